This is an optimization exercise on Yosys and OpenROAD, whose aim is small area, a short achievable clock period and few clock cycles per item, not a production implementation. The RTL was checked by simulation tests, not by an equivalence proof against the original design. The runs stand in the order in which they began. Some may have run side by side, so a run need not build on the results above it, and the first need not be the original design. Some runs may be left out. An edit can pass the tests and still lose a function that they never use.

<file path="flow/config.mk">
export PLATFORM = sky130hd
export DESIGN_NAME = TriDiagDet
export DESIGN_NICKNAME = TriDiagDet
export VERILOG_FILES = /design/flow/design.v
export SDC_FILE = /design/flow/constraint.sdc
export NUM_CORES = 4
export LEC_CHECK = 0
export CAP_MARGIN = 20
export CORE_MARGIN = 2
export CORE_UTILIZATION = 40
export SLEW_MARGIN = 20
</file>
<file path="flow/constraint.sdc">
create_clock -name core_clock -period 22.0 [get_ports {clk}]
set_input_delay 4.4000 -clock core_clock [delete_from_list [all_inputs] [get_ports {clk}]]
set_output_delay 4.4000 -clock core_clock [all_outputs]
set_load 0.01 [all_outputs]
</file>
<file path="flow/design.v">
module TriDiagDet #(
    parameter N = 16,  
    parameter WIDTH = 16  
)(
    input clk,
    input rst,
    input start,
    input ack,
    input [WIDTH*(N-1)-1:0] a_flat,   
    input [WIDTH*N-1:0] b_flat,       
    input [WIDTH*(N-1)-1:0] c_flat,   
    output reg done,
    output reg signed [4*WIDTH-1:0] det
);
    localparam IDLE = 1'd0, CALC = 1'd1;
    reg state;
    reg [$clog2(N):0] i;
    reg signed [4*WIDTH-1:0] D0, D1, D2;
    always @(*) begin
        D2 = $signed($signed($signed(b_flat[i*WIDTH +: WIDTH])*D1) - $signed($signed(a_flat[(i-1)*WIDTH +: WIDTH])*$signed(c_flat[(i-1)*WIDTH +: WIDTH])*D0));
    end
    always @(posedge clk or posedge rst) begin
        if (rst) begin
            state <= IDLE;
            i <= 0;
            D0 <= 0;
            D1 <= 0;
            det <= 0;
            done <= 0;
        end else begin
            case (state)
                IDLE: begin
                    done <= 0;
                    if (start) begin
                        D0 <= $signed(b_flat[0 +: WIDTH]);
                        D1 <= $signed(b_flat[WIDTH +: WIDTH])*$signed(b_flat[0 +: WIDTH]) - $signed(a_flat[0 +: WIDTH])*$signed(c_flat[0 +: WIDTH]);
                        i <= 2;
                        state <= CALC;
                    end
                end
                CALC: begin
                    if (i < N) begin
                        D0 <= D1;
                        D1 <= D2;
                        i <= i + 1;
                    end else begin
                        if (i == N) begin
                            det <= D1;
                            done <= 1;
                            i <= N + 1;
                        end else if (ack) begin
                            done <= 0;
                            state <= IDLE;
                        end
                    end
                end
            endcase
        end
    end
endmodule
</file>
<file path="flow/run.sh">
#!/bin/bash
# synth_recipe.tcl (not shown) runs the flow's synth.tcl, then flattens the netlist and writes it again
# the make line also repeats each setting of config.mk as NAME=value (left out here)
make -C /OpenROAD-flow-scripts/flow DESIGN_CONFIG=/design/flow/config.mk WORK_HOME=/design/flow/orfs CLKGATE_MAP_FILE= SYNTH_SCRIPT=/design/flow/synth_recipe.tcl finish
</file>
==> key figures, run 1 <==
Status
  – Status: timing/DRC/antenna clean

Detailed routing
  – DR vias: 87348
  – DRT Pass-1 Iters: 6
  – DRT iter0 DRCs: 8304
  – DR WL/cell: roughly 27 um
  – Number of remaining DRC errors: 0
  – Final WL: 443000 um
  – Vias/cell: 5.38
  – Remaining antenna violation count: 0

CTS
  – Root Driver: clkbuf_16
  – CTS tree: built
  – CTS max path bufs: 3
  – H-tree levels: 4
  – Later-pin clock latency in the skew report: 0.59 ns
  – Post-CTS Setup Inserts: 0
  – Clock transition at path regs: ~0.090 ns
  – Hold Buf Count CTS: 0
  – CTS sink count: 199
  – # resized after CTS: 0
  – Num CTS Buffers: 25

Synth
  – Post-synthesis sequential area ratio: around 4.3%
  – Ranking of synthesized cells by area: fa_1 54%, inv_1 8.5%, and2_1 6.5%, ha_1 5.8%, nand2_1 5.5%
  – Count leader, synth: fa_1
  – Area share of the largest cell type after synthesis: 53.6%
  – Avg Inst Size Synth: 9.58 um^2
  – Cell taking the most area after synthesis: fa_1
  – FFs w/ async S/R, synth: 100%
  – Number of register bits inferred by synthesis: 199
  – Synth warn: 1
  – Synth cell count leaders: 3092 x fa_1, 2623 x inv_1, 1694 x nand2_1
  – Post-Syn Instances: 12049
  – Yosys cell types: 79
  – Syn nets: 16418
  – Primary FF master, synth: dfrtp_1
  – Post-Syn Area: 0.115 mm^2
  – EDFF count, synth: 0

Floorplanning
  – Die area: 0.293 mm^2
  – Floorplan core area: around 0.29 mm^2
  – Initial core utilization: around two fifths
  – Die X: between 500 and 600 um
  – FP Rows: 197
  – Die H: 541 um
  – I/O Pins: 805

Worst setup path
  – Crit path kind: in -> reg
  – Crit path max fanout: 23
  – Most used cell, CP: fa_1
  – Worst setup EP type: flop
  – Slowest cell on crit path: xor2_4
  – CP peak stage delay: 0.74 ns
  – CP Launch Type: input port
  – CP Data Arrival Time: 21.09 ns
  – WP data required: 22.43 ns

Timing
  – RSZ-0062 raised after global routing: false
  – Worst Skew: just over 0.04 ns
  – Final Max Tran Viols: 0
  – Final Cycle Share: 93.9%
  – Minimum clock period: 20.66 ns
  – Max Clk Rate: just under 0.05 GHz
  – Slew @ Worst Pin: ~1.3 ns
  – Final setup viols: 0
  – Setup TNS: 0 ns
  – Rel. slew slack: 13.3%
  – Final hold viol count: 0

Global route
  – All-Layer GR Usage: 30.8%
  – Congestion Overflow GR: 0
  – Met1 GRT Util: 39.2%
  – GR peak layer: met2
  – Largest net degree at the start of global routing: around 110
  – GR Util met2: approximately half
  – Initial antenna violation count: 67
  – Global-route wire length before repair: 654000 um
  – Grt met3 use: about 6.7%
  – Vias in the first global route: 94408

Worst hold path
  – Worst min path class: reg -> reg

Place
  – Input/output buffers: 804
  – Post-DP HPWL: 352000 um
  – GP Congestion: between 0.9 and 1

Final layout
  – Nets: 16772
  – Area growth from synthesis to final layout: 11.7%
  – Filler cells: 27607
  – Share of layout cells above drive strength 1: 5.17%

Job
  – Max Cap Violations: 0
[sequential cells by signal, indices dropped and copies added (netlist names)]
register  flops
det          64
D1           64
i             5
D0           64
done          1
state         1
[path summary, 6_finish.rpt]
kind,startpoint,end,slack [ns],cells past startpoint
worst min register to register,D0[10],D0[10],0.49,2
worst max register to register,i[1],D1[63],3.55,60
worst min-delay path,D0[10],D0[10],0.49,2
min in group asynchronous,rst,det[11],4.31,2
max in group asynchronous,rst,det[37],16.29,3
worst max-delay path,c_flat[2],D1[63],1.34,58
[through the flow]
stage	instance area (um^2)	cells	hold slack, ns	setup WS [ns]	util, %
6_report	129000	16243	0.487	1.34	44.9
5_1_grt	129000	16222	0.498	0.523	44.8
4_1_cts	129000	16190	0.490	1.33	44.8
3_5_place_dp	128000	16157	0.471	0.783	44.5
3_3_place_gp	128000	16156	0.461	0.788	44.5
2_1_floorplan	115000	12049	0.450	3.26	-
[worst max-delay path, delay by kind of cell]
family | cells | cell delay (ns)
muxes | 2 | 1.20
buffers and inverters | 11 | 1.29
adders and majority gates | 17 | 7.81
AOI/OAI and AO/OA | 18 | 3.87
and+or+nand+nor | 8 | 1.37
xor gates and xnor gates | 2 | 1.07
[logic make-up (layout without fill, tap and decap cells)]
kind of cell / after synthesis / in the layout / share of synthesized area [%]
buffers and inverters: 3359 / 3719 / 11.0
flip-flops: 199 / 199 / 4.31
XOR/XNOR: 226 / 226 / 1.81
adder cells (fa/ha/maj): 3629 / 3629 / 59.4
multiplexers: 336 / 336 / 4.81
AND/OR/NAND/NOR: 3688 / 3688 / 15.5
other: 0 / 53 / 0
AO/OA/AOI/OAI: 612 / 612 / 3.16
[final cells by class]
cell class | instances | area [um^2] | area share [%]
clock buffers | 27 | 653 | 0.506
clock inverters | 6 | 161 | 0.125
repair buffers | 1061 | 10200 | 7.88
well taps | 3781 | 4730 | 3.67
flip-flops and latches | 199 | 5020 | 3.89
inverters | 2625 | 9860 | 7.64
diodes | 53 | 133 | 0.103
multi-input cells | 8491 | 98300 | 76.2
[cell usage in the layout, fill, tap and decap left out, drive strengths merged, types with 5 or more instances in the layout]
cell           instances
fa                  3092
inv                 2626
nand2               1695
and2                1204
clkdlybuf4s50        804
ha                   537
nor2                 327
buf                  257
a21oi                221
dfrtp                199
nor2b                198
o21ai                196
xnor2                179
mux4                 167
nand3                116
mux2i                 88
nand2b                81
mux2                  81
diode                 53
a21o                  42
xor2                  41
clkbuf                27
o21bai                21
nor3                  20
a31oi                 17
o21a                  16
a22oi                 13
a211oi                13
o22ai                 12
and3                  10
or3                    8
nand4                  7
o211ai                 6
or2                    6
xnor3                  5
bufinv                 5
a2111oi                5
[layer usage]
layer	part of all wire [%]	routed length [um]	vias up
met5	0.034	149	-
met4	7.2	31800	20
met3	9.6	42500	948
met2	46	202000	4676
met1	38	167000	45868
li1	-	-	35836
Testbench counts, summed over its fixed seeds: cycles 6,528, items 384.
Power of run 1 is not shown: default switching activity piles up to over one toggle a cycle in this logic, so the estimate is an artifact.
==> run 2: too many edits to list; what changed since run 1 <==
flow/design.v: 60 -> 2653 lines; modules unchanged: 0
  TriDiagDet: edited, 60 -> 2653 lines, shown in part
==> module TriDiagDet, changes in run 2, first 59 of 2703 lines <==
@@ -1,60 +1,2653 @@
 module TriDiagDet #(
-    parameter N = 16,  
-    parameter WIDTH = 16  
+    parameter N = 16,
+    parameter WIDTH = 16
 )(
     input clk,
     input rst,
     input start,
     input ack,
-    input [WIDTH*(N-1)-1:0] a_flat,   
-    input [WIDTH*N-1:0] b_flat,       
-    input [WIDTH*(N-1)-1:0] c_flat,   
+    input [WIDTH*(N-1)-1:0] a_flat,
+    input [WIDTH*N-1:0] b_flat,
+    input [WIDTH*(N-1)-1:0] c_flat,
     output reg done,
-    output reg signed [4*WIDTH-1:0] det
+    output [4*WIDTH-1:0] det
 );
-    localparam IDLE = 1'd0, CALC = 1'd1;
-    reg state;
-    reg [$clog2(N):0] i;
-    reg signed [4*WIDTH-1:0] D0, D1, D2;
-    always @(*) begin
-        D2 = $signed($signed($signed(b_flat[i*WIDTH +: WIDTH])*D1) - $signed($signed(a_flat[(i-1)*WIDTH +: WIDTH])*$signed(c_flat[(i-1)*WIDTH +: WIDTH])*D0));
+  reg busy, idle;
+  reg [3:0] j;         
+  reg [63:0] f, g;     
+  reg [15:0] cb, ca, cc;  
+  assign det = f;
+  reg [15:0] nb, na, nc;
+  integer k;
+  always @(*) begin
+    nb = (j == 4'd0) ? 16'd1 : 16'd0;
+    na = 16'd0;
+    nc = 16'd0;
+    for (k = 1; k < 16; k = k + 1) begin
+      if (j == k) begin
+        nb = nb | b_flat[16*k +: 16];
+        na = na | a_flat[16*(k-1) +: 16];
+        if (k < 15) nc = nc | c_flat[16*k +: 16];
+      end
     end
-    always @(posedge clk or posedge rst) begin
-        if (rst) begin
-            state <= IDLE;
-            i <= 0;
-            D0 <= 0;
-            D1 <= 0;
-            det <= 0;
-            done <= 0;
-        end else begin
-            case (state)
-                IDLE: begin
-                    done <= 0;
-                    if (start) begin
-                        D0 <= $signed(b_flat[0 +: WIDTH]);
==> run 2 against run 1 <==
Compared with the run above:
- non-clock buffer count fell by 47
- fmax rose by 120%
- die area fell by 40%
- flip-flop and latch count fell by 16
- hold slack improved by 0.087 ns
- wire length fell by 14%
- critical endpoint is now f[38]
==> key figures, run 2 <==
Timing
  – Slew @ Worst Pin: 1.24 ns (-0.0508 ns)
  – Final setup viols: 0 (unchanged)
  – Minimum clock period: 9.27 ns (-11.39 ns)
  – Final Cycle Share: 42.1% (-52 points)
  – Setup TNS: 0 ns (unchanged)
  – Final Max Tran Viols: 0 (unchanged)
  – RSZ-0062 raised after global routing: false
  – Rel. slew slack: 17.5% (+4.2 points)
  – Final hold viol count: 0 (unchanged)
  – Max Clk Rate: 0.108 GHz (+120%)
  – Worst Skew: 0.0318 ns (-0.00979 ns)

Final layout
  – Final Non-Filler Cells: 10739 (-34%)
  – Nets: 10501 (-37%)
  – Most common cell after layout, fill and taps aside: xnor2_1
  – Filler cells: 16987 (-38%)
  – Most frequent cells in the layout: 1265 x xnor2_1, 1216 x inv_1, 1096 x fa_1
  – Area growth from synthesis to final layout: 15.4%
  – Biggest regs: f x64, g x64
  – Share of layout cells above drive strength 1: 4.50% (-0.67 points)
  – Multi-input gate area: 0.0585 mm^2 (-40%)
  – Flip-flop and latch area: 0.00373 mm^2 (-26%)

Floorplanning
  – FP Rows: 152 (-23%)
  – I/O Pins: 805 (unchanged)
  – Die area: 0.177 mm^2 (-40%)
  – Initial core utilization: 40.4% (+0.21 points)
  – Die X: 421 um (-22%)
  – Die H: 421 um (-22%)
  – Floorplan core area: 0.172 mm^2 (-40%)

Worst setup path
  – Critical path's top delay family: adder cells
  – Worst path cell trace: ha_1, nor2b_4, buf_4, buf_4, xnor2_1, a22oi_1, fa_1, fa_1, fa_1, fa_1, inv_1, fa_1, fa_1, ha_1, a21o_1, a21o_1, a21oi_1, nor2_1, a211oi_1, a21oi_1, nor2b_1, o21ai_0, xnor2_1, o21ai_0
  – Most used cell, CP: fa_1
  – WP data required: 22.40 ns (-0.03 ns)
  – CP peak stage delay: 0.70 ns (-0.04 ns)
  – Crit path kind: reg -> reg
  – CP Launch Type: flop
  – Worst setup EP type: flop
  – Slowest cell on crit path: a211oi_1
  – Buffers plus inverters on the worst setup path: 3 (-8)
  – Crit path max fanout: 34 (+48%)
  – CP Data Arrival Time: 9.67 ns (-11.42 ns)

Synth
  – Ranking of synthesized cells by area: fa_1 32%, xnor2_1 16%, o22ai_1 7.3%, inv_1 6.6%, a22oi_1 5.7%
  – Area share of the largest cell type after synthesis: 31.6% (-22 points)
  – Avg Inst Size Synth: 8.56 um^2 (-11%)
  – Post-Syn Area: 0.0695 mm^2 (-40%)
  – Synth cell count leaders: 1265 x xnor2_1, 1219 x inv_1, 1096 x fa_1
  – Yosys cell types: 89 (+13%)
  – Synth warn: 1 (unchanged)
  – EDFF count, synth: 0 (unchanged)
  – Post-synthesis sequential area ratio: 5.33% (+1.0 points)
  – Syn nets: 10225 (-38%)
  – Count leader, synth: xnor2_1
  – Primary FF master, synth: dfxtp_1
  – Post-Syn Instances: 8114 (-33%)
  – Cell taking the most area after synthesis: fa_1
  – Number of register bits inferred by synthesis: 183 (-8.0%)
  – FFs w/ async S/R, synth: 3.83% (-96 points)

Detailed routing
  – Vias/cell: 6.46 (+20%)
  – DRT iter0 DRCs: 9673 (+16%)
  – DRT Pass-1 Iters: 8 (+2)
  – Final WL: 381000 um (-14%)
  – Number of remaining DRC errors: 0 (unchanged)
  – Remaining antenna violation count: 0 (unchanged)
  – DR WL/cell: 35.5 um (+30%)
  – DR vias: 69344 (-21%)

Global route
  – Vias in the first global route: 68234 (-28%)
  – Initial antenna violation count: 64 (-4.5%)
  – Global-route wire length before repair: 527000 um (-19%)
  – Largest net degree at the start of global routing: 69 (-36%)
  – All-Layer GR Usage: 42.4% (+12 points)
  – Congestion Overflow GR: 0 (unchanged)

Status
  – Status: timing/DRC/antenna clean

CTS
  – CTS tree: built
  – Hold Buf Count CTS: 0 (unchanged)
  – CTS sink count: 183 (-8.0%)
  – Num CTS Buffers: 17 (-32%)
  – Root Driver: clkbuf_16
  – Later-pin clock latency in the skew report: 0.58 ns (about the same)
  – Clock transition at path regs: 0.10 ns (about the same)
  – H-tree levels: 4 (unchanged)
  – CTS max path bufs: 2 (-1)
  – Post-CTS Setup Inserts: 0 (unchanged)
  – # resized after CTS: 0 (unchanged)

Place
  – Input/output buffers: 804 (unchanged)
  – GP Congestion: 1.04 (+8.5%)
  – Cells after DPL: 10678 (-34%)
  – Post-DP HPWL: 310000 um (-12%)

Worst hold path
  – Worst min path class: reg -> reg

Job
  – Max Cap Violations: 0 (unchanged)
## run 2: cell types whose count changed after synthesis, moves of 176 or more
| cell | delta |
|---|---|
| dfrtp_1 | -194 |
| nor2_1 | -193 |
| inv_1 | -1404 |
| xnor2_1 | +1088 |
| fa_1 | -1996 |
| dfxtp_1 | +176 |
| ha_1 | -262 |
| o22ai_1 | +795 |
| a22oi_1 | +512 |
| and2_1 | -1186 |
| nand2_1 | -1508 |
## run 2: final cells by class
type | instances | share of cell area (%)
clock inverters | 15 | 0.270
diodes | 26 | 0.0811
multi-input cells | 5919 | 73.0
inverters | 1255 | 5.87
well taps | 2310 | 3.60
repair buffers | 1014 | 12.0
flip-flops and latches | 183 | 4.66
clock buffers | 17 | 0.531
## run 2: metrics by stage
step           hold WS, ns  worst slack (ns)  cell area (um^2)  utilization, %
5_1_grt              0.611             12.55             80100            46.6
2_1_floorplan        0.496             14.57             69500               -
6_report             0.574             12.73             80200            46.6
3_5_place_dp         0.542             12.73             79400            46.1
3_3_place_gp         0.521             12.83             79400            46.1
4_1_cts              0.566             12.70             80100            46.5
## run 2: path summary, 6_finish.rpt
kind / end / depth (start not counted) / from / slack [ns]
hold / removal: done / 2 / done / 0.57
setup / recovery: f[38] / 24 / cb[13] / 12.73
hold reg to reg: done / 2 / done / 0.57
setup reg to reg: f[38] / 24 / cb[13] / 12.73
max in group asynchronous: idle / 2 / rst / 17.35
min in group asynchronous: j[3] / 2 / rst / 4.35
## run 2: layer usage
metal / share of wire [%] / up-vias / track usage [%]
met5: 0.14 / - / 0
met3: 13 / 1068 / 14.4
met2: 40 / 5074 / 59.7
met4: 7.0 / 56 / 24.5
li1: - / 28160 / -
met1: 39 / 34986 / 56.1
## run 2: cells by family after synthesis
| group | synth area share (%) |
|---|---|
| multiplexers | 1.06 |
| AND/OR/NAND/NOR | 4.57 |
| AO/OA/AOI/OAI | 23.2 |
| XOR/XNOR | 18.3 |
| adder cells (fa/ha/maj) | 36.5 |
| buffers and inverters | 10.9 |
| flip-flops | 5.33 |
## run 2: worst reg2reg max path, delay by kind of cell (launching register included)
family	cells	cell delay (ns)
XOR/XNOR	2	0.69
AND/OR/NAND/NOR	3	0.59
buffers and inverters	3	1.11
flip-flops	1	0.43
AO/OA/AOI/OAI	8	2.40
adder cells (fa/ha/maj)	8	3.85
Testbench counts for the RTL of run 2, summed over its fixed seeds: cycles 6,528, items 384.
Power of run 2 is left out for the same reason.
==> run 3: changes to the inputs <==
==> flow/flow/run.sh (new file) <==
#!/bin/bash
# Standard synthesis and layout; timing repair aims for extra setup slack
# (the period and constraints are the design's own).
set -euo pipefail
export SETUP_SLACK_MARGIN=16
bash standard.sh synth > synth.log 2>&1
bash standard.sh > layout.log 2>&1
==> flow/standard.sh (new file) <==
#!/bin/bash
# synth_recipe.tcl (not shown) runs the flow's synth.tcl, then flattens the netlist and writes it again
# the make line also repeats each setting of config.mk as NAME=value (left out here)
make -C /OpenROAD-flow-scripts/flow DESIGN_CONFIG=/design/flow/config.mk WORK_HOME=/design/flow/orfs CLKGATE_MAP_FILE= SYNTH_SCRIPT=/design/flow/synth_recipe.tcl "${@:-finish}"
removed: flow/run.sh
==> run 3 against run 2 <==
Compared with the run above:
- first-iteration DRC count is 18% higher
- clock skew fell by 0.0057 ns
- cell count grew 5.0%
- largest cell class unchanged
- synthesized cell count did not move
- core utilization rose by 7.6 points
- sequential share of layout area decreased by 0.53 points
==> key figures, run 3 <==
Floorplanning
  – I/O Pins: 805 (unchanged)
  – Floorplan core area: 0.172 mm^2 (unchanged)
  – FP Rows: 152 (unchanged)
  – Die H: 421 um (unchanged)
  – Die X: 421 um (unchanged)
  – Initial core utilization: 40.4% (unchanged)
  – Die area: 0.177 mm^2 (unchanged)

CTS
  – H-tree levels: 4 (unchanged)
  – Num CTS Buffers: 17 (unchanged)
  – CTS sink count: 183 (unchanged)
  – CTS max path bufs: 2 (unchanged)
  – Later-pin clock latency in the skew report: 0.58 ns (about the same)
  – Clock transition at path regs: 0.10 ns (about the same)
  – Root Driver: clkbuf_16
  – CTS tree: built

Timing
  – Min setup slack post-route: 14.82 ns (+2.09 ns)
  – Max Clk Rate: 0.139 GHz (+29%)
  – Final Cycle Share: 32.7% (-9.5 points)
  – Slew @ Worst Pin: 1.12 ns (-0.117 ns)
  – Hold_ws: 0.533 ns (-0.0406 ns)
  – Setup TNS: 0 ns (unchanged)
  – Final setup viols: 0 (unchanged)
  – Rel. slew slack: 24.8% (+7.3 points)
  – Final Max Tran Viols: 0 (unchanged)
  – Final hold viol count: 0 (unchanged)
  – Minimum clock period: 7.18 ns (-2.09 ns)
  – Worst Skew: 0.0261 ns (-0.00572 ns)
  – RSZ-0062 raised after global routing: true

Worst setup path
  – Worst path cell trace: buf_4, nand2b_1, o21ai_2, buf_4, a22oi_1, fa_1, fa_1, fa_2, fa_1, inv_2, fa_2, fa_1, ha_4, and3_4, buf_4, and2_1, a221oi_2, o21ai_1, a31o_2, a41oi_4, o31a_1, nor3_1, nor4_1, o41ai_1
  – Critical path's top delay family: adder cells
  – Worst setup EP type: flop
  – Slowest cell on crit path: fa_1
  – Crit path kind: reg -> reg
  – Most used cell, CP: fa_1
  – Buffers plus inverters on the worst setup path: 4 (+1)
  – CP Launch Type: flop
  – WP data required: 22.41 ns (about the same)
  – CP Data Arrival Time: 7.59 ns (-2.08 ns)
  – CP peak stage delay: 0.62 ns (-0.08 ns)
  – Crit path max fanout: 24 (-29%)
  – Crit path depth: 24 (unchanged)
  – Worst reg-to-reg path cell count: 24 (unchanged)

Global route
  – Global-route wire length before repair: 582000 um (+10%)
  – Largest net degree at the start of global routing: 74 (+7.2%)
  – All-Layer GR Usage: 47.3% (+5.0 points)
  – Congestion Overflow GR: 0 (unchanged)
  – Vias in the first global route: 73459 (+7.7%)
  – Initial antenna violation count: 93 (+45%)

Final layout
  – Most frequent cells in the layout: 1174 x inv_1, 1113 x xnor2_1, 986 x fa_1
  – Flip-flop and latch area: 0.00385 mm^2 (+3.2%)
  – Biggest regs: f x64, g x64
  – Area growth from synthesis to final layout: 34.3%
  – Multi-input gate area: 0.0638 mm^2 (+9.0%)
  – Most common cell after layout, fill and taps aside: inv_1
  – Share of layout cells above drive strength 1: 19.1% (+15 points)
  – Filler cells: 15633 (-8.0%)
  – Nets: 11015 (+4.9%)

Detailed routing
  – DRT iter0 DRCs: 11368 (+18%)
  – DRT Pass-1 Iters: 9 (+1)
  – Vias/cell: 6.61 (+2.4%)
  – DR vias: 74570 (+7.5%)
  – Final WL: 428000 um (+12%)
  – DR WL/cell: 38.0 um (+7.0%)
  – Remaining antenna violation count: 0 (unchanged)
  – Number of remaining DRC errors: 0 (unchanged)

Place
  – DP Worst Slack: 13.34 ns (+0.613 ns)
  – Post-DP HPWL: 312000 um (+0.73%)
  – GP Congestion: 1.03 (-1.1%)
  – Input/output buffers: 804 (unchanged)

Worst hold path
  – Worst min path class: reg -> reg
  – Hold Path Stages: 2 (unchanged)

Synth
  – Post-synthesis compound-gate area fraction: 23.2% (unchanged)
  – Post-Synth Simple-Gate Area: 4.57% (unchanged)
  – Syn nets: 10225 (unchanged)
  – Post-Syn Area: 0.0695 mm^2 (unchanged)
  – Count leader, synth: xnor2_1
  – Yosys cell types: 89 (unchanged)
  – Post-Synth XOR/XNOR Area: 18.3% (unchanged)
  – Largest family of logic cells by synthesized area: adder cells
  – Synth cell count leaders: 1265 x xnor2_1, 1219 x inv_1, 1096 x fa_1
  – Number of register bits inferred by synthesis: 183 (unchanged)
  – FFs w/ async S/R, synth: 3.83% (unchanged)
  – Avg Inst Size Synth: 8.56 um^2 (unchanged)
  – Ranking of synthesized cells by area: fa_1 32%, xnor2_1 16%, o22ai_1 7.3%, inv_1 6.6%, a22oi_1 5.7%
  – Post-Syn Instances: 8114 (unchanged)
  – Mux cell area share after synthesis: 1.06% (unchanged)
  – Post-synthesis sequential area ratio: 5.33% (unchanged)
  – EDFF count, synth: 0 (unchanged)
  – Cell taking the most area after synthesis: fa_1
  – Primary FF master, synth: dfxtp_1
  – Synth warn: 1 (unchanged)
  – Synth Area in Adders: 36.5% (unchanged)
  – Area share of the largest cell type after synthesis: 31.6% (unchanged)

Status
  – Status: timing/DRC/antenna clean

Job
  – Max Cap Violations: 0 (unchanged)
run 3: layout make-up:
type	count	area share (%)
flip-flops and latches	183	4.13
clock inverters	15	0.177
inverters	1255	5.21
repair inverters	1	0.00939
repair buffers	1519	18.4
multi-input cells	5927	68.4
well taps	2310	3.10
clock buffers	17	0.456
diodes	49	0.131
run 3: through the flow:
stage | cell area [um^2] | util (%) | cells
floorplan | 71200 | - | 8114
global placement | 80200 | 46.6 | 10677
detailed placement | 80200 | 46.6 | 10677
CTS | 90500 | 52.6 | 11130
global route | 93200 | 54.1 | 11246
finish | 93300 | 54.2 | 11276
run 3: worst register-to-register path, delay by kind of cell, from the launching register on:
kind	cells	cell delay, ns
and+or+nand+nor	5	0.74
buffers and inverters	4	0.79
DFF	1	0.39
adders and majority gates	7	3.29
AOI/OAI and AO/OA	8	1.79
run 3: final timing paths:
kind,startpoint,end,slack [ns]
worst min register to register,done,done,0.53
worst max-delay path,cb[7],f[51],14.82
min in group asynchronous,rst,j[2],4.31
max in group asynchronous,rst,idle,17.39
worst max register to register,cb[7],f[51],14.82
worst min-delay path,done,done,0.53
run 3: layer usage:
metal	GRT usage (%)	part of all wire, %
met4	33.6	9.0
met3	22.6	16
met2	66.3	40
met1	56.4	35
met5	0.875	0.17
run 3: timing repair:
| action | CTS | global route |
|---|---|---|
| buffers inserted | 362 | 91 |
| endpoints found under the hold margin | 0 | 0 |
| endpoints found under the setup margin | 178 | 106 |
| hold buffers | 0 | 0 |
| pin swaps | 222 | 196 |
| resized for setup | 1165 | 356 |
| gates cloned | 59 | 4 |
run 3: cells by family after synthesis:
| kind of cell | count (synthesis) |
|---|---|
| and+or+nand+nor | 630 |
| adders and majority gates | 1371 |
| muxes | 72 |
| buffers and inverters | 2012 |
| xor gates and xnor gates | 1455 |
| DFF | 183 |
| AOI/OAI and AO/OA | 2391 |
Power of run 3 is left out for the same reason.
==> run 4: changes to the inputs <==
==> flow/flow/run.sh (replaced) <==
#!/bin/bash
# Layout flow: the standard synthesis, then inverters around full adders
# are removed by choosing each full adder's polarity (flow/fixinv.py; a full
# adder is self-dual), then the standard layout. Timing repair aims for
# extra setup slack; the clock period and constraints are the design's.
set -euo pipefail
export SETUP_SLACK_MARGIN=16
export BUFFER_PORTS_ARGS="-buffer_cell sky130_fd_sc_hd__buf_1"
R=orfs/results/sky130hd/TriDiagDet/base
bash standard.sh synth > synth.log 2>&1
cp $R/1_2_yosys.v 1_2_yosys.standard.v
python3 flow/fixinv.py 1_2_yosys.standard.v $R/1_2_yosys.v > fixinv.log 2>&1
rm -f $R/1_synth.odb $R/1_synth.sdc
bash standard.sh > layout.log 2>&1
==> flow/flow/fixinv.py (new file) <==
#!/usr/bin/env python3
"""Remove inverters around full adders in a flat Yosys netlist.

A full adder is self-dual: FA(~a, ~b, ~c) = (~sum, ~cout). Each fa cell may
therefore be used "inverted" (its pins carry the complements of the logical
signals). This script deletes the netlist's inverters (not those on ports),
chooses a polarity for every fa cell by local search so that as few
complemented signals are needed as possible, and adds back one inverter per
signal that still needs its complement. Other cells are left as they are.

usage: fixinv.py IN.v OUT.v
"""
import re
import sys
from collections import defaultdict

src = open(sys.argv[1]).read()
m = re.search(r'module\s+(\w+)\s*\((.*?)\);', src, re.S)
mod_start = m.end()
end_idx = src.rindex('endmodule')
body = src[mod_start:end_idx]

# declarations and instances
decl_re = re.compile(r'^\s*(input|output|wire|inout)\s+(\[\d+:\d+\]\s+)?(\S+)\s*;\s*$', re.M)
inst_re = re.compile(r'^\s*(sky130_fd_sc_hd__\w+)\s+(\S+)\s*\((.*?)\);\s*$', re.M | re.S)
pin_re = re.compile(r'\.(\w+)\(\s*(.*?)\s*\)\s*(?:,|$)', re.S)

decls = []
ports = set()
for d in decl_re.finditer(body):
    kind, rng, name = d.group(1), d.group(2), d.group(3)
    decls.append((kind, rng, name))
    if kind in ('input', 'output', 'inout'):
        if rng:
            hi, lo = map(int, re.findall(r'\d+', rng))
            for i in range(min(hi, lo), max(hi, lo) + 1):
                ports.add('%s[%d]' % (name, i))
        ports.add(name)

insts = []
for im in inst_re.finditer(body):
    ty, name, pins = im.group(1), im.group(2), im.group(3)
    pl = [(p, n) for p, n in pin_re.findall(pins)]
    insts.append([ty, name, pl])
if 'assign' in body:
    sys.exit('assign statements not supported')

OUTP = {'Y', 'X', 'SUM', 'COUT', 'Q', 'Q_N', 'HI', 'LO'}

def norm(n):
    n = n.strip()
    if n.startswith('\\'):
        n = n[1:].strip()
    return n

def is_inv(ty):
    return re.match(r'sky130_fd_sc_hd__(clk)?inv_\d+$', ty) is not None

def is_fa(ty):
    return re.match(r'sky130_fd_sc_hd__fa_\d+$', ty) is not None

# inverters to remove: input and output not ports
inv_of = {}   # output net -> input net
removed = set()
for k, (ty, name, pl) in enumerate(insts):
    if is_inv(ty):
        d = dict((p, norm(n)) for p, n in pl)
        if d['A'] in ports or d['Y'] in ports or d['A'].startswith("1'"):
            continue
        inv_of[d['Y']] = d['A']
        removed.add(k)

def root(n):
    q = 0
    seen = 0
    while n in inv_of:
        n = inv_of[n]
        q ^= 1
        seen += 1
        assert seen < 1000
    return n, q

# drivers
driver = {}   # net -> (inst index, pin)
for k, (ty, name, pl) in enumerate(insts):
    if k in removed:
        continue
    for p, n in pl:
        if p in OUTP:
            driver[norm(n)] = (k, p)

fa_idx = [k for k, (ty, _, _) in enumerate(insts) if is_fa(ty)]
pol = defaultdict(int)  # inst index -> polarity (only fa may be 1)

# sinks: list of (inst index, pin, root, parity); ports handled as fixed sinks
sinks_of_root = defaultdict(list)
sink_list = []
for k, (ty, name, pl) in enumerate(insts):
    if k in removed:
        continue
    for pi, (p, n) in enumerate(pl):
        if p in OUTP:
            continue
        nn = norm(n)
        r, q = root(nn)
        s = (k, pi, r, q)
        sink_list.append(s)
        sinks_of_root[r].append(s)
# output ports driven through removed inverters: ports are never inverter
# outputs here (kept), so nothing to do.

def drv_pol(r):
    d = driver.get(r)
    if d is None:
        return 0
    return pol[d[0]]

def root_cost(r):
    pd = drv_pol(r)
    for (k, pi, _, q) in sinks_of_root[r]:
        if q ^ pol[k] ^ pd:
            return 1
    return 0

roots_of_inst = defaultdict(set)
for k in fa_idx:
    ty, name, pl = insts[k]
    for p, n in pl:
        nn = norm(n)
        if p in OUTP:
            roots_of_inst[k].add(nn)
        else:
            roots_of_inst[k].add(root(nn)[0])

before = sum(root_cost(r) for r in sinks_of_root)
changed = True
it = 0
while changed and it < 50:
    changed = False
    it += 1
    for k in fa_idx:
        rs = roots_of_inst[k]
        c0 = sum(root_cost(r) for r in rs)
        pol[k] ^= 1
        c1 = sum(root_cost(r) for r in rs)
        if c1 < c0:
            changed = True
        else:
            pol[k] ^= 1
after = sum(root_cost(r) for r in sinks_of_root)
sys.stderr.write('inverters removed %d, needed before %d, after %d (%d passes), fa inverted %d\n'
                 % (len(removed), before, after, it, sum(pol[k] for k in fa_idx)))

# rebuild
inv_net = {}
new_insts = []
cnt = 0

def esc(n):
    return n if re.match(r'^[A-Za-z_][A-Za-z0-9_$]*(\[\d+\])?$', n) and not re.search(r'\[\d+\]$', n) or n in ports else '\\' + n + ' '

for k, (ty, name, pl) in enumerate(insts):
    if k in removed:
        continue
    newpl = []
    for p, n in pl:
        if p in OUTP:
            newpl.append((p, n))
            continue
        nn = norm(n)
        r, q = root(nn)
        need = q ^ pol[k] ^ drv_pol(r)
        if need:
            if r not in inv_net:
                cnt += 1
                inv_net[r] = '_polinv_n%d_' % cnt
            newpl.append((p, inv_net[r]))
        else:
            newpl.append((p, r))
    insts[k][2] = newpl

used = set()
for k, (ty, name, pl) in enumerate(insts):
    if k in removed:
        continue
    for p, n in pl:
        used.add(norm(n))
for r in inv_net:
    used.add(r)

def fmt_net(n):
    n = norm(n)
    if n in ports:
        return n
    if re.match(r'^[A-Za-z_][A-Za-z0-9_$]*$', n):
        return n
    return '\\' + n + ' '

out = [src[:mod_start]]
for kind, rng, name in decls:
    nm = norm(name)
    if kind == 'wire' and not rng and nm not in used and nm not in ports:
        continue
    out.append('  %s %s%s ;' % (kind, rng or '', name))
for r, n in inv_net.items():
    out.append('  wire %s;' % n)
for k, (ty, name, pl) in enumerate(insts):
    if k in removed:
        continue
    out.append('  %s %s (' % (ty, name))
    out.append(',\n'.join('    .%s(%s)' % (p, fmt_net(n)) for p, n in pl))
    out.append('  );')
for i, (r, n) in enumerate(inv_net.items()):
    out.append('  sky130_fd_sc_hd__inv_1 _polinv_%d_ (' % i)
    out.append('    .A(%s),\n    .Y(%s)' % (fmt_net(r), n))
    out.append('  );')
out.append('endmodule\n')
open(sys.argv[2], 'w').write('\n'.join(out))
--- a/flow/config.mk
+++ b/flow/config.mk
@@ -7,5 +7,6 @@
 export LEC_CHECK = 0
 export CAP_MARGIN = 20
 export CORE_MARGIN = 2
-export CORE_UTILIZATION = 40
+export CORE_UTILIZATION = 60
 export SLEW_MARGIN = 20
+export TNS_END_PERCENT = 0
==> run 4 against run 3 <==
Compared with the run above:
- the run now fails in global routing (5_1_grt)
- synthesized cell count decreased by 10%
- area after synthesis shrank 4.4%
==> key figures, run 4 <==
Floorplanning
  – Die X: 337 um (-20%)
  – FP Rows: 122 (-20%)
  – I/O Pins: 805 (unchanged)
  – Die H: 337 um (-20%)
  – Initial core utilization: 60.3% (+20 points)

Synth
  – Synth warn: 1 (unchanged)
  – Post-Syn Area: 0.0664 mm^2 (-4.4%)
  – Avg Inst Size Synth: 9.09 um^2 (+6.2%)
  – Syn nets: 9416 (-7.9%)
  – Post-Syn Instances: 7305 (-10%)

Place
  – DP Worst Slack: 13.47 ns (+0.133 ns)
  – Post-DP Area: 0.0703 mm^2 (-12%)
  – Post-DP HPWL: 277000 um (-11%)
  – Cells after DPL: 9029 (-15%)
  – Input/output buffers: 804 (unchanged)
  – GP Congestion: 1.11 (+7.7%)

Status
  – Status: aborted with a tool error
  – Last stage the flow got to: global routing (5_1_grt)
  – Stop err: [ERROR GRT-0116] Global routing finished with congestion. Check the congestion regions in the DRC Viewer.

CTS
  – Root Driver: clkbuf_16
  – CTS max path bufs: 2 (unchanged)
  – Num CTS Buffers: 17 (unchanged)
  – H-tree levels: 4 (unchanged)
  – Hold Buf Count CTS: 0 (unchanged)

Global route
  – Largest net degree at the start of global routing: 74
## run 4: how the worst max path moves through the flow
stage / from / to / slack (ns) / cells after the start
CTS: cb[11] / f[51] / 15.23 / 25
global placement: cb[5] / f[62] / 13.64 / 24
floorplan: cb[11] / f[60] / 15.31 / 27
detailed placement: cb[5] / f[62] / 13.47 / 24
## run 4: through the flow
| stage | hold WS, ns | util, % |
|---|---|---|
| after floorplan | 0.496 | - |
| after CTS | 0.565 | 69.1 |
| after detailed placement | 0.544 | 63.8 |
| after global placement | 0.502 | 63.8 |
## run 4: repair_timing
| action | 4_1_cts |
|---|---|
| buffers inserted | 154 |
| pin swaps | 251 |
| gates cloned | 38 |
| gates resized for setup | 613 |
| endpoints found under the setup margin | 120 |
==> run 5: changes to the inputs <==
--- a/flow/flow/fixinv.py
+++ b/flow/flow/fixinv.py
@@ -147,6 +147,32 @@
             changed = True
         else:
             pol[k] ^= 1
+# simulated annealing on top of the greedy result (deterministic seed)
+import random
+import math
+rng = random.Random(1)
+cur = sum(root_cost(r) for r in sinks_of_root)
+best = cur
+best_pol = {k: pol[k] for k in fa_idx}
+T = 1.0
+steps = 40 * len(fa_idx)
+for step in range(steps):
+    k = fa_idx[rng.randrange(len(fa_idx))]
+    rs = roots_of_inst[k]
+    c0 = sum(root_cost(r) for r in rs)
+    pol[k] ^= 1
+    c1 = sum(root_cost(r) for r in rs)
+    d = c1 - c0
+    if d <= 0 or rng.random() < math.exp(-d / T):
+        cur += d
+        if cur < best:
+            best = cur
+            best_pol = {kk: pol[kk] for kk in fa_idx}
+    else:
+        pol[k] ^= 1
+    T = max(0.05, 1.0 * (1 - step / steps))
+for k in fa_idx:
+    pol[k] = best_pol[k]
 after = sum(root_cost(r) for r in sinks_of_root)
 sys.stderr.write('inverters removed %d, needed before %d, after %d (%d passes), fa inverted %d\n'
                  % (len(removed), before, after, it, sum(pol[k] for k in fa_idx)))
--- a/flow/config.mk
+++ b/flow/config.mk
@@ -7,6 +7,6 @@
 export LEC_CHECK = 0
 export CAP_MARGIN = 20
 export CORE_MARGIN = 2
-export CORE_UTILIZATION = 60
+export CORE_UTILIZATION = 55
 export SLEW_MARGIN = 20
 export TNS_END_PERCENT = 0
==> run 5 against run 4 <==
Compared with the run above:
- the run now finishes clean
- synthesized cell count is essentially flat
- area after synthesis is essentially flat
==> key figures, run 5 <==
CTS
  – CTS tree: built
  – Hold Buf Count CTS: 0 (unchanged)
  – Later-pin clock latency in the skew report: 0.59 ns
  – Root Driver: clkbuf_16
  – Clock transition at path regs: around 0.1 ns
  – CTS sink count: between 150 and 200
  – CTS max path bufs: 2 (unchanged)
  – Num CTS Buffers: 17 (unchanged)
  – H-tree levels: 4 (unchanged)

Final layout
  – Area growth from synthesis to final layout: 14.9%
  – Most frequent cells in the layout: 1220 x xnor2_1, 1026 x fa_1, 804 x buf_1
  – Nets: between 9000 and 10000
  – Biggest regs: f x64, g x64
  – Share of layout cells above drive strength 1: 11.1%
  – Filler cells: 10095
  – Most common cell after layout, fill and taps aside: xnor2_1

Floorplanning
  – I/O Pins: 805 (unchanged)
  – FP Rows: 127 (+4.1%)
  – Die H: 351 um (+4.4%)
  – Die X: 351 um (+4.4%)
  – Floorplan core area: 0.120 mm^2
  – Die area: 0.124 mm^2
  – Initial core utilization: 55.4% (-4.8 points)

Timing
  – Final Max Tran Viols: 0
  – Minimum clock period: 7.15 ns
  – Worst Skew: 0.0288 ns
  – Final Cycle Share: 32.5%
  – Final hold viol count: 0
  – Rel. slew slack: 12.4%
  – Min setup slack post-route: ~15 ns
  – RSZ-0062 raised after global routing: true
  – Setup TNS: 0 ns
  – Max Clk Rate: 0.140 GHz
  – Final setup viols: 0
  – Slew @ Worst Pin: 1.31 ns

Worst hold path
  – Hold Path Stages: 2
  – Worst min path class: reg -> reg

Synth
  – Synth warn: 1 (unchanged)
  – Syn nets: 9412 (-0.042%)
  – Post-Syn Area: 0.0664 mm^2 (about the same)
  – Post-Syn Instances: 7301 (-0.055%)
  – Avg Inst Size Synth: 9.10 um^2 (about the same)

Worst setup path
  – Crit path kind: reg -> reg
  – Slowest cell on crit path: fa_2
  – Buffers plus inverters on the worst setup path: 5
  – Crit path max fanout: 18
  – CP Launch Type: flop
  – Worst path cell trace: buf_12, clkinvlp_4, xnor2_2, a22oi_2, fa_1, fa_1, fa_1, fa_1, inv_1, fa_2, fa_2, ha_4, buf_4, a21o_1, a21o_1, a221oi_2, buf_4, nand2_1, nand2_1, o21ai_0, xnor2_1, o21ai_1
  – Crit path depth: 22
  – Worst setup EP type: flop
  – WP data required: between 20 and 25 ns
  – Worst reg-to-reg path cell count: 22
  – Critical path's top delay family: adder cells
  – CP peak stage delay: 0.64 ns
  – CP Data Arrival Time: 7.56 ns
  – Most used cell, CP: fa_1

Detailed routing
  – Top Metal Used: met5
  – Remaining antenna violation count: 0
  – Vias/cell: roughly 7.5
  – Number of remaining DRC errors: 0
  – Metal1 wirelength: 121000 um
  – Final WL: 372000 um
  – DR WL/cell: 39.5 um
  – DR vias: 71121
  – DRT Pass-1 Iters: 20
  – DRT iter0 DRCs: 13206
  – Met2 wire length: around 140000 um
  – Metal3 WL: 66300 um

Place
  – DP Worst Slack: 13.46 ns (-0.0111 ns)
  – Input/output buffers: 804 (unchanged)
  – Post-DP HPWL: 276000 um (-0.54%)
  – GP Congestion: 1.11 (+0.12%)

Global route
  – Initial antenna violation count: 59
  – Vias in the first global route: ~69000
  – Congestion Overflow GR: 0
  – Global-route wire length before repair: 511000 um
  – All-Layer GR Usage: 58.8%
  – Largest net degree at the start of global routing: 105

Job
  – Max Cap Violations: 0

Status
  – Status: timing/DRC/antenna clean
run 5: tightest hold or removal path: cells and delay by family, from the launching register on:
kind	cells	cell delay, ns
compound gates	1	0.09
flops	1	0.38
simple gates	1	0.06
run 5: cell type report:
type / count / area, um^2 / area share, %
timing repair buffer: 1191 / 7610 / 9.98
inverter: 442 / 1760 / 2.31
multi-input combinational: 5924 / 60400 / 79.2
antenna: 41 / 103 / 0.134
sequential: 183 / 3770 / 4.95
clock buffer: 19 / 453 / 0.594
tap: 1612 / 2020 / 2.64
clock inverter: 13 / 126 / 0.166
run 5: metal layers:
| metal | vias up | GRT usage, % |
|---|---|---|
| met5 | - | 5.02 |
| met4 | 42 | 53.9 |
| met3 | 2344 | 34.5 |
| met2 | 7369 | 75.4 |
| met1 | 34455 | 67.1 |
| li1 | 26911 | - |
run 5: path summary, 6_finish.rpt:
path	startpoint	to	slack, ns
max	f[2]	f[25]	14.85
min	done	done	0.55
max reg2reg	f[2]	f[25]	14.85
min reg2reg	done	done	0.55
max in group asynchronous	rst	j[0]	17.66
min in group asynchronous	rst	busy	4.06
run 5: metrics by stage:
stage / util [%] / std cells / hold WS (ns) / cell area [um^2]
final: 63.7 / 9425 / 0.553 / 76300
after global routing: 63.6 / 9396 / 0.590 / 76200
after CTS: 62.1 / 9312 / 0.546 / 74400
after detailed placement: 58.8 / 9155 / 0.515 / 70500
after global placement: 58.8 / 9155 / 0.516 / 70500
after floorplan: - / 7301 / 0.496 / 66800
run 5: repair_timing:
| action | in CTS | in global routing |
|---|---|---|
| endpoints found under the setup margin | 128 | 119 |
| pin swaps | 83 | 154 |
| cloned | 25 | 8 |
| buffers inserted | 100 | 61 |
| resized for setup | 403 | 231 |
Power of run 5 is left out for the same reason.
==> run 6: changes to the inputs <==
--- a/flow/design.v
+++ b/flow/design.v
@@ -1829,7 +1829,783 @@
   wire F_s1697 = F_c1568 ^ F_s1569 ^ F_s1443;
   wire [63:0] fs = {F_c1696, F_c1694, F_c1692, F_c1690, F_c1688, F_c1686, F_c1684, F_c1682, F_c1680, F_c1678, F_c1676, F_c1674, F_c1672, F_c1670, F_c1668, F_c1666, F_c1664, F_c1662, F_c1660, F_c1658, F_c1656, F_c1654, F_c1652, F_c1650, F_c1648, F_c1646, F_c1644, F_c1642, F_c1640, F_c1638, F_c1636, F_c1634, F_c1632, F_c1630, F_c1628, F_c1626, F_c1624, F_c1622, F_c1620, F_c1618, F_c1616, F_c1614, F_c1612, F_c1610, F_c1608, F_c1606, F_c1604, F_c1602, F_c1600, F_c1598, F_c1596, F_c1594, F_c1592, F_c1590, F_c1588, F_c1586, F_c1584, F_c1582, F_c1580, F_c1578, F_c1576, F_c1574, F_c1572, F_s1571};
   wire [63:0] fc = {F_s1697, F_s1695, F_s1693, F_s1691, F_s1689, F_s1687, F_s1685, F_s1683, F_s1681, F_s1679, F_s1677, F_s1675, F_s1673, F_s1671, F_s1669, F_s1667, F_s1665, F_s1663, F_s1661, F_s1659, F_s1657, F_s1655, F_s1653, F_s1651, F_s1649, F_s1647, F_s1645, F_s1643, F_s1641, F_s1639, F_s1637, F_s1635, F_s1633, F_s1631, F_s1629, F_s1627, F_s1625, F_s1623, F_s1621, F_s1619, F_s1617, F_s1615, F_s1613, F_s1611, F_s1609, F_s1607, F_s1605, F_s1603, F_s1601, F_s1599, F_s1597, F_s1595, F_s1593, F_s1591, F_s1589, F_s1587, F_s1585, F_s1583, F_s1581, F_s1579, F_s1577, F_s1575, F_s1573, ag_neg0};
-  assign fn = fs + fc;
+  wire [63:0] fa_g0 = fs & fc;
+  wire [63:0] fa_p0 = fs ^ fc;
+  wire [63:0] fa_g1, fa_p1;
+  assign fa_g1[0] = fa_g0[0];
+  assign fa_p1[0] = fa_p0[0];
+  assign fa_g1[1] = fa_g0[1] | (fa_p0[1] & fa_g0[0]);
+  assign fa_p1[1] = fa_p0[1] & fa_p0[0];
+  assign fa_g1[2] = fa_g0[2];
+  assign fa_p1[2] = fa_p0[2];
+  assign fa_g1[3] = fa_g0[3] | (fa_p0[3] & fa_g0[2]);
+  assign fa_p1[3] = fa_p0[3] & fa_p0[2];
+  assign fa_g1[4] = fa_g0[4];
+  assign fa_p1[4] = fa_p0[4];
+  assign fa_g1[5] = fa_g0[5] | (fa_p0[5] & fa_g0[4]);
+  assign fa_p1[5] = fa_p0[5] & fa_p0[4];
+  assign fa_g1[6] = fa_g0[6];
+  assign fa_p1[6] = fa_p0[6];
+  assign fa_g1[7] = fa_g0[7] | (fa_p0[7] & fa_g0[6]);
+  assign fa_p1[7] = fa_p0[7] & fa_p0[6];
+  assign fa_g1[8] = fa_g0[8];
+  assign fa_p1[8] = fa_p0[8];
+  assign fa_g1[9] = fa_g0[9] | (fa_p0[9] & fa_g0[8]);
+  assign fa_p1[9] = fa_p0[9] & fa_p0[8];
+  assign fa_g1[10] = fa_g0[10];
+  assign fa_p1[10] = fa_p0[10];
+  assign fa_g1[11] = fa_g0[11] | (fa_p0[11] & fa_g0[10]);
+  assign fa_p1[11] = fa_p0[11] & fa_p0[10];
+  assign fa_g1[12] = fa_g0[12];
+  assign fa_p1[12] = fa_p0[12];
+  assign fa_g1[13] = fa_g0[13] | (fa_p0[13] & fa_g0[12]);
+  assign fa_p1[13] = fa_p0[13] & fa_p0[12];
+  assign fa_g1[14] = fa_g0[14];
+  assign fa_p1[14] = fa_p0[14];
+  assign fa_g1[15] = fa_g0[15] | (fa_p0[15] & fa_g0[14]);
+  assign fa_p1[15] = fa_p0[15] & fa_p0[14];
+  assign fa_g1[16] = fa_g0[16];
+  assign fa_p1[16] = fa_p0[16];
+  assign fa_g1[17] = fa_g0[17] | (fa_p0[17] & fa_g0[16]);
+  assign fa_p1[17] = fa_p0[17] & fa_p0[16];
+  assign fa_g1[18] = fa_g0[18];
+  assign fa_p1[18] = fa_p0[18];
+  assign fa_g1[19] = fa_g0[19] | (fa_p0[19] & fa_g0[18]);
+  assign fa_p1[19] = fa_p0[19] & fa_p0[18];
+  assign fa_g1[20] = fa_g0[20];
+  assign fa_p1[20] = fa_p0[20];
+  assign fa_g1[21] = fa_g0[21] | (fa_p0[21] & fa_g0[20]);
+  assign fa_p1[21] = fa_p0[21] & fa_p0[20];
+  assign fa_g1[22] = fa_g0[22];
+  assign fa_p1[22] = fa_p0[22];
+  assign fa_g1[23] = fa_g0[23] | (fa_p0[23] & fa_g0[22]);
+  assign fa_p1[23] = fa_p0[23] & fa_p0[22];
+  assign fa_g1[24] = fa_g0[24];
+  assign fa_p1[24] = fa_p0[24];
+  assign fa_g1[25] = fa_g0[25] | (fa_p0[25] & fa_g0[24]);
+  assign fa_p1[25] = fa_p0[25] & fa_p0[24];
+  assign fa_g1[26] = fa_g0[26];
+  assign fa_p1[26] = fa_p0[26];
+  assign fa_g1[27] = fa_g0[27] | (fa_p0[27] & fa_g0[26]);
+  assign fa_p1[27] = fa_p0[27] & fa_p0[26];
+  assign fa_g1[28] = fa_g0[28];
+  assign fa_p1[28] = fa_p0[28];
+  assign fa_g1[29] = fa_g0[29] | (fa_p0[29] & fa_g0[28]);
+  assign fa_p1[29] = fa_p0[29] & fa_p0[28];
+  assign fa_g1[30] = fa_g0[30];
+  assign fa_p1[30] = fa_p0[30];
+  assign fa_g1[31] = fa_g0[31] | (fa_p0[31] & fa_g0[30]);
+  assign fa_p1[31] = fa_p0[31] & fa_p0[30];
+  assign fa_g1[32] = fa_g0[32];
+  assign fa_p1[32] = fa_p0[32];
+  assign fa_g1[33] = fa_g0[33] | (fa_p0[33] & fa_g0[32]);
+  assign fa_p1[33] = fa_p0[33] & fa_p0[32];
+  assign fa_g1[34] = fa_g0[34];
+  assign fa_p1[34] = fa_p0[34];
+  assign fa_g1[35] = fa_g0[35] | (fa_p0[35] & fa_g0[34]);
+  assign fa_p1[35] = fa_p0[35] & fa_p0[34];
+  assign fa_g1[36] = fa_g0[36];
+  assign fa_p1[36] = fa_p0[36];
+  assign fa_g1[37] = fa_g0[37] | (fa_p0[37] & fa_g0[36]);
+  assign fa_p1[37] = fa_p0[37] & fa_p0[36];
+  assign fa_g1[38] = fa_g0[38];
+  assign fa_p1[38] = fa_p0[38];
+  assign fa_g1[39] = fa_g0[39] | (fa_p0[39] & fa_g0[38]);
+  assign fa_p1[39] = fa_p0[39] & fa_p0[38];
+  assign fa_g1[40] = fa_g0[40];
+  assign fa_p1[40] = fa_p0[40];
+  assign fa_g1[41] = fa_g0[41] | (fa_p0[41] & fa_g0[40]);
+  assign fa_p1[41] = fa_p0[41] & fa_p0[40];
+  assign fa_g1[42] = fa_g0[42];
+  assign fa_p1[42] = fa_p0[42];
+  assign fa_g1[43] = fa_g0[43] | (fa_p0[43] & fa_g0[42]);
+  assign fa_p1[43] = fa_p0[43] & fa_p0[42];
+  assign fa_g1[44] = fa_g0[44];
+  assign fa_p1[44] = fa_p0[44];
+  assign fa_g1[45] = fa_g0[45] | (fa_p0[45] & fa_g0[44]);
+  assign fa_p1[45] = fa_p0[45] & fa_p0[44];
+  assign fa_g1[46] = fa_g0[46];
+  assign fa_p1[46] = fa_p0[46];
+  assign fa_g1[47] = fa_g0[47] | (fa_p0[47] & fa_g0[46]);
+  assign fa_p1[47] = fa_p0[47] & fa_p0[46];
+  assign fa_g1[48] = fa_g0[48];
+  assign fa_p1[48] = fa_p0[48];
+  assign fa_g1[49] = fa_g0[49] | (fa_p0[49] & fa_g0[48]);
+  assign fa_p1[49] = fa_p0[49] & fa_p0[48];
+  assign fa_g1[50] = fa_g0[50];
+  assign fa_p1[50] = fa_p0[50];
+  assign fa_g1[51] = fa_g0[51] | (fa_p0[51] & fa_g0[50]);
+  assign fa_p1[51] = fa_p0[51] & fa_p0[50];
+  assign fa_g1[52] = fa_g0[52];
+  assign fa_p1[52] = fa_p0[52];
+  assign fa_g1[53] = fa_g0[53] | (fa_p0[53] & fa_g0[52]);
+  assign fa_p1[53] = fa_p0[53] & fa_p0[52];
+  assign fa_g1[54] = fa_g0[54];
+  assign fa_p1[54] = fa_p0[54];
+  assign fa_g1[55] = fa_g0[55] | (fa_p0[55] & fa_g0[54]);
+  assign fa_p1[55] = fa_p0[55] & fa_p0[54];
+  assign fa_g1[56] = fa_g0[56];
+  assign fa_p1[56] = fa_p0[56];
+  assign fa_g1[57] = fa_g0[57] | (fa_p0[57] & fa_g0[56]);
+  assign fa_p1[57] = fa_p0[57] & fa_p0[56];
+  assign fa_g1[58] = fa_g0[58];
+  assign fa_p1[58] = fa_p0[58];
+  assign fa_g1[59] = fa_g0[59] | (fa_p0[59] & fa_g0[58]);
+  assign fa_p1[59] = fa_p0[59] & fa_p0[58];
+  assign fa_g1[60] = fa_g0[60];
+  assign fa_p1[60] = fa_p0[60];
+  assign fa_g1[61] = fa_g0[61] | (fa_p0[61] & fa_g0[60]);
+  assign fa_p1[61] = fa_p0[61] & fa_p0[60];
+  assign fa_g1[62] = fa_g0[62];
+  assign fa_p1[62] = fa_p0[62];
+  assign fa_g1[63] = fa_g0[63] | (fa_p0[63] & fa_g0[62]);
+  assign fa_p1[63] = fa_p0[63] & fa_p0[62];
+  wire [63:0] fa_g2, fa_p2;
+  assign fa_g2[0] = fa_g1[0];
+  assign fa_p2[0] = fa_p1[0];
+  assign fa_g2[1] = fa_g1[1];
+  assign fa_p2[1] = fa_p1[1];
+  assign fa_g2[2] = fa_g1[2] | (fa_p1[2] & fa_g1[1]);
+  assign fa_p2[2] = fa_p1[2] & fa_p1[1];
+  assign fa_g2[3] = fa_g1[3] | (fa_p1[3] & fa_g1[1]);
+  assign fa_p2[3] = fa_p1[3] & fa_p1[1];
+  assign fa_g2[4] = fa_g1[4];
+  assign fa_p2[4] = fa_p1[4];
+  assign fa_g2[5] = fa_g1[5];
+  assign fa_p2[5] = fa_p1[5];
+  assign fa_g2[6] = fa_g1[6] | (fa_p1[6] & fa_g1[5]);
+  assign fa_p2[6] = fa_p1[6] & fa_p1[5];
+  assign fa_g2[7] = fa_g1[7] | (fa_p1[7] & fa_g1[5]);
+  assign fa_p2[7] = fa_p1[7] & fa_p1[5];
+  assign fa_g2[8] = fa_g1[8];
+  assign fa_p2[8] = fa_p1[8];
+  assign fa_g2[9] = fa_g1[9];
+  assign fa_p2[9] = fa_p1[9];
+  assign fa_g2[10] = fa_g1[10] | (fa_p1[10] & fa_g1[9]);
+  assign fa_p2[10] = fa_p1[10] & fa_p1[9];
+  assign fa_g2[11] = fa_g1[11] | (fa_p1[11] & fa_g1[9]);
+  assign fa_p2[11] = fa_p1[11] & fa_p1[9];
+  assign fa_g2[12] = fa_g1[12];
+  assign fa_p2[12] = fa_p1[12];
+  assign fa_g2[13] = fa_g1[13];
+  assign fa_p2[13] = fa_p1[13];
+  assign fa_g2[14] = fa_g1[14] | (fa_p1[14] & fa_g1[13]);
+  assign fa_p2[14] = fa_p1[14] & fa_p1[13];
+  assign fa_g2[15] = fa_g1[15] | (fa_p1[15] & fa_g1[13]);
+  assign fa_p2[15] = fa_p1[15] & fa_p1[13];
+  assign fa_g2[16] = fa_g1[16];
+  assign fa_p2[16] = fa_p1[16];
+  assign fa_g2[17] = fa_g1[17];
+  assign fa_p2[17] = fa_p1[17];
+  assign fa_g2[18] = fa_g1[18] | (fa_p1[18] & fa_g1[17]);
+  assign fa_p2[18] = fa_p1[18] & fa_p1[17];
+  assign fa_g2[19] = fa_g1[19] | (fa_p1[19] & fa_g1[17]);
+  assign fa_p2[19] = fa_p1[19] & fa_p1[17];
+  assign fa_g2[20] = fa_g1[20];
+  assign fa_p2[20] = fa_p1[20];
+  assign fa_g2[21] = fa_g1[21];
+  assign fa_p2[21] = fa_p1[21];
+  assign fa_g2[22] = fa_g1[22] | (fa_p1[22] & fa_g1[21]);
+  assign fa_p2[22] = fa_p1[22] & fa_p1[21];
+  assign fa_g2[23] = fa_g1[23] | (fa_p1[23] & fa_g1[21]);
+  assign fa_p2[23] = fa_p1[23] & fa_p1[21];
+  assign fa_g2[24] = fa_g1[24];
+  assign fa_p2[24] = fa_p1[24];
+  assign fa_g2[25] = fa_g1[25];
+  assign fa_p2[25] = fa_p1[25];
+  assign fa_g2[26] = fa_g1[26] | (fa_p1[26] & fa_g1[25]);
+  assign fa_p2[26] = fa_p1[26] & fa_p1[25];
+  assign fa_g2[27] = fa_g1[27] | (fa_p1[27] & fa_g1[25]);
+  assign fa_p2[27] = fa_p1[27] & fa_p1[25];
+  assign fa_g2[28] = fa_g1[28];
+  assign fa_p2[28] = fa_p1[28];
+  assign fa_g2[29] = fa_g1[29];
+  assign fa_p2[29] = fa_p1[29];
+  assign fa_g2[30] = fa_g1[30] | (fa_p1[30] & fa_g1[29]);
+  assign fa_p2[30] = fa_p1[30] & fa_p1[29];
+  assign fa_g2[31] = fa_g1[31] | (fa_p1[31] & fa_g1[29]);
+  assign fa_p2[31] = fa_p1[31] & fa_p1[29];
+  assign fa_g2[32] = fa_g1[32];
+  assign fa_p2[32] = fa_p1[32];
+  assign fa_g2[33] = fa_g1[33];
+  assign fa_p2[33] = fa_p1[33];
+  assign fa_g2[34] = fa_g1[34] | (fa_p1[34] & fa_g1[33]);
+  assign fa_p2[34] = fa_p1[34] & fa_p1[33];
+  assign fa_g2[35] = fa_g1[35] | (fa_p1[35] & fa_g1[33]);
+  assign fa_p2[35] = fa_p1[35] & fa_p1[33];
+  assign fa_g2[36] = fa_g1[36];
+  assign fa_p2[36] = fa_p1[36];
+  assign fa_g2[37] = fa_g1[37];
+  assign fa_p2[37] = fa_p1[37];
+  assign fa_g2[38] = fa_g1[38] | (fa_p1[38] & fa_g1[37]);
+  assign fa_p2[38] = fa_p1[38] & fa_p1[37];
+  assign fa_g2[39] = fa_g1[39] | (fa_p1[39] & fa_g1[37]);
+  assign fa_p2[39] = fa_p1[39] & fa_p1[37];
+  assign fa_g2[40] = fa_g1[40];
+  assign fa_p2[40] = fa_p1[40];
+  assign fa_g2[41] = fa_g1[41];
+  assign fa_p2[41] = fa_p1[41];
+  assign fa_g2[42] = fa_g1[42] | (fa_p1[42] & fa_g1[41]);
+  assign fa_p2[42] = fa_p1[42] & fa_p1[41];
+  assign fa_g2[43] = fa_g1[43] | (fa_p1[43] & fa_g1[41]);
+  assign fa_p2[43] = fa_p1[43] & fa_p1[41];
+  assign fa_g2[44] = fa_g1[44];
+  assign fa_p2[44] = fa_p1[44];
+  assign fa_g2[45] = fa_g1[45];
+  assign fa_p2[45] = fa_p1[45];
+  assign fa_g2[46] = fa_g1[46] | (fa_p1[46] & fa_g1[45]);
+  assign fa_p2[46] = fa_p1[46] & fa_p1[45];
+  assign fa_g2[47] = fa_g1[47] | (fa_p1[47] & fa_g1[45]);
+  assign fa_p2[47] = fa_p1[47] & fa_p1[45];
+  assign fa_g2[48] = fa_g1[48];
+  assign fa_p2[48] = fa_p1[48];
+  assign fa_g2[49] = fa_g1[49];
+  assign fa_p2[49] = fa_p1[49];
+  assign fa_g2[50] = fa_g1[50] | (fa_p1[50] & fa_g1[49]);
+  assign fa_p2[50] = fa_p1[50] & fa_p1[49];
+  assign fa_g2[51] = fa_g1[51] | (fa_p1[51] & fa_g1[49]);
+  assign fa_p2[51] = fa_p1[51] & fa_p1[49];
+  assign fa_g2[52] = fa_g1[52];
+  assign fa_p2[52] = fa_p1[52];
+  assign fa_g2[53] = fa_g1[53];
+  assign fa_p2[53] = fa_p1[53];
+  assign fa_g2[54] = fa_g1[54] | (fa_p1[54] & fa_g1[53]);
+  assign fa_p2[54] = fa_p1[54] & fa_p1[53];
+  assign fa_g2[55] = fa_g1[55] | (fa_p1[55] & fa_g1[53]);
+  assign fa_p2[55] = fa_p1[55] & fa_p1[53];
+  assign fa_g2[56] = fa_g1[56];
+  assign fa_p2[56] = fa_p1[56];
+  assign fa_g2[57] = fa_g1[57];
+  assign fa_p2[57] = fa_p1[57];
+  assign fa_g2[58] = fa_g1[58] | (fa_p1[58] & fa_g1[57]);
+  assign fa_p2[58] = fa_p1[58] & fa_p1[57];
+  assign fa_g2[59] = fa_g1[59] | (fa_p1[59] & fa_g1[57]);
+  assign fa_p2[59] = fa_p1[59] & fa_p1[57];
+  assign fa_g2[60] = fa_g1[60];
+  assign fa_p2[60] = fa_p1[60];
+  assign fa_g2[61] = fa_g1[61];
+  assign fa_p2[61] = fa_p1[61];
+  assign fa_g2[62] = fa_g1[62] | (fa_p1[62] & fa_g1[61]);
+  assign fa_p2[62] = fa_p1[62] & fa_p1[61];
+  assign fa_g2[63] = fa_g1[63] | (fa_p1[63] & fa_g1[61]);
+  assign fa_p2[63] = fa_p1[63] & fa_p1[61];
+  wire [63:0] fa_g3, fa_p3;
+  assign fa_g3[0] = fa_g2[0];
+  assign fa_p3[0] = fa_p2[0];
+  assign fa_g3[1] = fa_g2[1];
+  assign fa_p3[1] = fa_p2[1];
+  assign fa_g3[2] = fa_g2[2];
+  assign fa_p3[2] = fa_p2[2];
+  assign fa_g3[3] = fa_g2[3];
+  assign fa_p3[3] = fa_p2[3];
+  assign fa_g3[4] = fa_g2[4] | (fa_p2[4] & fa_g2[3]);
+  assign fa_p3[4] = fa_p2[4] & fa_p2[3];
+  assign fa_g3[5] = fa_g2[5] | (fa_p2[5] & fa_g2[3]);
+  assign fa_p3[5] = fa_p2[5] & fa_p2[3];
+  assign fa_g3[6] = fa_g2[6] | (fa_p2[6] & fa_g2[3]);
+  assign fa_p3[6] = fa_p2[6] & fa_p2[3];
+  assign fa_g3[7] = fa_g2[7] | (fa_p2[7] & fa_g2[3]);
+  assign fa_p3[7] = fa_p2[7] & fa_p2[3];
+  assign fa_g3[8] = fa_g2[8];
+  assign fa_p3[8] = fa_p2[8];
+  assign fa_g3[9] = fa_g2[9];
+  assign fa_p3[9] = fa_p2[9];
+  assign fa_g3[10] = fa_g2[10];
+  assign fa_p3[10] = fa_p2[10];
+  assign fa_g3[11] = fa_g2[11];
+  assign fa_p3[11] = fa_p2[11];
+  assign fa_g3[12] = fa_g2[12] | (fa_p2[12] & fa_g2[11]);
+  assign fa_p3[12] = fa_p2[12] & fa_p2[11];
+  assign fa_g3[13] = fa_g2[13] | (fa_p2[13] & fa_g2[11]);
+  assign fa_p3[13] = fa_p2[13] & fa_p2[11];
+  assign fa_g3[14] = fa_g2[14] | (fa_p2[14] & fa_g2[11]);
+  assign fa_p3[14] = fa_p2[14] & fa_p2[11];
+  assign fa_g3[15] = fa_g2[15] | (fa_p2[15] & fa_g2[11]);
+  assign fa_p3[15] = fa_p2[15] & fa_p2[11];
+  assign fa_g3[16] = fa_g2[16];
+  assign fa_p3[16] = fa_p2[16];
+  assign fa_g3[17] = fa_g2[17];
+  assign fa_p3[17] = fa_p2[17];
+  assign fa_g3[18] = fa_g2[18];
+  assign fa_p3[18] = fa_p2[18];
+  assign fa_g3[19] = fa_g2[19];
+  assign fa_p3[19] = fa_p2[19];
+  assign fa_g3[20] = fa_g2[20] | (fa_p2[20] & fa_g2[19]);
+  assign fa_p3[20] = fa_p2[20] & fa_p2[19];
+  assign fa_g3[21] = fa_g2[21] | (fa_p2[21] & fa_g2[19]);
+  assign fa_p3[21] = fa_p2[21] & fa_p2[19];
+  assign fa_g3[22] = fa_g2[22] | (fa_p2[22] & fa_g2[19]);
+  assign fa_p3[22] = fa_p2[22] & fa_p2[19];
+  assign fa_g3[23] = fa_g2[23] | (fa_p2[23] & fa_g2[19]);
+  assign fa_p3[23] = fa_p2[23] & fa_p2[19];
+  assign fa_g3[24] = fa_g2[24];
+  assign fa_p3[24] = fa_p2[24];
+  assign fa_g3[25] = fa_g2[25];
+  assign fa_p3[25] = fa_p2[25];
+  assign fa_g3[26] = fa_g2[26];
+  assign fa_p3[26] = fa_p2[26];
+  assign fa_g3[27] = fa_g2[27];
+  assign fa_p3[27] = fa_p2[27];
+  assign fa_g3[28] = fa_g2[28] | (fa_p2[28] & fa_g2[27]);
+  assign fa_p3[28] = fa_p2[28] & fa_p2[27];
+  assign fa_g3[29] = fa_g2[29] | (fa_p2[29] & fa_g2[27]);
+  assign fa_p3[29] = fa_p2[29] & fa_p2[27];
+  assign fa_g3[30] = fa_g2[30] | (fa_p2[30] & fa_g2[27]);
+  assign fa_p3[30] = fa_p2[30] & fa_p2[27];
+  assign fa_g3[31] = fa_g2[31] | (fa_p2[31] & fa_g2[27]);
+  assign fa_p3[31] = fa_p2[31] & fa_p2[27];
+  assign fa_g3[32] = fa_g2[32];
+  assign fa_p3[32] = fa_p2[32];
+  assign fa_g3[33] = fa_g2[33];
+  assign fa_p3[33] = fa_p2[33];
+  assign fa_g3[34] = fa_g2[34];
+  assign fa_p3[34] = fa_p2[34];
+  assign fa_g3[35] = fa_g2[35];
+  assign fa_p3[35] = fa_p2[35];
+  assign fa_g3[36] = fa_g2[36] | (fa_p2[36] & fa_g2[35]);
+  assign fa_p3[36] = fa_p2[36] & fa_p2[35];
+  assign fa_g3[37] = fa_g2[37] | (fa_p2[37] & fa_g2[35]);
+  assign fa_p3[37] = fa_p2[37] & fa_p2[35];
+  assign fa_g3[38] = fa_g2[38] | (fa_p2[38] & fa_g2[35]);
+  assign fa_p3[38] = fa_p2[38] & fa_p2[35];
+  assign fa_g3[39] = fa_g2[39] | (fa_p2[39] & fa_g2[35]);
+  assign fa_p3[39] = fa_p2[39] & fa_p2[35];
+  assign fa_g3[40] = fa_g2[40];
+  assign fa_p3[40] = fa_p2[40];
+  assign fa_g3[41] = fa_g2[41];
+  assign fa_p3[41] = fa_p2[41];
+  assign fa_g3[42] = fa_g2[42];
+  assign fa_p3[42] = fa_p2[42];
+  assign fa_g3[43] = fa_g2[43];
+  assign fa_p3[43] = fa_p2[43];
+  assign fa_g3[44] = fa_g2[44] | (fa_p2[44] & fa_g2[43]);
+  assign fa_p3[44] = fa_p2[44] & fa_p2[43];
+  assign fa_g3[45] = fa_g2[45] | (fa_p2[45] & fa_g2[43]);
+  assign fa_p3[45] = fa_p2[45] & fa_p2[43];
+  assign fa_g3[46] = fa_g2[46] | (fa_p2[46] & fa_g2[43]);
+  assign fa_p3[46] = fa_p2[46] & fa_p2[43];
+  assign fa_g3[47] = fa_g2[47] | (fa_p2[47] & fa_g2[43]);
+  assign fa_p3[47] = fa_p2[47] & fa_p2[43];
+  assign fa_g3[48] = fa_g2[48];
+  assign fa_p3[48] = fa_p2[48];
+  assign fa_g3[49] = fa_g2[49];
+  assign fa_p3[49] = fa_p2[49];
+  assign fa_g3[50] = fa_g2[50];
+  assign fa_p3[50] = fa_p2[50];
+  assign fa_g3[51] = fa_g2[51];
+  assign fa_p3[51] = fa_p2[51];
+  assign fa_g3[52] = fa_g2[52] | (fa_p2[52] & fa_g2[51]);
+  assign fa_p3[52] = fa_p2[52] & fa_p2[51];
+  assign fa_g3[53] = fa_g2[53] | (fa_p2[53] & fa_g2[51]);
+  assign fa_p3[53] = fa_p2[53] & fa_p2[51];
+  assign fa_g3[54] = fa_g2[54] | (fa_p2[54] & fa_g2[51]);
+  assign fa_p3[54] = fa_p2[54] & fa_p2[51];
+  assign fa_g3[55] = fa_g2[55] | (fa_p2[55] & fa_g2[51]);
+  assign fa_p3[55] = fa_p2[55] & fa_p2[51];
+  assign fa_g3[56] = fa_g2[56];
+  assign fa_p3[56] = fa_p2[56];
+  assign fa_g3[57] = fa_g2[57];
+  assign fa_p3[57] = fa_p2[57];
+  assign fa_g3[58] = fa_g2[58];
+  assign fa_p3[58] = fa_p2[58];
+  assign fa_g3[59] = fa_g2[59];
+  assign fa_p3[59] = fa_p2[59];
+  assign fa_g3[60] = fa_g2[60] | (fa_p2[60] & fa_g2[59]);
+  assign fa_p3[60] = fa_p2[60] & fa_p2[59];
+  assign fa_g3[61] = fa_g2[61] | (fa_p2[61] & fa_g2[59]);
+  assign fa_p3[61] = fa_p2[61] & fa_p2[59];
+  assign fa_g3[62] = fa_g2[62] | (fa_p2[62] & fa_g2[59]);
+  assign fa_p3[62] = fa_p2[62] & fa_p2[59];
+  assign fa_g3[63] = fa_g2[63] | (fa_p2[63] & fa_g2[59]);
+  assign fa_p3[63] = fa_p2[63] & fa_p2[59];
+  wire [63:0] fa_g4, fa_p4;
+  assign fa_g4[0] = fa_g3[0];
+  assign fa_p4[0] = fa_p3[0];
+  assign fa_g4[1] = fa_g3[1];
+  assign fa_p4[1] = fa_p3[1];
+  assign fa_g4[2] = fa_g3[2];
+  assign fa_p4[2] = fa_p3[2];
+  assign fa_g4[3] = fa_g3[3];
+  assign fa_p4[3] = fa_p3[3];
+  assign fa_g4[4] = fa_g3[4];
+  assign fa_p4[4] = fa_p3[4];
+  assign fa_g4[5] = fa_g3[5];
+  assign fa_p4[5] = fa_p3[5];
+  assign fa_g4[6] = fa_g3[6];
+  assign fa_p4[6] = fa_p3[6];
+  assign fa_g4[7] = fa_g3[7];
+  assign fa_p4[7] = fa_p3[7];
+  assign fa_g4[8] = fa_g3[8] | (fa_p3[8] & fa_g3[7]);
+  assign fa_p4[8] = fa_p3[8] & fa_p3[7];
+  assign fa_g4[9] = fa_g3[9] | (fa_p3[9] & fa_g3[7]);
+  assign fa_p4[9] = fa_p3[9] & fa_p3[7];
+  assign fa_g4[10] = fa_g3[10] | (fa_p3[10] & fa_g3[7]);
+  assign fa_p4[10] = fa_p3[10] & fa_p3[7];
+  assign fa_g4[11] = fa_g3[11] | (fa_p3[11] & fa_g3[7]);
+  assign fa_p4[11] = fa_p3[11] & fa_p3[7];
+  assign fa_g4[12] = fa_g3[12] | (fa_p3[12] & fa_g3[7]);
+  assign fa_p4[12] = fa_p3[12] & fa_p3[7];
+  assign fa_g4[13] = fa_g3[13] | (fa_p3[13] & fa_g3[7]);
+  assign fa_p4[13] = fa_p3[13] & fa_p3[7];
+  assign fa_g4[14] = fa_g3[14] | (fa_p3[14] & fa_g3[7]);
+  assign fa_p4[14] = fa_p3[14] & fa_p3[7];
+  assign fa_g4[15] = fa_g3[15] | (fa_p3[15] & fa_g3[7]);
+  assign fa_p4[15] = fa_p3[15] & fa_p3[7];
+  assign fa_g4[16] = fa_g3[16];
+  assign fa_p4[16] = fa_p3[16];
+  assign fa_g4[17] = fa_g3[17];
+  assign fa_p4[17] = fa_p3[17];
+  assign fa_g4[18] = fa_g3[18];
+  assign fa_p4[18] = fa_p3[18];
+  assign fa_g4[19] = fa_g3[19];
+  assign fa_p4[19] = fa_p3[19];
+  assign fa_g4[20] = fa_g3[20];
+  assign fa_p4[20] = fa_p3[20];
+  assign fa_g4[21] = fa_g3[21];
+  assign fa_p4[21] = fa_p3[21];
+  assign fa_g4[22] = fa_g3[22];
+  assign fa_p4[22] = fa_p3[22];
+  assign fa_g4[23] = fa_g3[23];
+  assign fa_p4[23] = fa_p3[23];
+  assign fa_g4[24] = fa_g3[24] | (fa_p3[24] & fa_g3[23]);
+  assign fa_p4[24] = fa_p3[24] & fa_p3[23];
+  assign fa_g4[25] = fa_g3[25] | (fa_p3[25] & fa_g3[23]);
+  assign fa_p4[25] = fa_p3[25] & fa_p3[23];
+  assign fa_g4[26] = fa_g3[26] | (fa_p3[26] & fa_g3[23]);
+  assign fa_p4[26] = fa_p3[26] & fa_p3[23];
+  assign fa_g4[27] = fa_g3[27] | (fa_p3[27] & fa_g3[23]);
+  assign fa_p4[27] = fa_p3[27] & fa_p3[23];
+  assign fa_g4[28] = fa_g3[28] | (fa_p3[28] & fa_g3[23]);
+  assign fa_p4[28] = fa_p3[28] & fa_p3[23];
+  assign fa_g4[29] = fa_g3[29] | (fa_p3[29] & fa_g3[23]);
+  assign fa_p4[29] = fa_p3[29] & fa_p3[23];
+  assign fa_g4[30] = fa_g3[30] | (fa_p3[30] & fa_g3[23]);
+  assign fa_p4[30] = fa_p3[30] & fa_p3[23];
+  assign fa_g4[31] = fa_g3[31] | (fa_p3[31] & fa_g3[23]);
+  assign fa_p4[31] = fa_p3[31] & fa_p3[23];
+  assign fa_g4[32] = fa_g3[32];
+  assign fa_p4[32] = fa_p3[32];
+  assign fa_g4[33] = fa_g3[33];
+  assign fa_p4[33] = fa_p3[33];
+  assign fa_g4[34] = fa_g3[34];
+  assign fa_p4[34] = fa_p3[34];
+  assign fa_g4[35] = fa_g3[35];
+  assign fa_p4[35] = fa_p3[35];
+  assign fa_g4[36] = fa_g3[36];
+  assign fa_p4[36] = fa_p3[36];
+  assign fa_g4[37] = fa_g3[37];
+  assign fa_p4[37] = fa_p3[37];
+  assign fa_g4[38] = fa_g3[38];
+  assign fa_p4[38] = fa_p3[38];
+  assign fa_g4[39] = fa_g3[39];
+  assign fa_p4[39] = fa_p3[39];
+  assign fa_g4[40] = fa_g3[40] | (fa_p3[40] & fa_g3[39]);
+  assign fa_p4[40] = fa_p3[40] & fa_p3[39];
+  assign fa_g4[41] = fa_g3[41] | (fa_p3[41] & fa_g3[39]);
+  assign fa_p4[41] = fa_p3[41] & fa_p3[39];
+  assign fa_g4[42] = fa_g3[42] | (fa_p3[42] & fa_g3[39]);
+  assign fa_p4[42] = fa_p3[42] & fa_p3[39];
+  assign fa_g4[43] = fa_g3[43] | (fa_p3[43] & fa_g3[39]);
+  assign fa_p4[43] = fa_p3[43] & fa_p3[39];
+  assign fa_g4[44] = fa_g3[44] | (fa_p3[44] & fa_g3[39]);
+  assign fa_p4[44] = fa_p3[44] & fa_p3[39];
+  assign fa_g4[45] = fa_g3[45] | (fa_p3[45] & fa_g3[39]);
+  assign fa_p4[45] = fa_p3[45] & fa_p3[39];
+  assign fa_g4[46] = fa_g3[46] | (fa_p3[46] & fa_g3[39]);
+  assign fa_p4[46] = fa_p3[46] & fa_p3[39];
+  assign fa_g4[47] = fa_g3[47] | (fa_p3[47] & fa_g3[39]);
+  assign fa_p4[47] = fa_p3[47] & fa_p3[39];
+  assign fa_g4[48] = fa_g3[48];
+  assign fa_p4[48] = fa_p3[48];
+  assign fa_g4[49] = fa_g3[49];
+  assign fa_p4[49] = fa_p3[49];
+  assign fa_g4[50] = fa_g3[50];
+  assign fa_p4[50] = fa_p3[50];
+  assign fa_g4[51] = fa_g3[51];
+  assign fa_p4[51] = fa_p3[51];
+  assign fa_g4[52] = fa_g3[52];
+  assign fa_p4[52] = fa_p3[52];
+  assign fa_g4[53] = fa_g3[53];
+  assign fa_p4[53] = fa_p3[53];
+  assign fa_g4[54] = fa_g3[54];
+  assign fa_p4[54] = fa_p3[54];
+  assign fa_g4[55] = fa_g3[55];
+  assign fa_p4[55] = fa_p3[55];
+  assign fa_g4[56] = fa_g3[56] | (fa_p3[56] & fa_g3[55]);
+  assign fa_p4[56] = fa_p3[56] & fa_p3[55];
+  assign fa_g4[57] = fa_g3[57] | (fa_p3[57] & fa_g3[55]);
+  assign fa_p4[57] = fa_p3[57] & fa_p3[55];
+  assign fa_g4[58] = fa_g3[58] | (fa_p3[58] & fa_g3[55]);
+  assign fa_p4[58] = fa_p3[58] & fa_p3[55];
+  assign fa_g4[59] = fa_g3[59] | (fa_p3[59] & fa_g3[55]);
+  assign fa_p4[59] = fa_p3[59] & fa_p3[55];
+  assign fa_g4[60] = fa_g3[60] | (fa_p3[60] & fa_g3[55]);
+  assign fa_p4[60] = fa_p3[60] & fa_p3[55];
+  assign fa_g4[61] = fa_g3[61] | (fa_p3[61] & fa_g3[55]);
+  assign fa_p4[61] = fa_p3[61] & fa_p3[55];
+  assign fa_g4[62] = fa_g3[62] | (fa_p3[62] & fa_g3[55]);
+  assign fa_p4[62] = fa_p3[62] & fa_p3[55];
+  assign fa_g4[63] = fa_g3[63] | (fa_p3[63] & fa_g3[55]);
+  assign fa_p4[63] = fa_p3[63] & fa_p3[55];
+  wire [63:0] fa_g5, fa_p5;
+  assign fa_g5[0] = fa_g4[0];
+  assign fa_p5[0] = fa_p4[0];
+  assign fa_g5[1] = fa_g4[1];
+  assign fa_p5[1] = fa_p4[1];
+  assign fa_g5[2] = fa_g4[2];
+  assign fa_p5[2] = fa_p4[2];
+  assign fa_g5[3] = fa_g4[3];
+  assign fa_p5[3] = fa_p4[3];
+  assign fa_g5[4] = fa_g4[4];
+  assign fa_p5[4] = fa_p4[4];
+  assign fa_g5[5] = fa_g4[5];
+  assign fa_p5[5] = fa_p4[5];
+  assign fa_g5[6] = fa_g4[6];
+  assign fa_p5[6] = fa_p4[6];
+  assign fa_g5[7] = fa_g4[7];
+  assign fa_p5[7] = fa_p4[7];
+  assign fa_g5[8] = fa_g4[8];
+  assign fa_p5[8] = fa_p4[8];
+  assign fa_g5[9] = fa_g4[9];
+  assign fa_p5[9] = fa_p4[9];
+  assign fa_g5[10] = fa_g4[10];
+  assign fa_p5[10] = fa_p4[10];
+  assign fa_g5[11] = fa_g4[11];
+  assign fa_p5[11] = fa_p4[11];
+  assign fa_g5[12] = fa_g4[12];
+  assign fa_p5[12] = fa_p4[12];
+  assign fa_g5[13] = fa_g4[13];
+  assign fa_p5[13] = fa_p4[13];
+  assign fa_g5[14] = fa_g4[14];
+  assign fa_p5[14] = fa_p4[14];
+  assign fa_g5[15] = fa_g4[15];
+  assign fa_p5[15] = fa_p4[15];
+  assign fa_g5[16] = fa_g4[16] | (fa_p4[16] & fa_g4[15]);
+  assign fa_p5[16] = fa_p4[16] & fa_p4[15];
+  assign fa_g5[17] = fa_g4[17] | (fa_p4[17] & fa_g4[15]);
+  assign fa_p5[17] = fa_p4[17] & fa_p4[15];
+  assign fa_g5[18] = fa_g4[18] | (fa_p4[18] & fa_g4[15]);
+  assign fa_p5[18] = fa_p4[18] & fa_p4[15];
+  assign fa_g5[19] = fa_g4[19] | (fa_p4[19] & fa_g4[15]);
+  assign fa_p5[19] = fa_p4[19] & fa_p4[15];
+  assign fa_g5[20] = fa_g4[20] | (fa_p4[20] & fa_g4[15]);
+  assign fa_p5[20] = fa_p4[20] & fa_p4[15];
+  assign fa_g5[21] = fa_g4[21] | (fa_p4[21] & fa_g4[15]);
+  assign fa_p5[21] = fa_p4[21] & fa_p4[15];
+  assign fa_g5[22] = fa_g4[22] | (fa_p4[22] & fa_g4[15]);
+  assign fa_p5[22] = fa_p4[22] & fa_p4[15];
+  assign fa_g5[23] = fa_g4[23] | (fa_p4[23] & fa_g4[15]);
+  assign fa_p5[23] = fa_p4[23] & fa_p4[15];
+  assign fa_g5[24] = fa_g4[24] | (fa_p4[24] & fa_g4[15]);
+  assign fa_p5[24] = fa_p4[24] & fa_p4[15];
+  assign fa_g5[25] = fa_g4[25] | (fa_p4[25] & fa_g4[15]);
+  assign fa_p5[25] = fa_p4[25] & fa_p4[15];
+  assign fa_g5[26] = fa_g4[26] | (fa_p4[26] & fa_g4[15]);
+  assign fa_p5[26] = fa_p4[26] & fa_p4[15];
+  assign fa_g5[27] = fa_g4[27] | (fa_p4[27] & fa_g4[15]);
+  assign fa_p5[27] = fa_p4[27] & fa_p4[15];
+  assign fa_g5[28] = fa_g4[28] | (fa_p4[28] & fa_g4[15]);
+  assign fa_p5[28] = fa_p4[28] & fa_p4[15];
+  assign fa_g5[29] = fa_g4[29] | (fa_p4[29] & fa_g4[15]);
+  assign fa_p5[29] = fa_p4[29] & fa_p4[15];
+  assign fa_g5[30] = fa_g4[30] | (fa_p4[30] & fa_g4[15]);
+  assign fa_p5[30] = fa_p4[30] & fa_p4[15];
+  assign fa_g5[31] = fa_g4[31] | (fa_p4[31] & fa_g4[15]);
+  assign fa_p5[31] = fa_p4[31] & fa_p4[15];
+  assign fa_g5[32] = fa_g4[32];
+  assign fa_p5[32] = fa_p4[32];
+  assign fa_g5[33] = fa_g4[33];
+  assign fa_p5[33] = fa_p4[33];
+  assign fa_g5[34] = fa_g4[34];
+  assign fa_p5[34] = fa_p4[34];
+  assign fa_g5[35] = fa_g4[35];
+  assign fa_p5[35] = fa_p4[35];
+  assign fa_g5[36] = fa_g4[36];
+  assign fa_p5[36] = fa_p4[36];
+  assign fa_g5[37] = fa_g4[37];
+  assign fa_p5[37] = fa_p4[37];
+  assign fa_g5[38] = fa_g4[38];
+  assign fa_p5[38] = fa_p4[38];
+  assign fa_g5[39] = fa_g4[39];
+  assign fa_p5[39] = fa_p4[39];
+  assign fa_g5[40] = fa_g4[40];
+  assign fa_p5[40] = fa_p4[40];
+  assign fa_g5[41] = fa_g4[41];
+  assign fa_p5[41] = fa_p4[41];
+  assign fa_g5[42] = fa_g4[42];
+  assign fa_p5[42] = fa_p4[42];
+  assign fa_g5[43] = fa_g4[43];
+  assign fa_p5[43] = fa_p4[43];
+  assign fa_g5[44] = fa_g4[44];
+  assign fa_p5[44] = fa_p4[44];
+  assign fa_g5[45] = fa_g4[45];
+  assign fa_p5[45] = fa_p4[45];
+  assign fa_g5[46] = fa_g4[46];
+  assign fa_p5[46] = fa_p4[46];
+  assign fa_g5[47] = fa_g4[47];
+  assign fa_p5[47] = fa_p4[47];
+  assign fa_g5[48] = fa_g4[48] | (fa_p4[48] & fa_g4[47]);
+  assign fa_p5[48] = fa_p4[48] & fa_p4[47];
+  assign fa_g5[49] = fa_g4[49] | (fa_p4[49] & fa_g4[47]);
+  assign fa_p5[49] = fa_p4[49] & fa_p4[47];
+  assign fa_g5[50] = fa_g4[50] | (fa_p4[50] & fa_g4[47]);
+  assign fa_p5[50] = fa_p4[50] & fa_p4[47];
+  assign fa_g5[51] = fa_g4[51] | (fa_p4[51] & fa_g4[47]);
+  assign fa_p5[51] = fa_p4[51] & fa_p4[47];
+  assign fa_g5[52] = fa_g4[52] | (fa_p4[52] & fa_g4[47]);
+  assign fa_p5[52] = fa_p4[52] & fa_p4[47];
+  assign fa_g5[53] = fa_g4[53] | (fa_p4[53] & fa_g4[47]);
+  assign fa_p5[53] = fa_p4[53] & fa_p4[47];
+  assign fa_g5[54] = fa_g4[54] | (fa_p4[54] & fa_g4[47]);
+  assign fa_p5[54] = fa_p4[54] & fa_p4[47];
+  assign fa_g5[55] = fa_g4[55] | (fa_p4[55] & fa_g4[47]);
+  assign fa_p5[55] = fa_p4[55] & fa_p4[47];
+  assign fa_g5[56] = fa_g4[56] | (fa_p4[56] & fa_g4[47]);
+  assign fa_p5[56] = fa_p4[56] & fa_p4[47];
+  assign fa_g5[57] = fa_g4[57] | (fa_p4[57] & fa_g4[47]);
+  assign fa_p5[57] = fa_p4[57] & fa_p4[47];
+  assign fa_g5[58] = fa_g4[58] | (fa_p4[58] & fa_g4[47]);
+  assign fa_p5[58] = fa_p4[58] & fa_p4[47];
+  assign fa_g5[59] = fa_g4[59] | (fa_p4[59] & fa_g4[47]);
+  assign fa_p5[59] = fa_p4[59] & fa_p4[47];
+  assign fa_g5[60] = fa_g4[60] | (fa_p4[60] & fa_g4[47]);
+  assign fa_p5[60] = fa_p4[60] & fa_p4[47];
+  assign fa_g5[61] = fa_g4[61] | (fa_p4[61] & fa_g4[47]);
+  assign fa_p5[61] = fa_p4[61] & fa_p4[47];
+  assign fa_g5[62] = fa_g4[62] | (fa_p4[62] & fa_g4[47]);
+  assign fa_p5[62] = fa_p4[62] & fa_p4[47];
+  assign fa_g5[63] = fa_g4[63] | (fa_p4[63] & fa_g4[47]);
+  assign fa_p5[63] = fa_p4[63] & fa_p4[47];
+  wire [63:0] fa_g6, fa_p6;
+  assign fa_g6[0] = fa_g5[0];
+  assign fa_p6[0] = fa_p5[0];
+  assign fa_g6[1] = fa_g5[1];
+  assign fa_p6[1] = fa_p5[1];
+  assign fa_g6[2] = fa_g5[2];
+  assign fa_p6[2] = fa_p5[2];
+  assign fa_g6[3] = fa_g5[3];
+  assign fa_p6[3] = fa_p5[3];
+  assign fa_g6[4] = fa_g5[4];
+  assign fa_p6[4] = fa_p5[4];
+  assign fa_g6[5] = fa_g5[5];
+  assign fa_p6[5] = fa_p5[5];
+  assign fa_g6[6] = fa_g5[6];
+  assign fa_p6[6] = fa_p5[6];
+  assign fa_g6[7] = fa_g5[7];
+  assign fa_p6[7] = fa_p5[7];
+  assign fa_g6[8] = fa_g5[8];
+  assign fa_p6[8] = fa_p5[8];
+  assign fa_g6[9] = fa_g5[9];
+  assign fa_p6[9] = fa_p5[9];
+  assign fa_g6[10] = fa_g5[10];
+  assign fa_p6[10] = fa_p5[10];
+  assign fa_g6[11] = fa_g5[11];
+  assign fa_p6[11] = fa_p5[11];
+  assign fa_g6[12] = fa_g5[12];
+  assign fa_p6[12] = fa_p5[12];
+  assign fa_g6[13] = fa_g5[13];
+  assign fa_p6[13] = fa_p5[13];
+  assign fa_g6[14] = fa_g5[14];
+  assign fa_p6[14] = fa_p5[14];
+  assign fa_g6[15] = fa_g5[15];
+  assign fa_p6[15] = fa_p5[15];
+  assign fa_g6[16] = fa_g5[16];
+  assign fa_p6[16] = fa_p5[16];
+  assign fa_g6[17] = fa_g5[17];
+  assign fa_p6[17] = fa_p5[17];
+  assign fa_g6[18] = fa_g5[18];
+  assign fa_p6[18] = fa_p5[18];
+  assign fa_g6[19] = fa_g5[19];
+  assign fa_p6[19] = fa_p5[19];
+  assign fa_g6[20] = fa_g5[20];
+  assign fa_p6[20] = fa_p5[20];
+  assign fa_g6[21] = fa_g5[21];
+  assign fa_p6[21] = fa_p5[21];
+  assign fa_g6[22] = fa_g5[22];
+  assign fa_p6[22] = fa_p5[22];
+  assign fa_g6[23] = fa_g5[23];
+  assign fa_p6[23] = fa_p5[23];
+  assign fa_g6[24] = fa_g5[24];
+  assign fa_p6[24] = fa_p5[24];
+  assign fa_g6[25] = fa_g5[25];
+  assign fa_p6[25] = fa_p5[25];
+  assign fa_g6[26] = fa_g5[26];
+  assign fa_p6[26] = fa_p5[26];
+  assign fa_g6[27] = fa_g5[27];
+  assign fa_p6[27] = fa_p5[27];
+  assign fa_g6[28] = fa_g5[28];
+  assign fa_p6[28] = fa_p5[28];
+  assign fa_g6[29] = fa_g5[29];
+  assign fa_p6[29] = fa_p5[29];
+  assign fa_g6[30] = fa_g5[30];
+  assign fa_p6[30] = fa_p5[30];
+  assign fa_g6[31] = fa_g5[31];
+  assign fa_p6[31] = fa_p5[31];
+  assign fa_g6[32] = fa_g5[32] | (fa_p5[32] & fa_g5[31]);
+  assign fa_p6[32] = fa_p5[32] & fa_p5[31];
+  assign fa_g6[33] = fa_g5[33] | (fa_p5[33] & fa_g5[31]);
+  assign fa_p6[33] = fa_p5[33] & fa_p5[31];
+  assign fa_g6[34] = fa_g5[34] | (fa_p5[34] & fa_g5[31]);
+  assign fa_p6[34] = fa_p5[34] & fa_p5[31];
+  assign fa_g6[35] = fa_g5[35] | (fa_p5[35] & fa_g5[31]);
+  assign fa_p6[35] = fa_p5[35] & fa_p5[31];
+  assign fa_g6[36] = fa_g5[36] | (fa_p5[36] & fa_g5[31]);
+  assign fa_p6[36] = fa_p5[36] & fa_p5[31];
+  assign fa_g6[37] = fa_g5[37] | (fa_p5[37] & fa_g5[31]);
+  assign fa_p6[37] = fa_p5[37] & fa_p5[31];
+  assign fa_g6[38] = fa_g5[38] | (fa_p5[38] & fa_g5[31]);
+  assign fa_p6[38] = fa_p5[38] & fa_p5[31];
+  assign fa_g6[39] = fa_g5[39] | (fa_p5[39] & fa_g5[31]);
+  assign fa_p6[39] = fa_p5[39] & fa_p5[31];
+  assign fa_g6[40] = fa_g5[40] | (fa_p5[40] & fa_g5[31]);
+  assign fa_p6[40] = fa_p5[40] & fa_p5[31];
+  assign fa_g6[41] = fa_g5[41] | (fa_p5[41] & fa_g5[31]);
+  assign fa_p6[41] = fa_p5[41] & fa_p5[31];
+  assign fa_g6[42] = fa_g5[42] | (fa_p5[42] & fa_g5[31]);
+  assign fa_p6[42] = fa_p5[42] & fa_p5[31];
+  assign fa_g6[43] = fa_g5[43] | (fa_p5[43] & fa_g5[31]);
+  assign fa_p6[43] = fa_p5[43] & fa_p5[31];
+  assign fa_g6[44] = fa_g5[44] | (fa_p5[44] & fa_g5[31]);
+  assign fa_p6[44] = fa_p5[44] & fa_p5[31];
+  assign fa_g6[45] = fa_g5[45] | (fa_p5[45] & fa_g5[31]);
+  assign fa_p6[45] = fa_p5[45] & fa_p5[31];
+  assign fa_g6[46] = fa_g5[46] | (fa_p5[46] & fa_g5[31]);
+  assign fa_p6[46] = fa_p5[46] & fa_p5[31];
+  assign fa_g6[47] = fa_g5[47] | (fa_p5[47] & fa_g5[31]);
+  assign fa_p6[47] = fa_p5[47] & fa_p5[31];
+  assign fa_g6[48] = fa_g5[48] | (fa_p5[48] & fa_g5[31]);
+  assign fa_p6[48] = fa_p5[48] & fa_p5[31];
+  assign fa_g6[49] = fa_g5[49] | (fa_p5[49] & fa_g5[31]);
+  assign fa_p6[49] = fa_p5[49] & fa_p5[31];
+  assign fa_g6[50] = fa_g5[50] | (fa_p5[50] & fa_g5[31]);
+  assign fa_p6[50] = fa_p5[50] & fa_p5[31];
+  assign fa_g6[51] = fa_g5[51] | (fa_p5[51] & fa_g5[31]);
+  assign fa_p6[51] = fa_p5[51] & fa_p5[31];
+  assign fa_g6[52] = fa_g5[52] | (fa_p5[52] & fa_g5[31]);
+  assign fa_p6[52] = fa_p5[52] & fa_p5[31];
+  assign fa_g6[53] = fa_g5[53] | (fa_p5[53] & fa_g5[31]);
+  assign fa_p6[53] = fa_p5[53] & fa_p5[31];
+  assign fa_g6[54] = fa_g5[54] | (fa_p5[54] & fa_g5[31]);
+  assign fa_p6[54] = fa_p5[54] & fa_p5[31];
+  assign fa_g6[55] = fa_g5[55] | (fa_p5[55] & fa_g5[31]);
+  assign fa_p6[55] = fa_p5[55] & fa_p5[31];
+  assign fa_g6[56] = fa_g5[56] | (fa_p5[56] & fa_g5[31]);
+  assign fa_p6[56] = fa_p5[56] & fa_p5[31];
+  assign fa_g6[57] = fa_g5[57] | (fa_p5[57] & fa_g5[31]);
+  assign fa_p6[57] = fa_p5[57] & fa_p5[31];
+  assign fa_g6[58] = fa_g5[58] | (fa_p5[58] & fa_g5[31]);
+  assign fa_p6[58] = fa_p5[58] & fa_p5[31];
+  assign fa_g6[59] = fa_g5[59] | (fa_p5[59] & fa_g5[31]);
+  assign fa_p6[59] = fa_p5[59] & fa_p5[31];
+  assign fa_g6[60] = fa_g5[60] | (fa_p5[60] & fa_g5[31]);
+  assign fa_p6[60] = fa_p5[60] & fa_p5[31];
+  assign fa_g6[61] = fa_g5[61] | (fa_p5[61] & fa_g5[31]);
+  assign fa_p6[61] = fa_p5[61] & fa_p5[31];
+  assign fa_g6[62] = fa_g5[62] | (fa_p5[62] & fa_g5[31]);
+  assign fa_p6[62] = fa_p5[62] & fa_p5[31];
+  assign fa_g6[63] = fa_g5[63] | (fa_p5[63] & fa_g5[31]);
+  assign fa_p6[63] = fa_p5[63] & fa_p5[31];
+  assign fn = fa_p0 ^ {fa_g6[62:0], 1'b0};
   wire cf_one0 = cc[0] ^ 1'b0;
   wire cf_two0 = (cc[1] & ~cc[0] & ~1'b0) | (~cc[1] & cc[0] & 1'b0);
   wire cf_neg0 = cc[1] & ~(cc[0] & 1'b0);
@@ -2649,5 +3425,781 @@
   wire G_s2481 = G_c2356 ^ G_s2357 ^ G_s2237;
   wire [63:0] gs = {G_c2480, G_c2478, G_c2476, G_c2474, G_c2472, G_c2470, G_c2468, G_c2466, G_c2464, G_c2462, G_c2460, G_c2458, G_c2456, G_c2454, G_c2452, G_c2450, G_c2448, G_c2446, G_c2444, G_c2442, G_c2440, G_c2438, G_c2436, G_c2434, G_c2432, G_c2430, G_c2428, G_c2426, G_c2424, G_c2422, G_c2420, G_c2418, G_c2416, G_c2414, G_c2412, G_c2410, G_c2408, G_c2406, G_c2404, G_c2402, G_c2400, G_c2398, G_c2396, G_c2394, G_c2392, G_c2390, G_c2388, G_c2386, G_c2384, G_c2382, G_c2380, G_c2378, G_c2376, G_c2374, G_c2372, G_c2370, G_c2368, G_c2366, G_c2364, G_c2362, G_c2360, G_s2359, cf_p0[1], cf_p0[0]};
   wire [63:0] gc = {G_s2481, G_s2479, G_s2477, G_s2475, G_s2473, G_s2471, G_s2469, G_s2467, G_s2465, G_s2463, G_s2461, G_s2459, G_s2457, G_s2455, G_s2453, G_s2451, G_s2449, G_s2447, G_s2445, G_s2443, G_s2441, G_s2439, G_s2437, G_s2435, G_s2433, G_s2431, G_s2429, G_s2427, G_s2425, G_s2423, G_s2421, G_s2419, G_s2417, G_s2415, G_s2413, G_s2411, G_s2409, G_s2407, G_s2405, G_s2403, G_s2401, G_s2399, G_s2397, G_s2395, G_s2393, G_s2391, G_s2389, G_s2387, G_s2385, G_s2383, G_s2381, G_s2379, G_s2377, G_s2375, G_s2373, G_s2371, G_s2369, G_s2367, G_s2365, G_s2363, G_s2361, cf_neg1, 1'b0, cf_neg0};
-  assign gn = gs + gc;
+  wire [63:0] ga_g0 = gs & gc;
+  wire [63:0] ga_p0 = gs ^ gc;
+  wire [63:0] ga_g1, ga_p1;
+  assign ga_g1[0] = ga_g0[0];
+  assign ga_p1[0] = ga_p0[0];
+  assign ga_g1[1] = ga_g0[1] | (ga_p0[1] & ga_g0[0]);
+  assign ga_p1[1] = ga_p0[1] & ga_p0[0];
+  assign ga_g1[2] = ga_g0[2];
+  assign ga_p1[2] = ga_p0[2];
+  assign ga_g1[3] = ga_g0[3] | (ga_p0[3] & ga_g0[2]);
+  assign ga_p1[3] = ga_p0[3] & ga_p0[2];
+  assign ga_g1[4] = ga_g0[4];
+  assign ga_p1[4] = ga_p0[4];
+  assign ga_g1[5] = ga_g0[5] | (ga_p0[5] & ga_g0[4]);
+  assign ga_p1[5] = ga_p0[5] & ga_p0[4];
+  assign ga_g1[6] = ga_g0[6];
+  assign ga_p1[6] = ga_p0[6];
+  assign ga_g1[7] = ga_g0[7] | (ga_p0[7] & ga_g0[6]);
+  assign ga_p1[7] = ga_p0[7] & ga_p0[6];
+  assign ga_g1[8] = ga_g0[8];
+  assign ga_p1[8] = ga_p0[8];
+  assign ga_g1[9] = ga_g0[9] | (ga_p0[9] & ga_g0[8]);
+  assign ga_p1[9] = ga_p0[9] & ga_p0[8];
+  assign ga_g1[10] = ga_g0[10];
+  assign ga_p1[10] = ga_p0[10];
+  assign ga_g1[11] = ga_g0[11] | (ga_p0[11] & ga_g0[10]);
+  assign ga_p1[11] = ga_p0[11] & ga_p0[10];
+  assign ga_g1[12] = ga_g0[12];
+  assign ga_p1[12] = ga_p0[12];
+  assign ga_g1[13] = ga_g0[13] | (ga_p0[13] & ga_g0[12]);
+  assign ga_p1[13] = ga_p0[13] & ga_p0[12];
+  assign ga_g1[14] = ga_g0[14];
+  assign ga_p1[14] = ga_p0[14];
+  assign ga_g1[15] = ga_g0[15] | (ga_p0[15] & ga_g0[14]);
+  assign ga_p1[15] = ga_p0[15] & ga_p0[14];
+  assign ga_g1[16] = ga_g0[16];
+  assign ga_p1[16] = ga_p0[16];
+  assign ga_g1[17] = ga_g0[17] | (ga_p0[17] & ga_g0[16]);
+  assign ga_p1[17] = ga_p0[17] & ga_p0[16];
+  assign ga_g1[18] = ga_g0[18];
+  assign ga_p1[18] = ga_p0[18];
+  assign ga_g1[19] = ga_g0[19] | (ga_p0[19] & ga_g0[18]);
+  assign ga_p1[19] = ga_p0[19] & ga_p0[18];
+  assign ga_g1[20] = ga_g0[20];
+  assign ga_p1[20] = ga_p0[20];
+  assign ga_g1[21] = ga_g0[21] | (ga_p0[21] & ga_g0[20]);
+  assign ga_p1[21] = ga_p0[21] & ga_p0[20];
+  assign ga_g1[22] = ga_g0[22];
+  assign ga_p1[22] = ga_p0[22];
+  assign ga_g1[23] = ga_g0[23] | (ga_p0[23] & ga_g0[22]);
+  assign ga_p1[23] = ga_p0[23] & ga_p0[22];
+  assign ga_g1[24] = ga_g0[24];
+  assign ga_p1[24] = ga_p0[24];
+  assign ga_g1[25] = ga_g0[25] | (ga_p0[25] & ga_g0[24]);
+  assign ga_p1[25] = ga_p0[25] & ga_p0[24];
+  assign ga_g1[26] = ga_g0[26];
+  assign ga_p1[26] = ga_p0[26];
+  assign ga_g1[27] = ga_g0[27] | (ga_p0[27] & ga_g0[26]);
+  assign ga_p1[27] = ga_p0[27] & ga_p0[26];
+  assign ga_g1[28] = ga_g0[28];
+  assign ga_p1[28] = ga_p0[28];
+  assign ga_g1[29] = ga_g0[29] | (ga_p0[29] & ga_g0[28]);
+  assign ga_p1[29] = ga_p0[29] & ga_p0[28];
+  assign ga_g1[30] = ga_g0[30];
+  assign ga_p1[30] = ga_p0[30];
+  assign ga_g1[31] = ga_g0[31] | (ga_p0[31] & ga_g0[30]);
+  assign ga_p1[31] = ga_p0[31] & ga_p0[30];
+  assign ga_g1[32] = ga_g0[32];
+  assign ga_p1[32] = ga_p0[32];
+  assign ga_g1[33] = ga_g0[33] | (ga_p0[33] & ga_g0[32]);
+  assign ga_p1[33] = ga_p0[33] & ga_p0[32];
+  assign ga_g1[34] = ga_g0[34];
+  assign ga_p1[34] = ga_p0[34];
+  assign ga_g1[35] = ga_g0[35] | (ga_p0[35] & ga_g0[34]);
+  assign ga_p1[35] = ga_p0[35] & ga_p0[34];
+  assign ga_g1[36] = ga_g0[36];
+  assign ga_p1[36] = ga_p0[36];
+  assign ga_g1[37] = ga_g0[37] | (ga_p0[37] & ga_g0[36]);
+  assign ga_p1[37] = ga_p0[37] & ga_p0[36];
+  assign ga_g1[38] = ga_g0[38];
+  assign ga_p1[38] = ga_p0[38];
+  assign ga_g1[39] = ga_g0[39] | (ga_p0[39] & ga_g0[38]);
+  assign ga_p1[39] = ga_p0[39] & ga_p0[38];
+  assign ga_g1[40] = ga_g0[40];
+  assign ga_p1[40] = ga_p0[40];
+  assign ga_g1[41] = ga_g0[41] | (ga_p0[41] & ga_g0[40]);
+  assign ga_p1[41] = ga_p0[41] & ga_p0[40];
+  assign ga_g1[42] = ga_g0[42];
+  assign ga_p1[42] = ga_p0[42];
+  assign ga_g1[43] = ga_g0[43] | (ga_p0[43] & ga_g0[42]);
+  assign ga_p1[43] = ga_p0[43] & ga_p0[42];
+  assign ga_g1[44] = ga_g0[44];
+  assign ga_p1[44] = ga_p0[44];
+  assign ga_g1[45] = ga_g0[45] | (ga_p0[45] & ga_g0[44]);
+  assign ga_p1[45] = ga_p0[45] & ga_p0[44];
+  assign ga_g1[46] = ga_g0[46];
+  assign ga_p1[46] = ga_p0[46];
+  assign ga_g1[47] = ga_g0[47] | (ga_p0[47] & ga_g0[46]);
+  assign ga_p1[47] = ga_p0[47] & ga_p0[46];
+  assign ga_g1[48] = ga_g0[48];
+  assign ga_p1[48] = ga_p0[48];
+  assign ga_g1[49] = ga_g0[49] | (ga_p0[49] & ga_g0[48]);
+  assign ga_p1[49] = ga_p0[49] & ga_p0[48];
+  assign ga_g1[50] = ga_g0[50];
+  assign ga_p1[50] = ga_p0[50];
+  assign ga_g1[51] = ga_g0[51] | (ga_p0[51] & ga_g0[50]);
+  assign ga_p1[51] = ga_p0[51] & ga_p0[50];
+  assign ga_g1[52] = ga_g0[52];
+  assign ga_p1[52] = ga_p0[52];
+  assign ga_g1[53] = ga_g0[53] | (ga_p0[53] & ga_g0[52]);
+  assign ga_p1[53] = ga_p0[53] & ga_p0[52];
+  assign ga_g1[54] = ga_g0[54];
+  assign ga_p1[54] = ga_p0[54];
+  assign ga_g1[55] = ga_g0[55] | (ga_p0[55] & ga_g0[54]);
+  assign ga_p1[55] = ga_p0[55] & ga_p0[54];
+  assign ga_g1[56] = ga_g0[56];
+  assign ga_p1[56] = ga_p0[56];
+  assign ga_g1[57] = ga_g0[57] | (ga_p0[57] & ga_g0[56]);
+  assign ga_p1[57] = ga_p0[57] & ga_p0[56];
+  assign ga_g1[58] = ga_g0[58];
+  assign ga_p1[58] = ga_p0[58];
+  assign ga_g1[59] = ga_g0[59] | (ga_p0[59] & ga_g0[58]);
+  assign ga_p1[59] = ga_p0[59] & ga_p0[58];
+  assign ga_g1[60] = ga_g0[60];
+  assign ga_p1[60] = ga_p0[60];
+  assign ga_g1[61] = ga_g0[61] | (ga_p0[61] & ga_g0[60]);
+  assign ga_p1[61] = ga_p0[61] & ga_p0[60];
+  assign ga_g1[62] = ga_g0[62];
+  assign ga_p1[62] = ga_p0[62];
+  assign ga_g1[63] = ga_g0[63] | (ga_p0[63] & ga_g0[62]);
+  assign ga_p1[63] = ga_p0[63] & ga_p0[62];
+  wire [63:0] ga_g2, ga_p2;
+  assign ga_g2[0] = ga_g1[0];
+  assign ga_p2[0] = ga_p1[0];
+  assign ga_g2[1] = ga_g1[1];
+  assign ga_p2[1] = ga_p1[1];
+  assign ga_g2[2] = ga_g1[2] | (ga_p1[2] & ga_g1[1]);
+  assign ga_p2[2] = ga_p1[2] & ga_p1[1];
+  assign ga_g2[3] = ga_g1[3] | (ga_p1[3] & ga_g1[1]);
+  assign ga_p2[3] = ga_p1[3] & ga_p1[1];
+  assign ga_g2[4] = ga_g1[4];
+  assign ga_p2[4] = ga_p1[4];
+  assign ga_g2[5] = ga_g1[5];
+  assign ga_p2[5] = ga_p1[5];
+  assign ga_g2[6] = ga_g1[6] | (ga_p1[6] & ga_g1[5]);
+  assign ga_p2[6] = ga_p1[6] & ga_p1[5];
+  assign ga_g2[7] = ga_g1[7] | (ga_p1[7] & ga_g1[5]);
+  assign ga_p2[7] = ga_p1[7] & ga_p1[5];
+  assign ga_g2[8] = ga_g1[8];
+  assign ga_p2[8] = ga_p1[8];
+  assign ga_g2[9] = ga_g1[9];
+  assign ga_p2[9] = ga_p1[9];
+  assign ga_g2[10] = ga_g1[10] | (ga_p1[10] & ga_g1[9]);
+  assign ga_p2[10] = ga_p1[10] & ga_p1[9];
+  assign ga_g2[11] = ga_g1[11] | (ga_p1[11] & ga_g1[9]);
+  assign ga_p2[11] = ga_p1[11] & ga_p1[9];
+  assign ga_g2[12] = ga_g1[12];
+  assign ga_p2[12] = ga_p1[12];
+  assign ga_g2[13] = ga_g1[13];
+  assign ga_p2[13] = ga_p1[13];
+  assign ga_g2[14] = ga_g1[14] | (ga_p1[14] & ga_g1[13]);
+  assign ga_p2[14] = ga_p1[14] & ga_p1[13];
+  assign ga_g2[15] = ga_g1[15] | (ga_p1[15] & ga_g1[13]);
+  assign ga_p2[15] = ga_p1[15] & ga_p1[13];
+  assign ga_g2[16] = ga_g1[16];
+  assign ga_p2[16] = ga_p1[16];
+  assign ga_g2[17] = ga_g1[17];
+  assign ga_p2[17] = ga_p1[17];
+  assign ga_g2[18] = ga_g1[18] | (ga_p1[18] & ga_g1[17]);
+  assign ga_p2[18] = ga_p1[18] & ga_p1[17];
+  assign ga_g2[19] = ga_g1[19] | (ga_p1[19] & ga_g1[17]);
+  assign ga_p2[19] = ga_p1[19] & ga_p1[17];
+  assign ga_g2[20] = ga_g1[20];
+  assign ga_p2[20] = ga_p1[20];
+  assign ga_g2[21] = ga_g1[21];
+  assign ga_p2[21] = ga_p1[21];
+  assign ga_g2[22] = ga_g1[22] | (ga_p1[22] & ga_g1[21]);
+  assign ga_p2[22] = ga_p1[22] & ga_p1[21];
+  assign ga_g2[23] = ga_g1[23] | (ga_p1[23] & ga_g1[21]);
+  assign ga_p2[23] = ga_p1[23] & ga_p1[21];
+  assign ga_g2[24] = ga_g1[24];
+  assign ga_p2[24] = ga_p1[24];
+  assign ga_g2[25] = ga_g1[25];
+  assign ga_p2[25] = ga_p1[25];
+  assign ga_g2[26] = ga_g1[26] | (ga_p1[26] & ga_g1[25]);
+  assign ga_p2[26] = ga_p1[26] & ga_p1[25];
+  assign ga_g2[27] = ga_g1[27] | (ga_p1[27] & ga_g1[25]);
+  assign ga_p2[27] = ga_p1[27] & ga_p1[25];
+  assign ga_g2[28] = ga_g1[28];
+  assign ga_p2[28] = ga_p1[28];
+  assign ga_g2[29] = ga_g1[29];
+  assign ga_p2[29] = ga_p1[29];
+  assign ga_g2[30] = ga_g1[30] | (ga_p1[30] & ga_g1[29]);
+  assign ga_p2[30] = ga_p1[30] & ga_p1[29];
+  assign ga_g2[31] = ga_g1[31] | (ga_p1[31] & ga_g1[29]);
+  assign ga_p2[31] = ga_p1[31] & ga_p1[29];
+  assign ga_g2[32] = ga_g1[32];
+  assign ga_p2[32] = ga_p1[32];
+  assign ga_g2[33] = ga_g1[33];
+  assign ga_p2[33] = ga_p1[33];
+  assign ga_g2[34] = ga_g1[34] | (ga_p1[34] & ga_g1[33]);
+  assign ga_p2[34] = ga_p1[34] & ga_p1[33];
+  assign ga_g2[35] = ga_g1[35] | (ga_p1[35] & ga_g1[33]);
+  assign ga_p2[35] = ga_p1[35] & ga_p1[33];
+  assign ga_g2[36] = ga_g1[36];
+  assign ga_p2[36] = ga_p1[36];
+  assign ga_g2[37] = ga_g1[37];
+  assign ga_p2[37] = ga_p1[37];
+  assign ga_g2[38] = ga_g1[38] | (ga_p1[38] & ga_g1[37]);
+  assign ga_p2[38] = ga_p1[38] & ga_p1[37];
+  assign ga_g2[39] = ga_g1[39] | (ga_p1[39] & ga_g1[37]);
+  assign ga_p2[39] = ga_p1[39] & ga_p1[37];
+  assign ga_g2[40] = ga_g1[40];
+  assign ga_p2[40] = ga_p1[40];
+  assign ga_g2[41] = ga_g1[41];
+  assign ga_p2[41] = ga_p1[41];
+  assign ga_g2[42] = ga_g1[42] | (ga_p1[42] & ga_g1[41]);
+  assign ga_p2[42] = ga_p1[42] & ga_p1[41];
+  assign ga_g2[43] = ga_g1[43] | (ga_p1[43] & ga_g1[41]);
+  assign ga_p2[43] = ga_p1[43] & ga_p1[41];
+  assign ga_g2[44] = ga_g1[44];
+  assign ga_p2[44] = ga_p1[44];
+  assign ga_g2[45] = ga_g1[45];
+  assign ga_p2[45] = ga_p1[45];
+  assign ga_g2[46] = ga_g1[46] | (ga_p1[46] & ga_g1[45]);
+  assign ga_p2[46] = ga_p1[46] & ga_p1[45];
+  assign ga_g2[47] = ga_g1[47] | (ga_p1[47] & ga_g1[45]);
+  assign ga_p2[47] = ga_p1[47] & ga_p1[45];
+  assign ga_g2[48] = ga_g1[48];
+  assign ga_p2[48] = ga_p1[48];
+  assign ga_g2[49] = ga_g1[49];
+  assign ga_p2[49] = ga_p1[49];
+  assign ga_g2[50] = ga_g1[50] | (ga_p1[50] & ga_g1[49]);
+  assign ga_p2[50] = ga_p1[50] & ga_p1[49];
+  assign ga_g2[51] = ga_g1[51] | (ga_p1[51] & ga_g1[49]);
+  assign ga_p2[51] = ga_p1[51] & ga_p1[49];
+  assign ga_g2[52] = ga_g1[52];
+  assign ga_p2[52] = ga_p1[52];
+  assign ga_g2[53] = ga_g1[53];
+  assign ga_p2[53] = ga_p1[53];
+  assign ga_g2[54] = ga_g1[54] | (ga_p1[54] & ga_g1[53]);
+  assign ga_p2[54] = ga_p1[54] & ga_p1[53];
+  assign ga_g2[55] = ga_g1[55] | (ga_p1[55] & ga_g1[53]);
+  assign ga_p2[55] = ga_p1[55] & ga_p1[53];
+  assign ga_g2[56] = ga_g1[56];
+  assign ga_p2[56] = ga_p1[56];
+  assign ga_g2[57] = ga_g1[57];
+  assign ga_p2[57] = ga_p1[57];
+  assign ga_g2[58] = ga_g1[58] | (ga_p1[58] & ga_g1[57]);
+  assign ga_p2[58] = ga_p1[58] & ga_p1[57];
+  assign ga_g2[59] = ga_g1[59] | (ga_p1[59] & ga_g1[57]);
+  assign ga_p2[59] = ga_p1[59] & ga_p1[57];
+  assign ga_g2[60] = ga_g1[60];
+  assign ga_p2[60] = ga_p1[60];
+  assign ga_g2[61] = ga_g1[61];
+  assign ga_p2[61] = ga_p1[61];
+  assign ga_g2[62] = ga_g1[62] | (ga_p1[62] & ga_g1[61]);
+  assign ga_p2[62] = ga_p1[62] & ga_p1[61];
+  assign ga_g2[63] = ga_g1[63] | (ga_p1[63] & ga_g1[61]);
+  assign ga_p2[63] = ga_p1[63] & ga_p1[61];
+  wire [63:0] ga_g3, ga_p3;
+  assign ga_g3[0] = ga_g2[0];
+  assign ga_p3[0] = ga_p2[0];
+  assign ga_g3[1] = ga_g2[1];
+  assign ga_p3[1] = ga_p2[1];
+  assign ga_g3[2] = ga_g2[2];
+  assign ga_p3[2] = ga_p2[2];
+  assign ga_g3[3] = ga_g2[3];
+  assign ga_p3[3] = ga_p2[3];
+  assign ga_g3[4] = ga_g2[4] | (ga_p2[4] & ga_g2[3]);
+  assign ga_p3[4] = ga_p2[4] & ga_p2[3];
+  assign ga_g3[5] = ga_g2[5] | (ga_p2[5] & ga_g2[3]);
+  assign ga_p3[5] = ga_p2[5] & ga_p2[3];
+  assign ga_g3[6] = ga_g2[6] | (ga_p2[6] & ga_g2[3]);
+  assign ga_p3[6] = ga_p2[6] & ga_p2[3];
+  assign ga_g3[7] = ga_g2[7] | (ga_p2[7] & ga_g2[3]);
+  assign ga_p3[7] = ga_p2[7] & ga_p2[3];
+  assign ga_g3[8] = ga_g2[8];
+  assign ga_p3[8] = ga_p2[8];
+  assign ga_g3[9] = ga_g2[9];
+  assign ga_p3[9] = ga_p2[9];
+  assign ga_g3[10] = ga_g2[10];
+  assign ga_p3[10] = ga_p2[10];
+  assign ga_g3[11] = ga_g2[11];
+  assign ga_p3[11] = ga_p2[11];
+  assign ga_g3[12] = ga_g2[12] | (ga_p2[12] & ga_g2[11]);
+  assign ga_p3[12] = ga_p2[12] & ga_p2[11];
+  assign ga_g3[13] = ga_g2[13] | (ga_p2[13] & ga_g2[11]);
+  assign ga_p3[13] = ga_p2[13] & ga_p2[11];
+  assign ga_g3[14] = ga_g2[14] | (ga_p2[14] & ga_g2[11]);
+  assign ga_p3[14] = ga_p2[14] & ga_p2[11];
+  assign ga_g3[15] = ga_g2[15] | (ga_p2[15] & ga_g2[11]);
+  assign ga_p3[15] = ga_p2[15] & ga_p2[11];
+  assign ga_g3[16] = ga_g2[16];
+  assign ga_p3[16] = ga_p2[16];
+  assign ga_g3[17] = ga_g2[17];
+  assign ga_p3[17] = ga_p2[17];
+  assign ga_g3[18] = ga_g2[18];
+  assign ga_p3[18] = ga_p2[18];
+  assign ga_g3[19] = ga_g2[19];
+  assign ga_p3[19] = ga_p2[19];
+  assign ga_g3[20] = ga_g2[20] | (ga_p2[20] & ga_g2[19]);
+  assign ga_p3[20] = ga_p2[20] & ga_p2[19];
+  assign ga_g3[21] = ga_g2[21] | (ga_p2[21] & ga_g2[19]);
+  assign ga_p3[21] = ga_p2[21] & ga_p2[19];
+  assign ga_g3[22] = ga_g2[22] | (ga_p2[22] & ga_g2[19]);
+  assign ga_p3[22] = ga_p2[22] & ga_p2[19];
+  assign ga_g3[23] = ga_g2[23] | (ga_p2[23] & ga_g2[19]);
+  assign ga_p3[23] = ga_p2[23] & ga_p2[19];
+  assign ga_g3[24] = ga_g2[24];
+  assign ga_p3[24] = ga_p2[24];
+  assign ga_g3[25] = ga_g2[25];
+  assign ga_p3[25] = ga_p2[25];
+  assign ga_g3[26] = ga_g2[26];
+  assign ga_p3[26] = ga_p2[26];
+  assign ga_g3[27] = ga_g2[27];
+  assign ga_p3[27] = ga_p2[27];
+  assign ga_g3[28] = ga_g2[28] | (ga_p2[28] & ga_g2[27]);
+  assign ga_p3[28] = ga_p2[28] & ga_p2[27];
+  assign ga_g3[29] = ga_g2[29] | (ga_p2[29] & ga_g2[27]);
+  assign ga_p3[29] = ga_p2[29] & ga_p2[27];
+  assign ga_g3[30] = ga_g2[30] | (ga_p2[30] & ga_g2[27]);
+  assign ga_p3[30] = ga_p2[30] & ga_p2[27];
+  assign ga_g3[31] = ga_g2[31] | (ga_p2[31] & ga_g2[27]);
+  assign ga_p3[31] = ga_p2[31] & ga_p2[27];
+  assign ga_g3[32] = ga_g2[32];
+  assign ga_p3[32] = ga_p2[32];
+  assign ga_g3[33] = ga_g2[33];
+  assign ga_p3[33] = ga_p2[33];
+  assign ga_g3[34] = ga_g2[34];
+  assign ga_p3[34] = ga_p2[34];
+  assign ga_g3[35] = ga_g2[35];
+  assign ga_p3[35] = ga_p2[35];
+  assign ga_g3[36] = ga_g2[36] | (ga_p2[36] & ga_g2[35]);
+  assign ga_p3[36] = ga_p2[36] & ga_p2[35];
+  assign ga_g3[37] = ga_g2[37] | (ga_p2[37] & ga_g2[35]);
+  assign ga_p3[37] = ga_p2[37] & ga_p2[35];
+  assign ga_g3[38] = ga_g2[38] | (ga_p2[38] & ga_g2[35]);
+  assign ga_p3[38] = ga_p2[38] & ga_p2[35];
+  assign ga_g3[39] = ga_g2[39] | (ga_p2[39] & ga_g2[35]);
+  assign ga_p3[39] = ga_p2[39] & ga_p2[35];
+  assign ga_g3[40] = ga_g2[40];
+  assign ga_p3[40] = ga_p2[40];
+  assign ga_g3[41] = ga_g2[41];
+  assign ga_p3[41] = ga_p2[41];
+  assign ga_g3[42] = ga_g2[42];
+  assign ga_p3[42] = ga_p2[42];
+  assign ga_g3[43] = ga_g2[43];
+  assign ga_p3[43] = ga_p2[43];
+  assign ga_g3[44] = ga_g2[44] | (ga_p2[44] & ga_g2[43]);
+  assign ga_p3[44] = ga_p2[44] & ga_p2[43];
+  assign ga_g3[45] = ga_g2[45] | (ga_p2[45] & ga_g2[43]);
+  assign ga_p3[45] = ga_p2[45] & ga_p2[43];
+  assign ga_g3[46] = ga_g2[46] | (ga_p2[46] & ga_g2[43]);
+  assign ga_p3[46] = ga_p2[46] & ga_p2[43];
+  assign ga_g3[47] = ga_g2[47] | (ga_p2[47] & ga_g2[43]);
+  assign ga_p3[47] = ga_p2[47] & ga_p2[43];
+  assign ga_g3[48] = ga_g2[48];
+  assign ga_p3[48] = ga_p2[48];
+  assign ga_g3[49] = ga_g2[49];
+  assign ga_p3[49] = ga_p2[49];
+  assign ga_g3[50] = ga_g2[50];
+  assign ga_p3[50] = ga_p2[50];
+  assign ga_g3[51] = ga_g2[51];
+  assign ga_p3[51] = ga_p2[51];
+  assign ga_g3[52] = ga_g2[52] | (ga_p2[52] & ga_g2[51]);
+  assign ga_p3[52] = ga_p2[52] & ga_p2[51];
+  assign ga_g3[53] = ga_g2[53] | (ga_p2[53] & ga_g2[51]);
+  assign ga_p3[53] = ga_p2[53] & ga_p2[51];
+  assign ga_g3[54] = ga_g2[54] | (ga_p2[54] & ga_g2[51]);
+  assign ga_p3[54] = ga_p2[54] & ga_p2[51];
+  assign ga_g3[55] = ga_g2[55] | (ga_p2[55] & ga_g2[51]);
+  assign ga_p3[55] = ga_p2[55] & ga_p2[51];
+  assign ga_g3[56] = ga_g2[56];
+  assign ga_p3[56] = ga_p2[56];
+  assign ga_g3[57] = ga_g2[57];
+  assign ga_p3[57] = ga_p2[57];
+  assign ga_g3[58] = ga_g2[58];
+  assign ga_p3[58] = ga_p2[58];
+  assign ga_g3[59] = ga_g2[59];
+  assign ga_p3[59] = ga_p2[59];
+  assign ga_g3[60] = ga_g2[60] | (ga_p2[60] & ga_g2[59]);
+  assign ga_p3[60] = ga_p2[60] & ga_p2[59];
+  assign ga_g3[61] = ga_g2[61] | (ga_p2[61] & ga_g2[59]);
+  assign ga_p3[61] = ga_p2[61] & ga_p2[59];
+  assign ga_g3[62] = ga_g2[62] | (ga_p2[62] & ga_g2[59]);
+  assign ga_p3[62] = ga_p2[62] & ga_p2[59];
+  assign ga_g3[63] = ga_g2[63] | (ga_p2[63] & ga_g2[59]);
+  assign ga_p3[63] = ga_p2[63] & ga_p2[59];
+  wire [63:0] ga_g4, ga_p4;
+  assign ga_g4[0] = ga_g3[0];
+  assign ga_p4[0] = ga_p3[0];
+  assign ga_g4[1] = ga_g3[1];
+  assign ga_p4[1] = ga_p3[1];
+  assign ga_g4[2] = ga_g3[2];
+  assign ga_p4[2] = ga_p3[2];
+  assign ga_g4[3] = ga_g3[3];
+  assign ga_p4[3] = ga_p3[3];
+  assign ga_g4[4] = ga_g3[4];
+  assign ga_p4[4] = ga_p3[4];
+  assign ga_g4[5] = ga_g3[5];
+  assign ga_p4[5] = ga_p3[5];
+  assign ga_g4[6] = ga_g3[6];
+  assign ga_p4[6] = ga_p3[6];
+  assign ga_g4[7] = ga_g3[7];
+  assign ga_p4[7] = ga_p3[7];
+  assign ga_g4[8] = ga_g3[8] | (ga_p3[8] & ga_g3[7]);
+  assign ga_p4[8] = ga_p3[8] & ga_p3[7];
+  assign ga_g4[9] = ga_g3[9] | (ga_p3[9] & ga_g3[7]);
+  assign ga_p4[9] = ga_p3[9] & ga_p3[7];
+  assign ga_g4[10] = ga_g3[10] | (ga_p3[10] & ga_g3[7]);
+  assign ga_p4[10] = ga_p3[10] & ga_p3[7];
+  assign ga_g4[11] = ga_g3[11] | (ga_p3[11] & ga_g3[7]);
+  assign ga_p4[11] = ga_p3[11] & ga_p3[7];
+  assign ga_g4[12] = ga_g3[12] | (ga_p3[12] & ga_g3[7]);
+  assign ga_p4[12] = ga_p3[12] & ga_p3[7];
+  assign ga_g4[13] = ga_g3[13] | (ga_p3[13] & ga_g3[7]);
+  assign ga_p4[13] = ga_p3[13] & ga_p3[7];
+  assign ga_g4[14] = ga_g3[14] | (ga_p3[14] & ga_g3[7]);
+  assign ga_p4[14] = ga_p3[14] & ga_p3[7];
+  assign ga_g4[15] = ga_g3[15] | (ga_p3[15] & ga_g3[7]);
+  assign ga_p4[15] = ga_p3[15] & ga_p3[7];
+  assign ga_g4[16] = ga_g3[16];
+  assign ga_p4[16] = ga_p3[16];
+  assign ga_g4[17] = ga_g3[17];
+  assign ga_p4[17] = ga_p3[17];
+  assign ga_g4[18] = ga_g3[18];
+  assign ga_p4[18] = ga_p3[18];
+  assign ga_g4[19] = ga_g3[19];
+  assign ga_p4[19] = ga_p3[19];
+  assign ga_g4[20] = ga_g3[20];
+  assign ga_p4[20] = ga_p3[20];
+  assign ga_g4[21] = ga_g3[21];
+  assign ga_p4[21] = ga_p3[21];
+  assign ga_g4[22] = ga_g3[22];
+  assign ga_p4[22] = ga_p3[22];
+  assign ga_g4[23] = ga_g3[23];
+  assign ga_p4[23] = ga_p3[23];
+  assign ga_g4[24] = ga_g3[24] | (ga_p3[24] & ga_g3[23]);
+  assign ga_p4[24] = ga_p3[24] & ga_p3[23];
+  assign ga_g4[25] = ga_g3[25] | (ga_p3[25] & ga_g3[23]);
+  assign ga_p4[25] = ga_p3[25] & ga_p3[23];
+  assign ga_g4[26] = ga_g3[26] | (ga_p3[26] & ga_g3[23]);
+  assign ga_p4[26] = ga_p3[26] & ga_p3[23];
+  assign ga_g4[27] = ga_g3[27] | (ga_p3[27] & ga_g3[23]);
+  assign ga_p4[27] = ga_p3[27] & ga_p3[23];
+  assign ga_g4[28] = ga_g3[28] | (ga_p3[28] & ga_g3[23]);
+  assign ga_p4[28] = ga_p3[28] & ga_p3[23];
+  assign ga_g4[29] = ga_g3[29] | (ga_p3[29] & ga_g3[23]);
+  assign ga_p4[29] = ga_p3[29] & ga_p3[23];
+  assign ga_g4[30] = ga_g3[30] | (ga_p3[30] & ga_g3[23]);
+  assign ga_p4[30] = ga_p3[30] & ga_p3[23];
+  assign ga_g4[31] = ga_g3[31] | (ga_p3[31] & ga_g3[23]);
+  assign ga_p4[31] = ga_p3[31] & ga_p3[23];
+  assign ga_g4[32] = ga_g3[32];
+  assign ga_p4[32] = ga_p3[32];
+  assign ga_g4[33] = ga_g3[33];
+  assign ga_p4[33] = ga_p3[33];
+  assign ga_g4[34] = ga_g3[34];
+  assign ga_p4[34] = ga_p3[34];
+  assign ga_g4[35] = ga_g3[35];
+  assign ga_p4[35] = ga_p3[35];
+  assign ga_g4[36] = ga_g3[36];
+  assign ga_p4[36] = ga_p3[36];
+  assign ga_g4[37] = ga_g3[37];
+  assign ga_p4[37] = ga_p3[37];
+  assign ga_g4[38] = ga_g3[38];
+  assign ga_p4[38] = ga_p3[38];
+  assign ga_g4[39] = ga_g3[39];
+  assign ga_p4[39] = ga_p3[39];
+  assign ga_g4[40] = ga_g3[40] | (ga_p3[40] & ga_g3[39]);
+  assign ga_p4[40] = ga_p3[40] & ga_p3[39];
+  assign ga_g4[41] = ga_g3[41] | (ga_p3[41] & ga_g3[39]);
+  assign ga_p4[41] = ga_p3[41] & ga_p3[39];
+  assign ga_g4[42] = ga_g3[42] | (ga_p3[42] & ga_g3[39]);
+  assign ga_p4[42] = ga_p3[42] & ga_p3[39];
+  assign ga_g4[43] = ga_g3[43] | (ga_p3[43] & ga_g3[39]);
+  assign ga_p4[43] = ga_p3[43] & ga_p3[39];
+  assign ga_g4[44] = ga_g3[44] | (ga_p3[44] & ga_g3[39]);
+  assign ga_p4[44] = ga_p3[44] & ga_p3[39];
+  assign ga_g4[45] = ga_g3[45] | (ga_p3[45] & ga_g3[39]);
+  assign ga_p4[45] = ga_p3[45] & ga_p3[39];
+  assign ga_g4[46] = ga_g3[46] | (ga_p3[46] & ga_g3[39]);
+  assign ga_p4[46] = ga_p3[46] & ga_p3[39];
+  assign ga_g4[47] = ga_g3[47] | (ga_p3[47] & ga_g3[39]);
+  assign ga_p4[47] = ga_p3[47] & ga_p3[39];
+  assign ga_g4[48] = ga_g3[48];
+  assign ga_p4[48] = ga_p3[48];
+  assign ga_g4[49] = ga_g3[49];
+  assign ga_p4[49] = ga_p3[49];
+  assign ga_g4[50] = ga_g3[50];
+  assign ga_p4[50] = ga_p3[50];
+  assign ga_g4[51] = ga_g3[51];
+  assign ga_p4[51] = ga_p3[51];
+  assign ga_g4[52] = ga_g3[52];
+  assign ga_p4[52] = ga_p3[52];
+  assign ga_g4[53] = ga_g3[53];
+  assign ga_p4[53] = ga_p3[53];
+  assign ga_g4[54] = ga_g3[54];
+  assign ga_p4[54] = ga_p3[54];
+  assign ga_g4[55] = ga_g3[55];
+  assign ga_p4[55] = ga_p3[55];
+  assign ga_g4[56] = ga_g3[56] | (ga_p3[56] & ga_g3[55]);
+  assign ga_p4[56] = ga_p3[56] & ga_p3[55];
+  assign ga_g4[57] = ga_g3[57] | (ga_p3[57] & ga_g3[55]);
+  assign ga_p4[57] = ga_p3[57] & ga_p3[55];
+  assign ga_g4[58] = ga_g3[58] | (ga_p3[58] & ga_g3[55]);
+  assign ga_p4[58] = ga_p3[58] & ga_p3[55];
+  assign ga_g4[59] = ga_g3[59] | (ga_p3[59] & ga_g3[55]);
+  assign ga_p4[59] = ga_p3[59] & ga_p3[55];
+  assign ga_g4[60] = ga_g3[60] | (ga_p3[60] & ga_g3[55]);
+  assign ga_p4[60] = ga_p3[60] & ga_p3[55];
+  assign ga_g4[61] = ga_g3[61] | (ga_p3[61] & ga_g3[55]);
+  assign ga_p4[61] = ga_p3[61] & ga_p3[55];
+  assign ga_g4[62] = ga_g3[62] | (ga_p3[62] & ga_g3[55]);
+  assign ga_p4[62] = ga_p3[62] & ga_p3[55];
+  assign ga_g4[63] = ga_g3[63] | (ga_p3[63] & ga_g3[55]);
+  assign ga_p4[63] = ga_p3[63] & ga_p3[55];
+  wire [63:0] ga_g5, ga_p5;
+  assign ga_g5[0] = ga_g4[0];
+  assign ga_p5[0] = ga_p4[0];
+  assign ga_g5[1] = ga_g4[1];
+  assign ga_p5[1] = ga_p4[1];
+  assign ga_g5[2] = ga_g4[2];
+  assign ga_p5[2] = ga_p4[2];
+  assign ga_g5[3] = ga_g4[3];
+  assign ga_p5[3] = ga_p4[3];
+  assign ga_g5[4] = ga_g4[4];
+  assign ga_p5[4] = ga_p4[4];
+  assign ga_g5[5] = ga_g4[5];
+  assign ga_p5[5] = ga_p4[5];
+  assign ga_g5[6] = ga_g4[6];
+  assign ga_p5[6] = ga_p4[6];
+  assign ga_g5[7] = ga_g4[7];
+  assign ga_p5[7] = ga_p4[7];
+  assign ga_g5[8] = ga_g4[8];
+  assign ga_p5[8] = ga_p4[8];
+  assign ga_g5[9] = ga_g4[9];
+  assign ga_p5[9] = ga_p4[9];
+  assign ga_g5[10] = ga_g4[10];
+  assign ga_p5[10] = ga_p4[10];
+  assign ga_g5[11] = ga_g4[11];
+  assign ga_p5[11] = ga_p4[11];
+  assign ga_g5[12] = ga_g4[12];
+  assign ga_p5[12] = ga_p4[12];
+  assign ga_g5[13] = ga_g4[13];
+  assign ga_p5[13] = ga_p4[13];
+  assign ga_g5[14] = ga_g4[14];
+  assign ga_p5[14] = ga_p4[14];
+  assign ga_g5[15] = ga_g4[15];
+  assign ga_p5[15] = ga_p4[15];
+  assign ga_g5[16] = ga_g4[16] | (ga_p4[16] & ga_g4[15]);
+  assign ga_p5[16] = ga_p4[16] & ga_p4[15];
+  assign ga_g5[17] = ga_g4[17] | (ga_p4[17] & ga_g4[15]);
+  assign ga_p5[17] = ga_p4[17] & ga_p4[15];
+  assign ga_g5[18] = ga_g4[18] | (ga_p4[18] & ga_g4[15]);
+  assign ga_p5[18] = ga_p4[18] & ga_p4[15];
+  assign ga_g5[19] = ga_g4[19] | (ga_p4[19] & ga_g4[15]);
+  assign ga_p5[19] = ga_p4[19] & ga_p4[15];
+  assign ga_g5[20] = ga_g4[20] | (ga_p4[20] & ga_g4[15]);
+  assign ga_p5[20] = ga_p4[20] & ga_p4[15];
+  assign ga_g5[21] = ga_g4[21] | (ga_p4[21] & ga_g4[15]);
+  assign ga_p5[21] = ga_p4[21] & ga_p4[15];
+  assign ga_g5[22] = ga_g4[22] | (ga_p4[22] & ga_g4[15]);
+  assign ga_p5[22] = ga_p4[22] & ga_p4[15];
+  assign ga_g5[23] = ga_g4[23] | (ga_p4[23] & ga_g4[15]);
+  assign ga_p5[23] = ga_p4[23] & ga_p4[15];
+  assign ga_g5[24] = ga_g4[24] | (ga_p4[24] & ga_g4[15]);
+  assign ga_p5[24] = ga_p4[24] & ga_p4[15];
+  assign ga_g5[25] = ga_g4[25] | (ga_p4[25] & ga_g4[15]);
+  assign ga_p5[25] = ga_p4[25] & ga_p4[15];
+  assign ga_g5[26] = ga_g4[26] | (ga_p4[26] & ga_g4[15]);
+  assign ga_p5[26] = ga_p4[26] & ga_p4[15];
+  assign ga_g5[27] = ga_g4[27] | (ga_p4[27] & ga_g4[15]);
+  assign ga_p5[27] = ga_p4[27] & ga_p4[15];
+  assign ga_g5[28] = ga_g4[28] | (ga_p4[28] & ga_g4[15]);
+  assign ga_p5[28] = ga_p4[28] & ga_p4[15];
+  assign ga_g5[29] = ga_g4[29] | (ga_p4[29] & ga_g4[15]);
+  assign ga_p5[29] = ga_p4[29] & ga_p4[15];
+  assign ga_g5[30] = ga_g4[30] | (ga_p4[30] & ga_g4[15]);
+  assign ga_p5[30] = ga_p4[30] & ga_p4[15];
+  assign ga_g5[31] = ga_g4[31] | (ga_p4[31] & ga_g4[15]);
+  assign ga_p5[31] = ga_p4[31] & ga_p4[15];
+  assign ga_g5[32] = ga_g4[32];
+  assign ga_p5[32] = ga_p4[32];
+  assign ga_g5[33] = ga_g4[33];
+  assign ga_p5[33] = ga_p4[33];
+  assign ga_g5[34] = ga_g4[34];
+  assign ga_p5[34] = ga_p4[34];
+  assign ga_g5[35] = ga_g4[35];
+  assign ga_p5[35] = ga_p4[35];
+  assign ga_g5[36] = ga_g4[36];
+  assign ga_p5[36] = ga_p4[36];
+  assign ga_g5[37] = ga_g4[37];
+  assign ga_p5[37] = ga_p4[37];
+  assign ga_g5[38] = ga_g4[38];
+  assign ga_p5[38] = ga_p4[38];
+  assign ga_g5[39] = ga_g4[39];
+  assign ga_p5[39] = ga_p4[39];
+  assign ga_g5[40] = ga_g4[40];
+  assign ga_p5[40] = ga_p4[40];
+  assign ga_g5[41] = ga_g4[41];
+  assign ga_p5[41] = ga_p4[41];
+  assign ga_g5[42] = ga_g4[42];
+  assign ga_p5[42] = ga_p4[42];
+  assign ga_g5[43] = ga_g4[43];
+  assign ga_p5[43] = ga_p4[43];
+  assign ga_g5[44] = ga_g4[44];
+  assign ga_p5[44] = ga_p4[44];
+  assign ga_g5[45] = ga_g4[45];
+  assign ga_p5[45] = ga_p4[45];
+  assign ga_g5[46] = ga_g4[46];
+  assign ga_p5[46] = ga_p4[46];
+  assign ga_g5[47] = ga_g4[47];
+  assign ga_p5[47] = ga_p4[47];
+  assign ga_g5[48] = ga_g4[48] | (ga_p4[48] & ga_g4[47]);
+  assign ga_p5[48] = ga_p4[48] & ga_p4[47];
+  assign ga_g5[49] = ga_g4[49] | (ga_p4[49] & ga_g4[47]);
+  assign ga_p5[49] = ga_p4[49] & ga_p4[47];
+  assign ga_g5[50] = ga_g4[50] | (ga_p4[50] & ga_g4[47]);
+  assign ga_p5[50] = ga_p4[50] & ga_p4[47];
+  assign ga_g5[51] = ga_g4[51] | (ga_p4[51] & ga_g4[47]);
+  assign ga_p5[51] = ga_p4[51] & ga_p4[47];
+  assign ga_g5[52] = ga_g4[52] | (ga_p4[52] & ga_g4[47]);
+  assign ga_p5[52] = ga_p4[52] & ga_p4[47];
+  assign ga_g5[53] = ga_g4[53] | (ga_p4[53] & ga_g4[47]);
+  assign ga_p5[53] = ga_p4[53] & ga_p4[47];
+  assign ga_g5[54] = ga_g4[54] | (ga_p4[54] & ga_g4[47]);
+  assign ga_p5[54] = ga_p4[54] & ga_p4[47];
+  assign ga_g5[55] = ga_g4[55] | (ga_p4[55] & ga_g4[47]);
+  assign ga_p5[55] = ga_p4[55] & ga_p4[47];
+  assign ga_g5[56] = ga_g4[56] | (ga_p4[56] & ga_g4[47]);
+  assign ga_p5[56] = ga_p4[56] & ga_p4[47];
+  assign ga_g5[57] = ga_g4[57] | (ga_p4[57] & ga_g4[47]);
+  assign ga_p5[57] = ga_p4[57] & ga_p4[47];
+  assign ga_g5[58] = ga_g4[58] | (ga_p4[58] & ga_g4[47]);
+  assign ga_p5[58] = ga_p4[58] & ga_p4[47];
+  assign ga_g5[59] = ga_g4[59] | (ga_p4[59] & ga_g4[47]);
+  assign ga_p5[59] = ga_p4[59] & ga_p4[47];
+  assign ga_g5[60] = ga_g4[60] | (ga_p4[60] & ga_g4[47]);
+  assign ga_p5[60] = ga_p4[60] & ga_p4[47];
+  assign ga_g5[61] = ga_g4[61] | (ga_p4[61] & ga_g4[47]);
+  assign ga_p5[61] = ga_p4[61] & ga_p4[47];
+  assign ga_g5[62] = ga_g4[62] | (ga_p4[62] & ga_g4[47]);
+  assign ga_p5[62] = ga_p4[62] & ga_p4[47];
+  assign ga_g5[63] = ga_g4[63] | (ga_p4[63] & ga_g4[47]);
+  assign ga_p5[63] = ga_p4[63] & ga_p4[47];
+  wire [63:0] ga_g6, ga_p6;
+  assign ga_g6[0] = ga_g5[0];
+  assign ga_p6[0] = ga_p5[0];
+  assign ga_g6[1] = ga_g5[1];
+  assign ga_p6[1] = ga_p5[1];
+  assign ga_g6[2] = ga_g5[2];
+  assign ga_p6[2] = ga_p5[2];
+  assign ga_g6[3] = ga_g5[3];
+  assign ga_p6[3] = ga_p5[3];
+  assign ga_g6[4] = ga_g5[4];
+  assign ga_p6[4] = ga_p5[4];
+  assign ga_g6[5] = ga_g5[5];
+  assign ga_p6[5] = ga_p5[5];
+  assign ga_g6[6] = ga_g5[6];
+  assign ga_p6[6] = ga_p5[6];
+  assign ga_g6[7] = ga_g5[7];
+  assign ga_p6[7] = ga_p5[7];
+  assign ga_g6[8] = ga_g5[8];
+  assign ga_p6[8] = ga_p5[8];
+  assign ga_g6[9] = ga_g5[9];
+  assign ga_p6[9] = ga_p5[9];
+  assign ga_g6[10] = ga_g5[10];
+  assign ga_p6[10] = ga_p5[10];
+  assign ga_g6[11] = ga_g5[11];
+  assign ga_p6[11] = ga_p5[11];
+  assign ga_g6[12] = ga_g5[12];
+  assign ga_p6[12] = ga_p5[12];
+  assign ga_g6[13] = ga_g5[13];
+  assign ga_p6[13] = ga_p5[13];
+  assign ga_g6[14] = ga_g5[14];
+  assign ga_p6[14] = ga_p5[14];
+  assign ga_g6[15] = ga_g5[15];
+  assign ga_p6[15] = ga_p5[15];
+  assign ga_g6[16] = ga_g5[16];
+  assign ga_p6[16] = ga_p5[16];
+  assign ga_g6[17] = ga_g5[17];
+  assign ga_p6[17] = ga_p5[17];
+  assign ga_g6[18] = ga_g5[18];
+  assign ga_p6[18] = ga_p5[18];
+  assign ga_g6[19] = ga_g5[19];
+  assign ga_p6[19] = ga_p5[19];
+  assign ga_g6[20] = ga_g5[20];
+  assign ga_p6[20] = ga_p5[20];
+  assign ga_g6[21] = ga_g5[21];
+  assign ga_p6[21] = ga_p5[21];
+  assign ga_g6[22] = ga_g5[22];
+  assign ga_p6[22] = ga_p5[22];
+  assign ga_g6[23] = ga_g5[23];
+  assign ga_p6[23] = ga_p5[23];
+  assign ga_g6[24] = ga_g5[24];
+  assign ga_p6[24] = ga_p5[24];
+  assign ga_g6[25] = ga_g5[25];
+  assign ga_p6[25] = ga_p5[25];
+  assign ga_g6[26] = ga_g5[26];
+  assign ga_p6[26] = ga_p5[26];
+  assign ga_g6[27] = ga_g5[27];
+  assign ga_p6[27] = ga_p5[27];
+  assign ga_g6[28] = ga_g5[28];
+  assign ga_p6[28] = ga_p5[28];
+  assign ga_g6[29] = ga_g5[29];
+  assign ga_p6[29] = ga_p5[29];
+  assign ga_g6[30] = ga_g5[30];
+  assign ga_p6[30] = ga_p5[30];
+  assign ga_g6[31] = ga_g5[31];
+  assign ga_p6[31] = ga_p5[31];
+  assign ga_g6[32] = ga_g5[32] | (ga_p5[32] & ga_g5[31]);
+  assign ga_p6[32] = ga_p5[32] & ga_p5[31];
+  assign ga_g6[33] = ga_g5[33] | (ga_p5[33] & ga_g5[31]);
+  assign ga_p6[33] = ga_p5[33] & ga_p5[31];
+  assign ga_g6[34] = ga_g5[34] | (ga_p5[34] & ga_g5[31]);
+  assign ga_p6[34] = ga_p5[34] & ga_p5[31];
+  assign ga_g6[35] = ga_g5[35] | (ga_p5[35] & ga_g5[31]);
+  assign ga_p6[35] = ga_p5[35] & ga_p5[31];
+  assign ga_g6[36] = ga_g5[36] | (ga_p5[36] & ga_g5[31]);
+  assign ga_p6[36] = ga_p5[36] & ga_p5[31];
+  assign ga_g6[37] = ga_g5[37] | (ga_p5[37] & ga_g5[31]);
+  assign ga_p6[37] = ga_p5[37] & ga_p5[31];
+  assign ga_g6[38] = ga_g5[38] | (ga_p5[38] & ga_g5[31]);
+  assign ga_p6[38] = ga_p5[38] & ga_p5[31];
+  assign ga_g6[39] = ga_g5[39] | (ga_p5[39] & ga_g5[31]);
+  assign ga_p6[39] = ga_p5[39] & ga_p5[31];
+  assign ga_g6[40] = ga_g5[40] | (ga_p5[40] & ga_g5[31]);
+  assign ga_p6[40] = ga_p5[40] & ga_p5[31];
+  assign ga_g6[41] = ga_g5[41] | (ga_p5[41] & ga_g5[31]);
+  assign ga_p6[41] = ga_p5[41] & ga_p5[31];
+  assign ga_g6[42] = ga_g5[42] | (ga_p5[42] & ga_g5[31]);
+  assign ga_p6[42] = ga_p5[42] & ga_p5[31];
+  assign ga_g6[43] = ga_g5[43] | (ga_p5[43] & ga_g5[31]);
+  assign ga_p6[43] = ga_p5[43] & ga_p5[31];
+  assign ga_g6[44] = ga_g5[44] | (ga_p5[44] & ga_g5[31]);
+  assign ga_p6[44] = ga_p5[44] & ga_p5[31];
+  assign ga_g6[45] = ga_g5[45] | (ga_p5[45] & ga_g5[31]);
+  assign ga_p6[45] = ga_p5[45] & ga_p5[31];
+  assign ga_g6[46] = ga_g5[46] | (ga_p5[46] & ga_g5[31]);
+  assign ga_p6[46] = ga_p5[46] & ga_p5[31];
+  assign ga_g6[47] = ga_g5[47] | (ga_p5[47] & ga_g5[31]);
+  assign ga_p6[47] = ga_p5[47] & ga_p5[31];
+  assign ga_g6[48] = ga_g5[48] | (ga_p5[48] & ga_g5[31]);
+  assign ga_p6[48] = ga_p5[48] & ga_p5[31];
+  assign ga_g6[49] = ga_g5[49] | (ga_p5[49] & ga_g5[31]);
+  assign ga_p6[49] = ga_p5[49] & ga_p5[31];
+  assign ga_g6[50] = ga_g5[50] | (ga_p5[50] & ga_g5[31]);
+  assign ga_p6[50] = ga_p5[50] & ga_p5[31];
+  assign ga_g6[51] = ga_g5[51] | (ga_p5[51] & ga_g5[31]);
+  assign ga_p6[51] = ga_p5[51] & ga_p5[31];
+  assign ga_g6[52] = ga_g5[52] | (ga_p5[52] & ga_g5[31]);
+  assign ga_p6[52] = ga_p5[52] & ga_p5[31];
+  assign ga_g6[53] = ga_g5[53] | (ga_p5[53] & ga_g5[31]);
+  assign ga_p6[53] = ga_p5[53] & ga_p5[31];
+  assign ga_g6[54] = ga_g5[54] | (ga_p5[54] & ga_g5[31]);
+  assign ga_p6[54] = ga_p5[54] & ga_p5[31];
+  assign ga_g6[55] = ga_g5[55] | (ga_p5[55] & ga_g5[31]);
+  assign ga_p6[55] = ga_p5[55] & ga_p5[31];
+  assign ga_g6[56] = ga_g5[56] | (ga_p5[56] & ga_g5[31]);
+  assign ga_p6[56] = ga_p5[56] & ga_p5[31];
+  assign ga_g6[57] = ga_g5[57] | (ga_p5[57] & ga_g5[31]);
+  assign ga_p6[57] = ga_p5[57] & ga_p5[31];
+  assign ga_g6[58] = ga_g5[58] | (ga_p5[58] & ga_g5[31]);
+  assign ga_p6[58] = ga_p5[58] & ga_p5[31];
+  assign ga_g6[59] = ga_g5[59] | (ga_p5[59] & ga_g5[31]);
+  assign ga_p6[59] = ga_p5[59] & ga_p5[31];
+  assign ga_g6[60] = ga_g5[60] | (ga_p5[60] & ga_g5[31]);
+  assign ga_p6[60] = ga_p5[60] & ga_p5[31];
+  assign ga_g6[61] = ga_g5[61] | (ga_p5[61] & ga_g5[31]);
+  assign ga_p6[61] = ga_p5[61] & ga_p5[31];
+  assign ga_g6[62] = ga_g5[62] | (ga_p5[62] & ga_g5[31]);
+  assign ga_p6[62] = ga_p5[62] & ga_p5[31];
+  assign ga_g6[63] = ga_g5[63] | (ga_p5[63] & ga_g5[31]);
+  assign ga_p6[63] = ga_p5[63] & ga_p5[31];
+  assign gn = ga_p0 ^ {ga_g6[62:0], 1'b0};
 endmodule
--- a/flow/config.mk
+++ b/flow/config.mk
@@ -7,6 +7,6 @@
 export LEC_CHECK = 0
 export CAP_MARGIN = 20
 export CORE_MARGIN = 2
-export CORE_UTILIZATION = 55
+export CORE_UTILIZATION = 50
 export SLEW_MARGIN = 20
 export TNS_END_PERCENT = 0
==> run 6 against run 5 <==
Compared with the run above:
- flip-flop and latch count stayed put
- critical path depth up 3
- core utilization shrank 4.7 points
- hold slack gained 0.0053 ns
- non-clock buffer count is 7 higher
- die area increased by 5.4%
- wire length shrank 1.5%
- clock-buffer cell count down 2
- still clean
- global-route usage fell by 4.2 points
==> key figures, run 6 <==
Detailed routing
  – Number of remaining DRC errors: 0 (unchanged)
  – DRT Pass-1 Iters: 13 (-35%)
  – DRT iter0 DRCs: 11610 (-12%)
  – DR WL/cell: 40.4 um (+2.4%)
  – DR vias: 66585 (-6.4%)
  – Final WL: 366000 um (-1.5%)
  – Vias/cell: 7.34 (-2.7%)
  – Remaining antenna violation count: 0 (unchanged)

Floorplanning
  – Die H: 361 um (+2.7%)
  – Floorplan core area: 0.126 mm^2 (+5.2%)
  – Die X: 361 um (+2.7%)
  – I/O Pins: 805 (unchanged)
  – FP Rows: 130 (+2.4%)
  – Initial core utilization: 50.5% (-4.9 points)
  – Die area: 0.130 mm^2 (+5.4%)

Worst hold path
  – Worst min path class: reg -> reg
  – Start point of the worst hold path: done

Timing
  – Min setup slack post-route: 14.61 ns (-0.242 ns)
  – Final Cycle Share: 33.6% (+1.1 points)
  – Worst Skew: 0.0288 ns (+0.0000355 ns)
  – Rel. slew slack: 9.34% (-3.0 points)
  – Minimum clock period: 7.39 ns (+0.242 ns)
  – Slew @ Worst Pin: 1.36 ns (+0.0470 ns)
  – Final Max Tran Viols: 0 (unchanged)
  – Max Clk Rate: 0.135 GHz (-3.3%)
  – Final setup viols: 0 (unchanged)
  – Final hold viol count: 0 (unchanged)
  – RSZ-0062 raised after global routing: true
  – Setup TNS: 0 ns (unchanged)

Synth
  – Synth warn: 1 (unchanged)
  – Post-Syn Instances: 6841 (-6.3%)
  – Post-Syn Area: 0.0637 mm^2 (-4.1%)
  – Syn nets: 8961 (-4.8%)
  – Avg Inst Size Synth: 9.31 um^2 (+2.3%)

Worst setup path
  – Crit path max fanout: 6 (-12)
  – Crit. Startpoint: cb[1]
  – CP Launch Type: flop
  – CP Data Arrival Time: 7.83 ns (+0.27 ns)
  – Crit path kind: reg -> reg
  – Reg2reg start: cb[1]
  – WP data required: 22.44 ns (+0.03 ns)
  – Worst setup EP type: flop

Global route
  – Congestion Overflow GR: 0 (unchanged)
  – Global-route wire length before repair: 499000 um (-2.5%)
  – Initial antenna violation count: 70 (+19%)
  – Vias in the first global route: 65203 (-5.0%)
  – Largest net degree at the start of global routing: 76 (-28%)
  – All-Layer GR Usage: 54.6% (-4.2 points)

Job
  – Max Cap Violations: 0 (unchanged)

Status
  – Status: timing/DRC/antenna clean

CTS
  – Root Driver: clkbuf_16
  – Num CTS Buffers: 17 (unchanged)
  – CTS max path bufs: 2 (unchanged)
  – Hold Buf Count CTS: 0 (unchanged)
  – H-tree levels: 4 (unchanged)
  – CTS sink count: 183 (unchanged)
  – Clock transition at path regs: 0.11 ns (about the same)
  – CTS tree: built
  – Later-pin clock latency in the skew report: 0.60 ns (about the same)

Final layout
  – Most common cell after layout, fill and taps aside: xnor2_1
  – Final Non-Filler Cells: 9068 (-3.8%)
  – Share of layout cells above drive strength 1: 12.0% (+0.83 points)
  – Filler cells: 10897 (+7.9%)
  – Area growth from synthesis to final layout: 16.7%
  – Flip-flop and latch area: 0.00377 mm^2 (-0.20%)
  – Biggest regs: f x64, g x64
  – Multi-input gate area: 0.0586 mm^2 (-3.0%)
  – Most frequent cells in the layout: 1055 x xnor2_1, 1020 x fa_1, 804 x buf_1
  – Nets: 9476 (-4.0%)

Place
  – Post-DP HPWL: 268000 um (-2.8%)
  – Cells after DPL: 8791 (-4.0%)
  – DP Worst Slack: 12.74 ns (-0.725 ns)
  – GP Congestion: 1.07 (-3.9%)
  – Input/output buffers: 804 (unchanged)
run 6: area by class of cell:
class / count / area share [%]
Antenna cell: 49 / 0.165
Clock buffer: 17 / 0.573
Clock inverter: 15 / 0.222
Inverter: 341 / 1.79
Multi-Input combinational cell: 5612 / 78.9
Sequential cell: 183 / 5.07
Tap cell: 1650 / 2.78
Timing Repair Buffer: 1198 / 10.5
Timing Repair inverter: 3 / 0.0303
run 6: worst paths after layout:
check	endpoint	slack [ns]	cells past startpoint
worst max-delay path	f[23]	14.61	25
worst min-delay path	done	0.56	2
worst max register to register	f[23]	14.61	25
worst min register to register	done	0.56	2
max in group asynchronous	j[0]	18.01	2
min in group asynchronous	done	3.72	2
run 6: through the flow:
stage / hold slack, ns / util [%] / instance area (um^2)
after floorplan: 0.566 / - / 64600
after global placement: 0.529 / 54.2 / 68300
after global routing: 0.603 / 58.9 / 74200
after detailed placement: 0.544 / 54.2 / 68300
final: 0.559 / 58.9 / 74300
after CTS: 0.561 / 57.3 / 72300
run 6: what timing repair did:
item                                    in CTS  in global routing
setup buffers                               95                 54
gates resized for setup                    299                216
endpoints found under the setup margin     125                135
gates cloned                                37                  9
pin swaps                                  139                146
run 6: metal layers:
layer	wire length, um	GRT usage [%]	up-vias
li1	-	-	25329
met1	126000	66.5	32502
met2	137000	70.9	6799
met3	66600	29.6	1899
met4	36000	41.4	56
met5	1000	2.85	-
run 6: worst max-delay path: stages, from the launching register on:
cell and delay [ns]:
dfxtp_4 0.40, buf_12 0.15, ha_4 0.16, nor2b_4 0.12, buf_12 0.17, buf_4 0.14, buf_16 0.14, xnor2_1 0.16
o22ai_1 0.12, ha_1 0.32, fa_1 0.46, fa_1 0.53, fa_1 0.43, fa_1 0.50, fa_1 0.58, ha_4 0.23
and2_1 0.18, nor2b_1 0.16, a211oi_4 0.33, a21oi_4 0.16, o21ai_0 0.73, o21bai_1 0.21, a21oi_1 0.37, o21ai_0 0.18
xnor2_1 0.18, o21ai_0 0.09
Testbench counts for the RTL of run 6, summed over its fixed seeds: cycles 6,528, items 384.
Power of run 6 is left out for the same reason.
==> run 7: changes to the inputs <==
==> flow/design.v: back to that of run 2 <==
--- a/flow/flow/run.sh
+++ b/flow/flow/run.sh
@@ -3,6 +3,7 @@
 # are removed by choosing each full adder's polarity (flow/fixinv.py; a full
 # adder is self-dual), then the standard layout. Timing repair aims for
 # extra setup slack; the clock period and constraints are the design's.
+# Every port still gets a buffer, the smallest one (buf_1).
 set -euo pipefail
 export SETUP_SLACK_MARGIN=16
 export BUFFER_PORTS_ARGS="-buffer_cell sky130_fd_sc_hd__buf_1"
--- a/flow/flow/fixinv.py
+++ b/flow/flow/fixinv.py
@@ -6,10 +6,13 @@
 signals). This script deletes the netlist's inverters (not those on ports),
 chooses a polarity for every fa cell by local search so that as few
 complemented signals are needed as possible, and adds back one inverter per
-signal that still needs its complement. Other cells are left as they are.
+signal that still needs its complement. A few single-output cells may also
+be swapped for their complement (xor2/xnor2, a22oi/a22o, o22ai/o22a) when
+that saves an inverter's area. Registers and ports are left as they are.
 
 usage: fixinv.py IN.v OUT.v
 """
+import os
 import re
 import sys
 from collections import defaultdict
@@ -59,6 +62,26 @@
 def is_fa(ty):
     return re.match(r'sky130_fd_sc_hd__fa_\d+$', ty) is not None
 
+
+# single-output cells with a complemented counterpart: base -> (other, area delta um2)
+FLIP = {'xor2': ('xnor2', 0.0), 'xnor2': ('xor2', 0.0),
+        'a22oi': ('a22o', 1.26), 'a22o': ('a22oi', -1.26),
+        'o22ai': ('o22a', 2.5), 'o22a': ('o22ai', -2.5)}
+lib_cells = set(re.findall(r'cell\s*\(\s*"(sky130_fd_sc_hd__\w+)"', open(
+    os.path.join(os.environ.get('FLOW_HOME', '/OpenROAD-flow-scripts/flow'),
+                 'platforms/sky130hd/lib/sky130_fd_sc_hd__tt_025C_1v80.lib')).read()))
+
+
+def flip_of(ty):
+    m = re.match(r'sky130_fd_sc_hd__(\w+?)_(\d+)$', ty)
+    if not m or m.group(1) not in FLIP:
+        return None
+    other, delta = FLIP[m.group(1)]
+    cand = 'sky130_fd_sc_hd__%s_%s' % (other, m.group(2))
+    if cand in lib_cells:
+        return cand, delta
+    return None
+
 # inverters to remove: input and output not ports
 inv_of = {}   # output net -> input net
 removed = set()
@@ -90,6 +113,8 @@
             driver[norm(n)] = (k, p)
 
 fa_idx = [k for k, (ty, _, _) in enumerate(insts) if is_fa(ty)]
+fl_idx = [k for k, (ty, _, _) in enumerate(insts) if k not in removed and flip_of(ty)]
+flippable = set(fl_idx)
 pol = defaultdict(int)  # inst index -> polarity (only fa may be 1)
 
 # sinks: list of (inst index, pin, root, parity); ports handled as fixed sinks
@@ -115,14 +140,23 @@
         return 0
     return pol[d[0]]
 
+def sink_pol(k):
+    return 0 if k in flippable else pol[k]
+
+
 def root_cost(r):
     pd = drv_pol(r)
     for (k, pi, _, q) in sinks_of_root[r]:
-        if q ^ pol[k] ^ pd:
+        if q ^ sink_pol(k) ^ pd:
             return 1
     return 0
 
 roots_of_inst = defaultdict(set)
+for k in fl_idx:
+    ty, name, pl = insts[k]
+    for p, n in pl:
+        if p in OUTP:
+            roots_of_inst[k].add(norm(n))
 for k in fa_idx:
     ty, name, pl = insts[k]
     for p, n in pl:
@@ -132,18 +166,26 @@
         else:
             roots_of_inst[k].add(root(nn)[0])
 
+def node_cost(k, rs):
+    c = 3.75 * sum(root_cost(r) for r in rs)
+    if k in flippable and pol[k]:
+        c += flip_of(insts[k][0])[1]
+    return c
+
+
+nodes = fa_idx + fl_idx
 before = sum(root_cost(r) for r in sinks_of_root)
 changed = True
 it = 0
 while changed and it < 50:
     changed = False
     it += 1
-    for k in fa_idx:
+    for k in nodes:
         rs = roots_of_inst[k]
-        c0 = sum(root_cost(r) for r in rs)
+        c0 = node_cost(k, rs)
         pol[k] ^= 1
-        c1 = sum(root_cost(r) for r in rs)
-        if c1 < c0:
+        c1 = node_cost(k, rs)
+        if c1 < c0 - 1e-9:
             changed = True
         else:
             pol[k] ^= 1
@@ -151,31 +193,44 @@
 import random
 import math
 rng = random.Random(1)
-cur = sum(root_cost(r) for r in sinks_of_root)
+def total_cost():
+    return 3.75 * sum(root_cost(r) for r in sinks_of_root) + sum(
+        flip_of(insts[k][0])[1] for k in fl_idx if pol[k])
+
+
+cur = total_cost()
 best = cur
-best_pol = {k: pol[k] for k in fa_idx}
+best_pol = {k: pol[k] for k in nodes}
 T = 1.0
-steps = 40 * len(fa_idx)
+steps = 40 * len(nodes)
 for step in range(steps):
-    k = fa_idx[rng.randrange(len(fa_idx))]
+    k = nodes[rng.randrange(len(nodes))]
     rs = roots_of_inst[k]
-    c0 = sum(root_cost(r) for r in rs)
+    c0 = node_cost(k, rs)
     pol[k] ^= 1
-    c1 = sum(root_cost(r) for r in rs)
+    c1 = node_cost(k, rs)
     d = c1 - c0
-    if d <= 0 or rng.random() < math.exp(-d / T):
+    if d <= 0 or rng.random() < math.exp(-d / (3.75 * T)):
         cur += d
         if cur < best:
             best = cur
-            best_pol = {kk: pol[kk] for kk in fa_idx}
+            best_pol = {kk: pol[kk] for kk in nodes}
     else:
         pol[k] ^= 1
     T = max(0.05, 1.0 * (1 - step / steps))
-for k in fa_idx:
+for k in nodes:
     pol[k] = best_pol[k]
 after = sum(root_cost(r) for r in sinks_of_root)
 sys.stderr.write('inverters removed %d, needed before %d, after %d (%d passes), fa inverted %d\n'
                  % (len(removed), before, after, it, sum(pol[k] for k in fa_idx)))
+sys.stderr.write('cells swapped for their complement: %d\n' % sum(pol[k] for k in fl_idx))
+for k in fl_idx:
+    if pol[k]:
+        nt = flip_of(insts[k][0])[0]
+        # output pin is X on a non-inverting cell and Y on an inverting one
+        npin = 'Y' if re.match(r'sky130_fd_sc_hd__(xnor2|a22oi|o22ai)_', nt) else 'X'
+        insts[k][0] = nt
+        insts[k][2] = [((npin if p in ('X', 'Y') else p), n) for p, n in insts[k][2]]
 
 # rebuild
 inv_net = {}
@@ -195,7 +250,7 @@
             continue
         nn = norm(n)
         r, q = root(nn)
-        need = q ^ pol[k] ^ drv_pol(r)
+        need = q ^ sink_pol(k) ^ drv_pol(r)
         if need:
             if r not in inv_net:
                 cnt += 1
--- a/flow/config.mk
+++ b/flow/config.mk
@@ -7,6 +7,6 @@
 export LEC_CHECK = 0
 export CAP_MARGIN = 20
 export CORE_MARGIN = 2
-export CORE_UTILIZATION = 50
+export CORE_UTILIZATION = 55
 export SLEW_MARGIN = 20
 export TNS_END_PERCENT = 0
==> run 7 against run 6 <==
Compared with the run above:
- critical path depth unchanged
- largest cell class unchanged
- hold slack got worse by 0.016 ns
- clock skew up 0.0073 ns
- critical endpoint is now f[57]
- highest routed layer unchanged
- worst setup slack improved by 0.12 ns
- core utilization rose by 4.9 points
- critical path type unchanged
==> key figures, run 7 <==
Global route
  – Congestion Overflow GR: 0 (unchanged)
  – Initial antenna violation count: 46 (-34%)
  – Global-route wire length before repair: 506000 um (+1.5%)
  – All-Layer GR Usage: 58.4% (+3.8 points)
  – Largest net degree at the start of global routing: 79 (+3.9%)
  – Vias in the first global route: 69531 (+6.6%)

Timing
  – Final Max Tran Viols: 0 (unchanged)
  – Final hold viol count: 0 (unchanged)
  – Final setup viols: 0 (unchanged)
  – Worst Skew: 0.0361 ns (+0.00735 ns)
  – Final Cycle Share: 33.1% (-0.56 points)
  – Setup TNS: 0 ns (unchanged)
  – Rel. slew slack: 4.77% (-4.6 points)
  – Slew @ Worst Pin: 1.43 ns (+0.0686 ns)
  – Minimum clock period: 7.27 ns (-0.123 ns)
  – RSZ-0062 raised after global routing: true
  – Max Clk Rate: 0.138 GHz (+1.7%)

CTS
  – Later-pin clock latency in the skew report: 0.59 ns (about the same)
  – Clock transition at path regs: 0.10 ns (about the same)
  – Num CTS Buffers: 17 (unchanged)
  – CTS tree: built
  – Root Driver: clkbuf_16
  – CTS max path bufs: 2 (unchanged)
  – H-tree levels: 4 (unchanged)
  – CTS sink count: 183 (unchanged)

Worst setup path
  – Crit path max fanout: 28 (+22)
  – Worst setup EP type: flop
  – FF-to-FF End: f[57]
  – R2R setup slack: 14.73 ns (+0.12 ns)
  – Worst reg-to-reg path cell count: 25 (unchanged)
  – CP Launch Type: flop
  – Reg2reg start: cb[5]
  – WP data required: 22.44 ns (about the same)
  – CP Data Arrival Time: 7.71 ns (-0.12 ns)
  – Crit path kind: reg -> reg

Place
  – Input/output buffers: 804 (unchanged)
  – Post-DP Area: 0.0702 mm^2 (+2.7%)
  – Post-DP HPWL: 274000 um (+2.4%)
  – GP Congestion: 1.13 (+5.7%)

Detailed routing
  – DRT Pass-1 Iters: 14 (+1)
  – Final WL: 369000 um (+0.78%)
  – DR vias: 70284 (+5.6%)
  – DRT iter0 DRCs: 11410 (-1.7%)
  – Vias/cell: 7.60 (+3.5%)
  – Remaining antenna violation count: 0 (unchanged)
  – DR WL/cell: 39.9 um (-1.2%)
  – Number of remaining DRC errors: 0 (unchanged)

Final layout
  – Most frequent cells in the layout: 1203 x xnor2_1, 1022 x fa_1, 803 x buf_1
  – Most common cell after layout, fill and taps aside: xnor2_1
  – Share of layout cells above drive strength 1: 12.2% (+0.24 points)
  – Cell area after layout: 0.0763 mm^2 (+2.7%)
  – Final Util: 63.9% (+4.9 points)
  – Area growth from synthesis to final layout: 15.6%
  – Nets: 9707 (+2.4%)
  – Biggest regs: f x64, g x64

Job
  – Max Cap Violations: 0 (unchanged)

Worst hold path
  – Worst min path class: reg -> reg
  – Hold Path Stages: 2 (unchanged)
  – Hold EP: done
  – Start point of the worst hold path: done

Synth
  – Syn nets: 9226 (+3.0%)
  – Post-Syn Area: 0.0660 mm^2 (+3.7%)
  – Avg Inst Size Synth: 9.28 um^2 (-0.33%)
  – Post-Syn Instances: 7115 (+4.0%)
  – Synth warn: 1 (unchanged)

Floorplanning
  – Floorplan core area: 0.119 mm^2 (-5.2%)
  – FP Rows: 127 (-2.3%)
  – Die area: 0.123 mm^2 (-5.7%)
  – I/O Pins: 805 (unchanged)
  – Initial core utilization: 55.2% (+4.7 points)
  – Die H: 350 um (-2.9%)
  – Die X: 350 um (-2.9%)

Status
  – Status: timing/DRC/antenna clean
-- run 7: per-stage QoR --
step / hold slack, ns / setup WS, ns / std cells
5_1_grt: 0.586 / 14.66 / 9233
4_1_cts: 0.542 / 15.02 / 9144
2_1_floorplan: 0.496 / 15.42 / 7115
3_5_place_dp: 0.521 / 12.76 / 8973
6_report: 0.542 / 14.73 / 9249
3_3_place_gp: 0.515 / 12.90 / 8972
-- run 7: worst max-delay path by stage --
stage	start	endpoint	cells past startpoint
2_1_floorplan	cb[11]	f[60]	27
3_3_place_gp	ca[1]	f[57]	26
3_5_place_dp	ca[1]	f[57]	26
4_1_cts	cb[1]	f[57]	27
5_1_grt	cb[5]	f[57]	25
6_report	cb[5]	f[57]	25
-- run 7: final cells by class --
| type | count | area (um^2) |
|---|---|---|
| Antenna cell | 28 | 70.1 |
| Fill cell | 10016 | 43200 |
| Timing Repair Buffer | 1212 | 7870 |
| Tap cell | 1612 | 2020 |
| Sequential cell | 183 | 3770 |
| Multi-Input combinational cell | 5925 | 61000 |
| Timing Repair inverter | 1 | 5.00 |
| Inverter | 256 | 1040 |
| Clock buffer | 17 | 425 |
| Clock inverter | 15 | 138 |
-- run 7: per-layer routing --
layer	GRT usage (%)	vias to the layer above	share of wire (%)
li1	-	26568	-
met1	64.1	34082	32
met2	77.2	7153	38
met3	38.5	2427	19
met4	47.2	54	11
met5	7.30	-	0.35
-- run 7: critical path, cell delays in order (launching register included) --
cell and delay (ns):
dfxtp_4 0.43, nand3b_1 0.52, o21a_4 0.26, buf_6 0.31, nor2_1 0.10, a21oi_1 0.16, inv_1 0.09, fa_1 0.51
fa_1 0.46, fa_1 0.50, fa_1 0.58, fa_1 0.46, ha_4 0.34, nand3_1 0.08, o211ai_1 0.23, a311oi_1 0.09
buf_4 0.20, or4_4 0.58, a2111oi_4 0.30, buf_4 0.23, buf_6 0.12, o31ai_2 0.07, nand2b_1 0.13, a31oi_1 0.11
xor2_1 0.17, o21ai_1 0.07
-- run 7: timing repair --
item,CTS,global route
endpoints found under the setup margin,116,120
buffers inserted,111,63
cloned,28,8
hold buffers,0,0
pin swaps,125,133
resized for setup,395,253
Testbench counts for the RTL of run 7, summed over its fixed seeds: cycles 6,528, items 384.
Power of run 7 is left out for the same reason.
==> run 8: changes to the inputs <==
--- a/flow/design.v
+++ b/flow/design.v
@@ -2649,5 +2649,781 @@
   wire G_s2481 = G_c2356 ^ G_s2357 ^ G_s2237;
   wire [63:0] gs = {G_c2480, G_c2478, G_c2476, G_c2474, G_c2472, G_c2470, G_c2468, G_c2466, G_c2464, G_c2462, G_c2460, G_c2458, G_c2456, G_c2454, G_c2452, G_c2450, G_c2448, G_c2446, G_c2444, G_c2442, G_c2440, G_c2438, G_c2436, G_c2434, G_c2432, G_c2430, G_c2428, G_c2426, G_c2424, G_c2422, G_c2420, G_c2418, G_c2416, G_c2414, G_c2412, G_c2410, G_c2408, G_c2406, G_c2404, G_c2402, G_c2400, G_c2398, G_c2396, G_c2394, G_c2392, G_c2390, G_c2388, G_c2386, G_c2384, G_c2382, G_c2380, G_c2378, G_c2376, G_c2374, G_c2372, G_c2370, G_c2368, G_c2366, G_c2364, G_c2362, G_c2360, G_s2359, cf_p0[1], cf_p0[0]};
   wire [63:0] gc = {G_s2481, G_s2479, G_s2477, G_s2475, G_s2473, G_s2471, G_s2469, G_s2467, G_s2465, G_s2463, G_s2461, G_s2459, G_s2457, G_s2455, G_s2453, G_s2451, G_s2449, G_s2447, G_s2445, G_s2443, G_s2441, G_s2439, G_s2437, G_s2435, G_s2433, G_s2431, G_s2429, G_s2427, G_s2425, G_s2423, G_s2421, G_s2419, G_s2417, G_s2415, G_s2413, G_s2411, G_s2409, G_s2407, G_s2405, G_s2403, G_s2401, G_s2399, G_s2397, G_s2395, G_s2393, G_s2391, G_s2389, G_s2387, G_s2385, G_s2383, G_s2381, G_s2379, G_s2377, G_s2375, G_s2373, G_s2371, G_s2369, G_s2367, G_s2365, G_s2363, G_s2361, cf_neg1, 1'b0, cf_neg0};
-  assign gn = gs + gc;
+  wire [63:0] ga_g0 = gs & gc;
+  wire [63:0] ga_p0 = gs ^ gc;
+  wire [63:0] ga_g1, ga_p1;
+  assign ga_g1[0] = ga_g0[0];
+  assign ga_p1[0] = ga_p0[0];
+  assign ga_g1[1] = ga_g0[1] | (ga_p0[1] & ga_g0[0]);
+  assign ga_p1[1] = ga_p0[1] & ga_p0[0];
+  assign ga_g1[2] = ga_g0[2];
+  assign ga_p1[2] = ga_p0[2];
+  assign ga_g1[3] = ga_g0[3] | (ga_p0[3] & ga_g0[2]);
+  assign ga_p1[3] = ga_p0[3] & ga_p0[2];
+  assign ga_g1[4] = ga_g0[4];
+  assign ga_p1[4] = ga_p0[4];
+  assign ga_g1[5] = ga_g0[5] | (ga_p0[5] & ga_g0[4]);
+  assign ga_p1[5] = ga_p0[5] & ga_p0[4];
+  assign ga_g1[6] = ga_g0[6];
+  assign ga_p1[6] = ga_p0[6];
+  assign ga_g1[7] = ga_g0[7] | (ga_p0[7] & ga_g0[6]);
+  assign ga_p1[7] = ga_p0[7] & ga_p0[6];
+  assign ga_g1[8] = ga_g0[8];
+  assign ga_p1[8] = ga_p0[8];
+  assign ga_g1[9] = ga_g0[9] | (ga_p0[9] & ga_g0[8]);
+  assign ga_p1[9] = ga_p0[9] & ga_p0[8];
+  assign ga_g1[10] = ga_g0[10];
+  assign ga_p1[10] = ga_p0[10];
+  assign ga_g1[11] = ga_g0[11] | (ga_p0[11] & ga_g0[10]);
+  assign ga_p1[11] = ga_p0[11] & ga_p0[10];
+  assign ga_g1[12] = ga_g0[12];
+  assign ga_p1[12] = ga_p0[12];
+  assign ga_g1[13] = ga_g0[13] | (ga_p0[13] & ga_g0[12]);
+  assign ga_p1[13] = ga_p0[13] & ga_p0[12];
+  assign ga_g1[14] = ga_g0[14];
+  assign ga_p1[14] = ga_p0[14];
+  assign ga_g1[15] = ga_g0[15] | (ga_p0[15] & ga_g0[14]);
+  assign ga_p1[15] = ga_p0[15] & ga_p0[14];
+  assign ga_g1[16] = ga_g0[16];
+  assign ga_p1[16] = ga_p0[16];
+  assign ga_g1[17] = ga_g0[17] | (ga_p0[17] & ga_g0[16]);
+  assign ga_p1[17] = ga_p0[17] & ga_p0[16];
+  assign ga_g1[18] = ga_g0[18];
+  assign ga_p1[18] = ga_p0[18];
+  assign ga_g1[19] = ga_g0[19] | (ga_p0[19] & ga_g0[18]);
+  assign ga_p1[19] = ga_p0[19] & ga_p0[18];
+  assign ga_g1[20] = ga_g0[20];
+  assign ga_p1[20] = ga_p0[20];
+  assign ga_g1[21] = ga_g0[21] | (ga_p0[21] & ga_g0[20]);
+  assign ga_p1[21] = ga_p0[21] & ga_p0[20];
+  assign ga_g1[22] = ga_g0[22];
+  assign ga_p1[22] = ga_p0[22];
+  assign ga_g1[23] = ga_g0[23] | (ga_p0[23] & ga_g0[22]);
+  assign ga_p1[23] = ga_p0[23] & ga_p0[22];
+  assign ga_g1[24] = ga_g0[24];
+  assign ga_p1[24] = ga_p0[24];
+  assign ga_g1[25] = ga_g0[25] | (ga_p0[25] & ga_g0[24]);
+  assign ga_p1[25] = ga_p0[25] & ga_p0[24];
+  assign ga_g1[26] = ga_g0[26];
+  assign ga_p1[26] = ga_p0[26];
+  assign ga_g1[27] = ga_g0[27] | (ga_p0[27] & ga_g0[26]);
+  assign ga_p1[27] = ga_p0[27] & ga_p0[26];
+  assign ga_g1[28] = ga_g0[28];
+  assign ga_p1[28] = ga_p0[28];
+  assign ga_g1[29] = ga_g0[29] | (ga_p0[29] & ga_g0[28]);
+  assign ga_p1[29] = ga_p0[29] & ga_p0[28];
+  assign ga_g1[30] = ga_g0[30];
+  assign ga_p1[30] = ga_p0[30];
+  assign ga_g1[31] = ga_g0[31] | (ga_p0[31] & ga_g0[30]);
+  assign ga_p1[31] = ga_p0[31] & ga_p0[30];
+  assign ga_g1[32] = ga_g0[32];
+  assign ga_p1[32] = ga_p0[32];
+  assign ga_g1[33] = ga_g0[33] | (ga_p0[33] & ga_g0[32]);
+  assign ga_p1[33] = ga_p0[33] & ga_p0[32];
+  assign ga_g1[34] = ga_g0[34];
+  assign ga_p1[34] = ga_p0[34];
+  assign ga_g1[35] = ga_g0[35] | (ga_p0[35] & ga_g0[34]);
+  assign ga_p1[35] = ga_p0[35] & ga_p0[34];
+  assign ga_g1[36] = ga_g0[36];
+  assign ga_p1[36] = ga_p0[36];
+  assign ga_g1[37] = ga_g0[37] | (ga_p0[37] & ga_g0[36]);
+  assign ga_p1[37] = ga_p0[37] & ga_p0[36];
+  assign ga_g1[38] = ga_g0[38];
+  assign ga_p1[38] = ga_p0[38];
+  assign ga_g1[39] = ga_g0[39] | (ga_p0[39] & ga_g0[38]);
+  assign ga_p1[39] = ga_p0[39] & ga_p0[38];
+  assign ga_g1[40] = ga_g0[40];
+  assign ga_p1[40] = ga_p0[40];
+  assign ga_g1[41] = ga_g0[41] | (ga_p0[41] & ga_g0[40]);
+  assign ga_p1[41] = ga_p0[41] & ga_p0[40];
+  assign ga_g1[42] = ga_g0[42];
+  assign ga_p1[42] = ga_p0[42];
+  assign ga_g1[43] = ga_g0[43] | (ga_p0[43] & ga_g0[42]);
+  assign ga_p1[43] = ga_p0[43] & ga_p0[42];
+  assign ga_g1[44] = ga_g0[44];
+  assign ga_p1[44] = ga_p0[44];
+  assign ga_g1[45] = ga_g0[45] | (ga_p0[45] & ga_g0[44]);
+  assign ga_p1[45] = ga_p0[45] & ga_p0[44];
+  assign ga_g1[46] = ga_g0[46];
+  assign ga_p1[46] = ga_p0[46];
+  assign ga_g1[47] = ga_g0[47] | (ga_p0[47] & ga_g0[46]);
+  assign ga_p1[47] = ga_p0[47] & ga_p0[46];
+  assign ga_g1[48] = ga_g0[48];
+  assign ga_p1[48] = ga_p0[48];
+  assign ga_g1[49] = ga_g0[49] | (ga_p0[49] & ga_g0[48]);
+  assign ga_p1[49] = ga_p0[49] & ga_p0[48];
+  assign ga_g1[50] = ga_g0[50];
+  assign ga_p1[50] = ga_p0[50];
+  assign ga_g1[51] = ga_g0[51] | (ga_p0[51] & ga_g0[50]);
+  assign ga_p1[51] = ga_p0[51] & ga_p0[50];
+  assign ga_g1[52] = ga_g0[52];
+  assign ga_p1[52] = ga_p0[52];
+  assign ga_g1[53] = ga_g0[53] | (ga_p0[53] & ga_g0[52]);
+  assign ga_p1[53] = ga_p0[53] & ga_p0[52];
+  assign ga_g1[54] = ga_g0[54];
+  assign ga_p1[54] = ga_p0[54];
+  assign ga_g1[55] = ga_g0[55] | (ga_p0[55] & ga_g0[54]);
+  assign ga_p1[55] = ga_p0[55] & ga_p0[54];
+  assign ga_g1[56] = ga_g0[56];
+  assign ga_p1[56] = ga_p0[56];
+  assign ga_g1[57] = ga_g0[57] | (ga_p0[57] & ga_g0[56]);
+  assign ga_p1[57] = ga_p0[57] & ga_p0[56];
+  assign ga_g1[58] = ga_g0[58];
+  assign ga_p1[58] = ga_p0[58];
+  assign ga_g1[59] = ga_g0[59] | (ga_p0[59] & ga_g0[58]);
+  assign ga_p1[59] = ga_p0[59] & ga_p0[58];
+  assign ga_g1[60] = ga_g0[60];
+  assign ga_p1[60] = ga_p0[60];
+  assign ga_g1[61] = ga_g0[61] | (ga_p0[61] & ga_g0[60]);
+  assign ga_p1[61] = ga_p0[61] & ga_p0[60];
+  assign ga_g1[62] = ga_g0[62];
+  assign ga_p1[62] = ga_p0[62];
+  assign ga_g1[63] = ga_g0[63] | (ga_p0[63] & ga_g0[62]);
+  assign ga_p1[63] = ga_p0[63] & ga_p0[62];
+  wire [63:0] ga_g2, ga_p2;
+  assign ga_g2[0] = ga_g1[0];
+  assign ga_p2[0] = ga_p1[0];
+  assign ga_g2[1] = ga_g1[1];
+  assign ga_p2[1] = ga_p1[1];
+  assign ga_g2[2] = ga_g1[2] | (ga_p1[2] & ga_g1[1]);
+  assign ga_p2[2] = ga_p1[2] & ga_p1[1];
+  assign ga_g2[3] = ga_g1[3] | (ga_p1[3] & ga_g1[1]);
+  assign ga_p2[3] = ga_p1[3] & ga_p1[1];
+  assign ga_g2[4] = ga_g1[4];
+  assign ga_p2[4] = ga_p1[4];
+  assign ga_g2[5] = ga_g1[5];
+  assign ga_p2[5] = ga_p1[5];
+  assign ga_g2[6] = ga_g1[6] | (ga_p1[6] & ga_g1[5]);
+  assign ga_p2[6] = ga_p1[6] & ga_p1[5];
+  assign ga_g2[7] = ga_g1[7] | (ga_p1[7] & ga_g1[5]);
+  assign ga_p2[7] = ga_p1[7] & ga_p1[5];
+  assign ga_g2[8] = ga_g1[8];
+  assign ga_p2[8] = ga_p1[8];
+  assign ga_g2[9] = ga_g1[9];
+  assign ga_p2[9] = ga_p1[9];
+  assign ga_g2[10] = ga_g1[10] | (ga_p1[10] & ga_g1[9]);
+  assign ga_p2[10] = ga_p1[10] & ga_p1[9];
+  assign ga_g2[11] = ga_g1[11] | (ga_p1[11] & ga_g1[9]);
+  assign ga_p2[11] = ga_p1[11] & ga_p1[9];
+  assign ga_g2[12] = ga_g1[12];
+  assign ga_p2[12] = ga_p1[12];
+  assign ga_g2[13] = ga_g1[13];
+  assign ga_p2[13] = ga_p1[13];
+  assign ga_g2[14] = ga_g1[14] | (ga_p1[14] & ga_g1[13]);
+  assign ga_p2[14] = ga_p1[14] & ga_p1[13];
+  assign ga_g2[15] = ga_g1[15] | (ga_p1[15] & ga_g1[13]);
+  assign ga_p2[15] = ga_p1[15] & ga_p1[13];
+  assign ga_g2[16] = ga_g1[16];
+  assign ga_p2[16] = ga_p1[16];
+  assign ga_g2[17] = ga_g1[17];
+  assign ga_p2[17] = ga_p1[17];
+  assign ga_g2[18] = ga_g1[18] | (ga_p1[18] & ga_g1[17]);
+  assign ga_p2[18] = ga_p1[18] & ga_p1[17];
+  assign ga_g2[19] = ga_g1[19] | (ga_p1[19] & ga_g1[17]);
+  assign ga_p2[19] = ga_p1[19] & ga_p1[17];
+  assign ga_g2[20] = ga_g1[20];
+  assign ga_p2[20] = ga_p1[20];
+  assign ga_g2[21] = ga_g1[21];
+  assign ga_p2[21] = ga_p1[21];
+  assign ga_g2[22] = ga_g1[22] | (ga_p1[22] & ga_g1[21]);
+  assign ga_p2[22] = ga_p1[22] & ga_p1[21];
+  assign ga_g2[23] = ga_g1[23] | (ga_p1[23] & ga_g1[21]);
+  assign ga_p2[23] = ga_p1[23] & ga_p1[21];
+  assign ga_g2[24] = ga_g1[24];
+  assign ga_p2[24] = ga_p1[24];
+  assign ga_g2[25] = ga_g1[25];
+  assign ga_p2[25] = ga_p1[25];
+  assign ga_g2[26] = ga_g1[26] | (ga_p1[26] & ga_g1[25]);
+  assign ga_p2[26] = ga_p1[26] & ga_p1[25];
+  assign ga_g2[27] = ga_g1[27] | (ga_p1[27] & ga_g1[25]);
+  assign ga_p2[27] = ga_p1[27] & ga_p1[25];
+  assign ga_g2[28] = ga_g1[28];
+  assign ga_p2[28] = ga_p1[28];
+  assign ga_g2[29] = ga_g1[29];
+  assign ga_p2[29] = ga_p1[29];
+  assign ga_g2[30] = ga_g1[30] | (ga_p1[30] & ga_g1[29]);
+  assign ga_p2[30] = ga_p1[30] & ga_p1[29];
+  assign ga_g2[31] = ga_g1[31] | (ga_p1[31] & ga_g1[29]);
+  assign ga_p2[31] = ga_p1[31] & ga_p1[29];
+  assign ga_g2[32] = ga_g1[32];
+  assign ga_p2[32] = ga_p1[32];
+  assign ga_g2[33] = ga_g1[33];
+  assign ga_p2[33] = ga_p1[33];
+  assign ga_g2[34] = ga_g1[34] | (ga_p1[34] & ga_g1[33]);
+  assign ga_p2[34] = ga_p1[34] & ga_p1[33];
+  assign ga_g2[35] = ga_g1[35] | (ga_p1[35] & ga_g1[33]);
+  assign ga_p2[35] = ga_p1[35] & ga_p1[33];
+  assign ga_g2[36] = ga_g1[36];
+  assign ga_p2[36] = ga_p1[36];
+  assign ga_g2[37] = ga_g1[37];
+  assign ga_p2[37] = ga_p1[37];
+  assign ga_g2[38] = ga_g1[38] | (ga_p1[38] & ga_g1[37]);
+  assign ga_p2[38] = ga_p1[38] & ga_p1[37];
+  assign ga_g2[39] = ga_g1[39] | (ga_p1[39] & ga_g1[37]);
+  assign ga_p2[39] = ga_p1[39] & ga_p1[37];
+  assign ga_g2[40] = ga_g1[40];
+  assign ga_p2[40] = ga_p1[40];
+  assign ga_g2[41] = ga_g1[41];
+  assign ga_p2[41] = ga_p1[41];
+  assign ga_g2[42] = ga_g1[42] | (ga_p1[42] & ga_g1[41]);
+  assign ga_p2[42] = ga_p1[42] & ga_p1[41];
+  assign ga_g2[43] = ga_g1[43] | (ga_p1[43] & ga_g1[41]);
+  assign ga_p2[43] = ga_p1[43] & ga_p1[41];
+  assign ga_g2[44] = ga_g1[44];
+  assign ga_p2[44] = ga_p1[44];
+  assign ga_g2[45] = ga_g1[45];
+  assign ga_p2[45] = ga_p1[45];
+  assign ga_g2[46] = ga_g1[46] | (ga_p1[46] & ga_g1[45]);
+  assign ga_p2[46] = ga_p1[46] & ga_p1[45];
+  assign ga_g2[47] = ga_g1[47] | (ga_p1[47] & ga_g1[45]);
+  assign ga_p2[47] = ga_p1[47] & ga_p1[45];
+  assign ga_g2[48] = ga_g1[48];
+  assign ga_p2[48] = ga_p1[48];
+  assign ga_g2[49] = ga_g1[49];
+  assign ga_p2[49] = ga_p1[49];
+  assign ga_g2[50] = ga_g1[50] | (ga_p1[50] & ga_g1[49]);
+  assign ga_p2[50] = ga_p1[50] & ga_p1[49];
+  assign ga_g2[51] = ga_g1[51] | (ga_p1[51] & ga_g1[49]);
+  assign ga_p2[51] = ga_p1[51] & ga_p1[49];
+  assign ga_g2[52] = ga_g1[52];
+  assign ga_p2[52] = ga_p1[52];
+  assign ga_g2[53] = ga_g1[53];
+  assign ga_p2[53] = ga_p1[53];
+  assign ga_g2[54] = ga_g1[54] | (ga_p1[54] & ga_g1[53]);
+  assign ga_p2[54] = ga_p1[54] & ga_p1[53];
+  assign ga_g2[55] = ga_g1[55] | (ga_p1[55] & ga_g1[53]);
+  assign ga_p2[55] = ga_p1[55] & ga_p1[53];
+  assign ga_g2[56] = ga_g1[56];
+  assign ga_p2[56] = ga_p1[56];
+  assign ga_g2[57] = ga_g1[57];
+  assign ga_p2[57] = ga_p1[57];
+  assign ga_g2[58] = ga_g1[58] | (ga_p1[58] & ga_g1[57]);
+  assign ga_p2[58] = ga_p1[58] & ga_p1[57];
+  assign ga_g2[59] = ga_g1[59] | (ga_p1[59] & ga_g1[57]);
+  assign ga_p2[59] = ga_p1[59] & ga_p1[57];
+  assign ga_g2[60] = ga_g1[60];
+  assign ga_p2[60] = ga_p1[60];
+  assign ga_g2[61] = ga_g1[61];
+  assign ga_p2[61] = ga_p1[61];
+  assign ga_g2[62] = ga_g1[62] | (ga_p1[62] & ga_g1[61]);
+  assign ga_p2[62] = ga_p1[62] & ga_p1[61];
+  assign ga_g2[63] = ga_g1[63] | (ga_p1[63] & ga_g1[61]);
+  assign ga_p2[63] = ga_p1[63] & ga_p1[61];
+  wire [63:0] ga_g3, ga_p3;
+  assign ga_g3[0] = ga_g2[0];
+  assign ga_p3[0] = ga_p2[0];
+  assign ga_g3[1] = ga_g2[1];
+  assign ga_p3[1] = ga_p2[1];
+  assign ga_g3[2] = ga_g2[2];
+  assign ga_p3[2] = ga_p2[2];
+  assign ga_g3[3] = ga_g2[3];
+  assign ga_p3[3] = ga_p2[3];
+  assign ga_g3[4] = ga_g2[4] | (ga_p2[4] & ga_g2[3]);
+  assign ga_p3[4] = ga_p2[4] & ga_p2[3];
+  assign ga_g3[5] = ga_g2[5] | (ga_p2[5] & ga_g2[3]);
+  assign ga_p3[5] = ga_p2[5] & ga_p2[3];
+  assign ga_g3[6] = ga_g2[6] | (ga_p2[6] & ga_g2[3]);
+  assign ga_p3[6] = ga_p2[6] & ga_p2[3];
+  assign ga_g3[7] = ga_g2[7] | (ga_p2[7] & ga_g2[3]);
+  assign ga_p3[7] = ga_p2[7] & ga_p2[3];
+  assign ga_g3[8] = ga_g2[8];
+  assign ga_p3[8] = ga_p2[8];
+  assign ga_g3[9] = ga_g2[9];
+  assign ga_p3[9] = ga_p2[9];
+  assign ga_g3[10] = ga_g2[10];
+  assign ga_p3[10] = ga_p2[10];
+  assign ga_g3[11] = ga_g2[11];
+  assign ga_p3[11] = ga_p2[11];
+  assign ga_g3[12] = ga_g2[12] | (ga_p2[12] & ga_g2[11]);
+  assign ga_p3[12] = ga_p2[12] & ga_p2[11];
+  assign ga_g3[13] = ga_g2[13] | (ga_p2[13] & ga_g2[11]);
+  assign ga_p3[13] = ga_p2[13] & ga_p2[11];
+  assign ga_g3[14] = ga_g2[14] | (ga_p2[14] & ga_g2[11]);
+  assign ga_p3[14] = ga_p2[14] & ga_p2[11];
+  assign ga_g3[15] = ga_g2[15] | (ga_p2[15] & ga_g2[11]);
+  assign ga_p3[15] = ga_p2[15] & ga_p2[11];
+  assign ga_g3[16] = ga_g2[16];
+  assign ga_p3[16] = ga_p2[16];
+  assign ga_g3[17] = ga_g2[17];
+  assign ga_p3[17] = ga_p2[17];
+  assign ga_g3[18] = ga_g2[18];
+  assign ga_p3[18] = ga_p2[18];
+  assign ga_g3[19] = ga_g2[19];
+  assign ga_p3[19] = ga_p2[19];
+  assign ga_g3[20] = ga_g2[20] | (ga_p2[20] & ga_g2[19]);
+  assign ga_p3[20] = ga_p2[20] & ga_p2[19];
+  assign ga_g3[21] = ga_g2[21] | (ga_p2[21] & ga_g2[19]);
+  assign ga_p3[21] = ga_p2[21] & ga_p2[19];
+  assign ga_g3[22] = ga_g2[22] | (ga_p2[22] & ga_g2[19]);
+  assign ga_p3[22] = ga_p2[22] & ga_p2[19];
+  assign ga_g3[23] = ga_g2[23] | (ga_p2[23] & ga_g2[19]);
+  assign ga_p3[23] = ga_p2[23] & ga_p2[19];
+  assign ga_g3[24] = ga_g2[24];
+  assign ga_p3[24] = ga_p2[24];
+  assign ga_g3[25] = ga_g2[25];
+  assign ga_p3[25] = ga_p2[25];
+  assign ga_g3[26] = ga_g2[26];
+  assign ga_p3[26] = ga_p2[26];
+  assign ga_g3[27] = ga_g2[27];
+  assign ga_p3[27] = ga_p2[27];
+  assign ga_g3[28] = ga_g2[28] | (ga_p2[28] & ga_g2[27]);
+  assign ga_p3[28] = ga_p2[28] & ga_p2[27];
+  assign ga_g3[29] = ga_g2[29] | (ga_p2[29] & ga_g2[27]);
+  assign ga_p3[29] = ga_p2[29] & ga_p2[27];
+  assign ga_g3[30] = ga_g2[30] | (ga_p2[30] & ga_g2[27]);
+  assign ga_p3[30] = ga_p2[30] & ga_p2[27];
+  assign ga_g3[31] = ga_g2[31] | (ga_p2[31] & ga_g2[27]);
+  assign ga_p3[31] = ga_p2[31] & ga_p2[27];
+  assign ga_g3[32] = ga_g2[32];
+  assign ga_p3[32] = ga_p2[32];
+  assign ga_g3[33] = ga_g2[33];
+  assign ga_p3[33] = ga_p2[33];
+  assign ga_g3[34] = ga_g2[34];
+  assign ga_p3[34] = ga_p2[34];
+  assign ga_g3[35] = ga_g2[35];
+  assign ga_p3[35] = ga_p2[35];
+  assign ga_g3[36] = ga_g2[36] | (ga_p2[36] & ga_g2[35]);
+  assign ga_p3[36] = ga_p2[36] & ga_p2[35];
+  assign ga_g3[37] = ga_g2[37] | (ga_p2[37] & ga_g2[35]);
+  assign ga_p3[37] = ga_p2[37] & ga_p2[35];
+  assign ga_g3[38] = ga_g2[38] | (ga_p2[38] & ga_g2[35]);
+  assign ga_p3[38] = ga_p2[38] & ga_p2[35];
+  assign ga_g3[39] = ga_g2[39] | (ga_p2[39] & ga_g2[35]);
+  assign ga_p3[39] = ga_p2[39] & ga_p2[35];
+  assign ga_g3[40] = ga_g2[40];
+  assign ga_p3[40] = ga_p2[40];
+  assign ga_g3[41] = ga_g2[41];
+  assign ga_p3[41] = ga_p2[41];
+  assign ga_g3[42] = ga_g2[42];
+  assign ga_p3[42] = ga_p2[42];
+  assign ga_g3[43] = ga_g2[43];
+  assign ga_p3[43] = ga_p2[43];
+  assign ga_g3[44] = ga_g2[44] | (ga_p2[44] & ga_g2[43]);
+  assign ga_p3[44] = ga_p2[44] & ga_p2[43];
+  assign ga_g3[45] = ga_g2[45] | (ga_p2[45] & ga_g2[43]);
+  assign ga_p3[45] = ga_p2[45] & ga_p2[43];
+  assign ga_g3[46] = ga_g2[46] | (ga_p2[46] & ga_g2[43]);
+  assign ga_p3[46] = ga_p2[46] & ga_p2[43];
+  assign ga_g3[47] = ga_g2[47] | (ga_p2[47] & ga_g2[43]);
+  assign ga_p3[47] = ga_p2[47] & ga_p2[43];
+  assign ga_g3[48] = ga_g2[48];
+  assign ga_p3[48] = ga_p2[48];
+  assign ga_g3[49] = ga_g2[49];
+  assign ga_p3[49] = ga_p2[49];
+  assign ga_g3[50] = ga_g2[50];
+  assign ga_p3[50] = ga_p2[50];
+  assign ga_g3[51] = ga_g2[51];
+  assign ga_p3[51] = ga_p2[51];
+  assign ga_g3[52] = ga_g2[52] | (ga_p2[52] & ga_g2[51]);
+  assign ga_p3[52] = ga_p2[52] & ga_p2[51];
+  assign ga_g3[53] = ga_g2[53] | (ga_p2[53] & ga_g2[51]);
+  assign ga_p3[53] = ga_p2[53] & ga_p2[51];
+  assign ga_g3[54] = ga_g2[54] | (ga_p2[54] & ga_g2[51]);
+  assign ga_p3[54] = ga_p2[54] & ga_p2[51];
+  assign ga_g3[55] = ga_g2[55] | (ga_p2[55] & ga_g2[51]);
+  assign ga_p3[55] = ga_p2[55] & ga_p2[51];
+  assign ga_g3[56] = ga_g2[56];
+  assign ga_p3[56] = ga_p2[56];
+  assign ga_g3[57] = ga_g2[57];
+  assign ga_p3[57] = ga_p2[57];
+  assign ga_g3[58] = ga_g2[58];
+  assign ga_p3[58] = ga_p2[58];
+  assign ga_g3[59] = ga_g2[59];
+  assign ga_p3[59] = ga_p2[59];
+  assign ga_g3[60] = ga_g2[60] | (ga_p2[60] & ga_g2[59]);
+  assign ga_p3[60] = ga_p2[60] & ga_p2[59];
+  assign ga_g3[61] = ga_g2[61] | (ga_p2[61] & ga_g2[59]);
+  assign ga_p3[61] = ga_p2[61] & ga_p2[59];
+  assign ga_g3[62] = ga_g2[62] | (ga_p2[62] & ga_g2[59]);
+  assign ga_p3[62] = ga_p2[62] & ga_p2[59];
+  assign ga_g3[63] = ga_g2[63] | (ga_p2[63] & ga_g2[59]);
+  assign ga_p3[63] = ga_p2[63] & ga_p2[59];
+  wire [63:0] ga_g4, ga_p4;
+  assign ga_g4[0] = ga_g3[0];
+  assign ga_p4[0] = ga_p3[0];
+  assign ga_g4[1] = ga_g3[1];
+  assign ga_p4[1] = ga_p3[1];
+  assign ga_g4[2] = ga_g3[2];
+  assign ga_p4[2] = ga_p3[2];
+  assign ga_g4[3] = ga_g3[3];
+  assign ga_p4[3] = ga_p3[3];
+  assign ga_g4[4] = ga_g3[4];
+  assign ga_p4[4] = ga_p3[4];
+  assign ga_g4[5] = ga_g3[5];
+  assign ga_p4[5] = ga_p3[5];
+  assign ga_g4[6] = ga_g3[6];
+  assign ga_p4[6] = ga_p3[6];
+  assign ga_g4[7] = ga_g3[7];
+  assign ga_p4[7] = ga_p3[7];
+  assign ga_g4[8] = ga_g3[8] | (ga_p3[8] & ga_g3[7]);
+  assign ga_p4[8] = ga_p3[8] & ga_p3[7];
+  assign ga_g4[9] = ga_g3[9] | (ga_p3[9] & ga_g3[7]);
+  assign ga_p4[9] = ga_p3[9] & ga_p3[7];
+  assign ga_g4[10] = ga_g3[10] | (ga_p3[10] & ga_g3[7]);
+  assign ga_p4[10] = ga_p3[10] & ga_p3[7];
+  assign ga_g4[11] = ga_g3[11] | (ga_p3[11] & ga_g3[7]);
+  assign ga_p4[11] = ga_p3[11] & ga_p3[7];
+  assign ga_g4[12] = ga_g3[12] | (ga_p3[12] & ga_g3[7]);
+  assign ga_p4[12] = ga_p3[12] & ga_p3[7];
+  assign ga_g4[13] = ga_g3[13] | (ga_p3[13] & ga_g3[7]);
+  assign ga_p4[13] = ga_p3[13] & ga_p3[7];
+  assign ga_g4[14] = ga_g3[14] | (ga_p3[14] & ga_g3[7]);
+  assign ga_p4[14] = ga_p3[14] & ga_p3[7];
+  assign ga_g4[15] = ga_g3[15] | (ga_p3[15] & ga_g3[7]);
+  assign ga_p4[15] = ga_p3[15] & ga_p3[7];
+  assign ga_g4[16] = ga_g3[16];
+  assign ga_p4[16] = ga_p3[16];
+  assign ga_g4[17] = ga_g3[17];
+  assign ga_p4[17] = ga_p3[17];
+  assign ga_g4[18] = ga_g3[18];
+  assign ga_p4[18] = ga_p3[18];
+  assign ga_g4[19] = ga_g3[19];
+  assign ga_p4[19] = ga_p3[19];
+  assign ga_g4[20] = ga_g3[20];
+  assign ga_p4[20] = ga_p3[20];
+  assign ga_g4[21] = ga_g3[21];
+  assign ga_p4[21] = ga_p3[21];
+  assign ga_g4[22] = ga_g3[22];
+  assign ga_p4[22] = ga_p3[22];
+  assign ga_g4[23] = ga_g3[23];
+  assign ga_p4[23] = ga_p3[23];
+  assign ga_g4[24] = ga_g3[24] | (ga_p3[24] & ga_g3[23]);
+  assign ga_p4[24] = ga_p3[24] & ga_p3[23];
+  assign ga_g4[25] = ga_g3[25] | (ga_p3[25] & ga_g3[23]);
+  assign ga_p4[25] = ga_p3[25] & ga_p3[23];
+  assign ga_g4[26] = ga_g3[26] | (ga_p3[26] & ga_g3[23]);
+  assign ga_p4[26] = ga_p3[26] & ga_p3[23];
+  assign ga_g4[27] = ga_g3[27] | (ga_p3[27] & ga_g3[23]);
+  assign ga_p4[27] = ga_p3[27] & ga_p3[23];
+  assign ga_g4[28] = ga_g3[28] | (ga_p3[28] & ga_g3[23]);
+  assign ga_p4[28] = ga_p3[28] & ga_p3[23];
+  assign ga_g4[29] = ga_g3[29] | (ga_p3[29] & ga_g3[23]);
+  assign ga_p4[29] = ga_p3[29] & ga_p3[23];
+  assign ga_g4[30] = ga_g3[30] | (ga_p3[30] & ga_g3[23]);
+  assign ga_p4[30] = ga_p3[30] & ga_p3[23];
+  assign ga_g4[31] = ga_g3[31] | (ga_p3[31] & ga_g3[23]);
+  assign ga_p4[31] = ga_p3[31] & ga_p3[23];
+  assign ga_g4[32] = ga_g3[32];
+  assign ga_p4[32] = ga_p3[32];
+  assign ga_g4[33] = ga_g3[33];
+  assign ga_p4[33] = ga_p3[33];
+  assign ga_g4[34] = ga_g3[34];
+  assign ga_p4[34] = ga_p3[34];
+  assign ga_g4[35] = ga_g3[35];
+  assign ga_p4[35] = ga_p3[35];
+  assign ga_g4[36] = ga_g3[36];
+  assign ga_p4[36] = ga_p3[36];
+  assign ga_g4[37] = ga_g3[37];
+  assign ga_p4[37] = ga_p3[37];
+  assign ga_g4[38] = ga_g3[38];
+  assign ga_p4[38] = ga_p3[38];
+  assign ga_g4[39] = ga_g3[39];
+  assign ga_p4[39] = ga_p3[39];
+  assign ga_g4[40] = ga_g3[40] | (ga_p3[40] & ga_g3[39]);
+  assign ga_p4[40] = ga_p3[40] & ga_p3[39];
+  assign ga_g4[41] = ga_g3[41] | (ga_p3[41] & ga_g3[39]);
+  assign ga_p4[41] = ga_p3[41] & ga_p3[39];
+  assign ga_g4[42] = ga_g3[42] | (ga_p3[42] & ga_g3[39]);
+  assign ga_p4[42] = ga_p3[42] & ga_p3[39];
+  assign ga_g4[43] = ga_g3[43] | (ga_p3[43] & ga_g3[39]);
+  assign ga_p4[43] = ga_p3[43] & ga_p3[39];
+  assign ga_g4[44] = ga_g3[44] | (ga_p3[44] & ga_g3[39]);
+  assign ga_p4[44] = ga_p3[44] & ga_p3[39];
+  assign ga_g4[45] = ga_g3[45] | (ga_p3[45] & ga_g3[39]);
+  assign ga_p4[45] = ga_p3[45] & ga_p3[39];
+  assign ga_g4[46] = ga_g3[46] | (ga_p3[46] & ga_g3[39]);
+  assign ga_p4[46] = ga_p3[46] & ga_p3[39];
+  assign ga_g4[47] = ga_g3[47] | (ga_p3[47] & ga_g3[39]);
+  assign ga_p4[47] = ga_p3[47] & ga_p3[39];
+  assign ga_g4[48] = ga_g3[48];
+  assign ga_p4[48] = ga_p3[48];
+  assign ga_g4[49] = ga_g3[49];
+  assign ga_p4[49] = ga_p3[49];
+  assign ga_g4[50] = ga_g3[50];
+  assign ga_p4[50] = ga_p3[50];
+  assign ga_g4[51] = ga_g3[51];
+  assign ga_p4[51] = ga_p3[51];
+  assign ga_g4[52] = ga_g3[52];
+  assign ga_p4[52] = ga_p3[52];
+  assign ga_g4[53] = ga_g3[53];
+  assign ga_p4[53] = ga_p3[53];
+  assign ga_g4[54] = ga_g3[54];
+  assign ga_p4[54] = ga_p3[54];
+  assign ga_g4[55] = ga_g3[55];
+  assign ga_p4[55] = ga_p3[55];
+  assign ga_g4[56] = ga_g3[56] | (ga_p3[56] & ga_g3[55]);
+  assign ga_p4[56] = ga_p3[56] & ga_p3[55];
+  assign ga_g4[57] = ga_g3[57] | (ga_p3[57] & ga_g3[55]);
+  assign ga_p4[57] = ga_p3[57] & ga_p3[55];
+  assign ga_g4[58] = ga_g3[58] | (ga_p3[58] & ga_g3[55]);
+  assign ga_p4[58] = ga_p3[58] & ga_p3[55];
+  assign ga_g4[59] = ga_g3[59] | (ga_p3[59] & ga_g3[55]);
+  assign ga_p4[59] = ga_p3[59] & ga_p3[55];
+  assign ga_g4[60] = ga_g3[60] | (ga_p3[60] & ga_g3[55]);
+  assign ga_p4[60] = ga_p3[60] & ga_p3[55];
+  assign ga_g4[61] = ga_g3[61] | (ga_p3[61] & ga_g3[55]);
+  assign ga_p4[61] = ga_p3[61] & ga_p3[55];
+  assign ga_g4[62] = ga_g3[62] | (ga_p3[62] & ga_g3[55]);
+  assign ga_p4[62] = ga_p3[62] & ga_p3[55];
+  assign ga_g4[63] = ga_g3[63] | (ga_p3[63] & ga_g3[55]);
+  assign ga_p4[63] = ga_p3[63] & ga_p3[55];
+  wire [63:0] ga_g5, ga_p5;
+  assign ga_g5[0] = ga_g4[0];
+  assign ga_p5[0] = ga_p4[0];
+  assign ga_g5[1] = ga_g4[1];
+  assign ga_p5[1] = ga_p4[1];
+  assign ga_g5[2] = ga_g4[2];
+  assign ga_p5[2] = ga_p4[2];
+  assign ga_g5[3] = ga_g4[3];
+  assign ga_p5[3] = ga_p4[3];
+  assign ga_g5[4] = ga_g4[4];
+  assign ga_p5[4] = ga_p4[4];
+  assign ga_g5[5] = ga_g4[5];
+  assign ga_p5[5] = ga_p4[5];
+  assign ga_g5[6] = ga_g4[6];
+  assign ga_p5[6] = ga_p4[6];
+  assign ga_g5[7] = ga_g4[7];
+  assign ga_p5[7] = ga_p4[7];
+  assign ga_g5[8] = ga_g4[8];
+  assign ga_p5[8] = ga_p4[8];
+  assign ga_g5[9] = ga_g4[9];
+  assign ga_p5[9] = ga_p4[9];
+  assign ga_g5[10] = ga_g4[10];
+  assign ga_p5[10] = ga_p4[10];
+  assign ga_g5[11] = ga_g4[11];
+  assign ga_p5[11] = ga_p4[11];
+  assign ga_g5[12] = ga_g4[12];
+  assign ga_p5[12] = ga_p4[12];
+  assign ga_g5[13] = ga_g4[13];
+  assign ga_p5[13] = ga_p4[13];
+  assign ga_g5[14] = ga_g4[14];
+  assign ga_p5[14] = ga_p4[14];
+  assign ga_g5[15] = ga_g4[15];
+  assign ga_p5[15] = ga_p4[15];
+  assign ga_g5[16] = ga_g4[16] | (ga_p4[16] & ga_g4[15]);
+  assign ga_p5[16] = ga_p4[16] & ga_p4[15];
+  assign ga_g5[17] = ga_g4[17] | (ga_p4[17] & ga_g4[15]);
+  assign ga_p5[17] = ga_p4[17] & ga_p4[15];
+  assign ga_g5[18] = ga_g4[18] | (ga_p4[18] & ga_g4[15]);
+  assign ga_p5[18] = ga_p4[18] & ga_p4[15];
+  assign ga_g5[19] = ga_g4[19] | (ga_p4[19] & ga_g4[15]);
+  assign ga_p5[19] = ga_p4[19] & ga_p4[15];
+  assign ga_g5[20] = ga_g4[20] | (ga_p4[20] & ga_g4[15]);
+  assign ga_p5[20] = ga_p4[20] & ga_p4[15];
+  assign ga_g5[21] = ga_g4[21] | (ga_p4[21] & ga_g4[15]);
+  assign ga_p5[21] = ga_p4[21] & ga_p4[15];
+  assign ga_g5[22] = ga_g4[22] | (ga_p4[22] & ga_g4[15]);
+  assign ga_p5[22] = ga_p4[22] & ga_p4[15];
+  assign ga_g5[23] = ga_g4[23] | (ga_p4[23] & ga_g4[15]);
+  assign ga_p5[23] = ga_p4[23] & ga_p4[15];
+  assign ga_g5[24] = ga_g4[24] | (ga_p4[24] & ga_g4[15]);
+  assign ga_p5[24] = ga_p4[24] & ga_p4[15];
+  assign ga_g5[25] = ga_g4[25] | (ga_p4[25] & ga_g4[15]);
+  assign ga_p5[25] = ga_p4[25] & ga_p4[15];
+  assign ga_g5[26] = ga_g4[26] | (ga_p4[26] & ga_g4[15]);
+  assign ga_p5[26] = ga_p4[26] & ga_p4[15];
+  assign ga_g5[27] = ga_g4[27] | (ga_p4[27] & ga_g4[15]);
+  assign ga_p5[27] = ga_p4[27] & ga_p4[15];
+  assign ga_g5[28] = ga_g4[28] | (ga_p4[28] & ga_g4[15]);
+  assign ga_p5[28] = ga_p4[28] & ga_p4[15];
+  assign ga_g5[29] = ga_g4[29] | (ga_p4[29] & ga_g4[15]);
+  assign ga_p5[29] = ga_p4[29] & ga_p4[15];
+  assign ga_g5[30] = ga_g4[30] | (ga_p4[30] & ga_g4[15]);
+  assign ga_p5[30] = ga_p4[30] & ga_p4[15];
+  assign ga_g5[31] = ga_g4[31] | (ga_p4[31] & ga_g4[15]);
+  assign ga_p5[31] = ga_p4[31] & ga_p4[15];
+  assign ga_g5[32] = ga_g4[32];
+  assign ga_p5[32] = ga_p4[32];
+  assign ga_g5[33] = ga_g4[33];
+  assign ga_p5[33] = ga_p4[33];
+  assign ga_g5[34] = ga_g4[34];
+  assign ga_p5[34] = ga_p4[34];
+  assign ga_g5[35] = ga_g4[35];
+  assign ga_p5[35] = ga_p4[35];
+  assign ga_g5[36] = ga_g4[36];
+  assign ga_p5[36] = ga_p4[36];
+  assign ga_g5[37] = ga_g4[37];
+  assign ga_p5[37] = ga_p4[37];
+  assign ga_g5[38] = ga_g4[38];
+  assign ga_p5[38] = ga_p4[38];
+  assign ga_g5[39] = ga_g4[39];
+  assign ga_p5[39] = ga_p4[39];
+  assign ga_g5[40] = ga_g4[40];
+  assign ga_p5[40] = ga_p4[40];
+  assign ga_g5[41] = ga_g4[41];
+  assign ga_p5[41] = ga_p4[41];
+  assign ga_g5[42] = ga_g4[42];
+  assign ga_p5[42] = ga_p4[42];
+  assign ga_g5[43] = ga_g4[43];
+  assign ga_p5[43] = ga_p4[43];
+  assign ga_g5[44] = ga_g4[44];
+  assign ga_p5[44] = ga_p4[44];
+  assign ga_g5[45] = ga_g4[45];
+  assign ga_p5[45] = ga_p4[45];
+  assign ga_g5[46] = ga_g4[46];
+  assign ga_p5[46] = ga_p4[46];
+  assign ga_g5[47] = ga_g4[47];
+  assign ga_p5[47] = ga_p4[47];
+  assign ga_g5[48] = ga_g4[48] | (ga_p4[48] & ga_g4[47]);
+  assign ga_p5[48] = ga_p4[48] & ga_p4[47];
+  assign ga_g5[49] = ga_g4[49] | (ga_p4[49] & ga_g4[47]);
+  assign ga_p5[49] = ga_p4[49] & ga_p4[47];
+  assign ga_g5[50] = ga_g4[50] | (ga_p4[50] & ga_g4[47]);
+  assign ga_p5[50] = ga_p4[50] & ga_p4[47];
+  assign ga_g5[51] = ga_g4[51] | (ga_p4[51] & ga_g4[47]);
+  assign ga_p5[51] = ga_p4[51] & ga_p4[47];
+  assign ga_g5[52] = ga_g4[52] | (ga_p4[52] & ga_g4[47]);
+  assign ga_p5[52] = ga_p4[52] & ga_p4[47];
+  assign ga_g5[53] = ga_g4[53] | (ga_p4[53] & ga_g4[47]);
+  assign ga_p5[53] = ga_p4[53] & ga_p4[47];
+  assign ga_g5[54] = ga_g4[54] | (ga_p4[54] & ga_g4[47]);
+  assign ga_p5[54] = ga_p4[54] & ga_p4[47];
+  assign ga_g5[55] = ga_g4[55] | (ga_p4[55] & ga_g4[47]);
+  assign ga_p5[55] = ga_p4[55] & ga_p4[47];
+  assign ga_g5[56] = ga_g4[56] | (ga_p4[56] & ga_g4[47]);
+  assign ga_p5[56] = ga_p4[56] & ga_p4[47];
+  assign ga_g5[57] = ga_g4[57] | (ga_p4[57] & ga_g4[47]);
+  assign ga_p5[57] = ga_p4[57] & ga_p4[47];
+  assign ga_g5[58] = ga_g4[58] | (ga_p4[58] & ga_g4[47]);
+  assign ga_p5[58] = ga_p4[58] & ga_p4[47];
+  assign ga_g5[59] = ga_g4[59] | (ga_p4[59] & ga_g4[47]);
+  assign ga_p5[59] = ga_p4[59] & ga_p4[47];
+  assign ga_g5[60] = ga_g4[60] | (ga_p4[60] & ga_g4[47]);
+  assign ga_p5[60] = ga_p4[60] & ga_p4[47];
+  assign ga_g5[61] = ga_g4[61] | (ga_p4[61] & ga_g4[47]);
+  assign ga_p5[61] = ga_p4[61] & ga_p4[47];
+  assign ga_g5[62] = ga_g4[62] | (ga_p4[62] & ga_g4[47]);
+  assign ga_p5[62] = ga_p4[62] & ga_p4[47];
+  assign ga_g5[63] = ga_g4[63] | (ga_p4[63] & ga_g4[47]);
+  assign ga_p5[63] = ga_p4[63] & ga_p4[47];
+  wire [63:0] ga_g6, ga_p6;
+  assign ga_g6[0] = ga_g5[0];
+  assign ga_p6[0] = ga_p5[0];
+  assign ga_g6[1] = ga_g5[1];
+  assign ga_p6[1] = ga_p5[1];
+  assign ga_g6[2] = ga_g5[2];
+  assign ga_p6[2] = ga_p5[2];
+  assign ga_g6[3] = ga_g5[3];
+  assign ga_p6[3] = ga_p5[3];
+  assign ga_g6[4] = ga_g5[4];
+  assign ga_p6[4] = ga_p5[4];
+  assign ga_g6[5] = ga_g5[5];
+  assign ga_p6[5] = ga_p5[5];
+  assign ga_g6[6] = ga_g5[6];
+  assign ga_p6[6] = ga_p5[6];
+  assign ga_g6[7] = ga_g5[7];
+  assign ga_p6[7] = ga_p5[7];
+  assign ga_g6[8] = ga_g5[8];
+  assign ga_p6[8] = ga_p5[8];
+  assign ga_g6[9] = ga_g5[9];
+  assign ga_p6[9] = ga_p5[9];
+  assign ga_g6[10] = ga_g5[10];
+  assign ga_p6[10] = ga_p5[10];
+  assign ga_g6[11] = ga_g5[11];
+  assign ga_p6[11] = ga_p5[11];
+  assign ga_g6[12] = ga_g5[12];
+  assign ga_p6[12] = ga_p5[12];
+  assign ga_g6[13] = ga_g5[13];
+  assign ga_p6[13] = ga_p5[13];
+  assign ga_g6[14] = ga_g5[14];
+  assign ga_p6[14] = ga_p5[14];
+  assign ga_g6[15] = ga_g5[15];
+  assign ga_p6[15] = ga_p5[15];
+  assign ga_g6[16] = ga_g5[16];
+  assign ga_p6[16] = ga_p5[16];
+  assign ga_g6[17] = ga_g5[17];
+  assign ga_p6[17] = ga_p5[17];
+  assign ga_g6[18] = ga_g5[18];
+  assign ga_p6[18] = ga_p5[18];
+  assign ga_g6[19] = ga_g5[19];
+  assign ga_p6[19] = ga_p5[19];
+  assign ga_g6[20] = ga_g5[20];
+  assign ga_p6[20] = ga_p5[20];
+  assign ga_g6[21] = ga_g5[21];
+  assign ga_p6[21] = ga_p5[21];
+  assign ga_g6[22] = ga_g5[22];
+  assign ga_p6[22] = ga_p5[22];
+  assign ga_g6[23] = ga_g5[23];
+  assign ga_p6[23] = ga_p5[23];
+  assign ga_g6[24] = ga_g5[24];
+  assign ga_p6[24] = ga_p5[24];
+  assign ga_g6[25] = ga_g5[25];
+  assign ga_p6[25] = ga_p5[25];
+  assign ga_g6[26] = ga_g5[26];
+  assign ga_p6[26] = ga_p5[26];
+  assign ga_g6[27] = ga_g5[27];
+  assign ga_p6[27] = ga_p5[27];
+  assign ga_g6[28] = ga_g5[28];
+  assign ga_p6[28] = ga_p5[28];
+  assign ga_g6[29] = ga_g5[29];
+  assign ga_p6[29] = ga_p5[29];
+  assign ga_g6[30] = ga_g5[30];
+  assign ga_p6[30] = ga_p5[30];
+  assign ga_g6[31] = ga_g5[31];
+  assign ga_p6[31] = ga_p5[31];
+  assign ga_g6[32] = ga_g5[32] | (ga_p5[32] & ga_g5[31]);
+  assign ga_p6[32] = ga_p5[32] & ga_p5[31];
+  assign ga_g6[33] = ga_g5[33] | (ga_p5[33] & ga_g5[31]);
+  assign ga_p6[33] = ga_p5[33] & ga_p5[31];
+  assign ga_g6[34] = ga_g5[34] | (ga_p5[34] & ga_g5[31]);
+  assign ga_p6[34] = ga_p5[34] & ga_p5[31];
+  assign ga_g6[35] = ga_g5[35] | (ga_p5[35] & ga_g5[31]);
+  assign ga_p6[35] = ga_p5[35] & ga_p5[31];
+  assign ga_g6[36] = ga_g5[36] | (ga_p5[36] & ga_g5[31]);
+  assign ga_p6[36] = ga_p5[36] & ga_p5[31];
+  assign ga_g6[37] = ga_g5[37] | (ga_p5[37] & ga_g5[31]);
+  assign ga_p6[37] = ga_p5[37] & ga_p5[31];
+  assign ga_g6[38] = ga_g5[38] | (ga_p5[38] & ga_g5[31]);
+  assign ga_p6[38] = ga_p5[38] & ga_p5[31];
+  assign ga_g6[39] = ga_g5[39] | (ga_p5[39] & ga_g5[31]);
+  assign ga_p6[39] = ga_p5[39] & ga_p5[31];
+  assign ga_g6[40] = ga_g5[40] | (ga_p5[40] & ga_g5[31]);
+  assign ga_p6[40] = ga_p5[40] & ga_p5[31];
+  assign ga_g6[41] = ga_g5[41] | (ga_p5[41] & ga_g5[31]);
+  assign ga_p6[41] = ga_p5[41] & ga_p5[31];
+  assign ga_g6[42] = ga_g5[42] | (ga_p5[42] & ga_g5[31]);
+  assign ga_p6[42] = ga_p5[42] & ga_p5[31];
+  assign ga_g6[43] = ga_g5[43] | (ga_p5[43] & ga_g5[31]);
+  assign ga_p6[43] = ga_p5[43] & ga_p5[31];
+  assign ga_g6[44] = ga_g5[44] | (ga_p5[44] & ga_g5[31]);
+  assign ga_p6[44] = ga_p5[44] & ga_p5[31];
+  assign ga_g6[45] = ga_g5[45] | (ga_p5[45] & ga_g5[31]);
+  assign ga_p6[45] = ga_p5[45] & ga_p5[31];
+  assign ga_g6[46] = ga_g5[46] | (ga_p5[46] & ga_g5[31]);
+  assign ga_p6[46] = ga_p5[46] & ga_p5[31];
+  assign ga_g6[47] = ga_g5[47] | (ga_p5[47] & ga_g5[31]);
+  assign ga_p6[47] = ga_p5[47] & ga_p5[31];
+  assign ga_g6[48] = ga_g5[48] | (ga_p5[48] & ga_g5[31]);
+  assign ga_p6[48] = ga_p5[48] & ga_p5[31];
+  assign ga_g6[49] = ga_g5[49] | (ga_p5[49] & ga_g5[31]);
+  assign ga_p6[49] = ga_p5[49] & ga_p5[31];
+  assign ga_g6[50] = ga_g5[50] | (ga_p5[50] & ga_g5[31]);
+  assign ga_p6[50] = ga_p5[50] & ga_p5[31];
+  assign ga_g6[51] = ga_g5[51] | (ga_p5[51] & ga_g5[31]);
+  assign ga_p6[51] = ga_p5[51] & ga_p5[31];
+  assign ga_g6[52] = ga_g5[52] | (ga_p5[52] & ga_g5[31]);
+  assign ga_p6[52] = ga_p5[52] & ga_p5[31];
+  assign ga_g6[53] = ga_g5[53] | (ga_p5[53] & ga_g5[31]);
+  assign ga_p6[53] = ga_p5[53] & ga_p5[31];
+  assign ga_g6[54] = ga_g5[54] | (ga_p5[54] & ga_g5[31]);
+  assign ga_p6[54] = ga_p5[54] & ga_p5[31];
+  assign ga_g6[55] = ga_g5[55] | (ga_p5[55] & ga_g5[31]);
+  assign ga_p6[55] = ga_p5[55] & ga_p5[31];
+  assign ga_g6[56] = ga_g5[56] | (ga_p5[56] & ga_g5[31]);
+  assign ga_p6[56] = ga_p5[56] & ga_p5[31];
+  assign ga_g6[57] = ga_g5[57] | (ga_p5[57] & ga_g5[31]);
+  assign ga_p6[57] = ga_p5[57] & ga_p5[31];
+  assign ga_g6[58] = ga_g5[58] | (ga_p5[58] & ga_g5[31]);
+  assign ga_p6[58] = ga_p5[58] & ga_p5[31];
+  assign ga_g6[59] = ga_g5[59] | (ga_p5[59] & ga_g5[31]);
+  assign ga_p6[59] = ga_p5[59] & ga_p5[31];
+  assign ga_g6[60] = ga_g5[60] | (ga_p5[60] & ga_g5[31]);
+  assign ga_p6[60] = ga_p5[60] & ga_p5[31];
+  assign ga_g6[61] = ga_g5[61] | (ga_p5[61] & ga_g5[31]);
+  assign ga_p6[61] = ga_p5[61] & ga_p5[31];
+  assign ga_g6[62] = ga_g5[62] | (ga_p5[62] & ga_g5[31]);
+  assign ga_p6[62] = ga_p5[62] & ga_p5[31];
+  assign ga_g6[63] = ga_g5[63] | (ga_p5[63] & ga_g5[31]);
+  assign ga_p6[63] = ga_p5[63] & ga_p5[31];
+  assign gn = ga_p0 ^ {ga_g6[62:0], 1'b0};
 endmodule
==> run 8 against run 7 <==
Compared with the run above:
- wire length fell by 2.6%
- area after synthesis fell by 1.9%
- final area down 4.2%
- flip-flop and latch count unchanged
- register-to-register slack got worse by 0.17 ns
- largest cell class unchanged
- critical path depth down 4
- clock skew up 0.0096 ns
- core utilization fell by 1.1 points
- still clean on timing, DRC and antenna
- hold slack gained 0.018 ns
==> key figures, run 8 <==
Worst setup path
  – CP Data Arrival Time: 7.78 ns (+0.07 ns)
  – WP data required: 22.33 ns (-0.11 ns)
  – Crit path kind: reg -> reg
  – Worst setup EP type: flop
  – CP Launch Type: flop
  – Worst reg-to-reg path cell count: 21 (-16%)
  – Crit path max fanout: 18 (-36%)

CTS
  – Num CTS Buffers: 17 (unchanged)
  – Clock transition at path regs: 0.09 ns (about the same)
  – H-tree levels: 4 (unchanged)
  – CTS max path bufs: 2 (unchanged)
  – Root Driver: clkbuf_16
  – CTS sink count: 183 (unchanged)
  – Later-pin clock latency in the skew report: 0.58 ns (about the same)
  – CTS tree: built

Detailed routing
  – DRT iter0 DRCs: 11691 (+2.5%)
  – DR WL/cell: 40.3 um (+0.86%)
  – Vias/cell: 7.58 (-0.31%)
  – DRT Pass-1 Iters: 17 (+3)
  – Remaining antenna violation count: 0 (unchanged)
  – Final WL: 360000 um (-2.6%)
  – DR vias: 67642 (-3.8%)
  – Number of remaining DRC errors: 0 (unchanged)

Floorplanning
  – Die H: 347 um (-0.93%)
  – Die X: 347 um (-0.93%)
  – Floorplan core area: 0.117 mm^2 (-2.5%)
  – Initial core utilization: 55.6% (+0.35 points)
  – I/O Pins: 805 (unchanged)
  – Die area: 0.121 mm^2 (-1.9%)
  – FP Rows: 125 (-1.6%)

Final layout
  – Nets: 9471 (-2.4%)
  – Most frequent cells in the layout: 1212 x xnor2_1, 1064 x fa_1, 798 x buf_1
  – Most common cell after layout, fill and taps aside: xnor2_1
  – Area growth from synthesis to final layout: 12.9%
  – Biggest regs: f x64, g x64
  – Share of layout cells above drive strength 1: 9.53% (-2.7 points)
  – Filler cells: 9918 (-0.98%)

Timing
  – Final Max Tran Viols: 0 (unchanged)
  – Setup TNS: 0 ns (unchanged)
  – Final setup viols: 0 (unchanged)
  – Minimum clock period: 7.45 ns (+0.175 ns)
  – Max Clk Rate: 0.134 GHz (-2.3%)
  – Final Cycle Share: 33.8% (+0.79 points)
  – Worst Skew: 0.0458 ns (+0.00964 ns)
  – Slew @ Worst Pin: 1.39 ns (-0.0393 ns)
  – RSZ-0062 raised after global routing: true
  – Rel. slew slack: 7.39% (+2.6 points)
  – Final hold viol count: 0 (unchanged)

Global route
  – Vias in the first global route: 65681 (-5.5%)
  – Congestion Overflow GR: 0 (unchanged)
  – Global-route wire length before repair: 493000 um (-2.6%)
  – Initial antenna violation count: 48 (+4.3%)
  – All-Layer GR Usage: 57.8% (-0.56 points)
  – Largest net degree at the start of global routing: 79 (unchanged)

Synth
  – Synth warn: 1 (unchanged)
  – Post-Syn Instances: 6915 (-2.8%)
  – Avg Inst Size Synth: 9.37 um^2 (+0.96%)
  – Post-Syn Area: 0.0648 mm^2 (-1.9%)
  – Syn nets: 9031 (-2.1%)

Place
  – Input/output buffers: 804 (unchanged)
  – Post-DP HPWL: 270000 um (-1.5%)
  – GP Congestion: 1.15 (+1.8%)

Worst hold path
  – Hold Path Stages: 2 (unchanged)
  – Worst min path class: reg -> reg

Status
  – Status: timing/DRC/antenna clean

Job
  – Max Cap Violations: 0 (unchanged)
-- run 8: through the flow --
step | instances | utilization (%) | instance area, um^2 | hold slack [ns] | worst slack, ns
2_1_floorplan | 6915 | - | 65400 | 0.532 | 15.27
3_3_place_gp | 8696 | 59.0 | 68800 | 0.503 | 13.28
3_5_place_dp | 8696 | 59.0 | 68800 | 0.525 | 13.16
4_1_cts | 8808 | 61.0 | 71000 | 0.546 | 14.61
5_1_grt | 8898 | 62.7 | 73100 | 0.582 | 14.57
6_report | 8929 | 62.8 | 73200 | 0.560 | 14.55
-- run 8: worst max-delay path, stage by stage (launching register included) --
cell,delay (ns)
dfxtp_4,0.38
ha_2,0.20
nor2b_4,0.25
buf_4,0.17
buf_8,0.23
xnor2_1,0.25
o22ai_1,0.66
fa_1,0.55
fa_1,0.54
fa_1,0.58
fa_1,0.42
ha_1,0.36
a21oi_1,0.17
o211ai_1,0.22
a21oi_1,0.45
o21ai_0,0.26
a21o_1,0.25
a21oi_1,0.22
o21ai_0,0.10
a21oi_1,0.18
xor2_1,0.44
o21ai_1,0.32
-- run 8: final cells by class --
type / count / area [um^2] / area share (%)
Multi-Input combinational cell: 5722 / 58700 / 80.3
Timing Repair Buffer: 1142 / 6850 / 9.36
Sequential cell: 183 / 3770 / 5.16
Tap cell: 1524 / 1910 / 2.61
Inverter: 286 / 1150 / 1.57
Clock buffer: 17 / 425 / 0.582
Clock inverter: 15 / 196 / 0.269
Antenna cell: 37 / 92.6 / 0.127
Timing Repair inverter: 3 / 22.5 / 0.0308
-- run 8: what timing repair did --
item,CTS,global route
gates cloned,17,12
setup buffers,63,70
hold buffers,0,0
setup endpoints to repair,117,116
pin swaps,11,90
resized for setup,151,268
-- run 8: path summary, 6_finish.rpt --
path                       startpoint  endpoint  slack (ns)
setup / recovery                cb[5]     f[23]       14.55
hold / removal                   done      done        0.56
max in group asynchronous         rst      j[0]       17.63
min in group asynchronous         rst      j[3]        4.09
hold reg to reg                  done      done        0.56
setup reg to reg                cb[5]     f[23]       14.55
-- run 8: routing by layer --
layer	global-route usage, %	vias up	wire (um)
met1	66.9	33194	118000
met4	42.8	48	36600
met5	3.20	-	818
met3	39.2	1891	71500
met2	73.9	6817	133000
li1	-	25692	-
Testbench counts for the RTL of run 8, summed over its fixed seeds: cycles 6,528, items 384.
Power of run 8 is left out for the same reason.

re-timing with driven ports:
Ports are ideal in the flow. The routed layouts listed here were re-timed in OpenROAD. Step 1, drivers: a clkbuf_16 drives clk and a buf_2 each remaining input, both assumed. Step 2 also shifts input and output timing later by t, the mid clock arrival at the registers, as if the neighbouring blocks saw the same clock. Three values: ideal ports, drivers, drivers and shift; two values: the first two.
| run | t (ns) | setup WS [ns] | hold slack, ns |
|---|---|---|---|
| run 1 | 0.651 | 1.340 / 1.391 / 0.740 | 0.487 / 0.487 / 0.487 |
| run 2 | 0.657 | 12.730 / 12.730 / 12.730 | 0.574 / 0.574 / 0.574 |
| run 3 | 0.659 | 14.815 / 14.815 / 14.815 | 0.533 / 0.533 / 0.533 |
| run 5 | 0.659 | 14.848 / 14.848 / 14.848 | 0.553 / 0.553 / 0.553 |
| run 6 | 0.676 | 14.605 / 14.605 / 14.605 | 0.559 / 0.559 / 0.559 |
| run 7 | 0.657 | 14.728 / 14.728 / 14.728 | 0.542 / 0.542 / 0.542 |
| run 8 | 0.633 | 14.554 / 14.554 / 14.554 | 0.560 / 0.560 / 0.560 |
After both steps setup and hold are still met in every run listed. For run 1, which loses most, drivers alone change the setup slack by +0.051 ns; drivers and shift together by -0.600 ns.
